Context: an optimization exercise on an open-source flow, tuned for small area. The choices shown serve that exercise and are no tape-out recipe. Function was checked by simulation only, so behaviour that the tests miss may differ from the original. Order is by start time. A run may have started before the one above it ended, and the first run may already hold edits. Some runs may be left out. An edit can pass the tests and still lose a function that they never use. The clock cells of runs 6 to 10 come from the design's own scripts or RTL, not from TritonCTS. The clock input has no modelled driver; a real chip could not lean on it and would need a root buffer or a full tree.

## flow/design.v

```verilog
`default_nettype none
module fir  
 #(parameter n = 10,
             w = 16)
  (input  logic clock, reset,
   input  logic [w-1:0] xin,
   input  logic [n*w-1:0] taps,  
   output logic [w-1:0] y);
    logic [w-1:0] x[n-1:0];
    logic [2*w-1:0] y_comb[n:0];
    always_ff @(posedge clock) begin
        if (reset) begin
            for (int i = 0; i < n; i = i+1)
                x[i] <= 0;
            y <= 0;
        end
        else begin
            for (int i = 1; i < n; i = i+1)
                x[i] <= x[i-1];
            x[0] <= xin;
            y <= y_comb[n][w-1:0];
        end
    end
    always_comb begin
        y_comb[0] = 32'b0;
        for (int i = 0; i < n; i = i+1) begin
            if (x[i] >= 16'h8000)  
                y_comb[i+1] = y_comb[i] - (((16'hffff - x[i] + 16'b1) * taps[i*w +: w]) >> 15);
            else
                y_comb[i+1] = y_comb[i] + ((x[i] * taps[i*w +: w]) >> 15);
        end
    end
endmodule
`default_nettype none
module fir_lowpass
  (input  logic clock, reset,
   input  logic [15:0] xin,
   output logic [15:0] y);
    localparam logic [159:0] TAPS = {16'hF85, 16'h79E, 16'h8D8, 16'h9C0, 16'hA3C,
                                     16'hA3C, 16'h9C0, 16'h8D8, 16'h79E, 16'hF85};
    fir #(10, 16) dut (.clock(clock), .reset(reset), .xin(xin), .taps(TAPS), .y(y));
endmodule
```

## flow/constraint.sdc

```tcl
create_clock -name core_clock -period 20.0 [get_ports {clock}]
set_input_delay 4.0000 -clock core_clock [delete_from_list [all_inputs] [get_ports {clock}]]
set_output_delay 4.0000 -clock core_clock [all_outputs]
set_load 0.01 [all_outputs]
```

## flow/run.sh

```bash
#!/bin/bash
# synth_recipe.tcl (not shown) runs the flow's synth.tcl, then flattens the netlist and writes it again
# the make line also repeats each setting of config.mk as NAME=value (left out here)
make -C /OpenROAD-flow-scripts/flow DESIGN_CONFIG=/design/flow/config.mk WORK_HOME=/design/flow/orfs CLKGATE_MAP_FILE= SYNTH_SCRIPT=/design/flow/synth_recipe.tcl finish
```

## flow/config.mk

```make
export PLATFORM = sky130hd
export DESIGN_NAME = fir_lowpass
export DESIGN_NICKNAME = fir_lowpass
export VERILOG_FILES = /design/flow/design.v
export SDC_FILE = /design/flow/constraint.sdc
export NUM_CORES = 4
export LEC_CHECK = 0
export CAP_MARGIN = 20
export CORE_MARGIN = 2
export CORE_UTILIZATION = 40
export SLEW_MARGIN = 20
```

==> results of run 1 <==
==> layer usage <==
layer	vias to the layer above	wire length [µm]	track usage
met3	154	2820	0.0140
met1	24558	71200	0.231
met5	-	0	0
met4	0	4210	0.0505
li1	25158	-	-
met2	547	82600	0.341
==> kinds of logic after synthesis <==
| logic type | count (synthesis) | synth area share |
|---|---|---|
| xor gates and xnor gates | 559 | 0.0703 |
| DFF | 176 | 0.0499 |
| adders and majority gates | 2731 | 0.587 |
| and+or+nand+nor | 1422 | 0.0969 |
| AOI/OAI and AO/OA | 1100 | 0.102 |
| muxes | 27 | 0.00396 |
| buffers and inverters | 1671 | 0.0890 |
==> final cells by class <==
cell class | instances | area, µm²
multi-input cells | 5839 | 60800
clock buffers | 18 | 429
clock inverters | 14 | 128
well taps | 2340 | 2930
inverters | 1583 | 5940
flip-flops and latches | 176 | 3520
fillers | 17371 | 102000
repair buffers | 57 | 512
diodes | 1 | 2.50
==> flip-flops by register name (all words and copies together) (netlist names) <==
name   cells
dut.x    160
dut.y     16
==> critical path, delay by kind of cell, from the launching register on <==
family | cells | cell delay (ns)
AO/OA/AOI/OAI | 17 | 3.73
flip-flops | 1 | 0.66
XOR/XNOR | 15 | 3.53
buffers and inverters | 3 | 0.33
AND/OR/NAND/NOR | 12 | 2.21
adder cells (fa/ha/maj) | 15 | 5.40
==> cells in the final DEF (no fill, tap or decap), types with 18 or more instances in the layout <==
| cell | n |
|---|---|
| sky130_fd_sc_hd__a211oi_1 | 36 |
| sky130_fd_sc_hd__a21boi_0 | 21 |
| sky130_fd_sc_hd__a21o_1 | 122 |
| sky130_fd_sc_hd__a21oi_1 | 293 |
| sky130_fd_sc_hd__a31oi_1 | 46 |
| sky130_fd_sc_hd__and2_1 | 38 |
| sky130_fd_sc_hd__and3_1 | 64 |
| sky130_fd_sc_hd__buf_4 | 24 |
| sky130_fd_sc_hd__clkdlybuf4s50_1 | 32 |
| sky130_fd_sc_hd__dfxtp_1 | 176 |
| sky130_fd_sc_hd__fa_1 | 969 |
| sky130_fd_sc_hd__ha_1 | 1762 |
| sky130_fd_sc_hd__inv_1 | 1581 |
| sky130_fd_sc_hd__mux2i_1 | 20 |
| sky130_fd_sc_hd__nand2_1 | 318 |
| sky130_fd_sc_hd__nand2b_1 | 65 |
| sky130_fd_sc_hd__nand3_1 | 102 |
| sky130_fd_sc_hd__nand4_1 | 25 |
| sky130_fd_sc_hd__nor2_1 | 452 |
| sky130_fd_sc_hd__nor2b_1 | 80 |
| sky130_fd_sc_hd__nor3_1 | 118 |
| sky130_fd_sc_hd__nor4_1 | 20 |
| sky130_fd_sc_hd__o211ai_1 | 18 |
| sky130_fd_sc_hd__o21a_1 | 54 |
| sky130_fd_sc_hd__o21ai_0 | 217 |
| sky130_fd_sc_hd__o21ai_1 | 32 |
| sky130_fd_sc_hd__o21bai_1 | 41 |
| sky130_fd_sc_hd__or2_2 | 26 |
| sky130_fd_sc_hd__or3_1 | 36 |
| sky130_fd_sc_hd__xnor2_1 | 431 |
| sky130_fd_sc_hd__xor2_1 | 123 |
==> stage by stage <==
stage	setup slack (ns)	cell area, µm²	instances	util
finish	3.97	74200	10028	0.422
global route	2.73	74200	10027	0.422
CTS	4.02	74200	10027	0.422
detailed placement	4.16	73700	9995	0.419
global placement	4.26	73700	9995	0.419
floorplan	6.01	70500	7686	-
==> how the worst min path moves through the flow <==
stage	cells after the start	from	end
2_1_floorplan	2	dut.x[2][1]	dut.x[3][1]
3_3_place_gp	2	dut.x[2][10]	dut.x[3][10]
3_5_place_dp	2	dut.x[2][10]	dut.x[3][10]
4_1_cts	2	dut.x[2][12]	dut.x[3][12]
5_1_grt	2	dut.x[2][12]	dut.x[3][12]
6_report	2	dut.x[2][12]	dut.x[3][12]
==> results.ini, run 1 <==
[sta]
setup_viol_count_final=0
finalClockSkew_ns=0.0285
slew_headroom=0.287
period_minus_slack_ns=16.03
finalHoldViolations=0
rsz0062_at_grt=no
clock.fmax_mhz=62.4
slew_violations=0
worstMarginPinSlew_ns=1.07
hold-worst-slack_ns=0.628
timing.final.crit_share=0.801
totalNegativeSetupSlack_ns=0

[clock_network]
total_of_hold_buffers_inserted_after_clock_tree_synthesis=0
post_cts_resize_count=0
cts_max_level=4
cts-root-to-sink-buffers=2
cts_tree=yes
cts_post_setup_buffers_inserted=0
clkSlewWorstSetupHoldPaths_ns=0.10
clock_insertion_delay_worst_skew_ns=0.56
clock_tree.root_cell=sky130_fd_sc_hd__clkbuf_16
tritoncts.num_buffers=17
clock_sinks=176

[placement]
hpwlAfterDp_mm=143
numPortBuffers=33
gp_routability_congestion=0.881

[layout]
finalNetCount=10423
drive_above_1_share=0.0160
area_growth_syn_to_layout_pct=5.20

[floorplanning]
die_area_um2=180000
initial_core_util=0.401
row_count=154
chipWidth_um=424
core_footprint_um2=176000
die_height_um=424
ios=34

[setup_path]
timing.setup.critical_path_class=flop to flop
critPathLaunch=dut.x[0][2]
cp_common_cell=sky130_fd_sc_hd__xnor2_1
worst-endpoint-arrival_ns=16.44
critPathCaptureType=flop
worst-r2r-setup-slack_ns=3.97
crit_end=dut.y[15]
r2r_end=dut.y[15]
reg2regPathDepth=62
reg2reg_from=dut.x[0][2]
slowest_delay_ns=0.76
critPathSlowestCell=sky130_fd_sc_hd__a2111oi_0
cp_max_fo=10
cp.required_ns=20.41
worstSetupStartpointType=flop

[logic_synthesis]
synth_top_cells_by_count=sky130_fd_sc_hd__ha_1, sky130_fd_sc_hd__inv_1, sky130_fd_sc_hd__fa_1
synth.largest_area_cell=sky130_fd_sc_hd__ha_1
synth_area_leaders=sky130_fd_sc_hd__ha_1, sky130_fd_sc_hd__fa_1, sky130_fd_sc_hd__inv_1
synth.net_count=10435
postSynth.asyncResetShare=0
synth-main-ff-cell=sky130_fd_sc_hd__dfxtp_1
netlist_instances=7686
synthMostInstantiatedCell=sky130_fd_sc_hd__ha_1
number_of_enable_type_register_cells_in_the_synthesized_netlist=0
yosysSeqAreaShare=0.0499
synth-seq-cells=176
netlist.area_leader.share=0.313
synth_warnings=3
post_synth.cell_area_avg_um2=9.18
netlist-cell-type-count=99
synth.cell_area_um2=70500

[worst_hold_path]
hold_path.class=flop to flop

[drt]
vias_per_cell=5.03
routed_wire_per_std_cell_um=16.0
vias=50417
final_antenna_net_count=0
detail_route.first_pass.iterations=5
detail_route.drc_violations=0
wl_mm=161
dr.first_iter.drc_count=2053

[global_route]
grt_first_pass_wirelength_mm=272
grtUsageTotal=0.185
grt_start_max_net_pins=114
antenna_found_initial=0
global_route.overflow_total=0
number_of_global_route_vias_before_repair=53893

[run]
max_cap_violations=0

[outcome]
status=no timing/DRC/antenna violations

Power of run 1 is not shown: default switching activity piles up to over one toggle a cycle in this logic, so the estimate is an artifact.
==> inputs of run 2 (changes only) <==
==> flow/design.v (replaced) <==
`default_nettype none
module fir_lowpass
  (input  logic clock, reset,
   input  logic [15:0] xin,
   output logic [15:0] y);
    logic [15:0] xr;   
    logic [15:0] a1;   
    logic [15:0] a2;   
    logic [15:0] a3;   
    logic [14:0] a4;   
    logic [14:0] a5;   
    logic [14:0] a6;   
    logic [13:0] a7;   
    logic [13:0] a8;   
    logic [12:0] a9;   
    logic [15:0] d0;
    logic [15:0] d1;
    logic [15:0] d2;
    logic [15:0] d3;
    logic [14:0] d4;
    logic [14:0] d5;
    logic [14:0] d6;
    logic [13:0] d7;
    logic [13:0] d8;
    logic [12:0] d9;
    logic n1;
    logic n2;
    logic n3;
    logic n4;
    logic n5;
    logic n6;
    logic n7;
    logic n8;
    logic n9;
    logic n10;
    logic n11;
    logic n12;
    logic n13;
    logic n14;
    logic n15;
    logic n16;
    logic n17;
    logic n18;
    logic n19;
    logic n20;
    logic n21;
    logic n22;
    logic n23;
    logic n24;
    logic n25;
    logic n26;
    logic n27;
    logic n28;
    logic n29;
    logic n30;
    logic n31;
    logic n32;
    logic n33;
    logic n34;
    logic n35;
    logic n36;
    logic n37;
    logic n38;
    logic n39;
    logic n40;
    logic n41;
    logic n42;
    logic n43;
    logic n44;
    logic n45;
    logic n46;
    logic n47;
    logic n48;
    logic n49;
    logic n50;
    logic n51;
    logic n52;
    logic n53;
    logic n54;
    logic n55;
    logic n56;
    logic n57;
    logic n58;
    logic n59;
    logic n60;
    logic n61;
    logic n62;
    logic n63;
    logic n64;
    logic n65;
    logic n66;
    logic n67;
    logic n68;
    logic n69;
    logic n70;
    logic n71;
    logic n72;
    logic n73;
    logic n74;
    logic n75;
    logic n76;
    logic n77;
    logic n78;
    logic n79;
    logic n80;
    logic n81;
    logic n82;
    logic n83;
    logic n84;
    logic n85;
    logic n86;
    logic n87;
    logic n88;
    logic n89;
    logic n90;
    logic n91;
    logic n92;
    logic n93;
    logic n94;
    logic n95;
    logic n96;
    logic n97;
    logic n98;
    logic n99;
    logic n100;
    logic n101;
    logic n102;
    logic n103;
    logic n104;
    logic n105;
    logic n106;
    logic n107;
    logic n108;
    logic n109;
    logic n110;
    logic n111;
    logic n112;
    logic n113;
    logic n114;
    logic n115;
    logic n116;
    logic n117;
    logic n118;
    logic n119;
    logic n120;
    logic n121;
    logic n122;
    logic n123;
    logic n124;
    logic n125;
    logic n126;
    logic n127;
    logic n128;
    logic n129;
    logic n130;
    logic n131;
    logic n132;
    logic n133;
    logic n134;
    logic n135;
    logic n136;
    logic n137;
    logic n138;
    logic n139;
    logic n140;
    logic n141;
    logic n142;
    logic n143;
    logic n144;
    logic n145;
    logic n146;
    logic n147;
    logic n148;
    logic n149;
    logic n150;
    logic n151;
    logic n152;
    logic n153;
    logic n154;
    logic n155;
    logic n156;
    logic n157;
    logic n158;
    logic n159;
    logic n160;
    logic n161;
    logic n162;
    logic n163;
    logic n164;
    logic n165;
    logic n166;
    logic n167;
    logic n168;
    logic n169;
    logic n170;
    logic n171;
    logic n172;
    logic n173;
    logic n174;
    logic n175;
    logic n176;
    logic n177;
    logic n178;
    logic n179;
    logic n180;
    logic n181;
    logic n182;
    logic n183;
    logic n184;
    logic n185;
    logic n186;
    logic n187;
    logic n188;
    logic n189;
    logic n190;
    logic n191;
    logic n192;
    logic n193;
    logic n194;
    logic n195;
    logic n196;
    logic n197;
    logic n198;
    logic n199;
    logic n200;
    logic n201;
    logic n202;
    logic n203;
    logic n204;
    logic n205;
    logic n206;
    logic n207;
    logic n208;
    logic n209;
    logic n210;
    logic n211;
    logic n212;
    logic n213;
    logic n214;
    logic n215;
    logic n216;
    logic n217;
    logic n218;
    logic n219;
    logic n220;
    logic n221;
    logic n222;
    logic n223;
    logic n224;
    logic n225;
    logic n226;
    logic n227;
    logic n228;
    logic n229;
    logic n230;
    logic n231;
    logic n232;
    logic n233;
    logic n234;
    logic n235;
    logic n236;
    logic n237;
    logic n238;
    logic n239;
    logic n240;
    logic n241;
    logic n242;
    logic n243;
    logic n244;
    logic n245;
    logic n246;
    logic n247;
    logic n248;
    logic n249;
    logic n250;
    logic n251;
    logic n252;
    logic n253;
    logic n254;
    logic n255;
    logic n256;
    logic n257;
    logic n258;
    logic n259;
    logic n260;
    logic n261;
    logic n262;
    logic n263;
    logic n264;
    logic n265;
    logic n266;
    logic n267;
    logic n268;
    logic n269;
    logic n270;
    logic n271;
    logic n272;
    logic n273;
    logic n274;
    logic n275;
    logic n276;
    logic n277;
    logic n278;
    logic n279;
    logic n280;
    logic n281;
    logic n282;
    logic n283;
    logic n284;
    logic n285;
    logic n286;
    logic n287;
    logic n288;
    logic n289;
    logic n290;
    logic n291;
    logic n292;
    logic n293;
    logic n294;
    logic n295;
    logic n296;
    logic n297;
    logic n298;
    logic n299;
    logic n300;
    logic n301;
    logic n302;
    logic n303;
    logic n304;
    logic n305;
    logic n306;
    logic n307;
    logic n308;
    logic n309;
    logic n310;
    logic n311;
    logic n312;
    logic n313;
    logic n314;
    logic n315;
    logic n316;
    logic n317;
    logic n318;
    logic n319;
    logic n320;
    logic n321;
    logic n322;
    logic n323;
    logic n324;
    logic n325;
    logic n326;
    logic n327;
    logic n328;
    logic n329;
    logic n330;
    logic n331;
    logic n332;
    logic n333;
    logic n334;
    logic n335;
    logic n336;
    logic n337;
    logic n338;
    logic n339;
    logic n340;
    logic n341;
    logic n342;
    logic n343;
    logic n344;
    logic n345;
    logic n346;
    logic n347;
    logic n348;
    logic n349;
    logic n350;
    logic n351;
    logic n352;
    logic n353;
    logic n354;
    logic n355;
    logic n356;
    logic n357;
    logic n358;
    logic n359;
    logic n360;
    logic n361;
    logic n362;
    logic n363;
    logic n364;
    logic n365;
    logic n366;
    logic n367;
    logic n368;
    logic n369;
    logic n370;
    logic n371;
    logic n372;
    logic n373;
    logic n374;
    logic n375;
    logic n376;
    logic n377;
    logic n378;
    logic n379;
    logic n380;
    logic n381;
    logic n382;
    logic n383;
    logic n384;
    logic n385;
    logic n386;
    logic n387;
    logic n388;
    logic n389;
    logic n390;
    logic n391;
    logic n392;
    logic n393;
    logic n394;
    logic n395;
    logic n396;
    logic n397;
    logic n398;
    logic n399;
    logic n400;
    logic n401;
    logic n402;
    logic n403;
    logic n404;
    logic n405;
    logic n406;
    logic n407;
    logic n408;
    logic n409;
    logic n410;
    logic n411;
    logic n412;
    logic n413;
    logic n414;
    logic n415;
    logic n416;
    logic n417;
    logic n418;
    logic n419;
    logic n420;
    logic n421;
    logic n422;
    logic n423;
    logic n424;
    logic n425;
    logic n426;
    logic n427;
    logic n428;
    logic n429;
    logic n430;
    logic n431;
    logic n432;
    logic n433;
    logic n434;
    logic n435;
    logic n436;
    logic n437;
    logic n438;
    logic n439;
    logic n440;
    logic n441;
    logic n442;
    logic n443;
    logic n444;
    logic n445;
    logic n446;
    logic n447;
    logic n448;
    logic n449;
    logic n450;
    logic n451;
    logic n452;
    logic n453;
    logic n454;
    logic n455;
    logic n456;
    logic n457;
    logic n458;
    logic n459;
    logic n460;
    logic n461;
    logic n462;
    logic n463;
    logic n464;
    logic n465;
    logic n466;
    logic n467;
    logic n468;
    logic n469;
    logic n470;
    logic n471;
    logic n472;
    logic n473;
    logic n474;
    logic n475;
    logic n476;
    logic n477;
    logic n478;
    logic n479;
    logic n480;
    logic n481;
    logic n482;
    logic n483;
    logic n484;
    logic n485;
    logic n486;
    logic n487;
    logic n488;
    logic n489;
    logic n490;
    logic n491;
    logic n492;
    logic n493;
    logic n494;
    logic n495;
    logic n496;
    logic n497;
    logic n498;
    logic n499;
    logic n500;
    logic n501;
    logic n502;
    logic n503;
    logic n504;
    logic n505;
    logic n506;
    logic n507;
    logic n508;
    logic n509;
    logic n510;
    logic n511;
    logic n512;
    logic n513;
    logic n514;
    logic n515;
    logic n516;
    logic n517;
    logic n518;
    logic n519;
    logic n520;
    logic n521;
    logic n522;
    logic n523;
    logic n524;
    logic n525;
    logic n526;
    logic n527;
    logic n528;
    logic n529;
    logic n530;
    logic n531;
    logic n532;
    logic n533;
    logic n534;
    logic n535;
    logic n536;
    logic n537;
    logic n538;
    logic n539;
    logic n540;
    logic n541;
    logic n542;
    logic n543;
    logic n544;
    logic n545;
    logic n546;
    logic n547;
    logic n548;
    logic n549;
    logic n550;
    logic n551;
    logic n552;
    logic n553;
    logic n554;
    logic n555;
    logic n556;
    logic n557;
    logic n558;
    logic n559;
    logic n560;
    logic n561;
    logic n562;
    logic n563;
    logic n564;
    logic n565;
    logic n566;
    logic n567;
    logic n568;
    logic n569;
    logic n570;
    logic n571;
    logic n572;
    logic n573;
    logic n574;
    logic n575;
    logic n576;
    logic n577;
    logic n578;
    logic n579;
    logic n580;
    logic n581;
    logic n582;
    logic n583;
    logic n584;
    logic n585;
    logic n586;
    logic n587;
    logic n588;
    logic n589;
    logic n590;
    logic n591;
    logic n592;
    logic n593;
    logic n594;
    logic n595;
    logic n596;
    logic n597;
    logic n598;
    logic n599;
    logic n600;
    logic n601;
    logic n602;
    logic n603;
    logic n604;
    logic n605;
    logic n606;
    logic n607;
    logic n608;
    logic n609;
    logic n610;
    logic n611;
    logic n612;
    logic n613;
    logic n614;
    logic n615;
    logic n616;
    logic n617;
    logic n618;
    logic n619;
    logic n620;
    logic n621;
    logic n622;
    logic n623;
    logic n624;
    logic n625;
    logic n626;
    logic n627;
    logic n628;
    logic n629;
    logic n630;
    logic n631;
    logic n632;
    logic n633;
    logic n634;
    logic n635;
    logic n636;
    logic n637;
    logic n638;
    logic n639;
    logic n640;
    logic n641;
    logic n642;
    logic n643;
    logic n644;
    logic n645;
    logic n646;
    logic n647;
    logic n648;
    logic n649;
    logic n650;
    logic n651;
    logic n652;
    logic n653;
    logic n654;
    logic n655;
    logic n656;
    logic n657;
    logic n658;
    logic n659;
    logic n660;
    logic n661;
    logic n662;
    logic n663;
    logic n664;
    logic n665;
    logic n666;
    logic n667;
    logic n668;
    logic n669;
    logic n670;
    logic n671;
    logic n672;
    assign n1 = xr[0] ^ xr[2];
    assign n2 = xr[0] & xr[2];
    fa un3 (.a(xr[1]), .b(xr[3]), .c(n2), .s(n3), .co(n4));
    fa un5 (.a(xr[2]), .b(xr[4]), .c(n4), .s(n5), .co(n6));
    fa un7 (.a(xr[3]), .b(xr[5]), .c(n6), .s(n7), .co(n8));
    fa un9 (.a(xr[4]), .b(xr[6]), .c(n8), .s(n9), .co(n10));
    fa un11 (.a(xr[5]), .b(xr[7]), .c(n10), .s(n11), .co(n12));
    fa un13 (.a(xr[6]), .b(xr[8]), .c(n12), .s(n13), .co(n14));
    fa un15 (.a(xr[7]), .b(xr[9]), .c(n14), .s(n15), .co(n16));
    fa un17 (.a(xr[8]), .b(xr[10]), .c(n16), .s(n17), .co(n18));
    fa un19 (.a(xr[9]), .b(xr[11]), .c(n18), .s(n19), .co(n20));
    fa un21 (.a(xr[10]), .b(xr[12]), .c(n20), .s(n21), .co(n22));
    fa un23 (.a(xr[11]), .b(xr[13]), .c(n22), .s(n23), .co(n24));
    fa un25 (.a(xr[12]), .b(xr[14]), .c(n24), .s(n25), .co(n26));
    fa un27 (.a(xr[13]), .b(xr[15]), .c(n26), .s(n27), .co(n28));
    fa un29 (.a(xr[14]), .b(xr[15]), .c(n28), .s(n29), .co(n30));
    assign n31 = ~xr[0];
    assign n32 = ~xr[1];
    assign n33 = ~xr[2];
    assign n34 = ~xr[3];
    assign n35 = ~xr[4];
    assign n36 = ~xr[5];
    assign n37 = ~xr[6];
    assign n38 = ~xr[7];
    assign n39 = ~xr[8];
    assign n40 = ~xr[9];
    assign n41 = ~xr[10];
    assign n42 = ~xr[11];
    assign n43 = ~xr[12];
    assign n44 = ~xr[13];
    assign n45 = ~xr[14];
    assign n46 = ~xr[15];
    assign n47 = n31 ^ n34;
    assign n48 = ~n31 & ~n34;
    assign n49 = ~n48;
    fa un50 (.a(n32), .b(n35), .c(n49), .s(n50), .co(n51));
    fa un52 (.a(n33), .b(n36), .c(n51), .s(n52), .co(n53));
    fa un54 (.a(n34), .b(n37), .c(n53), .s(n54), .co(n55));
    fa un56 (.a(n35), .b(n38), .c(n55), .s(n56), .co(n57));
    fa un58 (.a(n36), .b(n39), .c(n57), .s(n58), .co(n59));
    fa un60 (.a(n37), .b(n40), .c(n59), .s(n60), .co(n61));
    fa un62 (.a(n38), .b(n41), .c(n61), .s(n62), .co(n63));
    fa un64 (.a(n39), .b(n42), .c(n63), .s(n64), .co(n65));
    fa un66 (.a(n40), .b(n43), .c(n65), .s(n66), .co(n67));
    fa un68 (.a(n41), .b(n44), .c(n67), .s(n68), .co(n69));
    fa un70 (.a(n42), .b(n45), .c(n69), .s(n70), .co(n71));
    fa un72 (.a(n43), .b(n46), .c(n71), .s(n72), .co(n73));
    fa un74 (.a(n44), .b(n46), .c(n73), .s(n74), .co(n75));
    fa un76 (.a(n45), .b(n46), .c(n75), .s(n76), .co(n77));
    assign n78 = n32 ^ n31;
    assign n79 = n32 & n31;
    assign n80 = n33 ^ n79;
    assign n81 = n33 & n79;
    assign n82 = n34 ^ n81;
    assign n83 = n34 & n81;
    assign n84 = n35 ^ n83;
    assign n85 = n35 & n83;
    fa un86 (.a(xr[0]), .b(n36), .c(n85), .s(n86), .co(n87));
    fa un88 (.a(xr[1]), .b(n37), .c(n87), .s(n88), .co(n89));
    fa un90 (.a(xr[2]), .b(n38), .c(n89), .s(n90), .co(n91));
    fa un92 (.a(xr[3]), .b(n39), .c(n91), .s(n92), .co(n93));
    fa un94 (.a(xr[4]), .b(n40), .c(n93), .s(n94), .co(n95));
    fa un96 (.a(xr[5]), .b(n41), .c(n95), .s(n96), .co(n97));
    fa un98 (.a(xr[6]), .b(n42), .c(n97), .s(n98), .co(n99));
    fa un100 (.a(xr[7]), .b(n43), .c(n99), .s(n100), .co(n101));
    fa un102 (.a(xr[8]), .b(n44), .c(n101), .s(n102), .co(n103));
    fa un104 (.a(xr[9]), .b(n45), .c(n103), .s(n104), .co(n105));
    fa un106 (.a(xr[10]), .b(n46), .c(n105), .s(n106), .co(n107));
    fa un108 (.a(xr[11]), .b(n46), .c(n107), .s(n108), .co(n109));
    fa un110 (.a(xr[12]), .b(n46), .c(n109), .s(n110), .co(n111));
    fa un112 (.a(xr[13]), .b(n46), .c(n111), .s(n112), .co(n113));
    fa un114 (.a(xr[14]), .b(n46), .c(n113), .s(n114), .co(n115));
    assign n116 = xr[15] ^ n46;
    assign n117 = n116 ^ n115;
    assign n118 = ~n31;
    assign n119 = xr[0] ^ n82;
    assign n120 = xr[0] & n82;
    fa un121 (.a(xr[1]), .b(n84), .c(n120), .s(n121), .co(n122));
    fa un123 (.a(xr[2]), .b(n86), .c(n122), .s(n123), .co(n124));
    fa un125 (.a(xr[3]), .b(n88), .c(n124), .s(n125), .co(n126));
    fa un127 (.a(xr[4]), .b(n90), .c(n126), .s(n127), .co(n128));
    fa un129 (.a(xr[5]), .b(n92), .c(n128), .s(n129), .co(n130));
    fa un131 (.a(xr[6]), .b(n94), .c(n130), .s(n131), .co(n132));
    fa un133 (.a(xr[7]), .b(n96), .c(n132), .s(n133), .co(n134));
    fa un135 (.a(xr[8]), .b(n98), .c(n134), .s(n135), .co(n136));
    fa un137 (.a(xr[9]), .b(n100), .c(n136), .s(n137), .co(n138));
    fa un139 (.a(xr[10]), .b(n102), .c(n138), .s(n139), .co(n140));
    fa un141 (.a(xr[11]), .b(n104), .c(n140), .s(n141), .co(n142));
    fa un143 (.a(xr[12]), .b(n106), .c(n142), .s(n143), .co(n144));
    fa un145 (.a(xr[13]), .b(n108), .c(n144), .s(n145), .co(n146));
    fa un147 (.a(xr[14]), .b(n110), .c(n146), .s(n147), .co(n148));
    fa un149 (.a(xr[15]), .b(n112), .c(n148), .s(n149), .co(n150));
    fa un151 (.a(xr[15]), .b(n114), .c(n150), .s(n151), .co(n152));
    fa un153 (.a(xr[15]), .b(n117), .c(n152), .s(n153), .co(n154));
    assign n155 = xr[15] ^ n117;
    assign n156 = n155 ^ n154;
    assign n157 = ~n47;
    assign n158 = xr[1] ^ xr[0];
    assign n159 = ~xr[1] & ~xr[0];
    assign n160 = n1 ^ n159;
    assign n161 = ~n1 & n159;
    assign n162 = n3 ^ n161;
    assign n163 = ~n3 & n161;
    assign n164 = n5 ^ n163;
    assign n165 = ~n5 & n163;
    assign n166 = ~n165;
    assign n167 = (n31 & n7) | (n31 & n166) | (n7 & n166);
    assign n168 = (n32 & n9) | (n32 & n167) | (n9 & n167);
    assign n169 = (n33 & n11) | (n33 & n168) | (n11 & n168);
    assign n170 = (n157 & n13) | (n157 & n169) | (n13 & n169);
    assign n171 = (n50 & n15) | (n50 & n170) | (n15 & n170);
    assign n172 = (n52 & n17) | (n52 & n171) | (n17 & n171);
    assign n173 = (n54 & n19) | (n54 & n172) | (n19 & n172);
    fa un174 (.a(n56), .b(n21), .c(n173), .s(n174), .co(n175));
    fa un176 (.a(n58), .b(n23), .c(n175), .s(n176), .co(n177));
    fa un178 (.a(n60), .b(n25), .c(n177), .s(n178), .co(n179));
    fa un180 (.a(n62), .b(n27), .c(n179), .s(n180), .co(n181));
    fa un182 (.a(n64), .b(n29), .c(n181), .s(n182), .co(n183));
    fa un184 (.a(n66), .b(n30), .c(n183), .s(n184), .co(n185));
    fa un186 (.a(n68), .b(xr[15]), .c(n185), .s(n186), .co(n187));
    fa un188 (.a(n70), .b(xr[15]), .c(n187), .s(n188), .co(n189));
    fa un190 (.a(n72), .b(xr[15]), .c(n189), .s(n190), .co(n191));
    fa un192 (.a(n74), .b(xr[15]), .c(n191), .s(n192), .co(n193));
    fa un194 (.a(n76), .b(xr[15]), .c(n193), .s(n194), .co(n195));
    fa un196 (.a(n77), .b(xr[15]), .c(n195), .s(n196), .co(n197));
    assign n198 = n46 ^ xr[15];
    assign n199 = n198 ^ n197;
    assign n200 = n84 ^ n118;
    assign n201 = n84 & n118;
    fa un202 (.a(n86), .b(n78), .c(n201), .s(n202), .co(n203));
    fa un204 (.a(n88), .b(n80), .c(n203), .s(n204), .co(n205));
    fa un206 (.a(n90), .b(n119), .c(n205), .s(n206), .co(n207));
    fa un208 (.a(n92), .b(n121), .c(n207), .s(n208), .co(n209));
    fa un210 (.a(n94), .b(n123), .c(n209), .s(n210), .co(n211));
    fa un212 (.a(n96), .b(n125), .c(n211), .s(n212), .co(n213));
    fa un214 (.a(n98), .b(n127), .c(n213), .s(n214), .co(n215));
    fa un216 (.a(n100), .b(n129), .c(n215), .s(n216), .co(n217));
    fa un218 (.a(n102), .b(n131), .c(n217), .s(n218), .co(n219));
    fa un220 (.a(n104), .b(n133), .c(n219), .s(n220), .co(n221));
    fa un222 (.a(n106), .b(n135), .c(n221), .s(n222), .co(n223));
    fa un224 (.a(n108), .b(n137), .c(n223), .s(n224), .co(n225));
    fa un226 (.a(n110), .b(n139), .c(n225), .s(n226), .co(n227));
    fa un228 (.a(n112), .b(n141), .c(n227), .s(n228), .co(n229));
    fa un230 (.a(n114), .b(n143), .c(n229), .s(n230), .co(n231));
    fa un232 (.a(n117), .b(n145), .c(n231), .s(n232), .co(n233));
    fa un234 (.a(n117), .b(n147), .c(n233), .s(n234), .co(n235));
    fa un236 (.a(n117), .b(n149), .c(n235), .s(n236), .co(n237));
    fa un238 (.a(n117), .b(n151), .c(n237), .s(n238), .co(n239));
    fa un240 (.a(n117), .b(n153), .c(n239), .s(n240), .co(n241));
    assign n242 = n117 ^ n156;
    assign n243 = n242 ^ n241;
    assign n244 = xr[0] ^ n204;
    assign n245 = xr[0] & n204;
    assign n246 = (xr[1] & n206) | (xr[1] & n245) | (n206 & n245);
    assign n247 = (n1 & n208) | (n1 & n246) | (n208 & n246);
    assign n248 = (n3 & n210) | (n3 & n247) | (n210 & n247);
    assign n249 = (n5 & n212) | (n5 & n248) | (n212 & n248);
    assign n250 = (n7 & n214) | (n7 & n249) | (n214 & n249);
    assign n251 = (n9 & n216) | (n9 & n250) | (n216 & n250);
    assign n252 = (n11 & n218) | (n11 & n251) | (n218 & n251);
    fa un253 (.a(n13), .b(n220), .c(n252), .s(n253), .co(n254));
    fa un255 (.a(n15), .b(n222), .c(n254), .s(n255), .co(n256));
    fa un257 (.a(n17), .b(n224), .c(n256), .s(n257), .co(n258));
    fa un259 (.a(n19), .b(n226), .c(n258), .s(n259), .co(n260));
    fa un261 (.a(n21), .b(n228), .c(n260), .s(n261), .co(n262));
    fa un263 (.a(n23), .b(n230), .c(n262), .s(n263), .co(n264));
    fa un265 (.a(n25), .b(n232), .c(n264), .s(n265), .co(n266));
    fa un267 (.a(n27), .b(n234), .c(n266), .s(n267), .co(n268));
    fa un269 (.a(n29), .b(n236), .c(n268), .s(n269), .co(n270));
    fa un271 (.a(n30), .b(n238), .c(n270), .s(n271), .co(n272));
    fa un273 (.a(xr[15]), .b(n240), .c(n272), .s(n273), .co(n274));
    assign n275 = xr[15] ^ n243;
    assign n276 = n275 ^ n274;
    assign n277 = n11 ^ n118;
    assign n278 = n11 & n118;
    assign n279 = (n13 & n78) | (n13 & n278) | (n78 & n278);
    assign n280 = (n15 & n80) | (n15 & n279) | (n80 & n279);
    assign n281 = (n17 & n82) | (n17 & n280) | (n82 & n280);
    assign n282 = (n19 & n84) | (n19 & n281) | (n84 & n281);
    assign n283 = (n21 & n86) | (n21 & n282) | (n86 & n282);
    assign n284 = (n23 & n88) | (n23 & n283) | (n88 & n283);
    assign n285 = (n25 & n90) | (n25 & n284) | (n90 & n284);
    fa un286 (.a(n27), .b(n92), .c(n285), .s(n286), .co(n287));
    fa un288 (.a(n29), .b(n94), .c(n287), .s(n288), .co(n289));
    fa un290 (.a(n30), .b(n96), .c(n289), .s(n290), .co(n291));
    fa un292 (.a(xr[15]), .b(n98), .c(n291), .s(n292), .co(n293));
    fa un294 (.a(xr[15]), .b(n100), .c(n293), .s(n294), .co(n295));
    fa un296 (.a(xr[15]), .b(n102), .c(n295), .s(n296), .co(n297));
    fa un298 (.a(xr[15]), .b(n104), .c(n297), .s(n298), .co(n299));
    fa un300 (.a(xr[15]), .b(n106), .c(n299), .s(n300), .co(n301));
    fa un302 (.a(xr[15]), .b(n108), .c(n301), .s(n302), .co(n303));
    fa un304 (.a(xr[15]), .b(n110), .c(n303), .s(n304), .co(n305));
    fa un306 (.a(xr[15]), .b(n112), .c(n305), .s(n306), .co(n307));
    fa un308 (.a(xr[15]), .b(n114), .c(n307), .s(n308), .co(n309));
    assign n310 = xr[15] ^ n117;
    assign n311 = n310 ^ n309;
    assign n312 = ~n218;
    assign n313 = ~n220;
    assign n314 = ~n222;
    assign n315 = ~n224;
    assign n316 = ~n226;
    assign n317 = ~n228;
    assign n318 = ~n230;
    assign n319 = ~n232;
    assign n320 = ~n234;
    assign n321 = ~n236;
    assign n322 = ~n238;
    assign n323 = ~n240;
    assign n324 = ~n243;
    assign n325 = xr[0] | xr[1];
    assign n326 = n325 | xr[2];
    assign n327 = n326 | xr[3];
    assign n328 = n327 | xr[4];
    assign n329 = n328 | xr[5];
    assign n330 = n329 | xr[6];
    assign n331 = n330 | xr[7];
    assign n332 = n331 | xr[8];
    assign n333 = n332 | xr[9];
    assign n334 = n333 | xr[10];
    assign n335 = n334 | xr[11];
    assign n336 = n335 | xr[12];
    assign n337 = n336 | xr[13];
    assign n338 = n337 | xr[14];
    assign n339 = xr[15] & n338;
    assign n340 = xr[15] & n337;
    assign n341 = xr[15] & n335;
    assign n342 = xr[15] & n332;
    assign n343 = xr[15] & n336;
    assign n344 = n286 ^ n339;
    assign n345 = n286 & n339;
    assign n346 = n288 ^ n345;
    assign n347 = n288 & n345;
    assign n348 = n290 ^ n347;
    assign n349 = n290 & n347;
    assign n350 = n292 ^ n349;
    assign n351 = n292 & n349;
    assign n352 = n294 ^ n351;
    assign n353 = n294 & n351;
    assign n354 = n296 ^ n353;
    assign n355 = n296 & n353;
    assign n356 = n298 ^ n355;
    assign n357 = n298 & n355;
    assign n358 = n300 ^ n357;
    assign n359 = n300 & n357;
    assign n360 = n302 ^ n359;
    assign n361 = n302 & n359;
    assign n362 = n304 ^ n361;
    assign n363 = n304 & n361;
    assign n364 = n306 ^ n363;
    assign n365 = n306 & n363;
    assign n366 = n308 ^ n365;
    assign n367 = n308 & n365;
    assign n368 = n311 ^ n367;
    assign n369 = ~a9[0];
    fa un370 (.a(n369), .b(n253), .c(n340), .s(n370), .co(n371));
    assign n372 = ~a9[1];
    fa un373 (.a(n372), .b(n255), .c(n371), .s(n373), .co(n374));
    assign n375 = ~a9[2];
    fa un376 (.a(n375), .b(n257), .c(n374), .s(n376), .co(n377));
    assign n378 = ~a9[3];
    fa un379 (.a(n378), .b(n259), .c(n377), .s(n379), .co(n380));
    assign n381 = ~a9[4];
    fa un382 (.a(n381), .b(n261), .c(n380), .s(n382), .co(n383));
    assign n384 = ~a9[5];
    fa un385 (.a(n384), .b(n263), .c(n383), .s(n385), .co(n386));
    assign n387 = ~a9[6];
    fa un388 (.a(n387), .b(n265), .c(n386), .s(n388), .co(n389));
    assign n390 = ~a9[7];
    fa un391 (.a(n390), .b(n267), .c(n389), .s(n391), .co(n392));
    assign n393 = ~a9[8];
    fa un394 (.a(n393), .b(n269), .c(n392), .s(n394), .co(n395));
    assign n396 = ~a9[9];
    fa un397 (.a(n396), .b(n271), .c(n395), .s(n397), .co(n398));
    assign n399 = ~a9[10];
    fa un400 (.a(n399), .b(n273), .c(n398), .s(n400), .co(n401));
    assign n402 = ~a9[11];
    fa un403 (.a(n402), .b(n276), .c(n401), .s(n403), .co(n404));
    assign n405 = ~a9[12];
    fa un406 (.a(n405), .b(n276), .c(n404), .s(n406), .co(n407));
    assign n408 = a9[12] ^ n276;
    assign n409 = n408 ^ n407;
    assign n410 = ~n341;
    fa un411 (.a(a8[0]), .b(n174), .c(n410), .s(n411), .co(n412));
    fa un413 (.a(a8[1]), .b(n176), .c(n412), .s(n413), .co(n414));
    fa un415 (.a(a8[2]), .b(n178), .c(n414), .s(n415), .co(n416));
    fa un417 (.a(a8[3]), .b(n180), .c(n416), .s(n417), .co(n418));
    fa un419 (.a(a8[4]), .b(n182), .c(n418), .s(n419), .co(n420));
    fa un421 (.a(a8[5]), .b(n184), .c(n420), .s(n421), .co(n422));
    fa un423 (.a(a8[6]), .b(n186), .c(n422), .s(n423), .co(n424));
    fa un425 (.a(a8[7]), .b(n188), .c(n424), .s(n425), .co(n426));
    fa un427 (.a(a8[8]), .b(n190), .c(n426), .s(n427), .co(n428));
    fa un429 (.a(a8[9]), .b(n192), .c(n428), .s(n429), .co(n430));
    fa un431 (.a(a8[10]), .b(n194), .c(n430), .s(n431), .co(n432));
    fa un433 (.a(a8[11]), .b(n196), .c(n432), .s(n433), .co(n434));
    fa un435 (.a(a8[12]), .b(n199), .c(n434), .s(n435), .co(n436));
    assign n437 = a8[13] ^ n199;
    assign n438 = n437 ^ n436;
    fa un439 (.a(a7[0]), .b(n131), .c(n342), .s(n439), .co(n440));
    fa un441 (.a(a7[1]), .b(n133), .c(n440), .s(n441), .co(n442));
    fa un443 (.a(a7[2]), .b(n135), .c(n442), .s(n443), .co(n444));
    fa un445 (.a(a7[3]), .b(n137), .c(n444), .s(n445), .co(n446));
    fa un447 (.a(a7[4]), .b(n139), .c(n446), .s(n447), .co(n448));
    fa un449 (.a(a7[5]), .b(n141), .c(n448), .s(n449), .co(n450));
    fa un451 (.a(a7[6]), .b(n143), .c(n450), .s(n451), .co(n452));
    fa un453 (.a(a7[7]), .b(n145), .c(n452), .s(n453), .co(n454));
    fa un455 (.a(a7[8]), .b(n147), .c(n454), .s(n455), .co(n456));
    fa un457 (.a(a7[9]), .b(n149), .c(n456), .s(n457), .co(n458));
    fa un459 (.a(a7[10]), .b(n151), .c(n458), .s(n459), .co(n460));
    fa un461 (.a(a7[11]), .b(n153), .c(n460), .s(n461), .co(n462));
    fa un463 (.a(a7[12]), .b(n156), .c(n462), .s(n463), .co(n464));
    assign n465 = ~a7[13];
    fa un466 (.a(n465), .b(n156), .c(n464), .s(n466), .co(n467));
    assign n468 = a7[13] ^ n156;
    assign n469 = n468 ^ n467;
    assign n470 = ~n343;
    fa un471 (.a(a6[0]), .b(n312), .c(n470), .s(n471), .co(n472));
    fa un473 (.a(a6[1]), .b(n313), .c(n472), .s(n473), .co(n474));
    fa un475 (.a(a6[2]), .b(n314), .c(n474), .s(n475), .co(n476));
    fa un477 (.a(a6[3]), .b(n315), .c(n476), .s(n477), .co(n478));
    fa un479 (.a(a6[4]), .b(n316), .c(n478), .s(n479), .co(n480));
    fa un481 (.a(a6[5]), .b(n317), .c(n480), .s(n481), .co(n482));
    fa un483 (.a(a6[6]), .b(n318), .c(n482), .s(n483), .co(n484));
    fa un485 (.a(a6[7]), .b(n319), .c(n484), .s(n485), .co(n486));
    fa un487 (.a(a6[8]), .b(n320), .c(n486), .s(n487), .co(n488));
    fa un489 (.a(a6[9]), .b(n321), .c(n488), .s(n489), .co(n490));
    fa un491 (.a(a6[10]), .b(n322), .c(n490), .s(n491), .co(n492));
    fa un493 (.a(a6[11]), .b(n323), .c(n492), .s(n493), .co(n494));
    fa un495 (.a(a6[12]), .b(n324), .c(n494), .s(n495), .co(n496));
    fa un497 (.a(a6[13]), .b(n324), .c(n496), .s(n497), .co(n498));
    assign n499 = a6[14] ^ n324;
    assign n500 = n499 ^ n498;
    fa un501 (.a(a5[0]), .b(n312), .c(n470), .s(n501), .co(n502));
    fa un503 (.a(a5[1]), .b(n313), .c(n502), .s(n503), .co(n504));
    fa un505 (.a(a5[2]), .b(n314), .c(n504), .s(n505), .co(n506));
    fa un507 (.a(a5[3]), .b(n315), .c(n506), .s(n507), .co(n508));
    fa un509 (.a(a5[4]), .b(n316), .c(n508), .s(n509), .co(n510));
    fa un511 (.a(a5[5]), .b(n317), .c(n510), .s(n511), .co(n512));
    fa un513 (.a(a5[6]), .b(n318), .c(n512), .s(n513), .co(n514));
    fa un515 (.a(a5[7]), .b(n319), .c(n514), .s(n515), .co(n516));
    fa un517 (.a(a5[8]), .b(n320), .c(n516), .s(n517), .co(n518));
    fa un519 (.a(a5[9]), .b(n321), .c(n518), .s(n519), .co(n520));
    fa un521 (.a(a5[10]), .b(n322), .c(n520), .s(n521), .co(n522));
    fa un523 (.a(a5[11]), .b(n323), .c(n522), .s(n523), .co(n524));
    fa un525 (.a(a5[12]), .b(n324), .c(n524), .s(n525), .co(n526));
    fa un527 (.a(a5[13]), .b(n324), .c(n526), .s(n527), .co(n528));
    assign n529 = a5[14] ^ n324;
    assign n530 = n529 ^ n528;
    fa un531 (.a(a4[0]), .b(n131), .c(n342), .s(n531), .co(n532));
    fa un533 (.a(a4[1]), .b(n133), .c(n532), .s(n533), .co(n534));
    fa un535 (.a(a4[2]), .b(n135), .c(n534), .s(n535), .co(n536));
    fa un537 (.a(a4[3]), .b(n137), .c(n536), .s(n537), .co(n538));
    fa un539 (.a(a4[4]), .b(n139), .c(n538), .s(n539), .co(n540));
    fa un541 (.a(a4[5]), .b(n141), .c(n540), .s(n541), .co(n542));
    fa un543 (.a(a4[6]), .b(n143), .c(n542), .s(n543), .co(n544));
    fa un545 (.a(a4[7]), .b(n145), .c(n544), .s(n545), .co(n546));
    fa un547 (.a(a4[8]), .b(n147), .c(n546), .s(n547), .co(n548));
    fa un549 (.a(a4[9]), .b(n149), .c(n548), .s(n549), .co(n550));
    fa un551 (.a(a4[10]), .b(n151), .c(n550), .s(n551), .co(n552));
    fa un553 (.a(a4[11]), .b(n153), .c(n552), .s(n553), .co(n554));
    fa un555 (.a(a4[12]), .b(n156), .c(n554), .s(n555), .co(n556));
    fa un557 (.a(a4[13]), .b(n156), .c(n556), .s(n557), .co(n558));
    assign n559 = ~a4[14];
    fa un560 (.a(n559), .b(n156), .c(n558), .s(n560), .co(n561));
    assign n562 = a4[14] ^ n156;
    assign n563 = n562 ^ n561;
    fa un564 (.a(a3[0]), .b(n174), .c(n410), .s(n564), .co(n565));
    fa un566 (.a(a3[1]), .b(n176), .c(n565), .s(n566), .co(n567));
    fa un568 (.a(a3[2]), .b(n178), .c(n567), .s(n568), .co(n569));
    fa un570 (.a(a3[3]), .b(n180), .c(n569), .s(n570), .co(n571));
    fa un572 (.a(a3[4]), .b(n182), .c(n571), .s(n572), .co(n573));
    fa un574 (.a(a3[5]), .b(n184), .c(n573), .s(n574), .co(n575));
    fa un576 (.a(a3[6]), .b(n186), .c(n575), .s(n576), .co(n577));
    fa un578 (.a(a3[7]), .b(n188), .c(n577), .s(n578), .co(n579));
    fa un580 (.a(a3[8]), .b(n190), .c(n579), .s(n580), .co(n581));
    fa un582 (.a(a3[9]), .b(n192), .c(n581), .s(n582), .co(n583));
    fa un584 (.a(a3[10]), .b(n194), .c(n583), .s(n584), .co(n585));
    fa un586 (.a(a3[11]), .b(n196), .c(n585), .s(n586), .co(n587));
    fa un588 (.a(a3[12]), .b(n199), .c(n587), .s(n588), .co(n589));
    fa un590 (.a(a3[13]), .b(n199), .c(n589), .s(n590), .co(n591));
    fa un592 (.a(a3[14]), .b(n199), .c(n591), .s(n592), .co(n593));
    assign n594 = a3[15] ^ n199;
    assign n595 = n594 ^ n593;
    fa un596 (.a(a2[0]), .b(n253), .c(n340), .s(n596), .co(n597));
    fa un598 (.a(a2[1]), .b(n255), .c(n597), .s(n598), .co(n599));
    fa un600 (.a(a2[2]), .b(n257), .c(n599), .s(n600), .co(n601));
    fa un602 (.a(a2[3]), .b(n259), .c(n601), .s(n602), .co(n603));
    fa un604 (.a(a2[4]), .b(n261), .c(n603), .s(n604), .co(n605));
    fa un606 (.a(a2[5]), .b(n263), .c(n605), .s(n606), .co(n607));
    fa un608 (.a(a2[6]), .b(n265), .c(n607), .s(n608), .co(n609));
    fa un610 (.a(a2[7]), .b(n267), .c(n609), .s(n610), .co(n611));
    fa un612 (.a(a2[8]), .b(n269), .c(n611), .s(n612), .co(n613));
    fa un614 (.a(a2[9]), .b(n271), .c(n613), .s(n614), .co(n615));
    fa un616 (.a(a2[10]), .b(n273), .c(n615), .s(n616), .co(n617));
    fa un618 (.a(a2[11]), .b(n276), .c(n617), .s(n618), .co(n619));
    fa un620 (.a(a2[12]), .b(n276), .c(n619), .s(n620), .co(n621));
    fa un622 (.a(a2[13]), .b(n276), .c(n621), .s(n622), .co(n623));
    fa un624 (.a(a2[14]), .b(n276), .c(n623), .s(n624), .co(n625));
    assign n626 = a2[15] ^ n276;
    assign n627 = n626 ^ n625;
    assign n628 = a1[0] ^ n344;
    assign n629 = ~a1[0] & n344;
    assign n630 = ~n346;
    assign n631 = ~n629;
    fa un632 (.a(a1[1]), .b(n630), .c(n631), .s(n632), .co(n633));
    assign n634 = ~n348;
    fa un635 (.a(a1[2]), .b(n634), .c(n633), .s(n635), .co(n636));
    assign n637 = ~n350;
    fa un638 (.a(a1[3]), .b(n637), .c(n636), .s(n638), .co(n639));
    assign n640 = ~n352;
    fa un641 (.a(a1[4]), .b(n640), .c(n639), .s(n641), .co(n642));
    assign n643 = ~n354;
    fa un644 (.a(a1[5]), .b(n643), .c(n642), .s(n644), .co(n645));
    assign n646 = ~n356;
    fa un647 (.a(a1[6]), .b(n646), .c(n645), .s(n647), .co(n648));
    assign n649 = ~n358;
    fa un650 (.a(a1[7]), .b(n649), .c(n648), .s(n650), .co(n651));
    assign n652 = ~n360;
    fa un653 (.a(a1[8]), .b(n652), .c(n651), .s(n653), .co(n654));
    assign n655 = ~n362;
    fa un656 (.a(a1[9]), .b(n655), .c(n654), .s(n656), .co(n657));
    assign n658 = ~n364;
    fa un659 (.a(a1[10]), .b(n658), .c(n657), .s(n659), .co(n660));
    assign n661 = ~n366;
    fa un662 (.a(a1[11]), .b(n661), .c(n660), .s(n662), .co(n663));
    assign n664 = ~n368;
    fa un665 (.a(a1[12]), .b(n664), .c(n663), .s(n665), .co(n666));
    fa un667 (.a(a1[13]), .b(n664), .c(n666), .s(n667), .co(n668));
    fa un669 (.a(a1[14]), .b(n664), .c(n668), .s(n669), .co(n670));
    assign n671 = a1[15] ^ n368;
    assign n672 = n671 ^ n670;
    assign d0 = {~(n672 | reset), ~(n669 | reset), ~(n667 | reset), ~(n665 | reset), ~(n662 | reset), ~(n659 | reset), ~(n656 | reset), ~(n653 | reset), ~(n650 | reset), ~(n647 | reset), ~(n644 | reset), ~(n641 | reset), ~(n638 | reset), ~(n635 | reset), ~(n632 | reset), ~(n628 | reset)};
    assign d1 = {~(n627 | reset), ~(n624 & ~reset), ~(n622 & ~reset), ~(n620 & ~reset), ~(n618 & ~reset), ~(n616 & ~reset), ~(n614 & ~reset), ~(n612 & ~reset), ~(n610 & ~reset), ~(n608 & ~reset), ~(n606 & ~reset), ~(n604 & ~reset), ~(n602 & ~reset), ~(n600 & ~reset), ~(n598 & ~reset), ~(n596 & ~reset)};
    assign d2 = {~(n595 & ~reset), ~(n592 | reset), ~(n590 | reset), ~(n588 | reset), ~(n586 | reset), ~(n584 | reset), ~(n582 | reset), ~(n580 | reset), ~(n578 | reset), ~(n576 | reset), ~(n574 | reset), ~(n572 | reset), ~(n570 | reset), ~(n568 | reset), ~(n566 | reset), ~(n564 | reset)};
    assign d3 = {~(n563 | reset), ~(n560 & ~reset), ~(n557 & ~reset), ~(n555 & ~reset), ~(n553 & ~reset), ~(n551 & ~reset), ~(n549 & ~reset), ~(n547 & ~reset), ~(n545 & ~reset), ~(n543 & ~reset), ~(n541 & ~reset), ~(n539 & ~reset), ~(n537 & ~reset), ~(n535 & ~reset), ~(n533 & ~reset), ~(n531 & ~reset)};
    assign d4 = {~(n530 & ~reset), ~(n527 | reset), ~(n525 | reset), ~(n523 | reset), ~(n521 | reset), ~(n519 | reset), ~(n517 | reset), ~(n515 | reset), ~(n513 | reset), ~(n511 | reset), ~(n509 | reset), ~(n507 | reset), ~(n505 | reset), ~(n503 | reset), ~(n501 | reset)};
    assign d5 = {(n500 & ~reset), (n497 | reset), (n495 | reset), (n493 | reset), (n491 | reset), (n489 | reset), (n487 | reset), (n485 | reset), (n483 | reset), (n481 | reset), (n479 | reset), (n477 | reset), (n475 | reset), (n473 | reset), (n471 | reset)};
    assign d6 = {~(n469 | reset), ~(n466 & ~reset), ~(n463 & ~reset), ~(n461 & ~reset), ~(n459 & ~reset), ~(n457 & ~reset), ~(n455 & ~reset), ~(n453 & ~reset), ~(n451 & ~reset), ~(n449 & ~reset), ~(n447 & ~reset), ~(n445 & ~reset), ~(n443 & ~reset), ~(n441 & ~reset), ~(n439 & ~reset)};
    assign d7 = {~(n438 & ~reset), ~(n435 | reset), ~(n433 | reset), ~(n431 | reset), ~(n429 | reset), ~(n427 | reset), ~(n425 | reset), ~(n423 | reset), ~(n421 | reset), ~(n419 | reset), ~(n417 | reset), ~(n415 | reset), ~(n413 | reset), ~(n411 | reset)};
    assign d8 = {~(n409 | reset), ~(n406 & ~reset), ~(n403 & ~reset), ~(n400 & ~reset), ~(n397 & ~reset), ~(n394 & ~reset), ~(n391 & ~reset), ~(n388 & ~reset), ~(n385 & ~reset), ~(n382 & ~reset), ~(n379 & ~reset), ~(n376 & ~reset), ~(n373 & ~reset), ~(n370 & ~reset)};
    assign d9 = {~(n368 & ~reset), ~(n366 & ~reset), ~(n364 & ~reset), ~(n362 & ~reset), ~(n360 & ~reset), ~(n358 & ~reset), ~(n356 & ~reset), ~(n354 & ~reset), ~(n352 & ~reset), ~(n350 & ~reset), ~(n348 & ~reset), ~(n346 & ~reset), ~(n344 & ~reset)};
    always_ff @(posedge clock) begin
        xr <= xin & {16{~reset}};
        y <= d0;
        a1 <= d1;
        a2 <= d2;
        a3 <= d3;
        a4 <= d4;
        a5 <= d5;
        a6 <= d6;
        a7 <= d7;
        a8 <= d8;
        a9 <= d9;
    end
endmodule
module fa (input logic a, b, c, output logic s, co);
    assign s = a ^ b ^ c;
    assign co = (a & b) | (a & c) | (b & c);
endmodule
--- a/flow/config.mk
+++ b/flow/config.mk
@@ -9,3 +9,4 @@
 export CORE_MARGIN = 2
 export CORE_UTILIZATION = 40
 export SLEW_MARGIN = 20
+export SYNTH_HIERARCHICAL = 1
==> run 2 against run 1 <==
  * Cell count shrank 89%
  * Design area shrank 85%
  * Fmax grew 15%
  * Critical path depth shrank 23
  * Sequential share of layout area grew 24 points
  * Worst hold slack lost 0.060 ns
  * Global-route usage shrank 2.5 points
  * Die area shrank 85%
  * Non-clock buffer count shrank 22
  * Highest routed layer unchanged
==> results.ini, run 2 <==
[outcome]
status=no timing/DRC/antenna violations

[drt]
final_antenna_net_count=0  ; unchanged
detail_route.first_pass.iterations=4  ; -1
vias_per_cell=4.56  ; -9.2%
routed_wire_per_std_cell_um=16.7  ; +3.9%
wl_mm=18.9  ; -88%
detail_route.drc_violations=0  ; unchanged
vias=5171  ; -90%
dr.first_iter.drc_count=290  ; -86%

[clock_network]
cts_post_setup_buffers_inserted=0  ; unchanged
total_of_hold_buffers_inserted_after_clock_tree_synthesis=0  ; unchanged
cts_tree=yes
clock_sinks=166  ; -5.7%
clkSlewWorstSetupHoldPaths_ns=0.08  ; -0.02 ns
clock_insertion_delay_worst_skew_ns=0.45  ; -0.11 ns
post_cts_resize_count=0  ; unchanged
tritoncts.num_buffers=17  ; unchanged
cts-root-to-sink-buffers=2  ; unchanged
cts_max_level=4  ; unchanged
clock_tree.root_cell=sky130_fd_sc_hd__clkbuf_16

[logic_synthesis]
netlist-cell-type-count=33  ; -67%
number_of_enable_type_register_cells_in_the_synthesized_netlist=0  ; unchanged
synth.largest_area_cell=sky130_fd_sc_hd__fa_1
synth_area_leaders=sky130_fd_sc_hd__fa_1, sky130_fd_sc_hd__dfxtp_1, sky130_fd_sc_hd__nand2b_1
synth_top_cells_by_count=sky130_fd_sc_hd__fa_1, sky130_fd_sc_hd__dfxtp_1, sky130_fd_sc_hd__nand2b_1
yosysSeqAreaShare=0.327  ; +0.277
post_synth.cell_area_avg_um2=13.5  ; +47%
synth_warnings=7  ; +4
synth-seq-cells=166  ; -5.7%
synthMostInstantiatedCell=sky130_fd_sc_hd__fa_1
postSynth.asyncResetShare=0  ; unchanged
netlist_instances=754  ; -90%
synth.cell_area_um2=10200  ; -86%
synth.net_count=1034  ; -90%
synth-main-ff-cell=sky130_fd_sc_hd__dfxtp_1
netlist.area_leader.share=0.476  ; +0.164

[layout]
n_fill_cell=2278  ; -87%
final_cell_mix=sky130_fd_sc_hd__fa_1, sky130_fd_sc_hd__dfxtp_1, sky130_fd_sc_hd__nand2b_1
area_growth_syn_to_layout_pct=13.0
diodes=0  ; -1
drive_above_1_share=0.0672  ; +0.0512
finalNetCount=1070  ; -90%
layout.core_utilization=0.458  ; +0.0355
mostFrequentLayoutCell=sky130_fd_sc_hd__fa_1

[sta]
slew_violations=0  ; unchanged
slew_headroom=0.402  ; +0.115
totalNegativeSetupSlack_ns=0  ; unchanged
period_minus_slack_ns=13.92  ; -2.10 ns
clock.fmax_mhz=71.8  ; +15%
finalHoldViolations=0  ; unchanged
finalClockSkew_ns=0.0164  ; -0.0121 ns
setup_viol_count_final=0  ; unchanged
rsz0062_at_grt=no
timing.final.crit_share=0.696  ; -0.105
worstMarginPinSlew_ns=0.891  ; -0.179 ns

[setup_path]
r2r_end=y[15]
worst-endpoint-arrival_ns=14.23  ; -2.21 ns
critPathCaptureType=flop
timing.critical_path.buf_inv=1  ; -2
crit_end=y[15]
critical-path-top-delay-family=adder cells
cp_max_fo=10  ; unchanged
critPathSlowestCell=sky130_fd_sc_hd__fa_1
slowest_delay_ns=0.59  ; -0.17 ns
reg2regPathDepth=39  ; -37%
cp_common_cell=sky130_fd_sc_hd__fa_1
worst-r2r-setup-slack_ns=6.08  ; +2.10 ns
cp.required_ns=20.30  ; -0.11 ns
timing.setup.critical_path_class=flop to flop
worstSetupStartpointType=flop
worst-path-stages=39  ; -37%
reg2reg_from=xr[0]
critPathLaunch=xr[0]

[floorplanning]
die_height_um=163  ; -61%
row_count=58  ; -62%
chipWidth_um=163  ; -61%
die_area_um2=26700  ; -85%
initial_core_util=0.405  ; +0.00362
ios=34  ; unchanged
core_footprint_um2=25100  ; -86%

[global_route]
antenna_found_initial=0  ; unchanged
grt_first_pass_wirelength_mm=31.9  ; -88%
number_of_global_route_vias_before_repair=5808  ; -89%
grtUsageTotal=0.161  ; -0.0246
global_route.overflow_total=0  ; unchanged
grt_start_max_net_pins=126  ; +11%

[placement]
hpwlAfterDp_mm=15.3  ; -89%
gp_routability_congestion=0.834  ; -5.3%
numPortBuffers=33  ; unchanged

[run]
max_cap_violations=0  ; unchanged

[worst_hold_path]
hold_path.class=flop to flop

==> run 2: cell count changes in the layout (fill, tap and decap cells not counted), moves of 212 or more <==
cell,change
sky130_fd_sc_hd__inv_1,-1519
sky130_fd_sc_hd__o21ai_0,-212
sky130_fd_sc_hd__nand2_1,-315
sky130_fd_sc_hd__fa_1,-727
sky130_fd_sc_hd__a21oi_1,-289
sky130_fd_sc_hd__xnor2_1,-415
sky130_fd_sc_hd__nor2_1,-384
sky130_fd_sc_hd__ha_1,-1742
==> run 2: how the worst min path moves through the flow <==
stage,from,to,depth (start not counted)
2_1_floorplan,a3[0],a2[0],2
3_3_place_gp,a5[10],a4[10],2
3_5_place_dp,a5[10],a4[10],2
4_1_cts,a5[9],a4[9],2
5_1_grt,a5[3],a4[3],2
6_report,a5[2],a4[2],2
==> run 2: cells by family (layout without fill, tap and decap cells) <==
kind of cell / after synthesis / in the layout / synth area share
buffers and inverters: 80 / 129 / 0.0295
AOI/OAI and AO/OA: 28 / 28 / 0.0194
xor gates and xnor gates: 25 / 25 / 0.0215
DFF: 166 / 166 / 0.327
adders and majority gates: 264 / 264 / 0.503
and+or+nand+nor: 191 / 191 / 0.0996
==> run 2: routing by layer <==
metal  global-route usage  wire length [µm]  vias to the layer above  part of all wire
li1                     -                 -                     2374                 -
met4               0.0494               333                        0             0.018
met3               0.0300               762                       28             0.040
met5                    0                 0                        -                 0
met2                0.236              8580                      101              0.45
met1                0.243              9200                     2668              0.49
==> run 2: through the flow <==
step	cells	worst slack [ns]	hold slack [ns]	cell area [µm²]
2_1_floorplan	754	6.98	0.556	10200
3_3_place_gp	1101	6.09	0.557	10900
3_5_place_dp	1101	6.04	0.565	10900
4_1_cts	1133	5.98	0.572	11500
5_1_grt	1133	5.46	0.582	11500
6_report	1133	6.08	0.567	11500
==> run 2: final cells by class <==
type,count,area (µm²),share of cell area
clock inverter,15,199,0.0173
inverter,62,233,0.0202
tap,330,413,0.0359
sequential,166,3320,0.289
multi-input combinational,508,6560,0.570
clock buffer,17,425,0.0370
timing repair buffer,35,347,0.0301
==> run 2: per-module statistics from Yosys, one instance, submodules excluded <==
module       area, µm²  flops+latches
fa                20.0              0
fir_lowpass       5330            166
==> run 2: worst min-delay path, delay by kind of cell (launching register included) <==
kind          cells  cell delay, ns
fa+ha+maj         1            0.16
flops             1            0.34
simple gates      1            0.04
Power of run 2 is not shown: the default activity estimate is doubtful for this run.
==> inputs of run 3 (changes only) <==
--- a/flow/design.v
+++ b/flow/design.v
@@ -681,20 +681,8 @@
     logic n656;
     logic n657;
     logic n658;
-    logic n659;
-    logic n660;
-    logic n661;
-    logic n662;
-    logic n663;
-    logic n664;
-    logic n665;
-    logic n666;
-    logic n667;
-    logic n668;
-    logic n669;
-    logic n670;
-    logic n671;
-    logic n672;
+    logic nreset;
+    inv u_nreset (.a(reset), .y(nreset));
     assign n1 = xr[0] ^ xr[2];
     assign n2 = xr[0] & xr[2];
     fa un3 (.a(xr[1]), .b(xr[3]), .c(n2), .s(n3), .co(n4));
@@ -948,32 +936,32 @@
     assign n366 = n308 ^ n365;
     assign n367 = n308 & n365;
     assign n368 = n311 ^ n367;
-    assign n369 = ~a9[0];
-    fa un370 (.a(n369), .b(n253), .c(n340), .s(n370), .co(n371));
-    assign n372 = ~a9[1];
-    fa un373 (.a(n372), .b(n255), .c(n371), .s(n373), .co(n374));
-    assign n375 = ~a9[2];
-    fa un376 (.a(n375), .b(n257), .c(n374), .s(n376), .co(n377));
-    assign n378 = ~a9[3];
-    fa un379 (.a(n378), .b(n259), .c(n377), .s(n379), .co(n380));
-    assign n381 = ~a9[4];
-    fa un382 (.a(n381), .b(n261), .c(n380), .s(n382), .co(n383));
-    assign n384 = ~a9[5];
-    fa un385 (.a(n384), .b(n263), .c(n383), .s(n385), .co(n386));
-    assign n387 = ~a9[6];
-    fa un388 (.a(n387), .b(n265), .c(n386), .s(n388), .co(n389));
-    assign n390 = ~a9[7];
-    fa un391 (.a(n390), .b(n267), .c(n389), .s(n391), .co(n392));
-    assign n393 = ~a9[8];
-    fa un394 (.a(n393), .b(n269), .c(n392), .s(n394), .co(n395));
-    assign n396 = ~a9[9];
-    fa un397 (.a(n396), .b(n271), .c(n395), .s(n397), .co(n398));
-    assign n399 = ~a9[10];
-    fa un400 (.a(n399), .b(n273), .c(n398), .s(n400), .co(n401));
-    assign n402 = ~a9[11];
-    fa un403 (.a(n402), .b(n276), .c(n401), .s(n403), .co(n404));
-    assign n405 = ~a9[12];
-    fa un406 (.a(n405), .b(n276), .c(n404), .s(n406), .co(n407));
+    assign n369 = ~n344;
+    assign n370 = ~n346;
+    assign n371 = ~n348;
+    assign n372 = ~n350;
+    assign n373 = ~n352;
+    assign n374 = ~n354;
+    assign n375 = ~n356;
+    assign n376 = ~n358;
+    assign n377 = ~n360;
+    assign n378 = ~n362;
+    assign n379 = ~n364;
+    assign n380 = ~n366;
+    assign n381 = ~n368;
+    fa un382 (.a(a9[0]), .b(n253), .c(n340), .s(n382), .co(n383));
+    fa un384 (.a(a9[1]), .b(n255), .c(n383), .s(n384), .co(n385));
+    fa un386 (.a(a9[2]), .b(n257), .c(n385), .s(n386), .co(n387));
+    fa un388 (.a(a9[3]), .b(n259), .c(n387), .s(n388), .co(n389));
+    fa un390 (.a(a9[4]), .b(n261), .c(n389), .s(n390), .co(n391));
+    fa un392 (.a(a9[5]), .b(n263), .c(n391), .s(n392), .co(n393));
+    fa un394 (.a(a9[6]), .b(n265), .c(n393), .s(n394), .co(n395));
+    fa un396 (.a(a9[7]), .b(n267), .c(n395), .s(n396), .co(n397));
+    fa un398 (.a(a9[8]), .b(n269), .c(n397), .s(n398), .co(n399));
+    fa un400 (.a(a9[9]), .b(n271), .c(n399), .s(n400), .co(n401));
+    fa un402 (.a(a9[10]), .b(n273), .c(n401), .s(n402), .co(n403));
+    fa un404 (.a(a9[11]), .b(n276), .c(n403), .s(n404), .co(n405));
+    fa un406 (.a(a9[12]), .b(n276), .c(n405), .s(n406), .co(n407));
     assign n408 = a9[12] ^ n276;
     assign n409 = n408 ^ n407;
     assign n410 = ~n341;
@@ -1005,136 +993,122 @@
     fa un459 (.a(a7[10]), .b(n151), .c(n458), .s(n459), .co(n460));
     fa un461 (.a(a7[11]), .b(n153), .c(n460), .s(n461), .co(n462));
     fa un463 (.a(a7[12]), .b(n156), .c(n462), .s(n463), .co(n464));
-    assign n465 = ~a7[13];
-    fa un466 (.a(n465), .b(n156), .c(n464), .s(n466), .co(n467));
-    assign n468 = a7[13] ^ n156;
-    assign n469 = n468 ^ n467;
-    assign n470 = ~n343;
-    fa un471 (.a(a6[0]), .b(n312), .c(n470), .s(n471), .co(n472));
-    fa un473 (.a(a6[1]), .b(n313), .c(n472), .s(n473), .co(n474));
-    fa un475 (.a(a6[2]), .b(n314), .c(n474), .s(n475), .co(n476));
-    fa un477 (.a(a6[3]), .b(n315), .c(n476), .s(n477), .co(n478));
-    fa un479 (.a(a6[4]), .b(n316), .c(n478), .s(n479), .co(n480));
-    fa un481 (.a(a6[5]), .b(n317), .c(n480), .s(n481), .co(n482));
-    fa un483 (.a(a6[6]), .b(n318), .c(n482), .s(n483), .co(n484));
-    fa un485 (.a(a6[7]), .b(n319), .c(n484), .s(n485), .co(n486));
-    fa un487 (.a(a6[8]), .b(n320), .c(n486), .s(n487), .co(n488));
-    fa un489 (.a(a6[9]), .b(n321), .c(n488), .s(n489), .co(n490));
-    fa un491 (.a(a6[10]), .b(n322), .c(n490), .s(n491), .co(n492));
-    fa un493 (.a(a6[11]), .b(n323), .c(n492), .s(n493), .co(n494));
-    fa un495 (.a(a6[12]), .b(n324), .c(n494), .s(n495), .co(n496));
-    fa un497 (.a(a6[13]), .b(n324), .c(n496), .s(n497), .co(n498));
-    assign n499 = a6[14] ^ n324;
-    assign n500 = n499 ^ n498;
-    fa un501 (.a(a5[0]), .b(n312), .c(n470), .s(n501), .co(n502));
-    fa un503 (.a(a5[1]), .b(n313), .c(n502), .s(n503), .co(n504));
-    fa un505 (.a(a5[2]), .b(n314), .c(n504), .s(n505), .co(n506));
-    fa un507 (.a(a5[3]), .b(n315), .c(n506), .s(n507), .co(n508));
-    fa un509 (.a(a5[4]), .b(n316), .c(n508), .s(n509), .co(n510));
-    fa un511 (.a(a5[5]), .b(n317), .c(n510), .s(n511), .co(n512));
-    fa un513 (.a(a5[6]), .b(n318), .c(n512), .s(n513), .co(n514));
-    fa un515 (.a(a5[7]), .b(n319), .c(n514), .s(n515), .co(n516));
-    fa un517 (.a(a5[8]), .b(n320), .c(n516), .s(n517), .co(n518));
-    fa un519 (.a(a5[9]), .b(n321), .c(n518), .s(n519), .co(n520));
-    fa un521 (.a(a5[10]), .b(n322), .c(n520), .s(n521), .co(n522));
-    fa un523 (.a(a5[11]), .b(n323), .c(n522), .s(n523), .co(n524));
-    fa un525 (.a(a5[12]), .b(n324), .c(n524), .s(n525), .co(n526));
-    fa un527 (.a(a5[13]), .b(n324), .c(n526), .s(n527), .co(n528));
-    assign n529 = a5[14] ^ n324;
-    assign n530 = n529 ^ n528;
-    fa un531 (.a(a4[0]), .b(n131), .c(n342), .s(n531), .co(n532));
-    fa un533 (.a(a4[1]), .b(n133), .c(n532), .s(n533), .co(n534));
-    fa un535 (.a(a4[2]), .b(n135), .c(n534), .s(n535), .co(n536));
-    fa un537 (.a(a4[3]), .b(n137), .c(n536), .s(n537), .co(n538));
-    fa un539 (.a(a4[4]), .b(n139), .c(n538), .s(n539), .co(n540));
-    fa un541 (.a(a4[5]), .b(n141), .c(n540), .s(n541), .co(n542));
-    fa un543 (.a(a4[6]), .b(n143), .c(n542), .s(n543), .co(n544));
-    fa un545 (.a(a4[7]), .b(n145), .c(n544), .s(n545), .co(n546));
-    fa un547 (.a(a4[8]), .b(n147), .c(n546), .s(n547), .co(n548));
-    fa un549 (.a(a4[9]), .b(n149), .c(n548), .s(n549), .co(n550));
-    fa un551 (.a(a4[10]), .b(n151), .c(n550), .s(n551), .co(n552));
-    fa un553 (.a(a4[11]), .b(n153), .c(n552), .s(n553), .co(n554));
-    fa un555 (.a(a4[12]), .b(n156), .c(n554), .s(n555), .co(n556));
-    fa un557 (.a(a4[13]), .b(n156), .c(n556), .s(n557), .co(n558));
-    assign n559 = ~a4[14];
-    fa un560 (.a(n559), .b(n156), .c(n558), .s(n560), .co(n561));
-    assign n562 = a4[14] ^ n156;
-    assign n563 = n562 ^ n561;
-    fa un564 (.a(a3[0]), .b(n174), .c(n410), .s(n564), .co(n565));
-    fa un566 (.a(a3[1]), .b(n176), .c(n565), .s(n566), .co(n567));
-    fa un568 (.a(a3[2]), .b(n178), .c(n567), .s(n568), .co(n569));
-    fa un570 (.a(a3[3]), .b(n180), .c(n569), .s(n570), .co(n571));
-    fa un572 (.a(a3[4]), .b(n182), .c(n571), .s(n572), .co(n573));
-    fa un574 (.a(a3[5]), .b(n184), .c(n573), .s(n574), .co(n575));
-    fa un576 (.a(a3[6]), .b(n186), .c(n575), .s(n576), .co(n577));
-    fa un578 (.a(a3[7]), .b(n188), .c(n577), .s(n578), .co(n579));
-    fa un580 (.a(a3[8]), .b(n190), .c(n579), .s(n580), .co(n581));
-    fa un582 (.a(a3[9]), .b(n192), .c(n581), .s(n582), .co(n583));
-    fa un584 (.a(a3[10]), .b(n194), .c(n583), .s(n584), .co(n585));
-    fa un586 (.a(a3[11]), .b(n196), .c(n585), .s(n586), .co(n587));
-    fa un588 (.a(a3[12]), .b(n199), .c(n587), .s(n588), .co(n589));
-    fa un590 (.a(a3[13]), .b(n199), .c(n589), .s(n590), .co(n591));
-    fa un592 (.a(a3[14]), .b(n199), .c(n591), .s(n592), .co(n593));
-    assign n594 = a3[15] ^ n199;
-    assign n595 = n594 ^ n593;
-    fa un596 (.a(a2[0]), .b(n253), .c(n340), .s(n596), .co(n597));
-    fa un598 (.a(a2[1]), .b(n255), .c(n597), .s(n598), .co(n599));
-    fa un600 (.a(a2[2]), .b(n257), .c(n599), .s(n600), .co(n601));
-    fa un602 (.a(a2[3]), .b(n259), .c(n601), .s(n602), .co(n603));
-    fa un604 (.a(a2[4]), .b(n261), .c(n603), .s(n604), .co(n605));
-    fa un606 (.a(a2[5]), .b(n263), .c(n605), .s(n606), .co(n607));
-    fa un608 (.a(a2[6]), .b(n265), .c(n607), .s(n608), .co(n609));
-    fa un610 (.a(a2[7]), .b(n267), .c(n609), .s(n610), .co(n611));
-    fa un612 (.a(a2[8]), .b(n269), .c(n611), .s(n612), .co(n613));
-    fa un614 (.a(a2[9]), .b(n271), .c(n613), .s(n614), .co(n615));
-    fa un616 (.a(a2[10]), .b(n273), .c(n615), .s(n616), .co(n617));
-    fa un618 (.a(a2[11]), .b(n276), .c(n617), .s(n618), .co(n619));
-    fa un620 (.a(a2[12]), .b(n276), .c(n619), .s(n620), .co(n621));
-    fa un622 (.a(a2[13]), .b(n276), .c(n621), .s(n622), .co(n623));
-    fa un624 (.a(a2[14]), .b(n276), .c(n623), .s(n624), .co(n625));
-    assign n626 = a2[15] ^ n276;
-    assign n627 = n626 ^ n625;
-    assign n628 = a1[0] ^ n344;
-    assign n629 = ~a1[0] & n344;
-    assign n630 = ~n346;
-    assign n631 = ~n629;
-    fa un632 (.a(a1[1]), .b(n630), .c(n631), .s(n632), .co(n633));
-    assign n634 = ~n348;
-    fa un635 (.a(a1[2]), .b(n634), .c(n633), .s(n635), .co(n636));
-    assign n637 = ~n350;
-    fa un638 (.a(a1[3]), .b(n637), .c(n636), .s(n638), .co(n639));
-    assign n640 = ~n352;
-    fa un641 (.a(a1[4]), .b(n640), .c(n639), .s(n641), .co(n642));
-    assign n643 = ~n354;
-    fa un644 (.a(a1[5]), .b(n643), .c(n642), .s(n644), .co(n645));
-    assign n646 = ~n356;
-    fa un647 (.a(a1[6]), .b(n646), .c(n645), .s(n647), .co(n648));
-    assign n649 = ~n358;
-    fa un650 (.a(a1[7]), .b(n649), .c(n648), .s(n650), .co(n651));
-    assign n652 = ~n360;
-    fa un653 (.a(a1[8]), .b(n652), .c(n651), .s(n653), .co(n654));
-    assign n655 = ~n362;
-    fa un656 (.a(a1[9]), .b(n655), .c(n654), .s(n656), .co(n657));
-    assign n658 = ~n364;
-    fa un659 (.a(a1[10]), .b(n658), .c(n657), .s(n659), .co(n660));
-    assign n661 = ~n366;
-    fa un662 (.a(a1[11]), .b(n661), .c(n660), .s(n662), .co(n663));
-    assign n664 = ~n368;
-    fa un665 (.a(a1[12]), .b(n664), .c(n663), .s(n665), .co(n666));
-    fa un667 (.a(a1[13]), .b(n664), .c(n666), .s(n667), .co(n668));
-    fa un669 (.a(a1[14]), .b(n664), .c(n668), .s(n669), .co(n670));
-    assign n671 = a1[15] ^ n368;
-    assign n672 = n671 ^ n670;
-    assign d0 = {~(n672 | reset), ~(n669 | reset), ~(n667 | reset), ~(n665 | reset), ~(n662 | reset), ~(n659 | reset), ~(n656 | reset), ~(n653 | reset), ~(n650 | reset), ~(n647 | reset), ~(n644 | reset), ~(n641 | reset), ~(n638 | reset), ~(n635 | reset), ~(n632 | reset), ~(n628 | reset)};
-    assign d1 = {~(n627 | reset), ~(n624 & ~reset), ~(n622 & ~reset), ~(n620 & ~reset), ~(n618 & ~reset), ~(n616 & ~reset), ~(n614 & ~reset), ~(n612 & ~reset), ~(n610 & ~reset), ~(n608 & ~reset), ~(n606 & ~reset), ~(n604 & ~reset), ~(n602 & ~reset), ~(n600 & ~reset), ~(n598 & ~reset), ~(n596 & ~reset)};
-    assign d2 = {~(n595 & ~reset), ~(n592 | reset), ~(n590 | reset), ~(n588 | reset), ~(n586 | reset), ~(n584 | reset), ~(n582 | reset), ~(n580 | reset), ~(n578 | reset), ~(n576 | reset), ~(n574 | reset), ~(n572 | reset), ~(n570 | reset), ~(n568 | reset), ~(n566 | reset), ~(n564 | reset)};
-    assign d3 = {~(n563 | reset), ~(n560 & ~reset), ~(n557 & ~reset), ~(n555 & ~reset), ~(n553 & ~reset), ~(n551 & ~reset), ~(n549 & ~reset), ~(n547 & ~reset), ~(n545 & ~reset), ~(n543 & ~reset), ~(n541 & ~reset), ~(n539 & ~reset), ~(n537 & ~reset), ~(n535 & ~reset), ~(n533 & ~reset), ~(n531 & ~reset)};
-    assign d4 = {~(n530 & ~reset), ~(n527 | reset), ~(n525 | reset), ~(n523 | reset), ~(n521 | reset), ~(n519 | reset), ~(n517 | reset), ~(n515 | reset), ~(n513 | reset), ~(n511 | reset), ~(n509 | reset), ~(n507 | reset), ~(n505 | reset), ~(n503 | reset), ~(n501 | reset)};
-    assign d5 = {(n500 & ~reset), (n497 | reset), (n495 | reset), (n493 | reset), (n491 | reset), (n489 | reset), (n487 | reset), (n485 | reset), (n483 | reset), (n481 | reset), (n479 | reset), (n477 | reset), (n475 | reset), (n473 | reset), (n471 | reset)};
-    assign d6 = {~(n469 | reset), ~(n466 & ~reset), ~(n463 & ~reset), ~(n461 & ~reset), ~(n459 & ~reset), ~(n457 & ~reset), ~(n455 & ~reset), ~(n453 & ~reset), ~(n451 & ~reset), ~(n449 & ~reset), ~(n447 & ~reset), ~(n445 & ~reset), ~(n443 & ~reset), ~(n441 & ~reset), ~(n439 & ~reset)};
-    assign d7 = {~(n438 & ~reset), ~(n435 | reset), ~(n433 | reset), ~(n431 | reset), ~(n429 | reset), ~(n427 | reset), ~(n425 | reset), ~(n423 | reset), ~(n421 | reset), ~(n419 | reset), ~(n417 | reset), ~(n415 | reset), ~(n413 | reset), ~(n411 | reset)};
-    assign d8 = {~(n409 | reset), ~(n406 & ~reset), ~(n403 & ~reset), ~(n400 & ~reset), ~(n397 & ~reset), ~(n394 & ~reset), ~(n391 & ~reset), ~(n388 & ~reset), ~(n385 & ~reset), ~(n382 & ~reset), ~(n379 & ~reset), ~(n376 & ~reset), ~(n373 & ~reset), ~(n370 & ~reset)};
-    assign d9 = {~(n368 & ~reset), ~(n366 & ~reset), ~(n364 & ~reset), ~(n362 & ~reset), ~(n360 & ~reset), ~(n358 & ~reset), ~(n356 & ~reset), ~(n354 & ~reset), ~(n352 & ~reset), ~(n350 & ~reset), ~(n348 & ~reset), ~(n346 & ~reset), ~(n344 & ~reset)};
+    fa un465 (.a(a7[13]), .b(n156), .c(n464), .s(n465), .co(n466));
+    assign n467 = a7[13] ^ n156;
+    assign n468 = n467 ^ n466;
+    assign n469 = ~n343;
+    fa un470 (.a(a6[0]), .b(n312), .c(n469), .s(n470), .co(n471));
+    fa un472 (.a(a6[1]), .b(n313), .c(n471), .s(n472), .co(n473));
+    fa un474 (.a(a6[2]), .b(n314), .c(n473), .s(n474), .co(n475));
+    fa un476 (.a(a6[3]), .b(n315), .c(n475), .s(n476), .co(n477));
+    fa un478 (.a(a6[4]), .b(n316), .c(n477), .s(n478), .co(n479));
+    fa un480 (.a(a6[5]), .b(n317), .c(n479), .s(n480), .co(n481));
+    fa un482 (.a(a6[6]), .b(n318), .c(n481), .s(n482), .co(n483));
+    fa un484 (.a(a6[7]), .b(n319), .c(n483), .s(n484), .co(n485));
+    fa un486 (.a(a6[8]), .b(n320), .c(n485), .s(n486), .co(n487));
+    fa un488 (.a(a6[9]), .b(n321), .c(n487), .s(n488), .co(n489));
+    fa un490 (.a(a6[10]), .b(n322), .c(n489), .s(n490), .co(n491));
+    fa un492 (.a(a6[11]), .b(n323), .c(n491), .s(n492), .co(n493));
+    fa un494 (.a(a6[12]), .b(n324), .c(n493), .s(n494), .co(n495));
+    fa un496 (.a(a6[13]), .b(n324), .c(n495), .s(n496), .co(n497));
+    assign n498 = a6[14] ^ n324;
+    assign n499 = n498 ^ n497;
+    fa un500 (.a(a5[0]), .b(n312), .c(n469), .s(n500), .co(n501));
+    fa un502 (.a(a5[1]), .b(n313), .c(n501), .s(n502), .co(n503));
+    fa un504 (.a(a5[2]), .b(n314), .c(n503), .s(n504), .co(n505));
+    fa un506 (.a(a5[3]), .b(n315), .c(n505), .s(n506), .co(n507));
+    fa un508 (.a(a5[4]), .b(n316), .c(n507), .s(n508), .co(n509));
+    fa un510 (.a(a5[5]), .b(n317), .c(n509), .s(n510), .co(n511));
+    fa un512 (.a(a5[6]), .b(n318), .c(n511), .s(n512), .co(n513));
+    fa un514 (.a(a5[7]), .b(n319), .c(n513), .s(n514), .co(n515));
+    fa un516 (.a(a5[8]), .b(n320), .c(n515), .s(n516), .co(n517));
+    fa un518 (.a(a5[9]), .b(n321), .c(n517), .s(n518), .co(n519));
+    fa un520 (.a(a5[10]), .b(n322), .c(n519), .s(n520), .co(n521));
+    fa un522 (.a(a5[11]), .b(n323), .c(n521), .s(n522), .co(n523));
+    fa un524 (.a(a5[12]), .b(n324), .c(n523), .s(n524), .co(n525));
+    fa un526 (.a(a5[13]), .b(n324), .c(n525), .s(n526), .co(n527));
+    assign n528 = a5[14] ^ n324;
+    assign n529 = n528 ^ n527;
+    fa un530 (.a(a4[0]), .b(n131), .c(n342), .s(n530), .co(n531));
+    fa un532 (.a(a4[1]), .b(n133), .c(n531), .s(n532), .co(n533));
+    fa un534 (.a(a4[2]), .b(n135), .c(n533), .s(n534), .co(n535));
+    fa un536 (.a(a4[3]), .b(n137), .c(n535), .s(n536), .co(n537));
+    fa un538 (.a(a4[4]), .b(n139), .c(n537), .s(n538), .co(n539));
+    fa un540 (.a(a4[5]), .b(n141), .c(n539), .s(n540), .co(n541));
+    fa un542 (.a(a4[6]), .b(n143), .c(n541), .s(n542), .co(n543));
+    fa un544 (.a(a4[7]), .b(n145), .c(n543), .s(n544), .co(n545));
+    fa un546 (.a(a4[8]), .b(n147), .c(n545), .s(n546), .co(n547));
+    fa un548 (.a(a4[9]), .b(n149), .c(n547), .s(n548), .co(n549));
+    fa un550 (.a(a4[10]), .b(n151), .c(n549), .s(n550), .co(n551));
+    fa un552 (.a(a4[11]), .b(n153), .c(n551), .s(n552), .co(n553));
+    fa un554 (.a(a4[12]), .b(n156), .c(n553), .s(n554), .co(n555));
+    fa un556 (.a(a4[13]), .b(n156), .c(n555), .s(n556), .co(n557));
+    fa un558 (.a(a4[14]), .b(n156), .c(n557), .s(n558), .co(n559));
+    assign n560 = a4[14] ^ n156;
+    assign n561 = n560 ^ n559;
+    fa un562 (.a(a3[0]), .b(n174), .c(n410), .s(n562), .co(n563));
+    fa un564 (.a(a3[1]), .b(n176), .c(n563), .s(n564), .co(n565));
+    fa un566 (.a(a3[2]), .b(n178), .c(n565), .s(n566), .co(n567));
+    fa un568 (.a(a3[3]), .b(n180), .c(n567), .s(n568), .co(n569));
+    fa un570 (.a(a3[4]), .b(n182), .c(n569), .s(n570), .co(n571));
+    fa un572 (.a(a3[5]), .b(n184), .c(n571), .s(n572), .co(n573));
+    fa un574 (.a(a3[6]), .b(n186), .c(n573), .s(n574), .co(n575));
+    fa un576 (.a(a3[7]), .b(n188), .c(n575), .s(n576), .co(n577));
+    fa un578 (.a(a3[8]), .b(n190), .c(n577), .s(n578), .co(n579));
+    fa un580 (.a(a3[9]), .b(n192), .c(n579), .s(n580), .co(n581));
+    fa un582 (.a(a3[10]), .b(n194), .c(n581), .s(n582), .co(n583));
+    fa un584 (.a(a3[11]), .b(n196), .c(n583), .s(n584), .co(n585));
+    fa un586 (.a(a3[12]), .b(n199), .c(n585), .s(n586), .co(n587));
+    fa un588 (.a(a3[13]), .b(n199), .c(n587), .s(n588), .co(n589));
+    fa un590 (.a(a3[14]), .b(n199), .c(n589), .s(n590), .co(n591));
+    assign n592 = a3[15] ^ n199;
+    assign n593 = n592 ^ n591;
+    fa un594 (.a(a2[0]), .b(n253), .c(n340), .s(n594), .co(n595));
+    fa un596 (.a(a2[1]), .b(n255), .c(n595), .s(n596), .co(n597));
+    fa un598 (.a(a2[2]), .b(n257), .c(n597), .s(n598), .co(n599));
+    fa un600 (.a(a2[3]), .b(n259), .c(n599), .s(n600), .co(n601));
+    fa un602 (.a(a2[4]), .b(n261), .c(n601), .s(n602), .co(n603));
+    fa un604 (.a(a2[5]), .b(n263), .c(n603), .s(n604), .co(n605));
+    fa un606 (.a(a2[6]), .b(n265), .c(n605), .s(n606), .co(n607));
+    fa un608 (.a(a2[7]), .b(n267), .c(n607), .s(n608), .co(n609));
+    fa un610 (.a(a2[8]), .b(n269), .c(n609), .s(n610), .co(n611));
+    fa un612 (.a(a2[9]), .b(n271), .c(n611), .s(n612), .co(n613));
+    fa un614 (.a(a2[10]), .b(n273), .c(n613), .s(n614), .co(n615));
+    fa un616 (.a(a2[11]), .b(n276), .c(n615), .s(n616), .co(n617));
+    fa un618 (.a(a2[12]), .b(n276), .c(n617), .s(n618), .co(n619));
+    fa un620 (.a(a2[13]), .b(n276), .c(n619), .s(n620), .co(n621));
+    fa un622 (.a(a2[14]), .b(n276), .c(n621), .s(n622), .co(n623));
+    assign n624 = a2[15] ^ n276;
+    assign n625 = n624 ^ n623;
+    assign n626 = a1[0] ^ n344;
+    assign n627 = ~a1[0] & n344;
+    assign n628 = ~n627;
+    fa un629 (.a(a1[1]), .b(n370), .c(n628), .s(n629), .co(n630));
+    fa un631 (.a(a1[2]), .b(n371), .c(n630), .s(n631), .co(n632));
+    fa un633 (.a(a1[3]), .b(n372), .c(n632), .s(n633), .co(n634));
+    fa un635 (.a(a1[4]), .b(n373), .c(n634), .s(n635), .co(n636));
+    fa un637 (.a(a1[5]), .b(n374), .c(n636), .s(n637), .co(n638));
+    fa un639 (.a(a1[6]), .b(n375), .c(n638), .s(n639), .co(n640));
+    fa un641 (.a(a1[7]), .b(n376), .c(n640), .s(n641), .co(n642));
+    fa un643 (.a(a1[8]), .b(n377), .c(n642), .s(n643), .co(n644));
+    fa un645 (.a(a1[9]), .b(n378), .c(n644), .s(n645), .co(n646));
+    fa un647 (.a(a1[10]), .b(n379), .c(n646), .s(n647), .co(n648));
+    fa un649 (.a(a1[11]), .b(n380), .c(n648), .s(n649), .co(n650));
+    fa un651 (.a(a1[12]), .b(n381), .c(n650), .s(n651), .co(n652));
+    fa un653 (.a(a1[13]), .b(n381), .c(n652), .s(n653), .co(n654));
+    fa un655 (.a(a1[14]), .b(n381), .c(n654), .s(n655), .co(n656));
+    assign n657 = a1[15] ^ n368;
+    assign n658 = n657 ^ n656;
+    assign d0 = {(n658 & ~reset), ~(n655 | reset), ~(n653 | reset), ~(n651 | reset), ~(n649 | reset), ~(n647 | reset), ~(n645 | reset), ~(n643 | reset), ~(n641 | reset), ~(n639 | reset), ~(n637 | reset), ~(n635 | reset), ~(n633 | reset), ~(n631 | reset), ~(n629 | reset), ~(n626 | reset)};
+    assign d1 = {~(n625 & nreset), ~(n622 & nreset), ~(n620 & nreset), ~(n618 & nreset), ~(n616 & nreset), ~(n614 & nreset), ~(n612 & nreset), ~(n610 & nreset), ~(n608 & nreset), ~(n606 & nreset), ~(n604 & nreset), ~(n602 & nreset), ~(n600 & nreset), ~(n598 & nreset), ~(n596 & nreset), ~(n594 & nreset)};
+    assign d2 = {~(n593 | reset), ~(n590 | reset), ~(n588 | reset), ~(n586 | reset), ~(n584 | reset), ~(n582 | reset), ~(n580 | reset), ~(n578 | reset), ~(n576 | reset), ~(n574 | reset), ~(n572 | reset), ~(n570 | reset), ~(n568 | reset), ~(n566 | reset), ~(n564 | reset), ~(n562 | reset)};
+    assign d3 = {~(n561 & nreset), ~(n558 & nreset), ~(n556 & nreset), ~(n554 & nreset), ~(n552 & nreset), ~(n550 & nreset), ~(n548 & nreset), ~(n546 & nreset), ~(n544 & nreset), ~(n542 & nreset), ~(n540 & nreset), ~(n538 & nreset), ~(n536 & nreset), ~(n534 & nreset), ~(n532 & nreset), ~(n530 & nreset)};
+    assign d4 = {~(n529 | reset), ~(n526 | reset), ~(n524 | reset), ~(n522 | reset), ~(n520 | reset), ~(n518 | reset), ~(n516 | reset), ~(n514 | reset), ~(n512 | reset), ~(n510 | reset), ~(n508 | reset), ~(n506 | reset), ~(n504 | reset), ~(n502 | reset), ~(n500 | reset)};
+    assign d5 = {(n499 | reset), (n496 | reset), (n494 | reset), (n492 | reset), (n490 | reset), (n488 | reset), (n486 | reset), (n484 | reset), (n482 | reset), (n480 | reset), (n478 | reset), (n476 | reset), (n474 | reset), (n472 | reset), (n470 | reset)};
+    assign d6 = {~(n468 & nreset), ~(n465 & nreset), ~(n463 & nreset), ~(n461 & nreset), ~(n459 & nreset), ~(n457 & nreset), ~(n455 & nreset), ~(n453 & nreset), ~(n451 & nreset), ~(n449 & nreset), ~(n447 & nreset), ~(n445 & nreset), ~(n443 & nreset), ~(n441 & nreset), ~(n439 & nreset)};
+    assign d7 = {~(n438 | reset), ~(n435 | reset), ~(n433 | reset), ~(n431 | reset), ~(n429 | reset), ~(n427 | reset), ~(n425 | reset), ~(n423 | reset), ~(n421 | reset), ~(n419 | reset), ~(n417 | reset), ~(n415 | reset), ~(n413 | reset), ~(n411 | reset)};
+    assign d8 = {~(n409 & nreset), ~(n406 & nreset), ~(n404 & nreset), ~(n402 & nreset), ~(n400 & nreset), ~(n398 & nreset), ~(n396 & nreset), ~(n394 & nreset), ~(n392 & nreset), ~(n390 & nreset), ~(n388 & nreset), ~(n386 & nreset), ~(n384 & nreset), ~(n382 & nreset)};
+    assign d9 = {~(n381 | reset), ~(n380 | reset), ~(n379 | reset), ~(n378 | reset), ~(n377 | reset), ~(n376 | reset), ~(n375 | reset), ~(n374 | reset), ~(n373 | reset), ~(n372 | reset), ~(n371 | reset), ~(n370 | reset), ~(n369 | reset)};
     always_ff @(posedge clock) begin
         xr <= xin & {16{~reset}};
         y <= d0;
@@ -1153,3 +1127,6 @@
     assign s = a ^ b ^ c;
     assign co = (a & b) | (a & c) | (b & c);
 endmodule
+module inv (input logic a, output logic y);
+    assign y = ~a;
+endmodule
==> flow/flow/run.sh (new file) <==
#!/bin/bash
# The standard layout (standard.sh: ORFS synthesis through finish), with two changes:
# ports are buffered with the smallest buffer, and clock tree synthesis uses small clock buffers
# and inserts no dummy loads. Each tool's output is kept by ORFS under orfs/logs/; make's own
# output goes to make_finish.log here.
set -euo pipefail
CTS="-sink_clustering_enable -repair_clock_nets -dont_use_dummy_load -buf_list ${FLOW_CTS_BUF:-sky130_fd_sc_hd__clkbuf_8} -sink_clustering_size ${FLOW_CTS_SIZE:-14}"
bash standard.sh "BUFFER_PORTS_ARGS=-buffer_cell sky130_fd_sc_hd__buf_1" "CTS_ARGS=$CTS" finish > make_finish.log 2>&1
==> flow/standard.sh (new file) <==
#!/bin/bash
# synth_recipe.tcl (not shown) runs the flow's synth.tcl, then flattens the netlist and writes it again
# the make line also repeats each setting of config.mk as NAME=value (left out here)
make -C /OpenROAD-flow-scripts/flow DESIGN_CONFIG=/design/flow/config.mk WORK_HOME=/design/flow/orfs CLKGATE_MAP_FILE= SYNTH_SCRIPT=/design/flow/synth_recipe.tcl "${@:-finish}"
--- a/flow/config.mk
+++ b/flow/config.mk
@@ -7,6 +7,7 @@
 export LEC_CHECK = 0
 export CAP_MARGIN = 20
 export CORE_MARGIN = 2
-export CORE_UTILIZATION = 40
+export CORE_UTILIZATION = 85
+export PLACE_DENSITY = 0.9
 export SLEW_MARGIN = 20
 export SYNTH_HIERARCHICAL = 1
removed: flow/run.sh
==> run 3 against run 2 <==
  * Still clean on timing, DRC and antenna
  * Count of clock-buffer cells in the layout unchanged
  * Non-clock buffer count down 1
  * Synthesized cell count is 1.7% lower
  * Die area is 53% lower
  * Core utilization rose by 46 points
  * Design area is 9.3% lower
  * Via count grew 24%
  * Setup slack lost 0.83 ns
  * Area after synthesis shrank 2.2%
  * Sequential cell count unchanged
  * Fmax decreased by 5.6%
  * Global-route usage rose by 34 points
  * Critical path type unchanged
  * Critical endpoint is now a1[15]
==> results.ini, run 3 <==
[clock_network]
cts_max_level=4  ; unchanged
post_cts_resize_count=0  ; unchanged
cts-root-to-sink-buffers=2  ; unchanged
total_of_hold_buffers_inserted_after_clock_tree_synthesis=0  ; unchanged
cts_post_setup_buffers_inserted=0  ; unchanged
tritoncts.num_buffers=17  ; unchanged
clock_sinks=166  ; unchanged
cts_tree=yes
clock_insertion_delay_worst_skew_ns=0.47  ; +0.02 ns
clkSlewWorstSetupHoldPaths_ns=0.08  ; about the same
clock_tree.root_cell=sky130_fd_sc_hd__clkbuf_8

[drt]
detail_route.drc_violations=0  ; unchanged
detail_route.first_pass.iterations=7  ; +3
final_antenna_net_count=0  ; unchanged
wl_mm=27.9  ; +48%
vias_per_cell=6.97  ; +53%
routed_wire_per_std_cell_um=30.4  ; +83%
dr.first_iter.drc_count=899  ; +210%
vias=6388  ; +24%

[placement]
hpwlAfterDp_mm=19.8  ; +29%
placed_cell_area_um2=10200  ; -6.2%
gp_routability_congestion=1.02  ; +23%
numPortBuffers=33  ; unchanged

[layout]
mostFrequentLayoutCell=sky130_fd_sc_hd__fa_1
final_cell_mix=sky130_fd_sc_hd__fa_1, sky130_fd_sc_hd__dfxtp_1, sky130_fd_sc_hd__nor2_1
postLayoutCellArea_um2=10400  ; -9.3%
finalNetCount=1055  ; -1.4%
area_growth_syn_to_layout_pct=4.89
drive_above_1_share=0.0492  ; -0.0181
diodes=0  ; unchanged

[setup_path]
critPathSlowestCell=sky130_fd_sc_hd__fa_1
reg2reg_from=xr[1]
slowest_delay_ns=0.61  ; +0.02 ns
worst-endpoint-arrival_ns=15.05  ; +0.82 ns
worst-r2r-setup-slack_ns=5.24  ; -0.83 ns
cp_max_fo=6  ; -4
cp_common_cell=sky130_fd_sc_hd__fa_1
worstSetupStartpointType=flop
cp.required_ns=20.29  ; about the same
timing.setup.critical_path_class=flop to flop
critPathLaunch=xr[1]
critPathCaptureType=flop

[logic_synthesis]
synth-seq-cells=166  ; unchanged
synth_top_cells_by_count=sky130_fd_sc_hd__fa_1, sky130_fd_sc_hd__dfxtp_1, sky130_fd_sc_hd__nor2_1
synth.largest_area_cell=sky130_fd_sc_hd__fa_1
synth-main-ff-cell=sky130_fd_sc_hd__dfxtp_1
netlist.area_leader.share=0.487  ; +0.0108
synth.net_count=1021  ; -1.3%
netlist-cell-type-count=34  ; +3.0%
postSynth.asyncResetShare=0  ; unchanged
synth_warnings=7  ; unchanged
synth_area_leaders=sky130_fd_sc_hd__fa_1, sky130_fd_sc_hd__dfxtp_1, sky130_fd_sc_hd__nor2_1
number_of_enable_type_register_cells_in_the_synthesized_netlist=0  ; unchanged
synth.cell_area_um2=9950  ; -2.2%
netlist_instances=741  ; -1.7%
synthMostInstantiatedCell=sky130_fd_sc_hd__fa_1
yosysSeqAreaShare=0.334  ; +0.00740
post_synth.cell_area_avg_um2=13.4  ; -0.50%

[floorplanning]
chipWidth_um=112  ; -31%
die_area_um2=12600  ; -53%
ios=34  ; unchanged
die_height_um=112  ; -31%
core_footprint_um2=11400  ; -55%
initial_core_util=0.871  ; +0.466
row_count=39  ; -33%

[outcome]
status=no timing/DRC/antenna violations

[global_route]
grtUsageTotal=0.496  ; +0.335
antenna_found_initial=0  ; unchanged
grt_first_pass_wirelength_mm=43.6  ; +37%
global_route.overflow_total=0  ; unchanged
grt_start_max_net_pins=107  ; -15%
number_of_global_route_vias_before_repair=7393  ; +27%

[worst_hold_path]
hold_path.class=flop to flop
timing.hold.worst.start=a5[1]

[sta]
period_minus_slack_ns=14.76  ; +0.833 ns
rsz0062_at_grt=no
setup_viol_count_final=0  ; unchanged
finalHoldViolations=0  ; unchanged
clock.fmax_mhz=67.8  ; -5.6%
slew_headroom=0.237  ; -0.164
finalClockSkew_ns=0.0238  ; +0.00743 ns
slew_violations=0  ; unchanged
timing.final.crit_share=0.738  ; +0.0417
worstMarginPinSlew_ns=1.14  ; +0.245 ns
totalNegativeSetupSlack_ns=0  ; unchanged

[run]
max_cap_violations=0  ; unchanged

==> run 3: logic make-up (layout without fill, tap and decap cells) <==
family,count (synthesis),count (layout),share of synthesized area
AOI/OAI and AO/OA,30,30,0.0218
buffers and inverters,66,98,0.0249
DFF,166,166,0.334
adders and majority gates,263,263,0.513
xor gates and xnor gates,25,25,0.0220
and+or+nand+nor,191,191,0.0839
==> run 3: worst paths after layout <==
check | cells after the start | to
setup / recovery | 37 | a1[15]
hold / removal | 2 | a4[1]
setup reg to reg | 37 | a1[15]
hold reg to reg | 2 | a4[1]
==> run 3: routing by layer <==
layer | share of wire | vias up | track usage
li1 | - | 2321 | -
met1 | 0.29 | 3161 | 0.561
met2 | 0.48 | 633 | 0.774
met3 | 0.12 | 273 | 0.196
met4 | 0.11 | 0 | 0.360
met5 | 0 | - | 0
==> run 3: cell type report <==
type,count,area [µm²]
clock buffers,17,234
fillers,362,986
inverters,47,178
multi-input cells,509,6380
flip-flops and latches,166,3320
well taps,143,179
repair buffers,34,135
==> run 3: worst max-delay path: cells and delay by family, from the launching register on <==
| kind | cells | cell delay, ns |
|---|---|---|
| adders and majority gates | 29 | 11.55 |
| xor gates and xnor gates | 3 | 1.16 |
| AOI/OAI and AO/OA | 2 | 0.70 |
| buffers and inverters | 2 | 0.55 |
| DFF | 1 | 0.47 |
| and+or+nand+nor | 1 | 0.14 |
==> run 3: per-stage QoR <==
stage | hold slack, ns | instances | worst slack (ns) | util
CTS | 0.586 | 916 | 5.66 | 0.913
floorplan | 0.556 | 741 | 7.02 | -
finish | 0.580 | 916 | 5.24 | 0.914
global route | 0.603 | 916 | 4.95 | 0.914
global placement | 0.559 | 899 | 6.42 | 0.892
detailed placement | 0.571 | 899 | 5.90 | 0.892
==> run 3: Yosys stat by module, one instance, submodules excluded <==
module | area (µm²) | cells | flops+latches | times used
inv | 3.75 | 1 | 0 | 1
fir_lowpass | 5100 | 498 | 166 | 1
fa | 20.0 | 1 | 0 | 242
Power of run 3 is not shown: default switching activity piles up to over one toggle a cycle in this logic, so the estimate is an artifact.
==> inputs of run 4 (changes only) <==
--- a/flow/config.mk
+++ b/flow/config.mk
@@ -7,7 +7,7 @@
 export LEC_CHECK = 0
 export CAP_MARGIN = 20
 export CORE_MARGIN = 2
-export CORE_UTILIZATION = 85
-export PLACE_DENSITY = 0.9
+export CORE_UTILIZATION = 90
+export PLACE_DENSITY = 0.95
 export SLEW_MARGIN = 20
 export SYNTH_HIERARCHICAL = 1
==> run 4 against run 3 <==
  * The flow now stops in 3_5_place_dp
  * Area after synthesis unchanged
  * Synthesized cell count unchanged
==> results.ini, run 4 <==
[logic_synthesis]
synth.largest_area_cell=sky130_fd_sc_hd__fa_1
synth_top_family_by_area=adder cells
synth-main-ff-cell=sky130_fd_sc_hd__dfxtp_1
postSynth.asyncResetShare=0  ; unchanged
netlist.area_leader.share=0.487  ; unchanged
post_synth_fa_ha_maj_area_fraction=0.513  ; unchanged
number_of_enable_type_register_cells_in_the_synthesized_netlist=0  ; unchanged
yosysSeqAreaShare=0.334  ; unchanged
post_synth_mux_area_share=0  ; unchanged
post_synth.cell_area_avg_um2=13.4  ; unchanged
synth_warnings=7  ; unchanged
synth_top_cells_by_count=sky130_fd_sc_hd__fa_1, sky130_fd_sc_hd__dfxtp_1, sky130_fd_sc_hd__nor2_1
compound_cell_area_share_of_the_yosys_netlist=0.0218  ; unchanged
synth_area_leaders=sky130_fd_sc_hd__fa_1, sky130_fd_sc_hd__dfxtp_1, sky130_fd_sc_hd__nor2_1
synth.net_count=1021  ; unchanged
synth.cell_area_um2=9950  ; unchanged
synthMostInstantiatedCell=sky130_fd_sc_hd__fa_1
netlist_instances=741  ; unchanged
synth-seq-cells=166  ; unchanged
netlist-cell-type-count=34  ; unchanged
synth_xor_area_frac=0.0220  ; unchanged
synth-simple-area-share=0.0839  ; unchanged

[floorplanning]
chipWidth_um=109  ; -2.7%
row_count=38  ; -2.6%
initial_core_util=0.922  ; +0.0505
die_height_um=109  ; -2.7%
ios=34  ; unchanged

[placement]
gp_routability_congestion=1.01  ; -1.7%
hpwlAfterDp_mm=21.8  ; +10%
numPortBuffers=33  ; unchanged

[outcome]
last-stage-reached=3_5_place_dp
status=stopped before the end
stop_error=[ERROR DPL-0033] detailed placement checks failed during check placement.

run 4: cell counts after synthesis:
No cell type changed its count.
run 4: cell families after synthesis:
family,after synthesis
AO/OA/AOI/OAI,30
adder cells (fa/ha/maj),263
flip-flops,166
XOR/XNOR,25
AND/OR/NAND/NOR,191
buffers and inverters,66
run 4: how the worst max path moves through the flow:
stage                   start     to  slack [ns]  cells after the start
after global placement  xr[0]  y[15]        6.45                     38
after floorplan         xr[0]  y[15]        7.02                     38
run 4: Yosys stat by module (local to each module, per instance):
module       area [µm²]  cells inside
fa                 20.0             1
fir_lowpass        5100           498
inv                3.75             1
run 4: metrics by stage:
| step | setup WS, ns | hold WS (ns) | std cells | instance area, µm² |
|---|---|---|---|---|
| after global placement | 6.45 | 0.559 | 897 | 10200 |
| after floorplan | 7.02 | 0.556 | 741 | 9950 |
==> inputs of run 5 (changes only) <==
--- a/flow/config.mk
+++ b/flow/config.mk
@@ -7,7 +7,6 @@
 export LEC_CHECK = 0
 export CAP_MARGIN = 20
 export CORE_MARGIN = 2
-export CORE_UTILIZATION = 90
-export PLACE_DENSITY = 0.95
+export CORE_UTILIZATION = 70
 export SLEW_MARGIN = 20
 export SYNTH_HIERARCHICAL = 1
==> run 5 against run 4 <==
  * The run now finishes clean
  * Synthesized cell count unchanged
  * Area after synthesis unchanged
==> results.ini, run 5 <==
[setup_path]
timing.setup.critical_path_class=flop to flop
reg2reg_from=xr[2]
slowest_delay_ns=0.58
cp_common_cell=sky130_fd_sc_hd__fa_1
critPathLaunch=xr[2]
critPathCaptureType=flop
worstSetupStartpointType=flop
worst-endpoint-arrival_ns=14.13
timing.critical_path.buf_inv=1
worst-path-stages=38
cp_max_fo=5
reg2regPathDepth=38
critPathSlowestCell=sky130_fd_sc_hd__fa_1
cp.required_ns=20.34
critical-path-top-delay-family=adder cells

[clock_network]
clkSlewWorstSetupHoldPaths_ns=0.10
cts_max_level=4
cts_tree=yes
clock_tree.root_cell=sky130_fd_sc_hd__clkbuf_8
cts_post_setup_buffers_inserted=0
tritoncts.num_buffers=17
clock_insertion_delay_worst_skew_ns=0.46
post_cts_resize_count=0
cts-root-to-sink-buffers=2
clock_sinks=166
total_of_hold_buffers_inserted_after_clock_tree_synthesis=0

[global_route]
grtUsageTotal=0.304
global_route.overflow_total=0
antenna_found_initial=0
grt_start_max_net_pins=62
grt_first_pass_wirelength_mm=32.4
number_of_global_route_vias_before_repair=5812

[sta]
slew_headroom=0.291
finalHoldViolations=0
worstMarginPinSlew_ns=1.06
totalNegativeSetupSlack_ns=0
setup_viol_count_final=0
hold-worst-slack_ns=0.546
finalClockSkew_ns=0.0383
clock.fmax_mhz=72.5
period_minus_slack_ns=13.79
timing.final.crit_share=0.689
rsz0062_at_grt=no
slew_violations=0

[floorplanning]
ios=34  ; unchanged
core_footprint_um2=13900
row_count=43  ; +13%
chipWidth_um=123  ; +13%
initial_core_util=0.717  ; -0.205
die_height_um=123  ; +13%
die_area_um2=15200

[drt]
vias=5361
dr.first_iter.drc_count=340
detail_route.first_pass.iterations=6
wl_mm=20.2
detail_route.drc_violations=0
vias_per_cell=5.62
routed_wire_per_std_cell_um=21.2
final_antenna_net_count=0

[placement]
hpwlAfterDp_mm=16.6  ; -24%
gp_routability_congestion=0.980  ; -2.5%
numPortBuffers=33  ; unchanged

[logic_synthesis]
yosysSeqAreaShare=0.334  ; unchanged
synth.largest_area_cell=sky130_fd_sc_hd__fa_1
netlist-cell-type-count=34  ; unchanged
synth.cell_area_um2=9950  ; unchanged
netlist_instances=741  ; unchanged
synthMostInstantiatedCell=sky130_fd_sc_hd__fa_1
synth_top_cells_by_count=sky130_fd_sc_hd__fa_1, sky130_fd_sc_hd__dfxtp_1, sky130_fd_sc_hd__nor2_1
synth_warnings=7  ; unchanged
synth-seq-cells=166  ; unchanged
netlist.area_leader.share=0.487  ; unchanged
postSynth.asyncResetShare=0  ; unchanged
synth_area_leaders=sky130_fd_sc_hd__fa_1, sky130_fd_sc_hd__dfxtp_1, sky130_fd_sc_hd__nor2_1
synth-main-ff-cell=sky130_fd_sc_hd__dfxtp_1
number_of_enable_type_register_cells_in_the_synthesized_netlist=0  ; unchanged
post_synth.cell_area_avg_um2=13.4  ; unchanged
synth.net_count=1021  ; unchanged

[layout]
area_growth_syn_to_layout_pct=5.42
layout.core_utilization=0.755
drive_above_1_share=0.0504
final_cell_mix=sky130_fd_sc_hd__fa_1, sky130_fd_sc_hd__dfxtp_1, sky130_fd_sc_hd__nor2_1
finalNetCount=1056
mostFrequentLayoutCell=sky130_fd_sc_hd__fa_1
diodes=0

[worst_hold_path]
hold_path.class=flop to flop
timing.hold.worst.start=a1[1]
hold_path_depth=2

[run]
max_cap_violations=0

[outcome]
status=no timing/DRC/antenna violations

## run 5: cell counts after synthesis
Identical to the previous run, type by type.
## run 5: area by class of cell
class | instances | area [µm²]
inverters | 47 | 176
repair buffers | 35 | 143
multi-input cells | 509 | 6380
fillers | 950 | 3400
clock buffers | 17 | 234
flip-flops and latches | 166 | 3320
well taps | 180 | 225
## run 5: layer usage
metal,up-vias,part of all wire,global-route usage
met1,2802,0.43,0.462
li1,2324,-,-
met5,-,0,0
met3,35,0.083,0.0660
met2,200,0.47,0.450
met4,0,0.019,0.0923
## run 5: worst paths after layout
path,endpoint,slack [ns]
worst min-delay path,y[1],0.55
worst min register to register,y[1],0.55
worst max-delay path,y[15],6.21
worst max register to register,y[15],6.21
## run 5: worst reg2reg max path: cells and delay by family, from the launching register on
kind,cells,cell delay (ns)
fa+ha+maj,30,12.01
simple gates,5,0.89
xor+xnor,2,0.30
buf+inv,1,0.08
flops,1,0.42
## run 5: per-module statistics from Yosys (local to each module, per instance)
| module | copies in the design | cells inside | flip-flops and latches | area [µm²] |
|---|---|---|---|---|
| fa | 242 | 1 | 0 | 20.0 |
| fir_lowpass | 1 | 498 | 166 | 5100 |
| inv | 1 | 1 | 0 | 3.75 |
## run 5: logic make-up after synthesis
| group | after synthesis | synth area share |
|---|---|---|
| AO/OA/AOI/OAI | 30 | 0.0218 |
| XOR/XNOR | 25 | 0.0220 |
| adder cells (fa/ha/maj) | 263 | 0.513 |
| buffers and inverters | 66 | 0.0249 |
| flip-flops | 166 | 0.334 |
| AND/OR/NAND/NOR | 191 | 0.0839 |
## run 5: stage by stage
step                instance area [µm²]  setup slack (ns)  cells
finish                            10500              6.21    954
global route                      10500              5.78    954
CTS                               10500              6.20    954
detailed placement                10200              6.21    937
global placement                  10200              6.36    937
floorplan                          9950              7.02    741
Power of run 5 is left out for the same reason.
==> inputs of run 6 (changes only) <==
==> flow/flow/run.sh (replaced) <==
#!/bin/bash
# The standard layout (standard.sh: ORFS from synthesis to finish) with three changes:
# - ports are buffered with the smallest buffer (BUFFER_PORTS_ARGS);
# - clock tree synthesis inserts no dummy loads;
# - after clock tree synthesis, flow/post_cts.tcl replaces its tree with a two-level tree of
#   fewer buffers (flow/mytree.tcl).
# ORFS keeps each tool's log under orfs/logs/; make's own output goes to make_finish.log here.
set -euo pipefail
here=$(pwd)
export POST_CTS_TCL="$here/flow/post_cts.tcl"
CTS="-sink_clustering_enable -repair_clock_nets -dont_use_dummy_load -buf_list sky130_fd_sc_hd__clkbuf_8"
bash standard.sh "BUFFER_PORTS_ARGS=-buffer_cell sky130_fd_sc_hd__buf_1" "CTS_ARGS=$CTS" "POST_CTS_TCL=$POST_CTS_TCL" finish > make_finish.log 2>&1
==> flow/flow/mytree.tcl (new file) <==
# Builds a two-level clock tree by hand: the clock port drives one root buffer, which drives
# NLEAF leaf buffers, each placed at the centroid of a k-means cluster of flip-flops.
proc build_clock_tree {nleaf leafcell rootcell} {
  set block [ord::get_db_block]
  set db [ord::get_db]
  set clknet [$block findNet clock]
  set sinks {}
  foreach it [$clknet getITerms] {
    lappend sinks $it
  }
  set n [llength $sinks]
  set xs {}; set ys {}
  foreach it $sinks {
    set bb [[$it getInst] getBBox]
    lappend xs [expr {([$bb xMin] + [$bb xMax]) / 2.0}]
    lappend ys [expr {([$bb yMin] + [$bb yMax]) / 2.0}]
  }
  # k-means, seeded with sinks spread along the sorted order of x+y
  set order [lsort -real -indices [lmap x $xs y $ys {expr {$x + 0.7 * $y}}]]
  set cx {}; set cy {}
  for {set k 0} {$k < $nleaf} {incr k} {
    set i [lindex $order [expr {int(($k + 0.5) * $n / $nleaf)}]]
    lappend cx [lindex $xs $i]; lappend cy [lindex $ys $i]
  }
  set cap [expr {int(ceil(double($n) / $nleaf)) + 2}]
  for {set iter 0} {$iter < 30} {incr iter} {
    # capacitated assignment: sinks in order of their best distance, each to the nearest cluster with room
    set cnt [lrepeat $nleaf 0]
    set assign [lrepeat $n -1]
    set pairs {}
    for {set i 0} {$i < $n} {incr i} {
      for {set k 0} {$k < $nleaf} {incr k} {
        set d [expr {abs([lindex $xs $i] - [lindex $cx $k]) + abs([lindex $ys $i] - [lindex $cy $k])}]
        lappend pairs [list $d $i $k]
      }
    }
    foreach p [lsort -real -index 0 $pairs] {
      lassign $p d i k
      if {[lindex $assign $i] >= 0} continue
      if {[lindex $cnt $k] >= $cap} continue
      lset assign $i $k
      lset cnt $k [expr {[lindex $cnt $k] + 1}]
    }
    set sx [lrepeat $nleaf 0.0]; set sy [lrepeat $nleaf 0.0]
    for {set i 0} {$i < $n} {incr i} {
      set k [lindex $assign $i]
      lset sx $k [expr {[lindex $sx $k] + [lindex $xs $i]}]
      lset sy $k [expr {[lindex $sy $k] + [lindex $ys $i]}]
    }
    for {set k 0} {$k < $nleaf} {incr k} {
      if {[lindex $cnt $k] > 0} {
        lset cx $k [expr {[lindex $sx $k] / [lindex $cnt $k]}]
        lset cy $k [expr {[lindex $sy $k] / [lindex $cnt $k]}]
      }
    }
  }
  set rootm [$db findMaster $rootcell]
  set leafm [$db findMaster $leafcell]
  set rootnet [odb::dbNet_create $block "clknet_root"]
  $rootnet setSigType CLOCK
  set root [odb::dbInst_create $block $rootm "clkbuf_root"]
  set mx 0.0; set my 0.0
  for {set k 0} {$k < $nleaf} {incr k} { set mx [expr {$mx + [lindex $cx $k]}]; set my [expr {$my + [lindex $cy $k]}] }
  $root setLocation [expr {int($mx / $nleaf)}] [expr {int($my / $nleaf)}]
  $root setPlacementStatus PLACED
  [$root findITerm A] connect $clknet
  [$root findITerm X] connect $rootnet
  set leafnets {}
  for {set k 0} {$k < $nleaf} {incr k} {
    set net [odb::dbNet_create $block "clknet_leaf_$k"]
    $net setSigType CLOCK
    set b [odb::dbInst_create $block $leafm "clkbuf_leaf_$k"]
    $b setLocation [expr {int([lindex $cx $k])}] [expr {int([lindex $cy $k])}]
    $b setPlacementStatus PLACED
    [$b findITerm A] connect $rootnet
    [$b findITerm X] connect $net
    lappend leafnets $net
  }
  for {set i 0} {$i < $n} {incr i} {
    set it [lindex $sinks $i]
    $it disconnect
    $it connect [lindex $leafnets [lindex $assign $i]]
  }
  puts "manual clock tree: $n sinks, $nleaf leaves of $leafcell, root $rootcell, cluster sizes $cnt"
}
==> flow/flow/post_cts.tcl (new file) <==
# POST_CTS_TCL hook: swap the clock tree that clock_tree_synthesis built for a two-level tree of
# fewer, larger clock buffers (clock port -> one root buffer -> leaf buffers -> flip-flops),
# then legalize the placement again.
set here [file dirname $::env(POST_CTS_TCL)]
source $here/mytree.tcl
source $here/replace_tree.tcl
replace_clock_tree 10 sky130_fd_sc_hd__clkbuf_8 sky130_fd_sc_hd__clkbuf_4
detailed_placement
check_placement -verbose
estimate_parasitics -placement
==> flow/flow/replace_tree.tcl (new file) <==
# Replaces the clock tree that clock_tree_synthesis built with build_clock_tree's.
proc replace_clock_tree {nleaf leafcell rootcell} {
  set block [ord::get_db_block]
  set clknet [$block findNet clock]
  foreach inst [$block getInsts] {
    if {[string match "sky130_fd_sc_hd__dfxtp*" [[$inst getMaster] getName]]} {
      set it [$inst findITerm CLK]
      $it disconnect
      $it connect $clknet
    }
  }
  set del {}
  foreach inst [$block getInsts] {
    set nm [$inst getName]
    if {[string match "clkbuf_*" $nm] || [string match "clkload*" $nm]} { lappend del $inst }
  }
  foreach inst $del { odb::dbInst_destroy $inst }
  foreach net [$block getNets] {
    if {[string match "clknet_*" [$net getName]] && [llength [$net getITerms]] == 0} { odb::dbNet_destroy $net }
  }
  puts "removed [llength $del] clock tree cells"
  build_clock_tree $nleaf $leafcell $rootcell
}
==> run 6 against run 5 <==
  * Still clean
  * Critical path depth is the same
  * First-iteration DRC count grew 8.5%
  * Worst hold slack gained 0.012 ns
  * Global-route usage shrank 0.86 points
==> results.ini, run 6 <==
[layout]
final_cell_mix=sky130_fd_sc_hd__fa_1, sky130_fd_sc_hd__dfxtp_1, sky130_fd_sc_hd__nor2_1
ff_latch_area_um2=3320  ; unchanged
mostFrequentLayoutCell=sky130_fd_sc_hd__fa_1
finalNetCount=1050  ; -0.57%
n_fill_cell=941  ; -0.95%
multiInputGateArea_um2=6380  ; unchanged
area_growth_syn_to_layout_pct=4.55
drive_above_1_share=0.0430  ; -0.00742

[logic_synthesis]
post_synth_fa_ha_maj_area_fraction=0.513  ; unchanged
post_synth_mux_area_share=0  ; unchanged
synth_top_family_by_area=adder cells
synth_warnings=7  ; unchanged
postSynth.asyncResetShare=0  ; unchanged
synth.cell_area_um2=9950  ; unchanged
netlist-cell-type-count=34  ; unchanged
synth_xor_area_frac=0.0220  ; unchanged
synth.net_count=1021  ; unchanged
synth-seq-cells=166  ; unchanged
post_synth.cell_area_avg_um2=13.4  ; unchanged
synth.largest_area_cell=sky130_fd_sc_hd__fa_1
netlist_instances=741  ; unchanged
synthMostInstantiatedCell=sky130_fd_sc_hd__fa_1
netlist.area_leader.share=0.487  ; unchanged
synth_top_cells_by_count=sky130_fd_sc_hd__fa_1, sky130_fd_sc_hd__dfxtp_1, sky130_fd_sc_hd__nor2_1
yosysSeqAreaShare=0.334  ; unchanged
synth-main-ff-cell=sky130_fd_sc_hd__dfxtp_1
synth_area_leaders=sky130_fd_sc_hd__fa_1, sky130_fd_sc_hd__dfxtp_1, sky130_fd_sc_hd__nor2_1
compound_cell_area_share_of_the_yosys_netlist=0.0218  ; unchanged
synth-simple-area-share=0.0839  ; unchanged
number_of_enable_type_register_cells_in_the_synthesized_netlist=0  ; unchanged

[sta]
setup_viol_count_final=0  ; unchanged
timing.final.crit_share=0.692  ; +0.00276
finalClockSkew_ns=0.0223  ; -0.0160 ns
totalNegativeSetupSlack_ns=0  ; unchanged
finalHoldViolations=0  ; unchanged
worstMarginPinSlew_ns=1.05  ; -0.00727 ns
slew_violations=0  ; unchanged
period_minus_slack_ns=13.84  ; +0.0551 ns
slew_headroom=0.296  ; +0.00485
rsz0062_at_grt=no
clock.fmax_mhz=72.2  ; -0.40%

[global_route]
global_route.overflow_total=0  ; unchanged
grt_start_max_net_pins=62  ; unchanged
grt_first_pass_wirelength_mm=32.3  ; -0.26%
grtUsageTotal=0.295  ; -0.00859
number_of_global_route_vias_before_repair=5786  ; -0.45%
antenna_found_initial=1  ; +1

[clock_network]
clock_sinks=166  ; unchanged
clkSlewWorstSetupHoldPaths_ns=0.10  ; about the same
clock_insertion_delay_worst_skew_ns=0.57  ; +0.11 ns

[setup_path]
critPathSlowestCell=sky130_fd_sc_hd__fa_1
cp.required_ns=20.44  ; +0.10 ns
worstSetupStartpointType=flop
cp_common_cell=sky130_fd_sc_hd__fa_1
worst-r2r-setup-slack_ns=6.16  ; -0.06 ns
slowest_delay_ns=0.58  ; about the same
critPathCaptureType=flop
cp_max_fo=11  ; +6
reg2regPathDepth=38  ; unchanged
timing.setup.critical_path_class=flop to flop
worst-endpoint-arrival_ns=14.28  ; +0.15 ns

[drt]
vias=5357  ; -0.075%
detail_route.drc_violations=0  ; unchanged
routed_wire_per_std_cell_um=21.2  ; about the same
final_antenna_net_count=0  ; unchanged
vias_per_cell=5.64  ; +0.45%
detail_route.first_pass.iterations=5  ; -1
dr.first_iter.drc_count=369  ; +8.5%
wl_mm=20.1  ; -0.44%

[placement]
gp_routability_congestion=0.980  ; unchanged
hpwlAfterDp_mm=16.6  ; unchanged
numPortBuffers=33  ; unchanged

[floorplanning]
ios=34  ; unchanged
initial_core_util=0.717  ; unchanged
core_footprint_um2=13900  ; unchanged
row_count=43  ; unchanged
die_area_um2=15200  ; unchanged
die_height_um=123  ; unchanged
chipWidth_um=123  ; unchanged

[outcome]
status=no timing/DRC/antenna violations

[worst_hold_path]
hold_path.class=flop to flop
hold_path_depth=2  ; unchanged

[run]
max_cap_violations=0  ; unchanged

## run 6: final timing paths
kind,startpoint,endpoint
setup reg to reg,xr[0],y[15]
hold reg to reg,a1[10],y[10]
setup / recovery,xr[0],y[15]
hold / removal,a1[10],y[10]
## run 6: kinds of logic (layout without fill, tap and decap cells)
| group | after synthesis | after routing |
|---|---|---|
| other | 0 | 1 |
| adders and majority gates | 263 | 263 |
| buffers and inverters | 66 | 93 |
| xor gates and xnor gates | 25 | 25 |
| and+or+nand+nor | 191 | 191 |
| DFF | 166 | 166 |
| AOI/OAI and AO/OA | 30 | 30 |
## run 6: per-module statistics from Yosys (local to each module, per instance)
module / flip-flops and latches / copies in the design
fa: 0 / 242
fir_lowpass: 166 / 1
inv: 0 / 1
## run 6: area by class of cell
cell class | instances | share of cell area
repair buffers | 35 | 0.0137
flip-flops and latches | 166 | 0.320
inverters | 47 | 0.0170
well taps | 180 | 0.0217
plain buffers | 11 | 0.0140
diodes | 1 | 0.000241
multi-input cells | 509 | 0.614
## run 6: worst max-delay path: cells and delay by family (launching register included)
family                     cells  cell delay [ns]
DFF                            1             0.44
adders and majority gates     30            11.99
xor gates and xnor gates       2             0.30
and+or+nand+nor                5             0.89
buffers and inverters          1             0.08
## run 6: per-layer routing
metal	global-route usage	wire, µm
met5	0	0
met4	0.0639	432
met3	0.0526	1510
met2	0.446	9400
met1	0.460	8770
## run 6: stage by stage
step / std cells / area (µm²) / hold slack, ns / utilization / worst slack, ns
floorplan: 741 / 9950 / 0.556 / - / 7.02
global placement: 937 / 10200 / 0.560 / 0.738 / 6.36
detailed placement: 937 / 10200 / 0.566 / 0.738 / 6.21
global route: 949 / 10400 / 0.574 / 0.749 / 5.76
finish: 949 / 10400 / 0.558 / 0.749 / 6.16
Power of run 6 is left out for the same reason.
==> inputs of run 7 (changes only) <==
--- a/flow/flow/post_cts.tcl
+++ b/flow/flow/post_cts.tcl
@@ -4,7 +4,7 @@
 set here [file dirname $::env(POST_CTS_TCL)]
 source $here/mytree.tcl
 source $here/replace_tree.tcl
-replace_clock_tree 10 sky130_fd_sc_hd__clkbuf_8 sky130_fd_sc_hd__clkbuf_4
+replace_clock_tree 6 sky130_fd_sc_hd__clkbuf_16 sky130_fd_sc_hd__clkbuf_8
 detailed_placement
 check_placement -verbose
 estimate_parasitics -placement
==> run 7 against run 6 <==
  * Register-to-register slack hardly changed
  * Sequential cell count stayed put
  * Global-route usage is 0.39 points higher
  * Cell count is 0.53% lower
  * Clock skew is 0.0041 ns lower
==> results.ini, run 7 <==
[logic_synthesis]
post_synth.cell_area_avg_um2=13.4  ; unchanged
post_synth_fa_ha_maj_area_fraction=0.513  ; unchanged
postSynth.asyncResetShare=0  ; unchanged
synth-seq-cells=166  ; unchanged
yosysSeqAreaShare=0.334  ; unchanged
synth.net_count=1021  ; unchanged
synth_top_cells_by_count=sky130_fd_sc_hd__fa_1, sky130_fd_sc_hd__dfxtp_1, sky130_fd_sc_hd__nor2_1
synthMostInstantiatedCell=sky130_fd_sc_hd__fa_1
netlist-cell-type-count=34  ; unchanged
netlist_instances=741  ; unchanged
synth_xor_area_frac=0.0220  ; unchanged
synth_warnings=7  ; unchanged
synth.largest_area_cell=sky130_fd_sc_hd__fa_1
number_of_enable_type_register_cells_in_the_synthesized_netlist=0  ; unchanged
post_synth_mux_area_share=0  ; unchanged
synth-simple-area-share=0.0839  ; unchanged
synth_area_leaders=sky130_fd_sc_hd__fa_1, sky130_fd_sc_hd__dfxtp_1, sky130_fd_sc_hd__nor2_1
synth-main-ff-cell=sky130_fd_sc_hd__dfxtp_1
synth_top_family_by_area=adder cells
netlist.area_leader.share=0.487  ; unchanged
synth.cell_area_um2=9950  ; unchanged
compound_cell_area_share_of_the_yosys_netlist=0.0218  ; unchanged

[global_route]
grt_start_max_net_pins=62  ; unchanged
antenna_found_initial=0  ; -1
global_route.overflow_total=0  ; unchanged
grt_first_pass_wirelength_mm=32.9  ; +1.7%
grtUsageTotal=0.299  ; +0.00387
number_of_global_route_vias_before_repair=5860  ; +1.3%

[sta]
clock.fmax_mhz=72.2  ; about the same
finalClockSkew_ns=0.0182  ; -0.00415 ns
timing.final.crit_share=0.692  ; about the same
slew_violations=0  ; unchanged
totalNegativeSetupSlack_ns=0  ; unchanged
rsz0062_at_grt=no
period_minus_slack_ns=13.84  ; -0.00122 ns
finalHoldViolations=0  ; unchanged
slew_headroom=0.252  ; -0.0444
worstMarginPinSlew_ns=1.12  ; +0.0665 ns
setup_viol_count_final=0  ; unchanged

[setup_path]
timing.setup.critical_path_class=flop to flop
timing.critical_path.buf_inv=1  ; unchanged
cp_max_fo=11  ; unchanged
reg2reg_from=xr[0]
critPathCaptureType=flop
reg2regPathDepth=38  ; unchanged
critPathSlowestCell=sky130_fd_sc_hd__fa_1
slowest_delay_ns=0.59  ; about the same
cp.required_ns=20.30  ; -0.14 ns
worst-endpoint-arrival_ns=14.14  ; -0.14 ns
worstSetupStartpointType=flop
cp_common_cell=sky130_fd_sc_hd__fa_1
r2r_end=y[15]
worst-r2r-setup-slack_ns=6.16  ; about the same
critical-path-top-delay-family=adder cells

[floorplanning]
die_area_um2=15200  ; unchanged
core_footprint_um2=13900  ; unchanged
row_count=43  ; unchanged
die_height_um=123  ; unchanged
initial_core_util=0.717  ; unchanged
chipWidth_um=123  ; unchanged
ios=34  ; unchanged

[outcome]
status=no timing/DRC/antenna violations

[layout]
diodes=0  ; -1
layout.core_utilization=0.750  ; +0.00117
final_cell_mix=sky130_fd_sc_hd__fa_1, sky130_fd_sc_hd__dfxtp_1, sky130_fd_sc_hd__nor2_1
area_growth_syn_to_layout_pct=4.72
drive_above_1_share=0.0380  ; -0.00501
finalNetCount=1046  ; -0.38%
mostFrequentLayoutCell=sky130_fd_sc_hd__fa_1

[placement]
gp_routability_congestion=0.980  ; unchanged
hpwlAfterDp_mm=16.6  ; unchanged
numPortBuffers=33  ; unchanged

[drt]
final_antenna_net_count=0  ; unchanged
vias_per_cell=5.64  ; about the same
wl_mm=20.4  ; +1.3%
detail_route.drc_violations=0  ; unchanged
detail_route.first_pass.iterations=4  ; -1
routed_wire_per_std_cell_um=21.6  ; +1.8%
vias=5326  ; -0.58%
dr.first_iter.drc_count=365  ; -1.1%

[worst_hold_path]
hold_path_depth=2  ; unchanged
hold_path.class=flop to flop
whs_endpoint=a4[3]
timing.hold.worst.start=a5[3]

[clock_network]
clock_insertion_delay_worst_skew_ns=0.43  ; -0.14 ns
clkSlewWorstSetupHoldPaths_ns=0.10  ; about the same
clock_sinks=166  ; unchanged

[run]
max_cap_violations=0  ; unchanged

-- run 7: cell types whose count changed in the layout (fill, tap and decap cells not counted) --
| cell | before | now |
|---|---|---|
| sky130_fd_sc_hd__clkbuf_4 | 2 | 1 |
| sky130_fd_sc_hd__diode_2 | 1 | 0 |
| sky130_fd_sc_hd__clkbuf_8 | 10 | 1 |
| sky130_fd_sc_hd__clkbuf_16 | 0 | 6 |
-- run 7: worst max path at each step --
| stage | start | endpoint | cells past startpoint |
|---|---|---|---|
| finish | xr[0] | y[15] | 38 |
| floorplan | xr[0] | y[15] | 38 |
| global route | xr[0] | y[15] | 38 |
| detailed placement | xr[2] | y[15] | 38 |
| global placement | xr[2] | y[15] | 38 |
-- run 7: final cells by class --
type	instances	area [µm²]
Buffer	7	164
Sequential cell	166	3320
Fill cell	963	3470
Inverter	47	176
Timing Repair Buffer	35	143
Tap cell	180	225
Multi-Input combinational cell	509	6380
-- run 7: worst reg2reg max path: cells and delay by family (launching register included) --
kind,cells,cell delay (ns)
xor+xnor,2,0.30
fa+ha+maj,30,12.02
simple gates,5,0.89
buf+inv,1,0.08
flops,1,0.44
-- run 7: layer usage --
layer  global-route usage  routed length (µm)  part of all wire
met3               0.0655                1510             0.074
met1                0.449                8810              0.43
met5                    0                   0                 0
met2                0.463                9620              0.47
met4               0.0604                 425             0.021
-- run 7: cell families after synthesis --
group / count (synthesis)
AOI/OAI and AO/OA: 30
DFF: 166
and+or+nand+nor: 191
xor gates and xnor gates: 25
buffers and inverters: 66
adders and majority gates: 263
-- run 7: stage by stage --
step | instance area [µm²] | std cells | worst slack (ns) | hold WS [ns]
after floorplan | 9950 | 741 | 7.02 | 0.556
after global routing | 10400 | 944 | 5.75 | 0.599
after detailed placement | 10200 | 937 | 6.21 | 0.566
final | 10400 | 944 | 6.16 | 0.570
after global placement | 10200 | 937 | 6.36 | 0.560
-- run 7: per-module statistics from Yosys, one instance, submodules excluded --
module       flip-flops and latches  copies in the design  cell area [µm²]
fir_lowpass                     166                     1             5100
inv                               0                     1             3.75
fa                                0                   242             20.0
Power of run 7 is left out for the same reason.
==> inputs of run 8 (changes only) <==
==> flow/design.v (replaced) <==
`default_nettype none
module fir_lowpass
  (input  logic clock, reset,
   input  logic [15:0] xin,
   output logic [15:0] y);
    logic [15:0] xr;   
    logic [15:0] a1;   
    logic [15:0] a2;   
    logic [15:0] a3;   
    logic [14:0] a4;   
    logic [14:0] a5;   
    logic [14:0] a6;   
    logic [13:0] a7;   
    logic [13:0] a8;   
    logic [12:0] a9;   
    logic [15:0] d0;
    logic [15:0] d1;
    logic [15:0] d2;
    logic [15:0] d3;
    logic [14:0] d4;
    logic [14:0] d5;
    logic [14:0] d6;
    logic [13:0] d7;
    logic [13:0] d8;
    logic [12:0] d9;
    logic n1;
    logic n2;
    logic n3;
    logic n4;
    logic n5;
    logic n6;
    logic n7;
    logic n8;
    logic n9;
    logic n10;
    logic n11;
    logic n12;
    logic n13;
    logic n14;
    logic n15;
    logic n16;
    logic n17;
    logic n18;
    logic n19;
    logic n20;
    logic n21;
    logic n22;
    logic n23;
    logic n24;
    logic n25;
    logic n26;
    logic n27;
    logic n28;
    logic n29;
    logic n30;
    logic n31;
    logic n32;
    logic n33;
    logic n34;
    logic n35;
    logic n36;
    logic n37;
    logic n38;
    logic n39;
    logic n40;
    logic n41;
    logic n42;
    logic n43;
    logic n44;
    logic n45;
    logic n46;
    logic n47;
    logic n48;
    logic n49;
    logic n50;
    logic n51;
    logic n52;
    logic n53;
    logic n54;
    logic n55;
    logic n56;
    logic n57;
    logic n58;
    logic n59;
    logic n60;
    logic n61;
    logic n62;
    logic n63;
    logic n64;
    logic n65;
    logic n66;
    logic n67;
    logic n68;
    logic n69;
    logic n70;
    logic n71;
    logic n72;
    logic n73;
    logic n74;
    logic n75;
    logic n76;
    logic n77;
    logic n78;
    logic n79;
    logic n80;
    logic n81;
    logic n82;
    logic n83;
    logic n84;
    logic n85;
    logic n86;
    logic n87;
    logic n88;
    logic n89;
    logic n90;
    logic n91;
    logic n92;
    logic n93;
    logic n94;
    logic n95;
    logic n96;
    logic n97;
    logic n98;
    logic n99;
    logic n100;
    logic n101;
    logic n102;
    logic n103;
    logic n104;
    logic n105;
    logic n106;
    logic n107;
    logic n108;
    logic n109;
    logic n110;
    logic n111;
    logic n112;
    logic n113;
    logic n114;
    logic n115;
    logic n116;
    logic n117;
    logic n118;
    logic n119;
    logic n120;
    logic n121;
    logic n122;
    logic n123;
    logic n124;
    logic n125;
    logic n126;
    logic n127;
    logic n128;
    logic n129;
    logic n130;
    logic n131;
    logic n132;
    logic n133;
    logic n134;
    logic n135;
    logic n136;
    logic n137;
    logic n138;
    logic n139;
    logic n140;
    logic n141;
    logic n142;
    logic n143;
    logic n144;
    logic n145;
    logic n146;
    logic n147;
    logic n148;
    logic n149;
    logic n150;
    logic n151;
    logic n152;
    logic n153;
    logic n154;
    logic n155;
    logic n156;
    logic n157;
    logic n158;
    logic n159;
    logic n160;
    logic n161;
    logic n162;
    logic n163;
    logic n164;
    logic n165;
    logic n166;
    logic n167;
    logic n168;
    logic n169;
    logic n170;
    logic n171;
    logic n172;
    logic n173;
    logic n174;
    logic n175;
    logic n176;
    logic n177;
    logic n178;
    logic n179;
    logic n180;
    logic n181;
    logic n182;
    logic n183;
    logic n184;
    logic n185;
    logic n186;
    logic n187;
    logic n188;
    logic n189;
    logic n190;
    logic n191;
    logic n192;
    logic n193;
    logic n194;
    logic n195;
    logic n196;
    logic n197;
    logic n198;
    logic n199;
    logic n200;
    logic n201;
    logic n202;
    logic n203;
    logic n204;
    logic n205;
    logic n206;
    logic n207;
    logic n208;
    logic n209;
    logic n210;
    logic n211;
    logic n212;
    logic n213;
    logic n214;
    logic n215;
    logic n216;
    logic n217;
    logic n218;
    logic n219;
    logic n220;
    logic n221;
    logic n222;
    logic n223;
    logic n224;
    logic n225;
    logic n226;
    logic n227;
    logic n228;
    logic n229;
    logic n230;
    logic n231;
    logic n232;
    logic n233;
    logic n234;
    logic n235;
    logic n236;
    logic n237;
    logic n238;
    logic n239;
    logic n240;
    logic n241;
    logic n242;
    logic n243;
    logic n244;
    logic n245;
    logic n246;
    logic n247;
    logic n248;
    logic n249;
    logic n250;
    logic n251;
    logic n252;
    logic n253;
    logic n254;
    logic n255;
    logic n256;
    logic n257;
    logic n258;
    logic n259;
    logic n260;
    logic n261;
    logic n262;
    logic n263;
    logic n264;
    logic n265;
    logic n266;
    logic n267;
    logic n268;
    logic n269;
    logic n270;
    logic n271;
    logic n272;
    logic n273;
    logic n274;
    logic n275;
    logic n276;
    logic n277;
    logic n278;
    logic n279;
    logic n280;
    logic n281;
    logic n282;
    logic n283;
    logic n284;
    logic n285;
    logic n286;
    logic n287;
    logic n288;
    logic n289;
    logic n290;
    logic n291;
    logic n292;
    logic n293;
    logic n294;
    logic n295;
    logic n296;
    logic n297;
    logic n298;
    logic n299;
    logic n300;
    logic n301;
    logic n302;
    logic n303;
    logic n304;
    logic n305;
    logic n306;
    logic n307;
    logic n308;
    logic n309;
    logic n310;
    logic n311;
    logic n312;
    logic n313;
    logic n314;
    logic n315;
    logic n316;
    logic n317;
    logic n318;
    logic n319;
    logic n320;
    logic n321;
    logic n322;
    logic n323;
    logic n324;
    logic n325;
    logic n326;
    logic n327;
    logic n328;
    logic n329;
    logic n330;
    logic n331;
    logic n332;
    logic n333;
    logic n334;
    logic n335;
    logic n336;
    logic n337;
    logic n338;
    logic n339;
    logic n340;
    logic n341;
    logic n342;
    logic n343;
    logic n344;
    logic n345;
    logic n346;
    logic n347;
    logic n348;
    logic n349;
    logic n350;
    logic n351;
    logic n352;
    logic n353;
    logic n354;
    logic n355;
    logic n356;
    logic n357;
    logic n358;
    logic n359;
    logic n360;
    logic n361;
    logic n362;
    logic n363;
    logic n364;
    logic n365;
    logic n366;
    logic n367;
    logic n368;
    logic n369;
    logic n370;
    logic n371;
    logic n372;
    logic n373;
    logic n374;
    logic n375;
    logic n376;
    logic n377;
    logic n378;
    logic n379;
    logic n380;
    logic n381;
    logic n382;
    logic n383;
    logic n384;
    logic n385;
    logic n386;
    logic n387;
    logic n388;
    logic n389;
    logic n390;
    logic n391;
    logic n392;
    logic n393;
    logic n394;
    logic n395;
    logic n396;
    logic n397;
    logic n398;
    logic n399;
    logic n400;
    logic n401;
    logic n402;
    logic n403;
    logic n404;
    logic n405;
    logic n406;
    logic n407;
    logic n408;
    logic n409;
    logic n410;
    logic n411;
    logic n412;
    logic n413;
    logic n414;
    logic n415;
    logic n416;
    logic n417;
    logic n418;
    logic n419;
    logic n420;
    logic n421;
    logic n422;
    logic n423;
    logic n424;
    logic n425;
    logic n426;
    logic n427;
    logic n428;
    logic n429;
    logic n430;
    logic n431;
    logic n432;
    logic n433;
    logic n434;
    logic n435;
    logic n436;
    logic n437;
    logic n438;
    logic n439;
    logic n440;
    logic n441;
    logic n442;
    logic n443;
    logic n444;
    logic n445;
    logic n446;
    logic n447;
    logic n448;
    logic n449;
    logic n450;
    logic n451;
    logic n452;
    logic n453;
    logic n454;
    logic n455;
    logic n456;
    logic n457;
    logic n458;
    logic n459;
    logic n460;
    logic n461;
    logic n462;
    logic n463;
    logic n464;
    logic n465;
    logic n466;
    logic n467;
    logic n468;
    logic n469;
    logic n470;
    logic n471;
    logic n472;
    logic n473;
    logic n474;
    logic n475;
    logic n476;
    logic n477;
    logic n478;
    logic n479;
    logic n480;
    logic n481;
    logic n482;
    logic n483;
    logic n484;
    logic n485;
    logic n486;
    logic n487;
    logic n488;
    logic n489;
    logic n490;
    logic n491;
    logic n492;
    logic n493;
    logic n494;
    logic n495;
    logic n496;
    logic n497;
    logic n498;
    logic n499;
    logic n500;
    logic n501;
    logic n502;
    logic n503;
    logic n504;
    logic n505;
    logic n506;
    logic n507;
    logic n508;
    logic n509;
    logic n510;
    logic n511;
    logic n512;
    logic n513;
    logic n514;
    logic n515;
    logic n516;
    logic n517;
    logic n518;
    logic n519;
    logic n520;
    logic n521;
    logic n522;
    logic n523;
    logic n524;
    logic n525;
    logic n526;
    logic n527;
    logic n528;
    logic n529;
    logic n530;
    logic n531;
    logic n532;
    logic n533;
    logic n534;
    logic n535;
    logic n536;
    logic n537;
    logic n538;
    logic n539;
    logic n540;
    logic n541;
    logic n542;
    logic n543;
    logic n544;
    logic n545;
    logic n546;
    logic n547;
    logic n548;
    logic n549;
    logic n550;
    logic n551;
    logic n552;
    logic n553;
    logic n554;
    logic n555;
    logic n556;
    logic n557;
    logic n558;
    logic n559;
    logic n560;
    logic n561;
    logic n562;
    logic n563;
    logic n564;
    logic n565;
    logic n566;
    logic n567;
    logic n568;
    logic n569;
    logic n570;
    logic n571;
    logic n572;
    logic n573;
    logic n574;
    logic n575;
    logic n576;
    logic n577;
    logic n578;
    logic n579;
    logic n580;
    logic n581;
    logic n582;
    logic n583;
    logic n584;
    logic n585;
    logic n586;
    logic n587;
    logic n588;
    logic n589;
    logic n590;
    logic n591;
    logic n592;
    logic n593;
    logic n594;
    logic n595;
    logic n596;
    logic n597;
    logic n598;
    logic n599;
    logic n600;
    logic n601;
    logic n602;
    logic n603;
    logic n604;
    logic n605;
    logic n606;
    logic n607;
    logic n608;
    logic n609;
    logic n610;
    logic n611;
    logic n612;
    logic n613;
    logic n614;
    logic n615;
    logic n616;
    logic n617;
    logic n618;
    logic n619;
    logic n620;
    logic n621;
    logic n622;
    logic n623;
    logic n624;
    logic n625;
    logic n626;
    logic n627;
    logic n628;
    logic n629;
    logic n630;
    logic n631;
    logic n632;
    logic n633;
    logic n634;
    logic n635;
    logic n636;
    logic n637;
    logic n638;
    logic n639;
    logic n640;
    logic n641;
    logic n642;
    logic n643;
    logic n644;
    logic n645;
    logic n646;
    logic n647;
    logic n648;
    logic n649;
    logic n650;
    logic n651;
    logic n652;
    logic n653;
    logic n654;
    logic n655;
    logic n656;
    logic n657;
    logic n658;
    logic n659;
    logic n660;
    logic n661;
    logic n662;
    logic n663;
    logic n664;
    logic n665;
    logic nreset;
    inv u_nreset (.a(reset), .y(nreset));
    assign n1 = xr[0] ^ xr[2];
    assign n2 = xr[0] & xr[2];
    fa un3 (.a(xr[1]), .b(xr[3]), .c(n2), .s(n3), .co(n4));
    fa un5 (.a(xr[2]), .b(xr[4]), .c(n4), .s(n5), .co(n6));
    fa un7 (.a(xr[3]), .b(xr[5]), .c(n6), .s(n7), .co(n8));
    fa un9 (.a(xr[4]), .b(xr[6]), .c(n8), .s(n9), .co(n10));
    fa un11 (.a(xr[5]), .b(xr[7]), .c(n10), .s(n11), .co(n12));
    fa un13 (.a(xr[6]), .b(xr[8]), .c(n12), .s(n13), .co(n14));
    fa un15 (.a(xr[7]), .b(xr[9]), .c(n14), .s(n15), .co(n16));
    fa un17 (.a(xr[8]), .b(xr[10]), .c(n16), .s(n17), .co(n18));
    fa un19 (.a(xr[9]), .b(xr[11]), .c(n18), .s(n19), .co(n20));
    fa un21 (.a(xr[10]), .b(xr[12]), .c(n20), .s(n21), .co(n22));
    fa un23 (.a(xr[11]), .b(xr[13]), .c(n22), .s(n23), .co(n24));
    fa un25 (.a(xr[12]), .b(xr[14]), .c(n24), .s(n25), .co(n26));
    fa un27 (.a(xr[13]), .b(xr[15]), .c(n26), .s(n27), .co(n28));
    fa un29 (.a(xr[14]), .b(xr[15]), .c(n28), .s(n29), .co(n30));
    assign n31 = ~xr[0];
    assign n32 = ~xr[1];
    assign n33 = ~xr[2];
    assign n34 = ~xr[3];
    assign n35 = ~xr[4];
    assign n36 = ~xr[5];
    assign n37 = ~xr[6];
    assign n38 = ~xr[7];
    assign n39 = ~xr[8];
    assign n40 = ~xr[9];
    assign n41 = ~xr[10];
    assign n42 = ~xr[11];
    assign n43 = ~xr[12];
    assign n44 = ~xr[13];
    assign n45 = ~xr[14];
    assign n46 = ~xr[15];
    assign n47 = n32 ^ n31;
    assign n48 = n32 & n31;
    assign n49 = n33 ^ n48;
    assign n50 = n33 & n48;
    assign n51 = n34 ^ n50;
    assign n52 = n34 & n50;
    fa un53 (.a(xr[0]), .b(n35), .c(n52), .s(n53), .co(n54));
    fa un55 (.a(xr[1]), .b(n36), .c(n54), .s(n55), .co(n56));
    fa un57 (.a(xr[2]), .b(n37), .c(n56), .s(n57), .co(n58));
    fa un59 (.a(xr[3]), .b(n38), .c(n58), .s(n59), .co(n60));
    fa un61 (.a(xr[4]), .b(n39), .c(n60), .s(n61), .co(n62));
    fa un63 (.a(xr[5]), .b(n40), .c(n62), .s(n63), .co(n64));
    fa un65 (.a(xr[6]), .b(n41), .c(n64), .s(n65), .co(n66));
    fa un67 (.a(xr[7]), .b(n42), .c(n66), .s(n67), .co(n68));
    fa un69 (.a(xr[8]), .b(n43), .c(n68), .s(n69), .co(n70));
    fa un71 (.a(xr[9]), .b(n44), .c(n70), .s(n71), .co(n72));
    fa un73 (.a(xr[10]), .b(n45), .c(n72), .s(n73), .co(n74));
    fa un75 (.a(xr[11]), .b(n46), .c(n74), .s(n75), .co(n76));
    fa un77 (.a(xr[12]), .b(n46), .c(n76), .s(n77), .co(n78));
    fa un79 (.a(xr[13]), .b(n46), .c(n78), .s(n79), .co(n80));
    fa un81 (.a(xr[14]), .b(n46), .c(n80), .s(n81), .co(n82));
    assign n83 = xr[15] ^ n46;
    assign n84 = n83 ^ n82;
    assign n85 = n32 ^ n31;
    assign n86 = n32 & n31;
    assign n87 = n33 ^ n86;
    assign n88 = n33 & n86;
    assign n89 = (xr[0] & n34) | (xr[0] & n88) | (n34 & n88);
    assign n90 = (xr[1] & n35) | (xr[1] & n89) | (n35 & n89);
    assign n91 = (n1 & n36) | (n1 & n90) | (n36 & n90);
    assign n92 = (n3 & n37) | (n3 & n91) | (n37 & n91);
    assign n93 = (n5 & n38) | (n5 & n92) | (n38 & n92);
    assign n94 = (n7 & n39) | (n7 & n93) | (n39 & n93);
    fa un95 (.a(n9), .b(n40), .c(n94), .s(n95), .co(n96));
    fa un97 (.a(n11), .b(n41), .c(n96), .s(n97), .co(n98));
    fa un99 (.a(n13), .b(n42), .c(n98), .s(n99), .co(n100));
    fa un101 (.a(n15), .b(n43), .c(n100), .s(n101), .co(n102));
    fa un103 (.a(n17), .b(n44), .c(n102), .s(n103), .co(n104));
    fa un105 (.a(n19), .b(n45), .c(n104), .s(n105), .co(n106));
    fa un107 (.a(n21), .b(n46), .c(n106), .s(n107), .co(n108));
    fa un109 (.a(n23), .b(n46), .c(n108), .s(n109), .co(n110));
    fa un111 (.a(n25), .b(n46), .c(n110), .s(n111), .co(n112));
    fa un113 (.a(n27), .b(n46), .c(n112), .s(n113), .co(n114));
    fa un115 (.a(n29), .b(n46), .c(n114), .s(n115), .co(n116));
    fa un117 (.a(n30), .b(n46), .c(n116), .s(n117), .co(n118));
    assign n119 = xr[15] ^ n46;
    assign n120 = n119 ^ n118;
    assign n121 = xr[0] ^ n11;
    assign n122 = xr[0] & n11;
    fa un123 (.a(xr[1]), .b(n13), .c(n122), .s(n123), .co(n124));
    fa un125 (.a(xr[2]), .b(n15), .c(n124), .s(n125), .co(n126));
    fa un127 (.a(xr[3]), .b(n17), .c(n126), .s(n127), .co(n128));
    fa un129 (.a(xr[4]), .b(n19), .c(n128), .s(n129), .co(n130));
    fa un131 (.a(xr[5]), .b(n21), .c(n130), .s(n131), .co(n132));
    fa un133 (.a(xr[6]), .b(n23), .c(n132), .s(n133), .co(n134));
    fa un135 (.a(xr[7]), .b(n25), .c(n134), .s(n135), .co(n136));
    fa un137 (.a(xr[8]), .b(n27), .c(n136), .s(n137), .co(n138));
    fa un139 (.a(xr[9]), .b(n29), .c(n138), .s(n139), .co(n140));
    fa un141 (.a(xr[10]), .b(n30), .c(n140), .s(n141), .co(n142));
    fa un143 (.a(xr[11]), .b(xr[15]), .c(n142), .s(n143), .co(n144));
    fa un145 (.a(xr[12]), .b(xr[15]), .c(n144), .s(n145), .co(n146));
    fa un147 (.a(xr[13]), .b(xr[15]), .c(n146), .s(n147), .co(n148));
    fa un149 (.a(xr[14]), .b(xr[15]), .c(n148), .s(n149), .co(n150));
    assign n151 = ~n31;
    assign n152 = xr[0] ^ n59;
    assign n153 = xr[0] & n59;
    assign n154 = (xr[1] & n61) | (xr[1] & n153) | (n61 & n153);
    assign n155 = (n1 & n63) | (n1 & n154) | (n63 & n154);
    assign n156 = (n3 & n65) | (n3 & n155) | (n65 & n155);
    assign n157 = (n5 & n67) | (n5 & n156) | (n67 & n156);
    assign n158 = (n7 & n69) | (n7 & n157) | (n69 & n157);
    fa un159 (.a(n9), .b(n71), .c(n158), .s(n159), .co(n160));
    fa un161 (.a(n11), .b(n73), .c(n160), .s(n161), .co(n162));
    fa un163 (.a(n13), .b(n75), .c(n162), .s(n163), .co(n164));
    fa un165 (.a(n15), .b(n77), .c(n164), .s(n165), .co(n166));
    fa un167 (.a(n17), .b(n79), .c(n166), .s(n167), .co(n168));
    fa un169 (.a(n19), .b(n81), .c(n168), .s(n169), .co(n170));
    fa un171 (.a(n21), .b(n84), .c(n170), .s(n171), .co(n172));
    fa un173 (.a(n23), .b(n84), .c(n172), .s(n173), .co(n174));
    fa un175 (.a(n25), .b(n84), .c(n174), .s(n175), .co(n176));
    fa un177 (.a(n27), .b(n84), .c(n176), .s(n177), .co(n178));
    fa un179 (.a(n29), .b(n84), .c(n178), .s(n179), .co(n180));
    fa un181 (.a(n30), .b(n84), .c(n180), .s(n181), .co(n182));
    assign n183 = xr[15] ^ n84;
    assign n184 = n183 ^ n182;
    assign n185 = n57 ^ n151;
    assign n186 = n57 & n151;
    assign n187 = (n59 & n47) | (n59 & n186) | (n47 & n186);
    assign n188 = (n61 & n49) | (n61 & n187) | (n49 & n187);
    assign n189 = (n63 & n51) | (n63 & n188) | (n51 & n188);
    assign n190 = (n65 & n53) | (n65 & n189) | (n53 & n189);
    assign n191 = (n67 & n55) | (n67 & n190) | (n55 & n190);
    assign n192 = (n69 & n57) | (n69 & n191) | (n57 & n191);
    assign n193 = (n71 & n59) | (n71 & n192) | (n59 & n192);
    fa un194 (.a(n73), .b(n61), .c(n193), .s(n194), .co(n195));
    fa un196 (.a(n75), .b(n63), .c(n195), .s(n196), .co(n197));
    fa un198 (.a(n77), .b(n65), .c(n197), .s(n198), .co(n199));
    fa un200 (.a(n79), .b(n67), .c(n199), .s(n200), .co(n201));
    fa un202 (.a(n81), .b(n69), .c(n201), .s(n202), .co(n203));
    fa un204 (.a(n84), .b(n71), .c(n203), .s(n204), .co(n205));
    fa un206 (.a(n84), .b(n73), .c(n205), .s(n206), .co(n207));
    fa un208 (.a(n84), .b(n75), .c(n207), .s(n208), .co(n209));
    fa un210 (.a(n84), .b(n77), .c(n209), .s(n210), .co(n211));
    fa un212 (.a(n84), .b(n79), .c(n211), .s(n212), .co(n213));
    fa un214 (.a(n84), .b(n81), .c(n213), .s(n214), .co(n215));
    assign n216 = n151 ^ n123;
    assign n217 = n151 & n123;
    fa un218 (.a(n47), .b(n125), .c(n217), .s(n218), .co(n219));
    fa un220 (.a(n49), .b(n127), .c(n219), .s(n220), .co(n221));
    fa un222 (.a(n51), .b(n129), .c(n221), .s(n222), .co(n223));
    fa un224 (.a(n53), .b(n131), .c(n223), .s(n224), .co(n225));
    fa un226 (.a(n55), .b(n133), .c(n225), .s(n226), .co(n227));
    fa un228 (.a(n57), .b(n135), .c(n227), .s(n228), .co(n229));
    fa un230 (.a(n59), .b(n137), .c(n229), .s(n230), .co(n231));
    fa un232 (.a(n61), .b(n139), .c(n231), .s(n232), .co(n233));
    fa un234 (.a(n63), .b(n141), .c(n233), .s(n234), .co(n235));
    fa un236 (.a(n65), .b(n143), .c(n235), .s(n236), .co(n237));
    fa un238 (.a(n67), .b(n145), .c(n237), .s(n238), .co(n239));
    fa un240 (.a(n69), .b(n147), .c(n239), .s(n240), .co(n241));
    fa un242 (.a(n71), .b(n149), .c(n241), .s(n242), .co(n243));
    fa un244 (.a(n73), .b(n150), .c(n243), .s(n244), .co(n245));
    fa un246 (.a(n75), .b(xr[15]), .c(n245), .s(n246), .co(n247));
    fa un248 (.a(n77), .b(xr[15]), .c(n247), .s(n248), .co(n249));
    fa un250 (.a(n79), .b(xr[15]), .c(n249), .s(n250), .co(n251));
    fa un252 (.a(n81), .b(xr[15]), .c(n251), .s(n252), .co(n253));
    assign n254 = n84 ^ xr[15];
    assign n255 = n254 ^ n253;
    assign n256 = ~n1;
    assign n257 = ~n3;
    assign n258 = ~n5;
    assign n259 = ~n7;
    assign n260 = ~n9;
    assign n261 = ~n121;
    assign n262 = ~n123;
    assign n263 = ~n125;
    assign n264 = ~n127;
    assign n265 = ~n129;
    assign n266 = ~n131;
    assign n267 = ~n133;
    assign n268 = ~n135;
    assign n269 = ~n137;
    assign n270 = ~n139;
    assign n271 = ~n141;
    assign n272 = ~n143;
    assign n273 = ~n145;
    assign n274 = ~n147;
    assign n275 = ~n149;
    assign n276 = ~n150;
    assign n277 = xr[1] ^ xr[0];
    assign n278 = ~xr[1] & ~xr[0];
    assign n279 = n1 ^ n278;
    assign n280 = ~n1 & n278;
    assign n281 = n3 ^ n280;
    assign n282 = ~n3 & n280;
    assign n283 = n5 ^ n282;
    assign n284 = ~n5 & n282;
    assign n285 = ~n284;
    assign n286 = (n31 & n7) | (n31 & n285) | (n7 & n285);
    assign n287 = (n32 & n9) | (n32 & n286) | (n9 & n286);
    assign n288 = (n256 & n121) | (n256 & n287) | (n121 & n287);
    assign n289 = (n257 & n216) | (n257 & n288) | (n216 & n288);
    assign n290 = (n258 & n218) | (n258 & n289) | (n218 & n289);
    assign n291 = (n259 & n220) | (n259 & n290) | (n220 & n290);
    assign n292 = (n260 & n222) | (n260 & n291) | (n222 & n291);
    fa un293 (.a(n261), .b(n224), .c(n292), .s(n293), .co(n294));
    fa un295 (.a(n262), .b(n226), .c(n294), .s(n295), .co(n296));
    fa un297 (.a(n263), .b(n228), .c(n296), .s(n297), .co(n298));
    fa un299 (.a(n264), .b(n230), .c(n298), .s(n299), .co(n300));
    fa un301 (.a(n265), .b(n232), .c(n300), .s(n301), .co(n302));
    fa un303 (.a(n266), .b(n234), .c(n302), .s(n303), .co(n304));
    fa un305 (.a(n267), .b(n236), .c(n304), .s(n305), .co(n306));
    fa un307 (.a(n268), .b(n238), .c(n306), .s(n307), .co(n308));
    fa un309 (.a(n269), .b(n240), .c(n308), .s(n309), .co(n310));
    fa un311 (.a(n270), .b(n242), .c(n310), .s(n311), .co(n312));
    fa un313 (.a(n271), .b(n244), .c(n312), .s(n313), .co(n314));
    fa un315 (.a(n272), .b(n246), .c(n314), .s(n315), .co(n316));
    assign n317 = n273 ^ n248;
    assign n318 = n317 ^ n316;
    assign n319 = ~n159;
    assign n320 = ~n161;
    assign n321 = ~n163;
    assign n322 = ~n165;
    assign n323 = ~n167;
    assign n324 = ~n169;
    assign n325 = ~n171;
    assign n326 = ~n173;
    assign n327 = ~n175;
    assign n328 = ~n177;
    assign n329 = ~n179;
    assign n330 = ~n181;
    assign n331 = ~n184;
    assign n332 = xr[0] | xr[1];
    assign n333 = n332 | xr[2];
    assign n334 = n333 | xr[3];
    assign n335 = n334 | xr[4];
    assign n336 = n335 | xr[5];
    assign n337 = n336 | xr[6];
    assign n338 = n337 | xr[7];
    assign n339 = n338 | xr[8];
    assign n340 = n339 | xr[9];
    assign n341 = n340 | xr[10];
    assign n342 = n341 | xr[11];
    assign n343 = n342 | xr[12];
    assign n344 = n343 | xr[13];
    assign n345 = n344 | xr[14];
    assign n346 = xr[15] & n345;
    assign n347 = xr[15] & n344;
    assign n348 = xr[15] & n342;
    assign n349 = xr[15] & n339;
    assign n350 = xr[15] & n343;
    assign n351 = n230 ^ n346;
    assign n352 = n230 & n346;
    assign n353 = n232 ^ n352;
    assign n354 = n232 & n352;
    assign n355 = n234 ^ n354;
    assign n356 = n234 & n354;
    assign n357 = n236 ^ n356;
    assign n358 = n236 & n356;
    assign n359 = n238 ^ n358;
    assign n360 = n238 & n358;
    assign n361 = n240 ^ n360;
    assign n362 = n240 & n360;
    assign n363 = n242 ^ n362;
    assign n364 = n242 & n362;
    assign n365 = n244 ^ n364;
    assign n366 = n244 & n364;
    assign n367 = n246 ^ n366;
    assign n368 = n246 & n366;
    assign n369 = n248 ^ n368;
    assign n370 = n248 & n368;
    assign n371 = n250 ^ n370;
    assign n372 = n250 & n370;
    assign n373 = n252 ^ n372;
    assign n374 = n252 & n372;
    assign n375 = n255 ^ n374;
    assign n376 = ~n351;
    assign n377 = ~n353;
    assign n378 = ~n355;
    assign n379 = ~n357;
    assign n380 = ~n359;
    assign n381 = ~n361;
    assign n382 = ~n363;
    assign n383 = ~n365;
    assign n384 = ~n367;
    assign n385 = ~n369;
    assign n386 = ~n371;
    assign n387 = ~n373;
    assign n388 = ~n375;
    fa un389 (.a(a9[0]), .b(n194), .c(n347), .s(n389), .co(n390));
    fa un391 (.a(a9[1]), .b(n196), .c(n390), .s(n391), .co(n392));
    fa un393 (.a(a9[2]), .b(n198), .c(n392), .s(n393), .co(n394));
    fa un395 (.a(a9[3]), .b(n200), .c(n394), .s(n395), .co(n396));
    fa un397 (.a(a9[4]), .b(n202), .c(n396), .s(n397), .co(n398));
    fa un399 (.a(a9[5]), .b(n204), .c(n398), .s(n399), .co(n400));
    fa un401 (.a(a9[6]), .b(n206), .c(n400), .s(n401), .co(n402));
    fa un403 (.a(a9[7]), .b(n208), .c(n402), .s(n403), .co(n404));
    fa un405 (.a(a9[8]), .b(n210), .c(n404), .s(n405), .co(n406));
    fa un407 (.a(a9[9]), .b(n212), .c(n406), .s(n407), .co(n408));
    fa un409 (.a(a9[10]), .b(n214), .c(n408), .s(n409), .co(n410));
    fa un411 (.a(a9[11]), .b(n215), .c(n410), .s(n411), .co(n412));
    fa un413 (.a(a9[12]), .b(n215), .c(n412), .s(n413), .co(n414));
    assign n415 = a9[12] ^ n215;
    assign n416 = n415 ^ n414;
    assign n417 = ~n348;
    fa un418 (.a(a8[0]), .b(n293), .c(n417), .s(n418), .co(n419));
    fa un420 (.a(a8[1]), .b(n295), .c(n419), .s(n420), .co(n421));
    fa un422 (.a(a8[2]), .b(n297), .c(n421), .s(n422), .co(n423));
    fa un424 (.a(a8[3]), .b(n299), .c(n423), .s(n424), .co(n425));
    fa un426 (.a(a8[4]), .b(n301), .c(n425), .s(n426), .co(n427));
    fa un428 (.a(a8[5]), .b(n303), .c(n427), .s(n428), .co(n429));
    fa un430 (.a(a8[6]), .b(n305), .c(n429), .s(n430), .co(n431));
    fa un432 (.a(a8[7]), .b(n307), .c(n431), .s(n432), .co(n433));
    fa un434 (.a(a8[8]), .b(n309), .c(n433), .s(n434), .co(n435));
    fa un436 (.a(a8[9]), .b(n311), .c(n435), .s(n436), .co(n437));
    fa un438 (.a(a8[10]), .b(n313), .c(n437), .s(n438), .co(n439));
    fa un440 (.a(a8[11]), .b(n315), .c(n439), .s(n440), .co(n441));
    fa un442 (.a(a8[12]), .b(n318), .c(n441), .s(n442), .co(n443));
    assign n444 = a8[13] ^ n318;
    assign n445 = n444 ^ n443;
    fa un446 (.a(a7[0]), .b(n95), .c(n349), .s(n446), .co(n447));
    fa un448 (.a(a7[1]), .b(n97), .c(n447), .s(n448), .co(n449));
    fa un450 (.a(a7[2]), .b(n99), .c(n449), .s(n450), .co(n451));
    fa un452 (.a(a7[3]), .b(n101), .c(n451), .s(n452), .co(n453));
    fa un454 (.a(a7[4]), .b(n103), .c(n453), .s(n454), .co(n455));
    fa un456 (.a(a7[5]), .b(n105), .c(n455), .s(n456), .co(n457));
    fa un458 (.a(a7[6]), .b(n107), .c(n457), .s(n458), .co(n459));
    fa un460 (.a(a7[7]), .b(n109), .c(n459), .s(n460), .co(n461));
    fa un462 (.a(a7[8]), .b(n111), .c(n461), .s(n462), .co(n463));
    fa un464 (.a(a7[9]), .b(n113), .c(n463), .s(n464), .co(n465));
    fa un466 (.a(a7[10]), .b(n115), .c(n465), .s(n466), .co(n467));
    fa un468 (.a(a7[11]), .b(n117), .c(n467), .s(n468), .co(n469));
    fa un470 (.a(a7[12]), .b(n120), .c(n469), .s(n470), .co(n471));
    fa un472 (.a(a7[13]), .b(n120), .c(n471), .s(n472), .co(n473));
    assign n474 = a7[13] ^ n120;
    assign n475 = n474 ^ n473;
    assign n476 = ~n350;
    fa un477 (.a(a6[0]), .b(n319), .c(n476), .s(n477), .co(n478));
    fa un479 (.a(a6[1]), .b(n320), .c(n478), .s(n479), .co(n480));
    fa un481 (.a(a6[2]), .b(n321), .c(n480), .s(n481), .co(n482));
    fa un483 (.a(a6[3]), .b(n322), .c(n482), .s(n483), .co(n484));
    fa un485 (.a(a6[4]), .b(n323), .c(n484), .s(n485), .co(n486));
    fa un487 (.a(a6[5]), .b(n324), .c(n486), .s(n487), .co(n488));
    fa un489 (.a(a6[6]), .b(n325), .c(n488), .s(n489), .co(n490));
    fa un491 (.a(a6[7]), .b(n326), .c(n490), .s(n491), .co(n492));
    fa un493 (.a(a6[8]), .b(n327), .c(n492), .s(n493), .co(n494));
    fa un495 (.a(a6[9]), .b(n328), .c(n494), .s(n495), .co(n496));
    fa un497 (.a(a6[10]), .b(n329), .c(n496), .s(n497), .co(n498));
    fa un499 (.a(a6[11]), .b(n330), .c(n498), .s(n499), .co(n500));
    fa un501 (.a(a6[12]), .b(n331), .c(n500), .s(n501), .co(n502));
    fa un503 (.a(a6[13]), .b(n331), .c(n502), .s(n503), .co(n504));
    assign n505 = a6[14] ^ n331;
    assign n506 = n505 ^ n504;
    fa un507 (.a(a5[0]), .b(n319), .c(n476), .s(n507), .co(n508));
    fa un509 (.a(a5[1]), .b(n320), .c(n508), .s(n509), .co(n510));
    fa un511 (.a(a5[2]), .b(n321), .c(n510), .s(n511), .co(n512));
    fa un513 (.a(a5[3]), .b(n322), .c(n512), .s(n513), .co(n514));
    fa un515 (.a(a5[4]), .b(n323), .c(n514), .s(n515), .co(n516));
    fa un517 (.a(a5[5]), .b(n324), .c(n516), .s(n517), .co(n518));
    fa un519 (.a(a5[6]), .b(n325), .c(n518), .s(n519), .co(n520));
    fa un521 (.a(a5[7]), .b(n326), .c(n520), .s(n521), .co(n522));
    fa un523 (.a(a5[8]), .b(n327), .c(n522), .s(n523), .co(n524));
    fa un525 (.a(a5[9]), .b(n328), .c(n524), .s(n525), .co(n526));
    fa un527 (.a(a5[10]), .b(n329), .c(n526), .s(n527), .co(n528));
    fa un529 (.a(a5[11]), .b(n330), .c(n528), .s(n529), .co(n530));
    fa un531 (.a(a5[12]), .b(n331), .c(n530), .s(n531), .co(n532));
    fa un533 (.a(a5[13]), .b(n331), .c(n532), .s(n533), .co(n534));
    assign n535 = a5[14] ^ n331;
    assign n536 = n535 ^ n534;
    fa un537 (.a(a4[0]), .b(n95), .c(n349), .s(n537), .co(n538));
    fa un539 (.a(a4[1]), .b(n97), .c(n538), .s(n539), .co(n540));
    fa un541 (.a(a4[2]), .b(n99), .c(n540), .s(n541), .co(n542));
    fa un543 (.a(a4[3]), .b(n101), .c(n542), .s(n543), .co(n544));
    fa un545 (.a(a4[4]), .b(n103), .c(n544), .s(n545), .co(n546));
    fa un547 (.a(a4[5]), .b(n105), .c(n546), .s(n547), .co(n548));
    fa un549 (.a(a4[6]), .b(n107), .c(n548), .s(n549), .co(n550));
    fa un551 (.a(a4[7]), .b(n109), .c(n550), .s(n551), .co(n552));
    fa un553 (.a(a4[8]), .b(n111), .c(n552), .s(n553), .co(n554));
    fa un555 (.a(a4[9]), .b(n113), .c(n554), .s(n555), .co(n556));
    fa un557 (.a(a4[10]), .b(n115), .c(n556), .s(n557), .co(n558));
    fa un559 (.a(a4[11]), .b(n117), .c(n558), .s(n559), .co(n560));
    fa un561 (.a(a4[12]), .b(n120), .c(n560), .s(n561), .co(n562));
    fa un563 (.a(a4[13]), .b(n120), .c(n562), .s(n563), .co(n564));
    fa un565 (.a(a4[14]), .b(n120), .c(n564), .s(n565), .co(n566));
    assign n567 = a4[14] ^ n120;
    assign n568 = n567 ^ n566;
    fa un569 (.a(a3[0]), .b(n293), .c(n417), .s(n569), .co(n570));
    fa un571 (.a(a3[1]), .b(n295), .c(n570), .s(n571), .co(n572));
    fa un573 (.a(a3[2]), .b(n297), .c(n572), .s(n573), .co(n574));
    fa un575 (.a(a3[3]), .b(n299), .c(n574), .s(n575), .co(n576));
    fa un577 (.a(a3[4]), .b(n301), .c(n576), .s(n577), .co(n578));
    fa un579 (.a(a3[5]), .b(n303), .c(n578), .s(n579), .co(n580));
    fa un581 (.a(a3[6]), .b(n305), .c(n580), .s(n581), .co(n582));
    fa un583 (.a(a3[7]), .b(n307), .c(n582), .s(n583), .co(n584));
    fa un585 (.a(a3[8]), .b(n309), .c(n584), .s(n585), .co(n586));
    fa un587 (.a(a3[9]), .b(n311), .c(n586), .s(n587), .co(n588));
    fa un589 (.a(a3[10]), .b(n313), .c(n588), .s(n589), .co(n590));
    fa un591 (.a(a3[11]), .b(n315), .c(n590), .s(n591), .co(n592));
    fa un593 (.a(a3[12]), .b(n318), .c(n592), .s(n593), .co(n594));
    fa un595 (.a(a3[13]), .b(n318), .c(n594), .s(n595), .co(n596));
    fa un597 (.a(a3[14]), .b(n318), .c(n596), .s(n597), .co(n598));
    assign n599 = a3[15] ^ n318;
    assign n600 = n599 ^ n598;
    fa un601 (.a(a2[0]), .b(n194), .c(n347), .s(n601), .co(n602));
    fa un603 (.a(a2[1]), .b(n196), .c(n602), .s(n603), .co(n604));
    fa un605 (.a(a2[2]), .b(n198), .c(n604), .s(n605), .co(n606));
    fa un607 (.a(a2[3]), .b(n200), .c(n606), .s(n607), .co(n608));
    fa un609 (.a(a2[4]), .b(n202), .c(n608), .s(n609), .co(n610));
    fa un611 (.a(a2[5]), .b(n204), .c(n610), .s(n611), .co(n612));
    fa un613 (.a(a2[6]), .b(n206), .c(n612), .s(n613), .co(n614));
    fa un615 (.a(a2[7]), .b(n208), .c(n614), .s(n615), .co(n616));
    fa un617 (.a(a2[8]), .b(n210), .c(n616), .s(n617), .co(n618));
    fa un619 (.a(a2[9]), .b(n212), .c(n618), .s(n619), .co(n620));
    fa un621 (.a(a2[10]), .b(n214), .c(n620), .s(n621), .co(n622));
    fa un623 (.a(a2[11]), .b(n215), .c(n622), .s(n623), .co(n624));
    fa un625 (.a(a2[12]), .b(n215), .c(n624), .s(n625), .co(n626));
    fa un627 (.a(a2[13]), .b(n215), .c(n626), .s(n627), .co(n628));
    fa un629 (.a(a2[14]), .b(n215), .c(n628), .s(n629), .co(n630));
    assign n631 = a2[15] ^ n215;
    assign n632 = n631 ^ n630;
    assign n633 = a1[0] ^ n351;
    assign n634 = ~a1[0] & n351;
    assign n635 = ~n634;
    fa un636 (.a(a1[1]), .b(n377), .c(n635), .s(n636), .co(n637));
    fa un638 (.a(a1[2]), .b(n378), .c(n637), .s(n638), .co(n639));
    fa un640 (.a(a1[3]), .b(n379), .c(n639), .s(n640), .co(n641));
    fa un642 (.a(a1[4]), .b(n380), .c(n641), .s(n642), .co(n643));
    fa un644 (.a(a1[5]), .b(n381), .c(n643), .s(n644), .co(n645));
    fa un646 (.a(a1[6]), .b(n382), .c(n645), .s(n646), .co(n647));
    fa un648 (.a(a1[7]), .b(n383), .c(n647), .s(n648), .co(n649));
    fa un650 (.a(a1[8]), .b(n384), .c(n649), .s(n650), .co(n651));
    fa un652 (.a(a1[9]), .b(n385), .c(n651), .s(n652), .co(n653));
    fa un654 (.a(a1[10]), .b(n386), .c(n653), .s(n654), .co(n655));
    fa un656 (.a(a1[11]), .b(n387), .c(n655), .s(n656), .co(n657));
    fa un658 (.a(a1[12]), .b(n388), .c(n657), .s(n658), .co(n659));
    fa un660 (.a(a1[13]), .b(n388), .c(n659), .s(n660), .co(n661));
    fa un662 (.a(a1[14]), .b(n388), .c(n661), .s(n662), .co(n663));
    assign n664 = a1[15] ^ n375;
    assign n665 = n664 ^ n663;
    assign d0 = {(n665 & ~reset), ~(n662 | reset), ~(n660 | reset), ~(n658 | reset), ~(n656 | reset), ~(n654 | reset), ~(n652 | reset), ~(n650 | reset), ~(n648 | reset), ~(n646 | reset), ~(n644 | reset), ~(n642 | reset), ~(n640 | reset), ~(n638 | reset), ~(n636 | reset), ~(n633 | reset)};
    assign d1 = {~(n632 & nreset), ~(n629 & nreset), ~(n627 & nreset), ~(n625 & nreset), ~(n623 & nreset), ~(n621 & nreset), ~(n619 & nreset), ~(n617 & nreset), ~(n615 & nreset), ~(n613 & nreset), ~(n611 & nreset), ~(n609 & nreset), ~(n607 & nreset), ~(n605 & nreset), ~(n603 & nreset), ~(n601 & nreset)};
    assign d2 = {~(n600 | reset), ~(n597 | reset), ~(n595 | reset), ~(n593 | reset), ~(n591 | reset), ~(n589 | reset), ~(n587 | reset), ~(n585 | reset), ~(n583 | reset), ~(n581 | reset), ~(n579 | reset), ~(n577 | reset), ~(n575 | reset), ~(n573 | reset), ~(n571 | reset), ~(n569 | reset)};
    assign d3 = {~(n568 & nreset), ~(n565 & nreset), ~(n563 & nreset), ~(n561 & nreset), ~(n559 & nreset), ~(n557 & nreset), ~(n555 & nreset), ~(n553 & nreset), ~(n551 & nreset), ~(n549 & nreset), ~(n547 & nreset), ~(n545 & nreset), ~(n543 & nreset), ~(n541 & nreset), ~(n539 & nreset), ~(n537 & nreset)};
    assign d4 = {~(n536 | reset), ~(n533 | reset), ~(n531 | reset), ~(n529 | reset), ~(n527 | reset), ~(n525 | reset), ~(n523 | reset), ~(n521 | reset), ~(n519 | reset), ~(n517 | reset), ~(n515 | reset), ~(n513 | reset), ~(n511 | reset), ~(n509 | reset), ~(n507 | reset)};
    assign d5 = {(n506 | reset), (n503 | reset), (n501 | reset), (n499 | reset), (n497 | reset), (n495 | reset), (n493 | reset), (n491 | reset), (n489 | reset), (n487 | reset), (n485 | reset), (n483 | reset), (n481 | reset), (n479 | reset), (n477 | reset)};
    assign d6 = {~(n475 & nreset), ~(n472 & nreset), ~(n470 & nreset), ~(n468 & nreset), ~(n466 & nreset), ~(n464 & nreset), ~(n462 & nreset), ~(n460 & nreset), ~(n458 & nreset), ~(n456 & nreset), ~(n454 & nreset), ~(n452 & nreset), ~(n450 & nreset), ~(n448 & nreset), ~(n446 & nreset)};
    assign d7 = {~(n445 | reset), ~(n442 | reset), ~(n440 | reset), ~(n438 | reset), ~(n436 | reset), ~(n434 | reset), ~(n432 | reset), ~(n430 | reset), ~(n428 | reset), ~(n426 | reset), ~(n424 | reset), ~(n422 | reset), ~(n420 | reset), ~(n418 | reset)};
    assign d8 = {~(n416 & nreset), ~(n413 & nreset), ~(n411 & nreset), ~(n409 & nreset), ~(n407 & nreset), ~(n405 & nreset), ~(n403 & nreset), ~(n401 & nreset), ~(n399 & nreset), ~(n397 & nreset), ~(n395 & nreset), ~(n393 & nreset), ~(n391 & nreset), ~(n389 & nreset)};
    assign d9 = {~(n388 | reset), ~(n387 | reset), ~(n386 | reset), ~(n385 | reset), ~(n384 | reset), ~(n383 | reset), ~(n382 | reset), ~(n381 | reset), ~(n380 | reset), ~(n379 | reset), ~(n378 | reset), ~(n377 | reset), ~(n376 | reset)};
    always_ff @(posedge clock) begin
        xr <= xin & {16{~reset}};
        y <= d0;
        a1 <= d1;
        a2 <= d2;
        a3 <= d3;
        a4 <= d4;
        a5 <= d5;
        a6 <= d6;
        a7 <= d7;
        a8 <= d8;
        a9 <= d9;
    end
endmodule
module fa (input logic a, b, c, output logic s, co);
    assign s = a ^ b ^ c;
    assign co = (a & b) | (a & c) | (b & c);
endmodule
module inv (input logic a, output logic y);
    assign y = ~a;
endmodule
--- a/flow/flow/post_cts.tcl
+++ b/flow/flow/post_cts.tcl
@@ -4,7 +4,7 @@
 set here [file dirname $::env(POST_CTS_TCL)]
 source $here/mytree.tcl
 source $here/replace_tree.tcl
-replace_clock_tree 6 sky130_fd_sc_hd__clkbuf_16 sky130_fd_sc_hd__clkbuf_8
+replace_clock_tree 10 sky130_fd_sc_hd__clkbuf_8 sky130_fd_sc_hd__clkbuf_4
 detailed_placement
 check_placement -verbose
 estimate_parasitics -placement
==> run 8 against run 7 <==
  * Still clean on timing, DRC and antenna
  * Design area is 0.66% lower
  * Via count is 2.0% higher
  * Fmax is 2.0% lower
  * Worst hold slack better by 0.0074 ns
  * Area after synthesis is 0.50% lower
  * Synthesized cell count is 2.7% higher
  * Routed wire length is 0.48% lower
  * Core utilization is 0.21 points lower
  * Critical endpoint unchanged
  * Highest routed layer unchanged
==> results.ini, run 8 <==
[outcome]
status=no timing/DRC/antenna violations

[sta]
totalNegativeSetupSlack_ns=0  ; unchanged
finalHoldViolations=0  ; unchanged
worstMarginPinSlew_ns=1.06  ; -0.0625 ns
slew_headroom=0.294  ; +0.0428
finalClockSkew_ns=0.0376  ; +0.0194 ns
slew_violations=0  ; unchanged
timing.final.crit_share=0.706  ; +0.0139
clock.fmax_mhz=70.8  ; -2.0%
setup_viol_count_final=0  ; unchanged
rsz0062_at_grt=no
period_minus_slack_ns=14.12  ; +0.278 ns

[layout]
n_fill_cell=904  ; -6.1%
mostFrequentLayoutCell=sky130_fd_sc_hd__fa_1
ff_latch_area_um2=3320  ; about the same
multiInputGateArea_um2=6260  ; -1.8%
finalNetCount=1063  ; +1.6%
area_growth_syn_to_layout_pct=4.55
diodes=0  ; unchanged
drive_above_1_share=0.0431  ; +0.00513
final_cell_mix=sky130_fd_sc_hd__fa_1, sky130_fd_sc_hd__dfxtp_1, sky130_fd_sc_hd__nor2_1

[setup_path]
critPathCaptureType=flop
timing.setup.critical_path_class=flop to flop
timing.critical_path.buf_inv=1  ; unchanged
critPathSlowestCell=sky130_fd_sc_hd__fa_1
cp_common_cell=sky130_fd_sc_hd__fa_1
worst-endpoint-arrival_ns=14.56  ; +0.42 ns
slowest_delay_ns=0.68  ; +0.09 ns
critical-path-top-delay-family=adder cells
cp.required_ns=20.44  ; +0.14 ns
cp_max_fo=9  ; -2
worstSetupStartpointType=flop

[drt]
dr.first_iter.drc_count=451  ; +24%
detail_route.drc_violations=0  ; unchanged
vias=5434  ; +2.0%
vias_per_cell=5.61  ; -0.60%
detail_route.first_pass.iterations=5  ; +1
wl_mm=20.3  ; -0.48%
final_antenna_net_count=0  ; unchanged
routed_wire_per_std_cell_um=20.9  ; -3.0%

[floorplanning]
ios=34  ; unchanged
core_footprint_um2=13800  ; -0.39%
die_area_um2=15100  ; -0.49%
die_height_um=123  ; -0.24%
initial_core_util=0.716  ; -0.000832
row_count=43  ; unchanged
chipWidth_um=123  ; -0.24%

[logic_synthesis]
synthMostInstantiatedCell=sky130_fd_sc_hd__fa_1
synth_top_cells_by_count=sky130_fd_sc_hd__fa_1, sky130_fd_sc_hd__dfxtp_1, sky130_fd_sc_hd__nor2_1
synth_area_leaders=sky130_fd_sc_hd__fa_1, sky130_fd_sc_hd__dfxtp_1, sky130_fd_sc_hd__nor2_1
netlist_instances=761  ; +2.7%
postSynth.asyncResetShare=0  ; unchanged
synth-seq-cells=166  ; unchanged
netlist.area_leader.share=0.475  ; -0.0117
yosysSeqAreaShare=0.336  ; +0.00169
number_of_enable_type_register_cells_in_the_synthesized_netlist=0  ; unchanged
netlist-cell-type-count=31  ; -8.8%
synth.largest_area_cell=sky130_fd_sc_hd__fa_1
synth-main-ff-cell=sky130_fd_sc_hd__dfxtp_1
synth.cell_area_um2=9900  ; -0.50%
synth_warnings=7  ; unchanged
post_synth.cell_area_avg_um2=13.0  ; -3.1%
synth.net_count=1033  ; +1.2%

[clock_network]
clkSlewWorstSetupHoldPaths_ns=0.11  ; about the same
clock_insertion_delay_worst_skew_ns=0.58  ; +0.15 ns
clock_sinks=166  ; unchanged

[worst_hold_path]
hold_path.class=flop to flop

[global_route]
antenna_found_initial=0  ; unchanged
number_of_global_route_vias_before_repair=5948  ; +1.5%
grtUsageTotal=0.298  ; -0.00101
grt_first_pass_wirelength_mm=32.8  ; -0.33%
global_route.overflow_total=0  ; unchanged
grt_start_max_net_pins=106  ; +71%

[placement]
hpwlAfterDp_mm=16.3  ; -2.3%
gp_routability_congestion=1.01  ; +3.5%
numPortBuffers=33  ; unchanged

[run]
max_cap_violations=0  ; unchanged

-- run 8: path summary, 6_finish.rpt --
path                            cells past startpoint     to    from  slack (ns)
worst max register to register                     36  y[15]   xr[0]        5.88
worst max-delay path                               36  y[15]   xr[0]        5.88
worst min register to register                      2  y[13]  a1[13]        0.58
worst min-delay path                                2  y[13]  a1[13]        0.58
-- run 8: layout make-up --
class | count | area share
Buffer | 11 | 0.0140
Sequential cell | 166 | 0.321
Inverter | 63 | 0.0230
Tap cell | 180 | 0.0218
Timing Repair Buffer | 36 | 0.0145
Multi-Input combinational cell | 513 | 0.606
-- run 8: per-module statistics from Yosys (local to each module, per instance) --
module,cells inside,times used
fir_lowpass,525,1
inv,1,1
fa,1,235
-- run 8: layer usage --
layer | vias to the layer above | global-route usage | part of all wire
met1 | 2858 | 0.458 | 0.44
met4 | 0 | 0.0675 | 0.024
li1 | 2356 | - | -
met3 | 40 | 0.0581 | 0.067
met5 | - | 0 | 0
met2 | 180 | 0.452 | 0.47
-- run 8: kinds of logic after synthesis --
family	synth area share
AO/OA/AOI/OAI	0.0211
XOR/XNOR	0.0212
adder cells (fa/ha/maj)	0.505
buffers and inverters	0.0311
flip-flops	0.336
AND/OR/NAND/NOR	0.0860
-- run 8: worst register-to-register path, delay by kind of cell (launching register included) --
kind	cells	cell delay, ns
fa+ha+maj	32	13.14
flops	1	0.43
xor+xnor	2	0.32
buf+inv	1	0.07
simple gates	1	0.05
-- run 8: per-stage QoR --
| stage | area, µm² | util | setup WS [ns] | hold WS (ns) | cells |
|---|---|---|---|---|---|
| 2_1_floorplan | 9900 | - | 6.73 | 0.556 | 761 |
| 3_3_place_gp | 10200 | 0.738 | 6.27 | 0.560 | 958 |
| 3_5_place_dp | 10200 | 0.738 | 6.00 | 0.566 | 958 |
| 5_1_grt | 10300 | 0.748 | 5.51 | 0.599 | 969 |
| 6_report | 10300 | 0.748 | 5.88 | 0.577 | 969 |
Power of run 8 is not shown: the default activity estimate is doubtful for this run.
==> inputs of run 9 (changes only) <==
--- a/flow/flow/post_cts.tcl
+++ b/flow/flow/post_cts.tcl
@@ -4,7 +4,7 @@
 set here [file dirname $::env(POST_CTS_TCL)]
 source $here/mytree.tcl
 source $here/replace_tree.tcl
-replace_clock_tree 10 sky130_fd_sc_hd__clkbuf_8 sky130_fd_sc_hd__clkbuf_4
+replace_clock_tree 10 sky130_fd_sc_hd__clkbuf_8 sky130_fd_sc_hd__clkbuf_2
 detailed_placement
 check_placement -verbose
 estimate_parasitics -placement
==> run 9 against run 8 <==
  * Still clean
  * Register-to-register slack barely moved
  * Routed wire length fell by 0.31%
  * Sequential cell count did not move
  * Core utilization barely moved
  * Sequential share of layout area barely moved
  * Design area barely moved
  * Critical path type unchanged
  * Critical endpoint unchanged
  * Largest cell class unchanged
  * Highest routed layer unchanged
==> results.ini, run 9 <==
[logic_synthesis]
post_synth.cell_area_avg_um2=13.0  ; unchanged
netlist-cell-type-count=31  ; unchanged
synth.largest_area_cell=sky130_fd_sc_hd__fa_1
netlist_instances=761  ; unchanged
synth.net_count=1033  ; unchanged
synth_area_leaders=sky130_fd_sc_hd__fa_1, sky130_fd_sc_hd__dfxtp_1, sky130_fd_sc_hd__nor2_1
synthMostInstantiatedCell=sky130_fd_sc_hd__fa_1
synth-seq-cells=166  ; unchanged
post_synth_mux_area_share=0  ; unchanged
compound_cell_area_share_of_the_yosys_netlist=0.0211  ; unchanged
synth-main-ff-cell=sky130_fd_sc_hd__dfxtp_1
yosysSeqAreaShare=0.336  ; unchanged
netlist.area_leader.share=0.475  ; unchanged
synth_top_cells_by_count=sky130_fd_sc_hd__fa_1, sky130_fd_sc_hd__dfxtp_1, sky130_fd_sc_hd__nor2_1
synth_top_family_by_area=adder cells
postSynth.asyncResetShare=0  ; unchanged
synth_warnings=7  ; unchanged
post_synth_fa_ha_maj_area_fraction=0.505  ; unchanged
number_of_enable_type_register_cells_in_the_synthesized_netlist=0  ; unchanged
synth.cell_area_um2=9900  ; unchanged
synth_xor_area_frac=0.0212  ; unchanged
synth-simple-area-share=0.0860  ; unchanged

[floorplanning]
die_area_um2=15100  ; unchanged
die_height_um=123  ; unchanged
ios=34  ; unchanged
chipWidth_um=123  ; unchanged
core_footprint_um2=13800  ; unchanged
initial_core_util=0.716  ; unchanged
row_count=43  ; unchanged

[drt]
routed_wire_per_std_cell_um=20.9  ; -0.31%
vias_per_cell=5.60  ; -0.20%
detail_route.drc_violations=0  ; unchanged
dr.first_iter.drc_count=452  ; +0.22%
vias=5423  ; -0.20%
wl_mm=20.2  ; -0.31%
detail_route.first_pass.iterations=5  ; unchanged
final_antenna_net_count=0  ; unchanged

[global_route]
global_route.overflow_total=0  ; unchanged
grt_start_max_net_pins=106  ; unchanged
antenna_found_initial=0  ; unchanged
grt_first_pass_wirelength_mm=32.8  ; unchanged
grtUsageTotal=0.298  ; unchanged
number_of_global_route_vias_before_repair=5948  ; unchanged

[sta]
finalClockSkew_ns=0.0378  ; +0.000246 ns
totalNegativeSetupSlack_ns=0  ; unchanged
period_minus_slack_ns=14.13  ; +0.0128 ns
timing.final.crit_share=0.707  ; about the same
slew_violations=0  ; unchanged
worstMarginPinSlew_ns=1.07  ; +0.00920 ns
slew_headroom=0.288  ; -0.00613
clock.fmax_mhz=70.8  ; about the same
finalHoldViolations=0  ; unchanged
setup_viol_count_final=0  ; unchanged
rsz0062_at_grt=no

[setup_path]
critPathCaptureType=flop
critPathSlowestCell=sky130_fd_sc_hd__fa_1
cp_max_fo=9  ; unchanged
worstSetupStartpointType=flop
slowest_delay_ns=0.68  ; about the same
worst-endpoint-arrival_ns=14.76  ; +0.20 ns
reg2regPathDepth=36  ; unchanged
r2r_end=y[15]
cp_common_cell=sky130_fd_sc_hd__fa_1
reg2reg_from=xr[0]
worst-r2r-setup-slack_ns=5.87  ; about the same
timing.setup.critical_path_class=flop to flop
cp.required_ns=20.63  ; +0.19 ns

[placement]
gp_routability_congestion=1.01  ; unchanged
hpwlAfterDp_mm=16.3  ; unchanged
dp_cells=958  ; unchanged
numPortBuffers=33  ; unchanged
placed_cell_area_um2=10200  ; unchanged

[worst_hold_path]
timing.hold.worst.start=a1[13]
hold_path_depth=2  ; unchanged
hold_path.class=flop to flop
whs_endpoint=y[13]

[layout]
area_growth_syn_to_layout_pct=4.53  ; about the same
finalNetCount=1063  ; unchanged
layout.cells.non_filler=969  ; unchanged
mostFrequentLayoutCell=sky130_fd_sc_hd__fa_1
postLayoutCellArea_um2=10300  ; about the same
drive_above_1_share=0.0431  ; unchanged
layout.core_utilization=0.748  ; about the same
final_cell_mix=sky130_fd_sc_hd__fa_1, sky130_fd_sc_hd__dfxtp_1, sky130_fd_sc_hd__nor2_1
diodes=0  ; unchanged

[clock_network]
clock_insertion_delay_worst_skew_ns=0.77  ; +0.19 ns
clkSlewWorstSetupHoldPaths_ns=0.11  ; about the same
clock_sinks=166  ; unchanged

[outcome]
status=no timing/DRC/antenna violations

[run]
max_cap_violations=0  ; unchanged

[run 9: cell counts after synthesis]
No cell type changed its count.
[run 9: worst max path at each step]
stage               slack, ns   from  depth (start not counted)  endpoint
detailed placement       6.00  xr[0]                         36     y[15]
global placement         6.27  xr[0]                         36     y[15]
global route             5.51  xr[0]                         36     y[15]
finish                   5.87  xr[0]                         36     y[15]
floorplan                6.73  xr[2]                         36     y[15]
[run 9: cell type report]
type	count	area (µm²)
Multi-Input combinational cell	513	6260
Fill cell	905	3480
Sequential cell	166	3320
Inverter	63	238
Tap cell	180	225
Timing Repair Buffer	36	150
Buffer	11	143
[run 9: logic make-up (layout without fill, tap and decap cells)]
logic type | Yosys count | after routing
and+or+nand+nor | 197 | 197
DFF | 166 | 166
adders and majority gates | 259 | 259
AOI/OAI and AO/OA | 33 | 33
buffers and inverters | 82 | 110
xor gates and xnor gates | 24 | 24
[run 9: Yosys stat by module (local to each module, per instance)]
| module | copies in the design | cells inside |
|---|---|---|
| inv | 1 | 1 |
| fir_lowpass | 1 | 525 |
| fa | 235 | 1 |
[run 9: per-stage QoR]
step | setup slack [ns] | hold WS (ns)
after floorplan | 6.73 | 0.556
after global placement | 6.27 | 0.560
after detailed placement | 6.00 | 0.566
after global routing | 5.51 | 0.599
final | 5.87 | 0.578
[run 9: metal layers]
metal / routed length [µm] / vias to the layer above / global-route usage
met5: 0 / - / 0
met4: 467 / 0 / 0.0675
met3: 1400 / 33 / 0.0581
met2: 9460 / 183 / 0.452
met1: 8890 / 2851 / 0.458
li1: - / 2356 / -
[run 9: critical path: cells and delay by family (launching register included)]
| family | cells | cell delay (ns) |
|---|---|---|
| xor+xnor | 2 | 0.32 |
| fa+ha+maj | 32 | 13.14 |
| buf+inv | 1 | 0.07 |
| flops | 1 | 0.43 |
| simple gates | 1 | 0.05 |
Power of run 9 is not shown: the default activity estimate is doubtful for this run.
==> inputs of run 10 (changes only) <==
--- a/flow/flow/post_cts.tcl
+++ b/flow/flow/post_cts.tcl
@@ -4,7 +4,7 @@
 set here [file dirname $::env(POST_CTS_TCL)]
 source $here/mytree.tcl
 source $here/replace_tree.tcl
-replace_clock_tree 10 sky130_fd_sc_hd__clkbuf_8 sky130_fd_sc_hd__clkbuf_2
+replace_clock_tree 10 sky130_fd_sc_hd__clkbuf_8 sky130_fd_sc_hd__clkbuf_4
 detailed_placement
 check_placement -verbose
 estimate_parasitics -placement
--- a/flow/config.mk
+++ b/flow/config.mk
@@ -7,6 +7,6 @@
 export LEC_CHECK = 0
 export CAP_MARGIN = 20
 export CORE_MARGIN = 2
-export CORE_UTILIZATION = 70
+export CORE_UTILIZATION = 55
 export SLEW_MARGIN = 20
 export SYNTH_HIERARCHICAL = 1
==> run 10 against run 9 <==
  * Still clean
  * Sequential cell count did not move
  * Sequential share of layout area down 0.20 points
  * Critical path depth stayed put
  * Synthesized cell count stayed put
  * First-iteration DRC count is 29% lower
  * Cell count is 5.2% higher
  * Global-route usage is 7.0 points lower
  * Core utilization is 16 points lower
  * Worst hold slack worse by 0.044 ns
==> results.ini, run 10 <==
[logic_synthesis]
synth-main-ff-cell=sky130_fd_sc_hd__dfxtp_1
synth-seq-cells=166  ; unchanged
synth.net_count=1033  ; unchanged
post_synth_fa_ha_maj_area_fraction=0.505  ; unchanged
netlist.area_leader.share=0.475  ; unchanged
synth.largest_area_cell=sky130_fd_sc_hd__fa_1
postSynth.asyncResetShare=0  ; unchanged
synth_xor_area_frac=0.0212  ; unchanged
compound_cell_area_share_of_the_yosys_netlist=0.0211  ; unchanged
number_of_enable_type_register_cells_in_the_synthesized_netlist=0  ; unchanged
synth-simple-area-share=0.0860  ; unchanged
synthMostInstantiatedCell=sky130_fd_sc_hd__fa_1
synth_warnings=7  ; unchanged
synth_top_cells_by_count=sky130_fd_sc_hd__fa_1, sky130_fd_sc_hd__dfxtp_1, sky130_fd_sc_hd__nor2_1
synth.cell_area_um2=9900  ; unchanged
netlist_instances=761  ; unchanged
post_synth.cell_area_avg_um2=13.0  ; unchanged
netlist-cell-type-count=31  ; unchanged
post_synth_mux_area_share=0  ; unchanged
yosysSeqAreaShare=0.336  ; unchanged
synth_area_leaders=sky130_fd_sc_hd__fa_1, sky130_fd_sc_hd__dfxtp_1, sky130_fd_sc_hd__nor2_1
synth_top_family_by_area=adder cells

[global_route]
grtUsageTotal=0.228  ; -0.0697
use_met2=0.353  ; -0.0983
antenna_found_initial=1  ; +1
grt_first_pass_wirelength_mm=33.6  ; +2.7%
grt.met3_usage=0.0232  ; -0.0349
grt_start_max_net_pins=62  ; -42%
global_route.overflow_total=0  ; unchanged
number_of_global_route_vias_before_repair=6044  ; +1.6%
global_route_met1_utilization=0.357  ; -0.101
gr-max-usage-layer=met1

[drt]
vias=5325  ; -1.8%
wl_mm=20.4  ; +0.76%
final_antenna_net_count=0  ; unchanged
detail_route.first_pass.iterations=5  ; unchanged
vias_per_cell=5.23  ; -6.6%
routed_wire_per_std_cell_um=20.0  ; -4.2%
detail_route.drc_violations=0  ; unchanged
dr.first_iter.drc_count=320  ; -29%

[layout]
final_cell_mix=sky130_fd_sc_hd__fa_1, sky130_fd_sc_hd__dfxtp_1, sky130_fd_sc_hd__nor2_1
finalNetCount=1063  ; unchanged
mostFrequentLayoutCell=sky130_fd_sc_hd__fa_1
area_growth_syn_to_layout_pct=5.20
postLayoutCellArea_um2=10400  ; +0.64%
drive_above_1_share=0.0431  ; unchanged

[floorplanning]
core_footprint_um2=17800  ; +29%
initial_core_util=0.557  ; -0.159
die_height_um=138  ; +12%
row_count=49  ; +14%
ios=34  ; unchanged
chipWidth_um=138  ; +12%
die_area_um2=19100  ; +26%

[setup_path]
critPathCaptureType=flop
r2r_end=y[15]
critPathSlowestCell=sky130_fd_sc_hd__fa_1
worst-r2r-setup-slack_ns=6.08  ; +0.22 ns
timing.critical_path.buf_inv=1  ; unchanged
cp_max_fo=9  ; unchanged
critical-path-top-delay-family=adder cells
reg2reg_from=xr[0]
worst-endpoint-arrival_ns=14.39  ; -0.37 ns
reg2regPathDepth=36  ; unchanged
timing.setup.critical_path_class=flop to flop
slowest_delay_ns=0.69  ; about the same
worstSetupStartpointType=flop
cp.required_ns=20.48  ; -0.15 ns
cp_common_cell=sky130_fd_sc_hd__fa_1

[sta]
hold-worst-slack_ns=0.533  ; -0.0441 ns
clock.fmax_mhz=71.9  ; +1.6%
finalHoldViolations=0  ; unchanged
slew_headroom=0.319  ; +0.0311
period_minus_slack_ns=13.92  ; -0.217 ns
slew_violations=0  ; unchanged
worstMarginPinSlew_ns=1.01  ; -0.0540 ns
totalNegativeSetupSlack_ns=0  ; unchanged
setup_viol_count_final=0  ; unchanged
finalClockSkew_ns=0.0426  ; +0.00474 ns
timing.final.crit_share=0.696  ; -0.0108
rsz0062_at_grt=no

[placement]
numPortBuffers=33  ; unchanged
gp_routability_congestion=0.979  ; -3.5%
placed_cell_area_um2=10300  ; +0.60%
hpwlAfterDp_mm=16.6  ; +2.3%

[worst_hold_path]
hold_path_depth=2  ; unchanged
whs_endpoint=a4[10]
hold_path.class=flop to flop
timing.hold.worst.start=a5[10]

[clock_network]
clock_sinks=166  ; unchanged
clock_insertion_delay_worst_skew_ns=0.60  ; -0.17 ns
clkSlewWorstSetupHoldPaths_ns=0.11  ; about the same

[outcome]
status=no timing/DRC/antenna violations

[run]
max_cap_violations=0  ; unchanged

## run 10: changes by cell type in the layout (fill, tap and decap cells not counted), sizes merged
cell	change
diode	+1
## run 10: worst register-to-register path: cells and delay by family, from the launching register on
kind,cells,cell delay [ns]
xor+xnor,2,0.33
fa+ha+maj,32,12.91
buf+inv,1,0.07
simple gates,1,0.05
flops,1,0.44
## run 10: Yosys stat by module (local to each module, per instance)
module	times used	flip-flops and latches	cells	cell area [µm²]
fir_lowpass	1	166	525	5190
fa	235	0	1	20.0
inv	1	0	1	3.75
## run 10: final cells by class
class,instances,area (µm²)
diodes,1,2.50
plain buffers,11,145
fillers,1442,7370
inverters,63,238
multi-input cells,513,6260
flip-flops and latches,166,3320
well taps,229,287
repair buffers,36,150
## run 10: worst max path at each step
stage                     startpoint    end  slack, ns  cells past startpoint
after floorplan                xr[2]  y[15]       6.73                     36
after global placement         xr[0]  y[15]       6.26                     36
after detailed placement       xr[0]  y[15]       6.11                     36
after global routing           xr[0]  y[15]       5.59                     36
final                          xr[0]  y[15]       6.08                     36
## run 10: cell families after synthesis
kind of cell,Yosys count
compound gates,33
flops,166
simple gates,197
buf+inv,82
fa+ha+maj,259
xor+xnor,24
## run 10: layer usage
layer	routed length, µm	vias up
met3	883	30
met2	9460	125
li1	-	2356
met1	9560	2814
met4	460	0
met5	0	-
## run 10: through the flow
stage,utilization,worst slack [ns],cells
finish,0.586,6.08,1019
global route,0.586,5.59,1019
detailed placement,0.577,6.11,1007
global placement,0.577,6.26,1007
floorplan,-,6.73,761
Power of run 10 is not shown: the default activity estimate is doubtful for this run.

port drivers added, routing unchanged:
The results above use ideal ports. As a check the final layouts listed here were re-extracted and re-timed, cells and wires unchanged.
Step 1 assumes that a clkbuf_16 drives the clock port and a buf_2 every other input.
Step 2 times the ports against the registers' clock, not the clock port: input delays grow and output delays shrink by t, the midpoint of the rising clock arrivals with the driver on.
Slacks: no drivers / after step 1 / after step 2; pairs: no drivers / after step 1.
| run | shift t [ns] | setup slack, ns | worst setup path after step 2 | worst data-port slew with drivers (ns) | cell pins on the clock port's net |
|---|---|---|---|---|---|
| run 1 | 0.629 | 3.972 / 3.972 / 3.972 | register to register | 0.07 | 1 |
| run 2 | 0.485 | 6.075 / 6.075 / 6.075 | register to register | 0.04 | 1 |
| run 3 | 0.492 | 5.242 / 5.242 / 5.242 | register to register | 0.04 | 1 |
| run 5 | 0.482 | 6.212 / 6.212 / 6.212 | register to register | 0.04 | 1 |
| run 6 | 0.596 | 6.157 / 6.157 / 6.157 | register to register | 0.04 | 1 |
| run 7 | 0.458 | 6.158 / 6.158 / 6.158 | register to register | 0.04 | 1 |
| run 8 | 0.602 | 5.880 / 5.880 / 5.880 | register to register | 0.04 | 1 |
| run 9 | 0.784 | 5.867 / 5.867 / 5.867 | register to register | 0.04 | 1 |
| run 10 | 0.621 | 6.084 / 6.084 / 6.084 | register to register | 0.04 | 1 |
After both steps setup and hold are still met in every run listed.
